Source: an optimization exercise on an open RTL-to-GDS flow (aim: small area, a short achievable clock period and few clock cycles). Production flows keep margins and buffers that such runs may drop.
RTL that was checked went through simulation tests only; none was proved equivalent to the original.
The runs stand in the order in which they began. Some may have run side by side, so a run need not build on the results above it, and the first need not be the original design.
The series may have gaps, and a smaller design here may also do less where the tests do not look.
No functional check of the RTL was part of runs 2, 4 to 6, 9, 14, 20 and 23.

$ cat flow/config.mk
export PLATFORM = sky130hd
export DESIGN_NAME = crack_partial
export DESIGN_NICKNAME = crack_partial
export VERILOG_FILES = /design/flow/design.v
export SDC_FILE = /design/flow/constraint.sdc
export NUM_CORES = 4
export LEC_CHECK = 0
export CAP_MARGIN = 20
export CORE_MARGIN = 2
export CORE_UTILIZATION = 40
export SLEW_MARGIN = 20
$ cat flow/constraint.sdc
create_clock -name core_clock -period 12.0 [get_ports {clk}]
set_input_delay 2.4000 -clock core_clock [delete_from_list [all_inputs] [get_ports {clk}]]
set_output_delay 2.4000 -clock core_clock [all_outputs]
set_load 0.01 [all_outputs]
$ cat flow/design.v
module BCDUnitAdder (input  [3:0] A,
                     input  [3:0] B,
                     input        Cin,
                     output [3:0] Sum,
                     output       Carry);
    wire [4:0] bin = A + B + Cin;
    assign Carry = (bin > 5'd9);
    assign Sum   = Carry ? (bin[3:0] + 4'd6) : bin[3:0];
endmodule
module BCDAdder #(parameter SIZE = 8)
                 (input [SIZE*4-1:0] A,
                  input [SIZE*4-1:0] B,
                  output [SIZE*4-1:0] Answer);
    wire [SIZE-1:0] carry;
    genvar i;
    BCDUnitAdder A0(
        .A(A[3:0]),
        .B(B[3:0]),
        .Cin(0),
        .Sum(Answer[3:0]),
        .Carry(carry[0])
    );
    for (i=1;i<SIZE;i=i+1)begin
        BCDUnitAdder unit(
        .A(A[4*i+:4]),
        .B(B[4*i+:4]),
        .Cin(carry[i-1]),
        .Sum(Answer[4*i+:4]),
        .Carry(carry[i])
    );
    end
endmodule
`timescale 1ns / 1ps
module md5 (input clk,
            input reset_n,
            input [63:0] pwd,
            output [127:0] hash,
            output done);
    function [31:0] LeftRotate;
        input [31:0]x;
        input [4:0]c;
        LeftRotate = (((x) << (c)) | ((x) >> (32'd32 - (c))));
    endfunction
    function [31:0] R;
        input [5:0] i;
        case (i)
            6'd0: R = 32'd7;
            6'd1: R = 32'd12;
            6'd2: R = 32'd17;
            6'd3: R = 32'd22;
            6'd4: R = 32'd7;
            6'd5: R = 32'd12;
            6'd6: R = 32'd17;
            6'd7: R = 32'd22;
            6'd8: R = 32'd7;
            6'd9: R = 32'd12;
            6'd10: R = 32'd17;
            6'd11: R = 32'd22;
            6'd12: R = 32'd7;
            6'd13: R = 32'd12;
            6'd14: R = 32'd17;
            6'd15: R = 32'd22;
            6'd16: R = 32'd5;
            6'd17: R = 32'd9;
            6'd18: R = 32'd14;
            6'd19: R = 32'd20;
            6'd20: R = 32'd5;
            6'd21: R = 32'd9;
            6'd22: R = 32'd14;
            6'd23: R = 32'd20;
            6'd24: R = 32'd5;
            6'd25: R = 32'd9;
            6'd26: R = 32'd14;
            6'd27: R = 32'd20;
            6'd28: R = 32'd5;
            6'd29: R = 32'd9;
            6'd30: R = 32'd14;
            6'd31: R = 32'd20;
            6'd32: R = 32'd4;
            6'd33: R = 32'd11;
            6'd34: R = 32'd16;
            6'd35: R = 32'd23;
            6'd36: R = 32'd4;
            6'd37: R = 32'd11;
            6'd38: R = 32'd16;
            6'd39: R = 32'd23;
            6'd40: R = 32'd4;
            6'd41: R = 32'd11;
            6'd42: R = 32'd16;
            6'd43: R = 32'd23;
            6'd44: R = 32'd4;
            6'd45: R = 32'd11;
            6'd46: R = 32'd16;
            6'd47: R = 32'd23;
            6'd48: R = 32'd6;
            6'd49: R = 32'd10;
            6'd50: R = 32'd15;
            6'd51: R = 32'd21;
            6'd52: R = 32'd6;
            6'd53: R = 32'd10;
            6'd54: R = 32'd15;
            6'd55: R = 32'd21;
            6'd56: R = 32'd6;
            6'd57: R = 32'd10;
            6'd58: R = 32'd15;
            6'd59: R = 32'd21;
            6'd60: R = 32'd6;
            6'd61: R = 32'd10;
            6'd62: R = 32'd15;
            6'd63: R = 32'd21;
            default: R = 32'd0;
        endcase
    endfunction
    function [31:0] K;
        input [5:0] i;
        case (i)
            6'd0: K = 32'hd76aa478;
            6'd1: K = 32'he8c7b756;
            6'd2: K = 32'h242070db;
            6'd3: K = 32'hc1bdceee;
            6'd4: K = 32'hf57c0faf;
            6'd5: K = 32'h4787c62a;
            6'd6: K = 32'ha8304613;
            6'd7: K = 32'hfd469501;
            6'd8: K = 32'h698098d8;
            6'd9: K = 32'h8b44f7af;
            6'd10: K = 32'hffff5bb1;
            6'd11: K = 32'h895cd7be;
            6'd12: K = 32'h6b901122;
            6'd13: K = 32'hfd987193;
            6'd14: K = 32'ha679438e;
            6'd15: K = 32'h49b40821;
            6'd16: K = 32'hf61e2562;
            6'd17: K = 32'hc040b340;
            6'd18: K = 32'h265e5a51;
            6'd19: K = 32'he9b6c7aa;
            6'd20: K = 32'hd62f105d;
            6'd21: K = 32'h02441453;
            6'd22: K = 32'hd8a1e681;
            6'd23: K = 32'he7d3fbc8;
            6'd24: K = 32'h21e1cde6;
            6'd25: K = 32'hc33707d6;
            6'd26: K = 32'hf4d50d87;
            6'd27: K = 32'h455a14ed;
            6'd28: K = 32'ha9e3e905;
            6'd29: K = 32'hfcefa3f8;
            6'd30: K = 32'h676f02d9;
            6'd31: K = 32'h8d2a4c8a;
            6'd32: K = 32'hfffa3942;
            6'd33: K = 32'h8771f681;
            6'd34: K = 32'h6d9d6122;
            6'd35: K = 32'hfde5380c;
            6'd36: K = 32'ha4beea44;
            6'd37: K = 32'h4bdecfa9;
            6'd38: K = 32'hf6bb4b60;
            6'd39: K = 32'hbebfbc70;
            6'd40: K = 32'h289b7ec6;
            6'd41: K = 32'heaa127fa;
            6'd42: K = 32'hd4ef3085;
            6'd43: K = 32'h04881d05;
            6'd44: K = 32'hd9d4d039;
            6'd45: K = 32'he6db99e5;
            6'd46: K = 32'h1fa27cf8;
            6'd47: K = 32'hc4ac5665;
            6'd48: K = 32'hf4292244;
            6'd49: K = 32'h432aff97;
            6'd50: K = 32'hab9423a7;
            6'd51: K = 32'hfc93a039;
            6'd52: K = 32'h655b59c3;
            6'd53: K = 32'h8f0ccc92;
            6'd54: K = 32'hffeff47d;
            6'd55: K = 32'h85845dd1;
            6'd56: K = 32'h6fa87e4f;
            6'd57: K = 32'hfe2ce6e0;
            6'd58: K = 32'ha3014314;
            6'd59: K = 32'h4e0811a1;
            6'd60: K = 32'hf7537e82;
            6'd61: K = 32'hbd3af235;
            6'd62: K = 32'h2ad7d2bb;
            6'd63: K = 32'heb86d391;
            default: K = 32'd0;
        endcase
    endfunction
    wire [31:0] w [15:0];
    localparam [31:0] h0 = 32'h67452301;
    localparam [31:0] h1 = 32'hefcdab89;
    localparam [31:0] h2 = 32'h98badcfe;
    localparam [31:0] h3 = 32'h10325476;
    reg [31:0] a;
    reg [31:0] b;
    reg [31:0] c;
    reg [31:0] d;
    wire [31:0] h0_a;
    wire [31:0] h1_b;
    wire [31:0] h2_c;
    wire [31:0] h3_d;
    reg [31:0] f;
    reg [8:0] g;
    wire[31:0] k_show;
    wire [31:0] w_show;
    wire [31:0] r_show;
    reg [7:0] msg [7:0];
    parameter PAD_LEN = 56;
    localparam S_IDLE = 0;
    localparam S_LOOP = 1;
    localparam S_DONE = 2;
    reg [1:0]current_state, next_state;
    reg[6:0]loop_idx;
    assign w[0]  = {msg[3],msg[2],msg[1],msg[0]};
    assign w[1]  = {msg[7],msg[6],msg[5],msg[4]};
    assign w[2]  = 32'h00000080;
    assign w[3]  = 32'd0;
    assign w[4]  = 32'd0;
    assign w[5]  = 32'd0;
    assign w[6]  = 32'd0;
    assign w[7]  = 32'd0;
    assign w[8]  = 32'd0;
    assign w[9]  = 32'd0;
    assign w[10] = 32'd0;
    assign w[11] = 32'd0;
    assign w[12] = 32'd0;
    assign w[13] = 32'd0;
    assign w[14] = {24'd0, 8'd64};
    assign w[15] = 32'd0;
    always @(posedge clk) begin
        if (current_state == S_IDLE)begin
            msg[7]       <= pwd[ 0+:8]+"0";
            msg[6]       <= pwd[ 8+:8]+"0";
            msg[5]       <= pwd[16+:8]+"0";
            msg[4]       <= pwd[24+:8]+"0";
            msg[3]       <= pwd[32+:8]+"0";
            msg[2]       <= pwd[40+:8]+"0";
            msg[1]       <= pwd[48+:8]+"0";
            msg[0]       <= pwd[56+:8]+"0";
        end
    end
    always @(posedge clk) begin
        if (!reset_n)current_state <= S_IDLE;
        else current_state         <= next_state;
    end
    always @(*) begin
        case(current_state)
            S_IDLE:next_state = S_LOOP;
            S_LOOP:next_state = (loop_idx == 63)?S_DONE:S_LOOP;
            S_DONE:next_state = S_DONE;
            default next_state =S_IDLE;
        endcase
    end
    always @(posedge clk) begin
        if (current_state == S_IDLE) loop_idx      <= 0;
        else if (current_state == S_LOOP) loop_idx <= loop_idx+1;
    end
    always @(*) begin
        if (current_state == S_IDLE)f = 0;
        else if (current_state == S_LOOP)begin
        if (loop_idx< 16)f         = (b & c) | ((~b) & d);
        else if (loop_idx<32)f     = (d & b) | ((~d) & c);
        else if (loop_idx<48)f = b ^ c ^ d;
        else f                 = c ^ (b | (~d));
            end
        else f = 0;
    end
    always @(*) begin
        if (current_state == S_IDLE) g = 0;
        else if (current_state == S_LOOP)begin
            if (loop_idx< 16)g = loop_idx;
            else if (loop_idx<32)g = (5*loop_idx + 1) % 16;
            else if (loop_idx<48)g = (3*loop_idx + 5) % 16;
            else g                 = (7*loop_idx) % 16;
        end
        else g = 0;
    end
    always @(posedge clk) begin
        if (current_state == S_IDLE)begin
            a <= h0;
            b <= h1;
            c <= h2;
            d <= h3;
        end
        else if (current_state == S_LOOP)begin
            a <= d;
            d <= c;
            c <= b;
            b <= b+LeftRotate(a+f+k_show+w_show, r_show[4:0]);
        end        
    end
    assign k_show = K(loop_idx[5:0]);
    assign w_show = w[g%64];
    assign r_show = R(loop_idx[5:0]);
    assign h0_a = h0+a;
    assign h1_b = h1+b;
    assign h2_c = h2+c;
    assign h3_d = h3+d;
    assign hash = {
    h0_a[7:0],h0_a[15:8],h0_a[23:16],h0_a[31:24],
    h1_b[0+:8],h1_b[8+:8],h1_b[16+:8],h1_b[24+:8],
    h2_c[0+:8],h2_c[8+:8],h2_c[16+:8],h2_c[24+:8],
    h3_d[0+:8],h3_d[8+:8],h3_d[16+:8],h3_d[24+:8]
    };
    assign done = (current_state == S_DONE);
endmodule
`timescale 1ns / 1ps
module crack_partial(
    input clk,
    input rst_n,
    input [31:0]lower_bound,
    input [31:0]upper_bound,
    input [127:0]hash_answer,
    output [31:0]answer,
    output reg answer_found,
    output done);
    reg [31:0] i;
    localparam S_IDLE = 0;
    localparam S_CHECK = 1;
    localparam S_CRACK = 2;
    localparam S_DONE = 3;
    reg [1:0] current_state, next_state;
    reg md5_rst_n;
    wire [63:0] md5_pwd;
    wire [127:0] md5_hash;
    wire md5_done;
    assign md5_pwd = {
        4'd0,i[28+:4],4'd0,i[24+:4],4'd0,i[20+:4],4'd0,i[16+:4],4'd0,i[12+:4],4'd0,i[8+:4],4'd0,i[4+:4],4'd0,i[0+:4]
        };
    md5 md5(
    .clk(clk),
    .reset_n(md5_rst_n),
    .pwd(md5_pwd),
    .hash(md5_hash),
    .done(md5_done)
    );
    wire [31:0] BCD_Answer;
    BCDAdder BCDAdder(
     .A(i),
     .B(1),
     .Answer(BCD_Answer)
    );
    always @(posedge clk ) begin
        if(!rst_n)current_state<=S_IDLE;
        else current_state<=next_state;
    end
    always @(*) begin
        case(current_state)
        S_IDLE:next_state=S_CHECK;
        S_CHECK:next_state=(i>upper_bound)?S_DONE:S_CRACK;
        S_CRACK:begin
            if(md5_done && md5_hash != hash_answer) next_state = S_CHECK;
            else if(md5_done && md5_hash == hash_answer) next_state = S_DONE;
            else next_state = S_CRACK;
        end
        S_DONE:next_state= S_DONE;
        endcase
    end
    always @(posedge clk ) begin
        if(current_state == S_IDLE) i<=lower_bound;
        else if(current_state == S_CRACK && next_state ==S_CHECK) i<=BCD_Answer;
    end
    always @(posedge clk ) begin
        if(current_state == S_CRACK && next_state == S_CHECK)  md5_rst_n <=0;
        else if(current_state == S_IDLE && next_state == S_CHECK) md5_rst_n <= 0;
        else md5_rst_n<=1;
    end
    assign done =(current_state == S_DONE);
    assign answer = i;
    always @(posedge clk ) begin
        if(current_state == S_IDLE) answer_found <= 0;
        else if(current_state == S_CRACK && next_state == S_DONE) answer_found <= 1;
    end
endmodule
$ cat flow/run.sh
#!/bin/bash
# synth_recipe.tcl (not shown) runs the flow's synth.tcl, then flattens the netlist and writes it again
# the make line also repeats each setting of config.mk as NAME=value (left out here)
make -C /OpenROAD-flow-scripts/flow DESIGN_CONFIG=/design/flow/config.mk WORK_HOME=/design/flow/orfs CLKGATE_MAP_FILE= SYNTH_SCRIPT=/design/flow/synth_recipe.tcl finish
==> qor.csv, run 1 <==
stage,metric,value,unit
status,status,no timing/DRC/antenna violations,
grt,antenna_found_initial,9,
synthesis,synth_top_area_share,0.120,
placed_design,place_area,0.0324,mm2
critical_path,cp_max_fo,4,
critical_path,worstReg2RegStart,i[0]$_DFFE_PP_,
min_path,whs_path_depth,2,
synthesis,synth-seq-area-share,0.185,
synthesis,ys_dominant_reg_cell,dfxtp_1,
drt,drcViolationCount,0,
die,core,0.0731,mm2
critical_path,worstPathArrival,11.84,ns
synthesis,synth_area_leaders,"dfxtp_1 12%, ha_1 6.7%, edfxtp_1 6.5%",
sta,fin_tns_setup,0,ns
sta,tightest_slew,1.12,ns
clock_tree,ctsHoldBuffers,0,
synthesis,synth_edf_count,64,
grt,grt_max_degree,86,
sta,period_minus_slack,11.54,ns
critical_path,crit_type,flop to flop,
min_path,holdPathEnd,md5.current_state[0]$_SDFF_PN0_,
placed_design,port_buffers,227,
sta,relSlewSlack,0.253,
sta,fmax,0.0866,GHz
die,die-area,0.0761,mm2
sta,post-route-period-util,0.962,
critical_path,cp_common_cell,ha_2,
clock_tree,clk_pin_slew,0.07,ns
critical_path,required,12.30,ns
flow_run,maxCapViolations,0,
synthesis,synth_cell_type_count,98,
drt,via_per_inst,6.31,
grt,grt.overflow.total,0,
drt,dr.pass1.iters,19,
synthesis,syn_area_per_cell,7.30,um2
sta,final-setup-viol-count,0,
die,die_w,276,um
clock_tree,clock-sinks,242,
drt,antenna_left,0,
die,initial_core_util,0.405,
clock_tree,clock_path_buffers,3,
clock_tree,cts_tree,built,
drt,routed_wirelength,124,mm
critical_path,critPathLaunchType,flop,
die,num_rows,99,
final_layout,area_growth,14.9,%
final_layout,fillers,7387,
synthesis,synth_cells,4051,
synthesis,ys.warnings.count,4,
synthesis,yosysTopAreaCell,dfxtp_1,
synthesis,syn_area,0.0296,mm2
sta,finalMaxSlewViolations,0,
final_layout,final_area,0.0340,mm2
grt,track_usage,0.315,
synthesis,async_reset_ff_frac,0,
sta,clock_skew,0.0468,ns
critical_path,r2r_end,i[31]$_DFFE_PP_,
min_path,min_path_type,flop to flop,
grt,grt_pass1_vias,28600,
placed_design,gp_congestion,1.01,
critical_path,cp_slowest_cell,edfxtp_1,
synthesis,synth_nets,4464,
placed_design,dp_hpwl,93.8,mm
synthesis,synth_seq_cells,242,
drt,num_vias,31900,
sta,hold_viol_final,0,
critical_path,worst_setup_path_end_kind,flop,
final_layout,nets,4484,
die,ios,228,
critical_path,max_stage_delay,0.46,ns
grt,grt_pass1_wl,183,mm
critical_path,rrSetupSlack,0.46,ns
clock_tree,ctsHtreeMaxLevel,2,
drt,drt_iter0_markers,4360,
critical_path,r2r_cells,68,
clock_tree,worstSkewPairLatency,0.60,ns
drt,drt-wirelength-per-cell,24.5,um
die,fp.dieH,276,um
clock_tree,ctsRootBufferMaster,clkbuf_16,
final_layout,drive_gt1_frac,0.0720,
clock_tree,numCtsBuffers,34,
min_path,holdCritStartpoint,md5_rst_n$_SDFF_PP0_,
[registers in the layout (all words and copies together) (netlist names)]
| name | cells |
|---|---|
| i | 32 |
| md5.a | 32 |
| md5.b | 32 |
| md5.c | 32 |
| md5.d | 32 |
| md5.k_show | 32 |
| md5.msg | 32 |
| md5.loop_idx | 7 |
| md5.r_show | 5 |
| current_state | 2 |
| md5.current_state | 2 |
| answer_found | 1 |
| md5_rst_n | 1 |
[cell families (layout without fill, tap and decap cells)]
kind of cell / after synthesis / count (layout) / synth area share
and+or+nand+nor: 1242 / 1242 / 0.189
muxes: 132 / 132 / 0.0501
xor gates and xnor gates: 342 / 342 / 0.101
buffers and inverters: 517 / 563 / 0.0663
DFF: 242 / 242 / 0.185
AOI/OAI and AO/OA: 1357 / 1357 / 0.300
adders and majority gates: 219 / 219 / 0.108
other: 0 / 2 / 0
[layout by cell type, fill, tap and decap left out, types with 108 or more instances in the layout]
cell type / count
a21oi_1: 335
ha_1: 141
xnor2_1: 195
nand3_1: 108
clkdlybuf4s50_1: 227
nand2_1: 456
xor2_1: 137
dfxtp_1: 173
inv_1: 168
nor2_1: 339
o21ai_0: 319
[layout make-up]
type | instances | area, um2 | share of cell area
multi-input cells | 3292 | 22400 | 0.660
flip-flops and latches | 242 | 5500 | 0.162
repair buffers | 317 | 2950 | 0.0867
well taps | 959 | 1200 | 0.0353
clock buffers | 44 | 973 | 0.0286
inverters | 184 | 691 | 0.0203
clock inverters | 18 | 230 | 0.00677
diodes | 2 | 5.00 | 0.000147
[repair_timing]
item | CTS | global route
gates resized for setup | 15 | 40
pin swaps | 5 | 15
buffers inserted | 6 | 7
endpoints found under the setup margin | 3 | 3
cloned | 0 | 0
[metrics by stage]
stage	utilization	setup slack, ns	std cells	hold WS (ns)
2_1_floorplan	-	0.0539	4051	0.417
3_3_place_gp	0.444	0.108	4981	0.423
3_5_place_dp	0.444	-0.366	4981	0.422
4_1_cts	0.462	0.0293	5049	0.433
5_1_grt	0.465	-0.142	5056	0.450
6_report	0.465	0.457	5058	0.429
[cell usage after synthesis (all sizes together), types with 15 or more instances]
| master | count |
|---|---|
| a2111oi | 17 |
| a211oi | 48 |
| a21boi | 20 |
| a21o | 61 |
| a21oi | 338 |
| a221o | 24 |
| a221oi | 28 |
| a22oi | 38 |
| a2bb2oi | 52 |
| a311oi | 15 |
| a31oi | 54 |
| and3 | 23 |
| buf | 45 |
| clkbuf | 288 |
| dfxtp | 178 |
| edfxtp | 64 |
| fa | 60 |
| ha | 159 |
| inv | 177 |
| mux2 | 28 |
| mux2i | 94 |
| nand2 | 456 |
| nand2b | 46 |
| nand3 | 109 |
| nand4 | 33 |
| nor2 | 341 |
| nor2b | 22 |
| nor3 | 95 |
| nor3b | 18 |
| nor4 | 22 |
| o2111ai | 18 |
| o211ai | 48 |
| o21a | 50 |
| o21ai | 333 |
| o221ai | 51 |
| o22ai | 62 |
| or2 | 28 |
| or3 | 21 |
| xnor2 | 204 |
| xor2 | 138 |
[worst max path at each step]
stage	end	start	cells after the start	slack, ns
6_report	i[31]$_DFFE_PP_	i[0]$_DFFE_PP_	68	0.46
5_1_grt	i[31]$_DFFE_PP_	i[0]$_DFFE_PP_	69	-0.14
4_1_cts	i[31]$_DFFE_PP_	i[0]$_DFFE_PP_	67	0.03
3_5_place_dp	i[31]$_DFFE_PP_	i[1]$_DFFE_PP_	65	-0.37
3_3_place_gp	i[31]$_DFFE_PP_	i[0]$_DFFE_PP_	65	0.11
2_1_floorplan	i[31]$_DFFE_PP_	i[0]$_DFFE_PP_	65	0.05
[layer usage]
metal | GRT usage | part of all wire | vias to the layer above
met5 | 0 | 0.00078 | -
met4 | 0.129 | 0.046 | 14
met3 | 0.0655 | 0.11 | 336
met2 | 0.476 | 0.43 | 1808
met1 | 0.436 | 0.41 | 15000
li1 | - | - | 14700
[worst max-delay path: cells and delay by family (launching register included)]
kind                     cells  cell delay (ns)
AND/OR/NAND/NOR              5             0.40
flip-flops                   1             0.46
XOR/XNOR                     6             0.91
multiplexers                 3             0.84
buffers and inverters       11             0.90
adder cells (fa/ha/maj)     23             4.80
AO/OA/AOI/OAI               20             2.94
Testbench counts, summed over its fixed seeds: cycles 85,709.
Power of run 1 is not shown: default switching activity piles up to over one toggle a cycle in this logic, so the estimate is an artifact.
==> run 2: changes to the inputs <==
==> flow/design.v (replaced) <==
module BCDUnitAdder (input  [3:0] A,
                     input  [3:0] B,
                     input        Cin,
                     output [3:0] Sum,
                     output       Carry);
    wire [4:0] bin = A + B + Cin;
    assign Carry = (bin > 5'd9);
    assign Sum   = Carry ? (bin[3:0] + 4'd6) : bin[3:0];
endmodule
module BCDAdder #(parameter SIZE = 8)
                 (input [SIZE*4-1:0] A,
                  input [SIZE*4-1:0] B,
                  output [SIZE*4-1:0] Answer);
    wire [SIZE-1:0] carry;
    genvar i;
    BCDUnitAdder A0(
        .A(A[3:0]),
        .B(B[3:0]),
        .Cin(0),
        .Sum(Answer[3:0]),
        .Carry(carry[0])
    );
    for (i=1;i<SIZE;i=i+1)begin
        BCDUnitAdder unit(
        .A(A[4*i+:4]),
        .B(B[4*i+:4]),
        .Cin(carry[i-1]),
        .Sum(Answer[4*i+:4]),
        .Carry(carry[i])
    );
    end
endmodule
module md5_round (
    input  [5:0]  r,
    input  [31:0] P,
    input  [31:0] B,
    input  [31:0] C,
    input  [31:0] D,
    output [31:0] Q
);
function [1:0] FR; input [5:0] r; case (r)
    6'd0: FR = 2'd3;
    6'd1: FR = 2'd3;
    6'd2: FR = 2'd3;
    6'd3: FR = 2'd2;
    6'd4: FR = 2'd3;
    6'd5: FR = 2'd3;
    6'd6: FR = 2'd3;
    6'd7: FR = 2'd2;
    6'd8: FR = 2'd3;
    6'd9: FR = 2'd3;
    6'd10: FR = 2'd3;
    6'd11: FR = 2'd2;
    6'd12: FR = 2'd3;
    6'd13: FR = 2'd3;
    6'd14: FR = 2'd3;
    6'd15: FR = 2'd2;
    6'd16: FR = 2'd1;
    6'd17: FR = 2'd0;
    6'd18: FR = 2'd0;
    6'd19: FR = 2'd0;
    6'd20: FR = 2'd1;
    6'd21: FR = 2'd0;
    6'd22: FR = 2'd0;
    6'd23: FR = 2'd0;
    6'd24: FR = 2'd1;
    6'd25: FR = 2'd0;
    6'd26: FR = 2'd0;
    6'd27: FR = 2'd0;
    6'd28: FR = 2'd1;
    6'd29: FR = 2'd0;
    6'd30: FR = 2'd0;
    6'd31: FR = 2'd0;
    6'd32: FR = 2'd0;
    6'd33: FR = 2'd2;
    6'd34: FR = 2'd2;
    6'd35: FR = 2'd3;
    6'd36: FR = 2'd0;
    6'd37: FR = 2'd2;
    6'd38: FR = 2'd2;
    6'd39: FR = 2'd3;
    6'd40: FR = 2'd0;
    6'd41: FR = 2'd2;
    6'd42: FR = 2'd2;
    6'd43: FR = 2'd3;
    6'd44: FR = 2'd0;
    6'd45: FR = 2'd2;
    6'd46: FR = 2'd2;
    6'd47: FR = 2'd3;
    6'd48: FR = 2'd2;
    6'd49: FR = 2'd1;
    6'd50: FR = 2'd1;
    6'd51: FR = 2'd1;
    6'd52: FR = 2'd2;
    6'd53: FR = 2'd1;
    6'd54: FR = 2'd1;
    6'd55: FR = 2'd1;
    6'd56: FR = 2'd2;
    6'd57: FR = 2'd1;
    6'd58: FR = 2'd1;
    6'd59: FR = 2'd1;
    6'd60: FR = 2'd2;
    6'd61: FR = 2'd1;
    6'd62: FR = 2'd1;
    6'd63: FR = 2'd1;
endcase endfunction
    reg [31:0] F;
    always @(*) begin
        case (r[5:4])
            2'd0: F = (B & C) | (~B & D);
            2'd1: F = (D & B) | (~D & C);
            2'd2: F = B ^ C ^ D;
            default: F = C ^ (B | ~D);
        endcase
    end
    wire [31:0] S = P + F;
    wire [1:0] fr = FR(r);
    reg [31:0] t1, t2;
    always @(*) begin
        case (fr)
            2'd0: t1 = {S[27:0], S[31:28]};
            2'd1: t1 = {S[26:0], S[31:27]};
            2'd2: t1 = {S[25:0], S[31:26]};
            default: t1 = {S[24:0], S[31:25]};
        endcase
        case (r[1:0])
            2'd0: t2 = t1;
            2'd1: t2 = {t1[26:0], t1[31:27]};
            2'd2: t2 = {t1[21:0], t1[31:22]};
            default: t2 = {t1[15:0], t1[31:16]};
        endcase
    end
    assign Q = B + t2;
endmodule
module md5_kwn (
    input  [5:0]  r,
    output [31:0] kw
);
function [31:0] KWN; input [5:0] r; case (r)
    6'd0: KWN = 32'h18f7e786;
    6'd1: KWN = 32'h2420715b;
    6'd2: KWN = 32'hc1bdceee;
    6'd3: KWN = 32'hf57c0faf;
    6'd4: KWN = 32'h4787c62a;
    6'd5: KWN = 32'ha8304613;
    6'd6: KWN = 32'hfd469501;
    6'd7: KWN = 32'h698098d8;
    6'd8: KWN = 32'h8b44f7af;
    6'd9: KWN = 32'hffff5bb1;
    6'd10: KWN = 32'h895cd7be;
    6'd11: KWN = 32'h6b901122;
    6'd12: KWN = 32'hfd987193;
    6'd13: KWN = 32'ha67943ce;
    6'd14: KWN = 32'h49b40821;
    6'd15: KWN = 32'h264e5592;
    6'd16: KWN = 32'hc040b340;
    6'd17: KWN = 32'h265e5a51;
    6'd18: KWN = 32'h19e6f7da;
    6'd19: KWN = 32'hd62f105d;
    6'd20: KWN = 32'h02441453;
    6'd21: KWN = 32'hd8a1e681;
    6'd22: KWN = 32'he7d3fbc8;
    6'd23: KWN = 32'h21e1cde6;
    6'd24: KWN = 32'hc3370816;
    6'd25: KWN = 32'hf4d50d87;
    6'd26: KWN = 32'h455a14ed;
    6'd27: KWN = 32'ha9e3e905;
    6'd28: KWN = 32'hfcefa478;
    6'd29: KWN = 32'h676f02d9;
    6'd30: KWN = 32'h8d2a4c8a;
    6'd31: KWN = 32'hfffa3942;
    6'd32: KWN = 32'h8771f681;
    6'd33: KWN = 32'h6d9d6122;
    6'd34: KWN = 32'hfde5384c;
    6'd35: KWN = 32'hd4ef1a74;
    6'd36: KWN = 32'h4bdecfa9;
    6'd37: KWN = 32'hf6bb4b60;
    6'd38: KWN = 32'hbebfbc70;
    6'd39: KWN = 32'h289b7ec6;
    6'd40: KWN = 32'h1ad1582a;
    6'd41: KWN = 32'hd4ef3085;
    6'd42: KWN = 32'h04881d05;
    6'd43: KWN = 32'hd9d4d039;
    6'd44: KWN = 32'he6db99e5;
    6'd45: KWN = 32'h1fa27cf8;
    6'd46: KWN = 32'hc4ac56e5;
    6'd47: KWN = 32'h24595274;
    6'd48: KWN = 32'h432aff97;
    6'd49: KWN = 32'hab9423e7;
    6'd50: KWN = 32'hfc93a039;
    6'd51: KWN = 32'h655b59c3;
    6'd52: KWN = 32'h8f0ccc92;
    6'd53: KWN = 32'hffeff47d;
    6'd54: KWN = 32'hb5b48e01;
    6'd55: KWN = 32'h6fa87e4f;
    6'd56: KWN = 32'hfe2ce6e0;
    6'd57: KWN = 32'ha3014314;
    6'd58: KWN = 32'h4e0811a1;
    6'd59: KWN = 32'hf7537e82;
    6'd60: KWN = 32'hbd3af235;
    6'd61: KWN = 32'h2ad7d33b;
    6'd62: KWN = 32'heb86d391;
    6'd63: KWN = 32'h079ad4a8;
endcase endfunction
    assign kw = KWN(r);
endmodule
module crack_partial(
    input clk,
    input rst_n,
    input [31:0]lower_bound,
    input [31:0]upper_bound,
    input [127:0]hash_answer,
    output [31:0]answer,
    output reg answer_found,
    output reg done);
    localparam [31:0] H0 = 32'h67452301;
    localparam [31:0] H1 = 32'hefcdab89;
    localparam [31:0] H2 = 32'h98badcfe;
    localparam [31:0] H3 = 32'h10325476;
    localparam [31:0] KW0 = 32'h6edff7a9;
    function sum_eq;
        input [31:0] x, y, z;
        reg [32:0] c;
        integer k;
        begin
            c[0] = 1'b0;
            for (k = 0; k < 32; k = k + 1)
                c[k+1] = (x[k] & y[k]) | ((x[k] ^ y[k]) & ~z[k]);
            sum_eq = &(~(x ^ y ^ z ^ c[31:0]));
        end
    endfunction
    function [31:0] bswap;
        input [31:0] x;
        bswap = {x[7:0], x[15:8], x[23:16], x[31:24]};
    endfunction
    function [31:0] bcd_inc;
        input [31:0] x;
        reg cy;
        integer k;
        begin
            cy = 1'b1;
            for (k = 0; k < 8; k = k + 1) begin
                if (cy) bcd_inc[4*k +: 4] = (x[4*k +: 4] == 4'd9) ? 4'd0 : x[4*k +: 4] + 4'd1;
                else    bcd_inc[4*k +: 4] = x[4*k +: 4];
                cy = cy & (x[4*k +: 4] == 4'd9);
            end
        end
    endfunction
    function [31:0] w0d;
        input [31:0] x;
        w0d = {4'd0, x[19:16], 4'd0, x[23:20], 4'd0, x[27:24], 4'd0, x[31:28]};
    endfunction
    function [31:0] w1d;
        input [31:0] x;
        w1d = {4'd0, x[3:0], 4'd0, x[7:4], 4'd0, x[11:8], 4'd0, x[15:12]};
    endfunction
    reg [31:0] i;             
    reg [31:0] P, B, C, D;    
    reg [5:0]  r;             
    reg        prep;          
    reg        run;           
    reg        vfy;           
    reg        vm;            
    reg        last;          
    wire [31:0] Q;
    md5_round round (.r(r), .P(P), .B(B), .C(C), .D(D), .Q(Q));
    wire [31:0] kwn;
    md5_kwn kwtab (.r(r), .kw(kwn));
    wire [31:0] inc = bcd_inc(i);
    wire gt = i > upper_bound;
    wire ge = i >= upper_bound;
    wire [1:0] vsel = !vfy ? 2'd0 : (r == 6'd62) ? 2'd1 : (r == 6'd63) ? 2'd2 : 2'd3;
    reg [31:0] hsel, zsel;
    always @(*) begin
        case (vsel)
            2'd0: begin hsel = H0; zsel = bswap(hash_answer[127:96]); end
            2'd1: begin hsel = H3; zsel = bswap(hash_answer[31:0]);   end
            2'd2: begin hsel = H2; zsel = bswap(hash_answer[63:32]);  end
            default: begin hsel = H1; zsel = bswap(hash_answer[95:64]); end
        endcase
    end
    wire m = sum_eq(B, hsel, zsel);
    wire at61  = run & ~vfy & (r == 6'd61);
    wire atfin = run & vfy & (r == 6'd0);
    wire fail  = (at61 & ~m) | (atfin & ~(vm & m));
    wire hit   = atfin & vm & m;
    wire restart = (prep & ~gt) | (fail & ~last);
    wire stop    = (prep & gt) | (fail & last);
    wire [31:0] wd = (r == 6'd18 || r == 6'd40 || r == 6'd47) ? w0d(i) :
                     (r == 6'd0 || r == 6'd15 || r == 6'd35 || r == 6'd54) ? w1d(i) : 32'd0;
    wire [31:0] pinit = KW0 + w0d(prep ? i : inc);
    always @(posedge clk) begin
        if (!rst_n) begin
            i <= lower_bound;
            prep <= 1'b1;
            run <= 1'b0;
            vfy <= 1'b0;
            done <= 1'b0;
            answer_found <= 1'b0;
        end else begin
            prep <= 1'b0;
            if (restart) begin
                run <= 1'b1;
                vfy <= 1'b0;
                if (!prep) i <= inc;
            end else if (stop) begin
                run <= 1'b0;
                done <= 1'b1;
            end else if (hit) begin
                run <= 1'b0;
                done <= 1'b1;
                answer_found <= 1'b1;
            end else if (at61) begin
                vfy <= 1'b1;
            end
        end
    end
    always @(posedge clk) begin
        last <= ge;
        vm <= (r == 6'd62) ? m : (vm & m);
        if (restart) begin
            r <= 6'd0;
            P <= pinit;
            B <= H1;
            C <= H2;
            D <= H3;
        end else begin
            r <= r + 6'd1;
            P <= D + kwn + wd;
            B <= Q;
            C <= B;
            D <= C;
        end
    end
    assign answer = i;
endmodule
==> qor.csv, run 2 <==
stage,metric,value,unit,change
critical_path,crit_type,flop to flop,,
die,initial_core_util,0.405,,about the same
synthesis,ys_dominant_reg_cell,dfxtp_1,,
sta,relSlewSlack,0.246,,-0.00689
critical_path,worst_setup_path_end_kind,flop,,
critical_path,cp_max_fo,38,,+34
critical_path,rrSetupSlack,3.07,ns,+2.61 ns
final_layout,area_growth,17.4,%,
sta,post-route-period-util,0.744,,-0.217
die,fp.dieH,237,um,-14%
clock_tree,clock_path_buffers,3,,unchanged
die,die_w,237,um,-14%
clock_tree,cts_resized,0,,-15
sta,fin_tns_setup,0,ns,unchanged
sta,hold_viol_final,0,,unchanged
sta,tightest_slew,1.13,ns,+0.0103 ns
drt,via_per_inst,6.24,,-1.2%
synthesis,ys.warnings.count,3,,-1
min_path,whs_path_depth,2,,unchanged
critical_path,r2r_end,kwn[22]$_DFF_P_,,
die,num_rows,85,,-14%
critical_path,required,12.41,ns,+0.11 ns
synthesis,async_reset_ff_frac,0,,unchanged
synthesis,ys_top_cells_by_count,"321 x nand2_1, 303 x a21oi_1, 276 x nor2_1",,
sta,hold_slack,0.460,ns,+0.0306 ns
final_layout,nets,3415,,-24%
grt,grt_pass1_vias,21900,,-23%
die,die-area,0.0563,mm2,-26%
critical_path,worstPathArrival,9.34,ns,-2.50 ns
sta,finalMaxSlewViolations,0,,unchanged
synthesis,synth_cells,2873,,-29%
clock_tree,ctsHoldBuffers,0,,unchanged
sta,fmax,0.112,GHz,+29%
sta,rsz0062_at_grt,no,,
synthesis,syn_area_per_cell,7.58,um2,+3.8%
status,status,no timing/DRC/antenna violations,,
grt,grt_pass1_wl,135,mm,-27%
synthesis,synth_cell_type_count,97,,-1.0%
placed_design,gp_congestion,1.01,,-0.51%
placed_design,port_buffers,227,,unchanged
min_path,holdPathEnd,D[19]$_SDFF_PP0_,,
synthesis,yosysTopAreaCell,dfxtp_1,,
drt,drcViolationCount,0,,unchanged
clock_tree,ctsHtreeMaxLevel,1,,-1
grt,grt_max_degree,75,,-13%
critical_path,worstReg2RegStart,r[0]$_SDFF_PP0_,,
synthesis,synth.most_common_cell,nand2_1,,
drt,dr.pass1.iters,6,,-13
drt,routed_wirelength,89.6,mm,-28%
synthesis,synth_seq_cells,207,,-14%
synthesis,synth_area_leaders,"dfxtp_1 16%, ha_1 11%, a21oi_1 7.0%",,
drt,num_vias,23100,,-28%
grt,grt.overflow.total,0,,unchanged
clock_tree,ctsRootBufferMaster,clkbuf_16,,
clock_tree,worstSkewPairLatency,0.58,ns,-0.02 ns
final_layout,fillers,5349,,-28%
final_layout,mostFrequentLayoutCells,"321 x nand2_1, 303 x a21oi_1, 276 x nor2_1",,
clock_tree,cts_tree,built,,
clock_tree,clk_pin_slew,0.07,ns,about the same
critical_path,crit_start,r[0]$_SDFF_PP0_,,
placed_design,dp_hpwl,67.9,mm,-28%
min_path,holdCritStartpoint,C[19]$_SDFF_PP1_,,
final_layout,drive_gt1_frac,0.0492,,-0.0228
flow_run,maxCapViolations,0,,unchanged
grt,antenna_found_initial,2,,-7
synthesis,syn_area,0.0218,mm2,-26%
sta,clock_skew,0.0225,ns,-0.0243 ns
synthesis,synth_nets,3300,,-26%
synthesis,synth_edf_count,32,,-50%
drt,antenna_left,0,,unchanged
die,ios,228,,unchanged
clock_tree,cts_setup_buffers,0,,-6
drt,drt_iter0_markers,2315,,-47%
die,core,0.0538,mm2,-26%
grt,track_usage,0.306,,-0.00913
sta,period_minus_slack,8.93,ns,-2.61 ns
drt,drt-wirelength-per-cell,24.2,um,-1.4%
clock_tree,clock-sinks,207,,-14%
synthesis,synth-seq-area-share,0.205,,+0.0196
final_layout,layout_commonest_cell,nand2_1,,
clock_tree,numCtsBuffers,27,,-21%
sta,final-setup-viol-count,0,,unchanged
critical_path,r2r_cells,27,,-60%
min_path,min_path_type,flop to flop,,
synthesis,synth_top_area_share,0.161,,+0.0404
critical_path,critPathLaunchType,flop,,
-- run 2: cell count changes after synthesis, moves of 52 or more --
cell | previous run | this run
mux2i_1 | 94 | 38
o21ai_0 | 320 | 173
nor2_1 | 340 | 276
nand2_1 | 456 | 321
nand3_1 | 108 | 56
xnor2_1 | 204 | 125
nor3_1 | 94 | 32
xor2_1 | 138 | 78
clkbuf_1 | 288 | 139
-- run 2: worst max path at each step --
stage	end	slack, ns	cells after the start
6_report	kwn[22]$_DFF_P_	3.07	27
3_5_place_dp	kwn[22]$_DFF_P_	3.24	20
5_1_grt	B[29]$_SDFF_PP1_	2.83	30
4_1_cts	kwn[22]$_DFF_P_	3.44	27
3_3_place_gp	kwn[22]$_DFF_P_	3.35	20
2_1_floorplan	B[30]$_SDFF_PP1_	4.91	31
-- run 2: worst max-delay path: stages (launching register included) --
cell and delay, ns:
dfxtp_1 0.31, inv_1 0.44, ha_1 0.25, buf_4 0.38, inv_1 0.13, a31o_2 0.27, inv_1 0.06, ha_1 0.13
buf_4 0.31, clkinv_1 0.33, buf_4 0.32, o21ai_0 0.35, fa_1 0.49, xor2_1 0.27, nand4_1 0.14, nor4_1 0.34
nand4_1 0.36, o211ai_1 0.32, a21oi_2 0.13, a31o_4 0.39, nor2_1 0.48, inv_1 0.25, ha_1 0.87, nor2_1 0.22
a2111oi_0 0.79, a31oi_1 0.15, nand2_1 0.13, o31ai_1 0.09
-- run 2: cell type report --
cell class,count,area [um2],area share
inverters,133,499,0.0195
well taps,696,871,0.0341
clock buffers,33,771,0.0302
repair buffers,274,2630,0.103
flip-flops and latches,207,4470,0.175
clock inverters,16,171,0.00671
diodes,1,2.50,0.0000979
multi-input cells,2345,16100,0.632
-- run 2: through the flow --
| step | utilization | setup WS, ns | area [um2] | std cells |
|---|---|---|---|---|
| floorplan | - | 4.91 | 21800 | 2873 |
| global placement | 0.457 | 3.35 | 24600 | 3654 |
| detailed placement | 0.457 | 3.24 | 24600 | 3655 |
| CTS | 0.475 | 3.44 | 25600 | 3704 |
| global route | 0.475 | 2.83 | 25600 | 3704 |
| finish | 0.475 | 3.07 | 25600 | 3705 |
-- run 2: cell families (layout without fill, tap and decap cells) --
family / after synthesis / after routing / share of synthesized area
simple gates: 856 / 856 / 0.177
other cells: 0 / 1 / 0
xor+xnor: 204 / 204 / 0.0824
fa+ha+maj: 234 / 234 / 0.152
buf+inv: 321 / 456 / 0.0576
flops: 207 / 207 / 0.205
mux: 47 / 47 / 0.0237
compound gates: 1004 / 1004 / 0.303
-- run 2: layer usage --
layer | track usage | part of all wire | routed length, um
met4 | 0.140 | 0.050 | 4490
met5 | 0 | 0.00015 | 13
met1 | 0.416 | 0.43 | 38500
met2 | 0.484 | 0.45 | 40300
met3 | 0.0403 | 0.070 | 6310
Power of run 2 is not shown: the default activity estimate is doubtful for this run.
==> run 3: changes to the inputs <==
--- a/flow/design.v
+++ b/flow/design.v
@@ -32,6 +32,7 @@
 endmodule
 module md5_round (
     input  [5:0]  r,
+    input  [3:0]  fs,
     input  [31:0] P,
     input  [31:0] B,
     input  [31:0] C,
@@ -104,15 +105,10 @@
     6'd62: FR = 2'd1;
     6'd63: FR = 2'd1;
 endcase endfunction
-    reg [31:0] F;
-    always @(*) begin
-        case (r[5:4])
-            2'd0: F = (B & C) | (~B & D);
-            2'd1: F = (D & B) | (~D & C);
-            2'd2: F = B ^ C ^ D;
-            default: F = C ^ (B | ~D);
-        endcase
-    end
+    wire [31:0] F = ({32{fs[0]}} & ((B & C) | (~B & D)))
+                  | ({32{fs[1]}} & ((D & B) | (~D & C)))
+                  | ({32{fs[2]}} & (B ^ C ^ D))
+                  | ({32{fs[3]}} & (C ^ (B | ~D)));
     wire [31:0] S = P + F;
     wire [1:0] fr = FR(r);
     reg [31:0] t1, t2;
@@ -136,73 +132,8 @@
     input  [5:0]  r,
     output [31:0] kw
 );
-function [31:0] KWN; input [5:0] r; case (r)
-    6'd0: KWN = 32'h18f7e786;
-    6'd1: KWN = 32'h2420715b;
-    6'd2: KWN = 32'hc1bdceee;
-    6'd3: KWN = 32'hf57c0faf;
-    6'd4: KWN = 32'h4787c62a;
-    6'd5: KWN = 32'ha8304613;
-    6'd6: KWN = 32'hfd469501;
-    6'd7: KWN = 32'h698098d8;
-    6'd8: KWN = 32'h8b44f7af;
-    6'd9: KWN = 32'hffff5bb1;
-    6'd10: KWN = 32'h895cd7be;
-    6'd11: KWN = 32'h6b901122;
-    6'd12: KWN = 32'hfd987193;
-    6'd13: KWN = 32'ha67943ce;
-    6'd14: KWN = 32'h49b40821;
-    6'd15: KWN = 32'h264e5592;
-    6'd16: KWN = 32'hc040b340;
-    6'd17: KWN = 32'h265e5a51;
-    6'd18: KWN = 32'h19e6f7da;
-    6'd19: KWN = 32'hd62f105d;
-    6'd20: KWN = 32'h02441453;
-    6'd21: KWN = 32'hd8a1e681;
-    6'd22: KWN = 32'he7d3fbc8;
-    6'd23: KWN = 32'h21e1cde6;
-    6'd24: KWN = 32'hc3370816;
-    6'd25: KWN = 32'hf4d50d87;
-    6'd26: KWN = 32'h455a14ed;
-    6'd27: KWN = 32'ha9e3e905;
-    6'd28: KWN = 32'hfcefa478;
-    6'd29: KWN = 32'h676f02d9;
-    6'd30: KWN = 32'h8d2a4c8a;
-    6'd31: KWN = 32'hfffa3942;
-    6'd32: KWN = 32'h8771f681;
-    6'd33: KWN = 32'h6d9d6122;
-    6'd34: KWN = 32'hfde5384c;
-    6'd35: KWN = 32'hd4ef1a74;
-    6'd36: KWN = 32'h4bdecfa9;
-    6'd37: KWN = 32'hf6bb4b60;
-    6'd38: KWN = 32'hbebfbc70;
-    6'd39: KWN = 32'h289b7ec6;
-    6'd40: KWN = 32'h1ad1582a;
-    6'd41: KWN = 32'hd4ef3085;
-    6'd42: KWN = 32'h04881d05;
-    6'd43: KWN = 32'hd9d4d039;
-    6'd44: KWN = 32'he6db99e5;
-    6'd45: KWN = 32'h1fa27cf8;
-    6'd46: KWN = 32'hc4ac56e5;
-    6'd47: KWN = 32'h24595274;
-    6'd48: KWN = 32'h432aff97;
-    6'd49: KWN = 32'hab9423e7;
-    6'd50: KWN = 32'hfc93a039;
-    6'd51: KWN = 32'h655b59c3;
-    6'd52: KWN = 32'h8f0ccc92;
-    6'd53: KWN = 32'hffeff47d;
-    6'd54: KWN = 32'hb5b48e01;
-    6'd55: KWN = 32'h6fa87e4f;
-    6'd56: KWN = 32'hfe2ce6e0;
-    6'd57: KWN = 32'ha3014314;
-    6'd58: KWN = 32'h4e0811a1;
-    6'd59: KWN = 32'hf7537e82;
-    6'd60: KWN = 32'hbd3af235;
-    6'd61: KWN = 32'h2ad7d33b;
-    6'd62: KWN = 32'heb86d391;
-    6'd63: KWN = 32'h079ad4a8;
-endcase endfunction
-    assign kw = KWN(r);
+    localparam [2047:0] KWN = 2048'h079ad4a8eb86d3912ad7d33bbd3af235f7537e824e0811a1a3014314fe2ce6e06fa87e4fb5b48e01ffeff47d8f0ccc92655b59c3fc93a039ab9423e7432aff9724595274c4ac56e51fa27cf8e6db99e5d9d4d03904881d05d4ef30851ad1582a289b7ec6bebfbc70f6bb4b604bdecfa9d4ef1a74fde5384c6d9d61228771f681fffa39428d2a4c8a676f02d9fcefa478a9e3e905455a14edf4d50d87c337081621e1cde6e7d3fbc8d8a1e68102441453d62f105d19e6f7da265e5a51c040b340264e559249b40821a67943cefd9871936b901122895cd7beffff5bb18b44f7af698098d8fd469501a83046134787c62af57c0fafc1bdceee2420715b18f7e786;
+    assign kw = KWN[32*r +: 32];
 endmodule
 module crack_partial(
     input clk,
@@ -257,13 +188,14 @@
     reg [31:0] i;             
     reg [31:0] P, B, C, D;    
     reg [5:0]  r;             
+    reg [3:0]  fs;            
     reg        prep;          
     reg        run;           
     reg        vfy;           
     reg        vm;            
     reg        last;          
     wire [31:0] Q;
-    md5_round round (.r(r), .P(P), .B(B), .C(C), .D(D), .Q(Q));
+    md5_round round (.r(r), .fs(fs), .P(P), .B(B), .C(C), .D(D), .Q(Q));
     wire [31:0] kwn;
     md5_kwn kwtab (.r(r), .kw(kwn));
     wire [31:0] inc = bcd_inc(i);
@@ -320,12 +252,14 @@
         vm <= (r == 6'd62) ? m : (vm & m);
         if (restart) begin
             r <= 6'd0;
+            fs <= 4'b0001;
             P <= pinit;
             B <= H1;
             C <= H2;
             D <= H3;
         end else begin
             r <= r + 6'd1;
+            if (r[3:0] == 4'd15) fs <= {fs[2:0], fs[3]};
             P <= D + kwn + wd;
             B <= Q;
             C <= B;
--- a/flow/config.mk
+++ b/flow/config.mk
@@ -5,6 +5,7 @@
 export SDC_FILE = /design/flow/constraint.sdc
 export NUM_CORES = 4
 export LEC_CHECK = 0
+export ABC_AREA = 1
 export CAP_MARGIN = 20
 export CORE_MARGIN = 2
 export CORE_UTILIZATION = 40
==> qor.csv, run 3 <==
stage,metric,value,unit,change
status,status,no timing/DRC/antenna violations,,
die,die_w,239,um,+0.90%
clock_tree,ctsHoldBuffers,0,,unchanged
critical_path,critPathLaunchType,flop,,
drt,antenna_left,0,,unchanged
die,initial_core_util,0.403,,-0.00134
final_layout,fillers,5962,,+11%
drt,num_vias,25800,,+11%
synthesis,synth_area_leaders,"nand2_1 16%, dfxtp_1 13%, ha_1 10%",,
drt,drt_iter0_markers,2842,,+23%
synthesis,ys_dominant_reg_cell,dfxtp_1,,
sta,rsz0062_at_grt,no,,
critical_path,worst_setup_path_end_kind,flop,,
sta,clock_skew,0.0211,ns,-0.00139 ns
clock_tree,cts_setup_buffers,0,,unchanged
grt,grt.overflow.total,0,,unchanged
final_layout,layout.cells.non_filler,4602,,+24%
die,ios,228,,unchanged
sta,fmax,0.119,GHz,+6.6%
critical_path,timing.critical_path.buf_inv,6,,-2
final_layout,area_growth,16.2,%,
placed_design,port_buffers,227,,unchanged
die,num_rows,86,,+1.2%
die,die-area,0.0573,mm2,+1.8%
synthesis,synth.most_common_cell,nand2_1,,
placed_design,dpl.cell_count,4569,,+25%
critical_path,max_stage_delay,0.77,ns,-0.10 ns
synthesis,synth_seq_cells,179,,-14%
sta,tightest_slew,1.21,ns,+0.0828 ns
synthesis,syn_area,0.0222,mm2,+1.8%
clock_tree,cts_resized,0,,unchanged
placed_design,dp_hpwl,78.0,mm,+15%
synthesis,synth_nets,4091,,+24%
placed_design,place_ws,3.83,ns,+0.587 ns
grt,grt_max_degree,66,,-12%
critical_path,cp_max_fo,65,,+71%
final_layout,mostFrequentLayoutCells,"937 x nand2_1, 524 x inv_1, 402 x nor2_1",,
critical_path,cp_common_cell,nand2_1,,
sta,post-route-period-util,0.698,,-0.0460
drt,drt-wirelength-per-cell,21.0,um,-13%
synthesis,synth_top_area_share,0.159,,-0.00228
critical_path,crit_type,flop to flop,,
final_layout,layout_commonest_cell,nand2_1,,
clock_tree,ctsHtreeMaxLevel,4,,+3
grt,grt_pass1_vias,23600,,+7.7%
clock_tree,ctsRootBufferMaster,clkbuf_16,,
sta,period_minus_slack,8.38,ns,-0.552 ns
synthesis,synth_edf_count,32,,unchanged
clock_tree,clock-sinks,179,,-14%
critical_path,critPathTopFamily,simple AND/OR/NAND/NOR gates,,
critical_path,required,12.03,ns,-0.38 ns
clock_tree,numCtsBuffers,17,,-37%
final_layout,fin_util,0.469,,-0.00618
sta,worst_slack,3.62,ns,+0.552 ns
critical_path,path_cells,"ha_1, buf_4, inv_1, a31oi_1, ha_1, buf_4, inv_1, o21ai_0, fa_1, nand2_1, nand2_1, nor3_1, nand2_1, nor2_1, nand2_1, nor2_1, nand3_2, nand2_1, nand2_1, nand3_2, nand2_4, inv_2, buf_4, nand2_1",,
grt,grt_pass1_wl,144,mm,+7.2%
flow_run,maxCapViolations,0,,unchanged
clock_tree,worstSkewPairLatency,0.49,ns,-0.09 ns
sta,hold_viol_final,0,,unchanged
synthesis,ys_top_cells_by_count,"937 x nand2_1, 524 x inv_1, 403 x nor2_1",,
sta,final-setup-viol-count,0,,unchanged
synthesis,synth_cell_type_count,57,,-41%
synthesis,synth-seq-area-share,0.176,,-0.0290
die,fp.dieH,239,um,+0.90%
drt,dr.pass1.iters,6,,unchanged
drt,routed_wirelength,96.5,mm,+7.6%
clock_tree,cts_tree,built,,
critical_path,cp_slowest_cell,dfxtp_1,,
min_path,min_path_type,flop to flop,,
synthesis,yosysTopAreaCell,nand2_1,,
critical_path,worstPathArrival,8.41,ns,-0.93 ns
final_layout,drive_gt1_frac,0.0293,,-0.0199
placed_design,gp_congestion,1.02,,+1.2%
sta,relSlewSlack,0.170,,-0.0761
die,core,0.0550,mm2,+2.2%
clock_tree,clock_path_buffers,2,,-1
grt,antenna_found_initial,3,,+1
synthesis,syn_area_per_cell,6.05,um2,-20%
synthesis,ys.warnings.count,2,,-1
clock_tree,clk_pin_slew,0.07,ns,about the same
drt,drcViolationCount,0,,unchanged
sta,finalMaxSlewViolations,0,,unchanged
final_layout,nets,4266,,+25%
synthesis,async_reset_ff_frac,0,,unchanged
synthesis,synth_cells,3665,,+28%
drt,via_per_inst,5.60,,-10%
sta,fin_tns_setup,0,ns,unchanged
grt,track_usage,0.334,,+0.0277
==> run 3: logic make-up after synthesis <==
family | share of synthesized area
AO/OA/AOI/OAI | 0.202
flip-flops | 0.176
XOR/XNOR | 0.0316
AND/OR/NAND/NOR | 0.330
adder cells (fa/ha/maj) | 0.148
buffers and inverters | 0.112
==> run 3: layout make-up <==
class / instances / area, um2 / area share
Antenna cell: 1 / 2.50 / 0.0000971
Sequential cell: 179 / 3910 / 0.152
Clock buffer: 18 / 429 / 0.0167
Inverter: 539 / 2020 / 0.0785
Clock inverter: 14 / 128 / 0.00495
Timing Repair Buffer: 264 / 2550 / 0.0989
Multi-Input combinational cell: 2839 / 15800 / 0.613
Tap cell: 748 / 936 / 0.0363
==> run 3: metrics by stage <==
| stage | hold slack, ns | instance area, um2 |
|---|---|---|
| 2_1_floorplan | 0.443 | 22200 |
| 3_3_place_gp | 0.455 | 25200 |
| 3_5_place_dp | 0.459 | 25200 |
| 4_1_cts | 0.468 | 25800 |
| 5_1_grt | 0.482 | 25800 |
| 6_report | 0.458 | 25800 |
==> run 3: worst reg2reg max path: stages (launching register included) <==
cell and delay (ns):
dfxtp_1 0.77, ha_1 0.52, buf_4 0.40, inv_1 0.33
a31oi_1 0.57, ha_1 0.26, buf_4 0.34, inv_1 0.55
o21ai_0 0.46, fa_1 0.49, nand2_1 0.09, nand2_1 0.07
nor3_1 0.14, nand2_1 0.07, nor2_1 0.10, nand2_1 0.05
nor2_1 0.37, nand3_2 0.15, nand2_1 0.11, nand2_1 0.07
nand3_2 0.16, nand2_4 0.30, inv_2 0.12, buf_4 0.66
nand2_1 0.79
==> run 3: path summary, 6_finish.rpt <==
path	startpoint	endpoint	slack (ns)	depth (start not counted)
worst max register to register	r[1]$_SDFF_PP0_	i[31]$_DFFE_PN_	3.62	24
worst min register to register	answer_found$_SDFFE_PN0P_	answer_found$_SDFFE_PN0P_	0.46	2
worst max-delay path	r[1]$_SDFF_PP0_	i[31]$_DFFE_PN_	3.62	24
worst min-delay path	answer_found$_SDFFE_PN0P_	answer_found$_SDFFE_PN0P_	0.46	2
==> run 3: layer usage <==
| metal | track usage | vias up | part of all wire |
|---|---|---|---|
| met2 | 0.492 | 1306 | 0.42 |
| met1 | 0.466 | 11800 | 0.44 |
| met5 | 0 | - | 0 |
| met4 | 0.139 | 0 | 0.044 |
| li1 | - | 12500 | - |
| met3 | 0.0766 | 191 | 0.10 |
Testbench counts for the RTL of run 3, summed over its fixed seeds: cycles 79,517.
Power of run 3 is not shown: default switching activity piles up to over one toggle a cycle in this logic, so the estimate is an artifact.
==> run 4: changes to the inputs <==
--- a/flow/design.v
+++ b/flow/design.v
@@ -189,7 +189,9 @@
     reg [31:0] P, B, C, D;    
     reg [5:0]  r;             
     reg [3:0]  fs;            
+    reg        prep1;         
     reg        prep;          
+    reg        gtr;           
     reg        run;           
     reg        vfy;           
     reg        vm;            
@@ -199,38 +201,39 @@
     wire [31:0] kwn;
     md5_kwn kwtab (.r(r), .kw(kwn));
     wire [31:0] inc = bcd_inc(i);
-    wire gt = i > upper_bound;
     wire ge = i >= upper_bound;
-    wire [1:0] vsel = !vfy ? 2'd0 : (r == 6'd62) ? 2'd1 : (r == 6'd63) ? 2'd2 : 2'd3;
-    reg [31:0] hsel, zsel;
+    reg [31:0] hsel;
+    reg [31:0] hc;
     always @(*) begin
-        case (vsel)
-            2'd0: begin hsel = H0; zsel = bswap(hash_answer[127:96]); end
-            2'd1: begin hsel = H3; zsel = bswap(hash_answer[31:0]);   end
-            2'd2: begin hsel = H2; zsel = bswap(hash_answer[63:32]);  end
-            default: begin hsel = H1; zsel = bswap(hash_answer[95:64]); end
-        endcase
-    end
-    wire m = sum_eq(B, hsel, zsel);
+        case (r[1:0])
+            2'd1: hc = H0;
+            2'd2: hc = H3;
+            2'd3: hc = H2;
+            default: hc = H1;
+        endcase
+    end
+    wire m = sum_eq(B, hc, hsel);
     wire at61  = run & ~vfy & (r == 6'd61);
     wire atfin = run & vfy & (r == 6'd0);
     wire fail  = (at61 & ~m) | (atfin & ~(vm & m));
     wire hit   = atfin & vm & m;
-    wire restart = (prep & ~gt) | (fail & ~last);
-    wire stop    = (prep & gt) | (fail & last);
+    wire restart = (prep & ~gtr) | (fail & ~last);
+    wire stop    = (prep & gtr) | (fail & last);
     wire [31:0] wd = (r == 6'd18 || r == 6'd40 || r == 6'd47) ? w0d(i) :
                      (r == 6'd0 || r == 6'd15 || r == 6'd35 || r == 6'd54) ? w1d(i) : 32'd0;
     wire [31:0] pinit = KW0 + w0d(prep ? i : inc);
     always @(posedge clk) begin
         if (!rst_n) begin
             i <= lower_bound;
-            prep <= 1'b1;
+            prep1 <= 1'b1;
+            prep <= 1'b0;
             run <= 1'b0;
             vfy <= 1'b0;
             done <= 1'b0;
             answer_found <= 1'b0;
         end else begin
-            prep <= 1'b0;
+            prep1 <= 1'b0;
+            prep <= prep1;
             if (restart) begin
                 run <= 1'b1;
                 vfy <= 1'b0;
@@ -249,6 +252,13 @@
     end
     always @(posedge clk) begin
         last <= ge;
+        gtr <= i > upper_bound;
+        case (r[1:0])
+            2'd0: hsel <= bswap(hash_answer[127:96]);
+            2'd1: hsel <= bswap(hash_answer[31:0]);
+            2'd2: hsel <= bswap(hash_answer[63:32]);
+            default: hsel <= bswap(hash_answer[95:64]);
+        endcase
         vm <= (r == 6'd62) ? m : (vm & m);
         if (restart) begin
             r <= 6'd0;
==> flow/flow/run.sh (new file) <==
#!/bin/bash
set -euo pipefail
MARGIN=$(cat flow/margin.txt)
bash standard.sh synth > synth.log 2>&1
sed "s/\"\\\${@:-finish}\"/SETUP_SLACK_MARGIN=${MARGIN} \"\${@:-finish}\"/" standard.sh > standard_margin.sh
grep -q "SETUP_SLACK_MARGIN=${MARGIN}" standard_margin.sh
bash standard_margin.sh finish > layout.log 2>&1
==> flow/flow/margin.txt (new file) <==
7.5
==> flow/standard.sh (new file) <==
#!/bin/bash
# synth_recipe.tcl (not shown) runs the flow's synth.tcl, then flattens the netlist and writes it again
# the make line also repeats each setting of config.mk as NAME=value (left out here)
make -C /OpenROAD-flow-scripts/flow DESIGN_CONFIG=/design/flow/config.mk WORK_HOME=/design/flow/orfs CLKGATE_MAP_FILE= SYNTH_SCRIPT=/design/flow/synth_recipe.tcl "${@:-finish}"
removed: flow/run.sh
==> qor.csv, run 4 <==
stage,metric,value,unit,change
die,num_rows,87,,+1.2%
clock_tree,worstSkewPairLatency,0.56,ns,+0.07 ns
die,initial_core_util,0.406,,+0.00285
sta,relSlewSlack,0.301,,+0.131
sta,fin_tns_setup,0,ns,unchanged
grt,use_met2,0.535,,+0.0430
critical_path,crit_type,flop to flop,,
final_layout,layout_commonest_cell,nand2_1,,
final_layout,mostFrequentLayoutCells,"804 x nand2_1, 471 x inv_1, 285 x nor2_1",,
synthesis,synth_area_leaders,"dfxtp_1 16%, nand2_1 15%, ha_1 9.9%",,
synthesis,synth_seq_cells,213,,+19%
final_layout,fillers,5302,,-11%
grt,grt_pass1_vias,25900,,+9.5%
grt,grtUsageMet3,0.0507,,-0.0259
drt,routed_wirelength,109,mm,+13%
grt,antenna_found_initial,2,,-1
clock_tree,clock-sinks,213,,+19%
flow_run,maxCapViolations,0,,unchanged
synthesis,synth_cells,3692,,+0.74%
sta,rsz0062_at_grt,yes,,
synthesis,syn_area,0.0230,mm2,+3.9%
final_layout,area_growth,41.7,%,
sta,hold_viol_final,0,,unchanged
sta,fmax,0.198,GHz,+66%
synthesis,synth_edf_count,32,,unchanged
synthesis,yosysTopAreaCell,dfxtp_1,,
drt,num_vias,28000,,+8.7%
drt,drt_iter0_markers,3170,,+12%
placed_design,dp_hpwl,79.1,mm,+1.4%
min_path,min_path_type,flop to flop,,
grt,busiest_layer,met2,,
final_layout,nets,4500,,+5.5%
critical_path,required,12.49,ns,+0.46 ns
synthesis,synth_cell_type_count,75,,+32%
drt,antenna_left,0,,unchanged
sta,final-setup-viol-count,0,,unchanged
critical_path,critPathLaunchType,flop,,
drt,drt-wirelength-per-cell,22.5,um,+7.6%
sta,tightest_slew,1.05,ns,-0.167 ns
synthesis,ys_dominant_reg_cell,dfxtp_1,,
die,fp.dieH,244,um,+1.9%
final_layout,final_area,0.0326,mm2,+27%
grt,grt_pass1_wl,157,mm,+8.9%
clock_tree,ctsHtreeMaxLevel,1,,-3
sta,period_minus_slack,5.06,ns,-3.32 ns
grt,met1_usage,0.470,,+0.00387
grt,track_usage,0.343,,+0.00872
synthesis,synth-seq-area-share,0.199,,+0.0230
clock_tree,clock_path_buffers,3,,+1
drt,via_per_inst,5.77,,+3.2%
die,ios,228,,unchanged
grt,grt_max_degree,84,,+27%
drt,dr.pass1.iters,7,,+1
clock_tree,ctsRootBufferMaster,clkbuf_16,,
synthesis,syn_area_per_cell,6.24,um2,+3.1%
placed_design,gp_congestion,0.999,,-1.9%
critical_path,cp_max_fo,4,,-94%
synthesis,synth.most_common_cell,nand2_1,,
sta,clock_skew,0.0102,ns,-0.0110 ns
clock_tree,ctsHoldBuffers,0,,unchanged
critical_path,worst_setup_path_end_kind,flop,,
placed_design,port_buffers,227,,unchanged
synthesis,ys_top_cells_by_count,"919 x nand2_1, 541 x inv_1, 364 x nor2_1",,
status,status,no timing/DRC/antenna violations,,
synthesis,synth_nets,4119,,+0.68%
drt,drcViolationCount,0,,unchanged
die,core,0.0567,mm2,+3.1%
clock_tree,numCtsBuffers,27,,+10
clock_tree,clk_pin_slew,0.06,ns,about the same
synthesis,async_reset_ff_frac,0,,unchanged
final_layout,drive_gt1_frac,0.250,,+0.221
critical_path,worstPathArrival,5.55,ns,-2.86 ns
sta,finalMaxSlewViolations,0,,unchanged
placed_design,place_area,0.0260,mm2,+3.2%
synthesis,synth_top_area_share,0.157,,-0.00129
sta,post-route-period-util,0.422,,-0.277
die,die_w,244,um,+1.9%
grt,grt.overflow.total,0,,unchanged
synthesis,ys.warnings.count,2,,unchanged
clock_tree,cts_tree,built,,
die,die-area,0.0595,mm2,+3.8%
## run 4: cell types whose count changed after synthesis, moves of 17 or more
| cell | change |
|---|---|
| nand3_1 | -25 |
| nand2_1 | -18 |
| a31oi_1 | +30 |
| or2_2 | +24 |
| inv_1 | +17 |
| a21oi_1 | +19 |
| nor2_1 | -39 |
| dfxtp_1 | +34 |
## run 4: path summary, 6_finish.rpt
check	start	to	slack [ns]	depth (start not counted)
worst max register to register	B[0]$_SDFF_PP1_	B[29]$_SDFF_PP1_	6.94	26
worst max-delay path	B[0]$_SDFF_PP1_	B[29]$_SDFF_PP1_	6.94	26
worst min register to register	prep1$_DFF_P_	prep$_SDFF_PN0_	0.42	2
worst min-delay path	prep1$_DFF_P_	prep$_SDFF_PN0_	0.42	2
## run 4: stage by stage
| stage | setup WS (ns) | hold slack, ns | cells | utilization |
|---|---|---|---|---|
| finish | 6.94 | 0.416 | 4849 | 0.575 |
| global route | 6.74 | 0.450 | 4848 | 0.575 |
| CTS | 7.10 | 0.416 | 4759 | 0.536 |
| detailed placement | 5.83 | 0.400 | 4586 | 0.459 |
| global placement | 5.88 | 0.399 | 4586 | 0.459 |
| floorplan | 7.49 | 0.390 | 3692 | - |
## run 4: what timing repair did
| item | 4_1_cts | 5_1_grt |
|---|---|---|
| endpoints found under the setup margin | 176 | 111 |
| hold endpoints to repair | 0 | 0 |
| resized for setup | 565 | 405 |
| pin swaps | 123 | 205 |
| setup buffers | 121 | 84 |
| cloned | 4 | 5 |
## run 4: layer usage
layer / part of all wire / wire length [um]
met1: 0.42 / 45800
met4: 0.052 / 5650
met2: 0.44 / 47800
met5: 0.00013 / 14
met3: 0.091 / 10000
## run 4: layout make-up
| cell class | instances | area [um2] | area share |
|---|---|---|---|
| clock buffer | 35 | 771 | 0.0236 |
| timing repair inverter | 1 | 5.00 | 0.000153 |
| tap | 756 | 946 | 0.0290 |
| inverter | 550 | 2160 | 0.0663 |
| clock inverter | 13 | 130 | 0.00399 |
| multi-input combinational | 2814 | 19300 | 0.592 |
| sequential | 213 | 4760 | 0.146 |
| antenna | 1 | 2.50 | 0.0000767 |
| timing repair buffer | 466 | 4540 | 0.139 |
## run 4: kinds of logic (layout without fill, tap and decap cells)
family,count (synthesis),after routing,synth area share
AOI/OAI and AO/OA,806,807,0.209
xor gates and xnor gates,59,59,0.0228
adders and majority gates,233,233,0.143
buffers and inverters,666,1065,0.111
DFF,213,213,0.199
other,0,1,0
and+or+nand+nor,1715,1715,0.316
## run 4: critical path, cell delays in order (launching register included)
cell	delay [ns]
dfxtp_4	0.38
nor2_1	0.06
nor3_1	0.28
o2111ai_2	0.18
ha_2	0.23
fa_2	0.41
nand2_1	0.11
nand3_2	0.09
and2_4	0.18
xor2_4	0.25
inv_1	0.10
o221ai_1	0.15
o21ai_1	0.20
o21ai_0	0.21
a21oi_1	0.07
a21oi_1	0.35
ha_1	0.30
nand2_1	0.19
nor4_4	0.32
nand2_1	0.07
o211ai_1	0.23
nand2_1	0.08
o211ai_1	0.15
nand2_1	0.11
nand2_2	0.10
a21oi_2	0.05
o21ai_1	0.11
Power of run 4 is left out for the same reason.
==> run 5: changes to the inputs <==
==> flow/design.v (replaced) <==
module BCDUnitAdder (input  [3:0] A,
                     input  [3:0] B,
                     input        Cin,
                     output [3:0] Sum,
                     output       Carry);
    wire [4:0] bin = A + B + Cin;
    assign Carry = (bin > 5'd9);
    assign Sum   = Carry ? (bin[3:0] + 4'd6) : bin[3:0];
endmodule
module BCDAdder #(parameter SIZE = 8)
                 (input [SIZE*4-1:0] A,
                  input [SIZE*4-1:0] B,
                  output [SIZE*4-1:0] Answer);
    wire [SIZE-1:0] carry;
    genvar i;
    BCDUnitAdder A0(
        .A(A[3:0]),
        .B(B[3:0]),
        .Cin(0),
        .Sum(Answer[3:0]),
        .Carry(carry[0])
    );
    for (i=1;i<SIZE;i=i+1)begin
        BCDUnitAdder unit(
        .A(A[4*i+:4]),
        .B(B[4*i+:4]),
        .Cin(carry[i-1]),
        .Sum(Answer[4*i+:4]),
        .Carry(carry[i])
    );
    end
endmodule
module md5_s1 (
    input  [3:0]  fs,
    input  [31:0] P,
    input  [31:0] B,
    input  [31:0] C,
    input  [31:0] D,
    output [31:0] S
);
    wire [31:0] F = ({32{fs[0]}} & ((B & C) | (~B & D)))
                  | ({32{fs[1]}} & ((D & B) | (~D & C)))
                  | ({32{fs[2]}} & (B ^ C ^ D))
                  | ({32{fs[3]}} & (C ^ (B | ~D)));
    assign S = P + F;
endmodule
module md5_s2 (
    input  [1:0]  fine,
    input  [1:0]  coarse,
    input  [31:0] S,
    input  [31:0] B,
    output [31:0] Q
);
    reg [31:0] t1, t2;
    always @(*) begin
        case (fine)
            2'd0: t1 = {S[27:0], S[31:28]};
            2'd1: t1 = {S[26:0], S[31:27]};
            2'd2: t1 = {S[25:0], S[31:26]};
            default: t1 = {S[24:0], S[31:25]};
        endcase
        case (coarse)
            2'd0: t2 = t1;
            2'd1: t2 = {t1[26:0], t1[31:27]};
            2'd2: t2 = {t1[21:0], t1[31:22]};
            default: t2 = {t1[15:0], t1[31:16]};
        endcase
    end
    assign Q = B + t2;
endmodule
module md5_tab (
    input  [5:0]  r,
    output [31:0] kw2,
    output [1:0]  fine
);
    localparam [2047:0] KW2 = 2048'h18f7e786079ad4a8eb86d3912ad7d33bbd3af235f7537e824e0811a1a3014314fe2ce6e06fa87e4fb5b48e01ffeff47d8f0ccc92655b59c3fc93a039ab9423e7432aff9724595274c4ac56e51fa27cf8e6db99e5d9d4d03904881d05d4ef30851ad1582a289b7ec6bebfbc70f6bb4b604bdecfa9d4ef1a74fde5384c6d9d61228771f681fffa39428d2a4c8a676f02d9fcefa478a9e3e905455a14edf4d50d87c337081621e1cde6e7d3fbc8d8a1e68102441453d62f105d19e6f7da265e5a51c040b340264e559249b40821a67943cefd9871936b901122895cd7beffff5bb18b44f7af698098d8fd469501a83046134787c62af57c0fafc1bdceee2420715b;
    localparam [127:0] FR = 128'b01010110010101100101011001010110111010001110100011101000111010000000000100000001000000010000000110111111101111111011111110111111;
    assign kw2 = KW2[32*r +: 32];
    assign fine = FR[2*r +: 2];
endmodule
module crack_partial(
    input clk,
    input rst_n,
    input [31:0]lower_bound,
    input [31:0]upper_bound,
    input [127:0]hash_answer,
    output [31:0]answer,
    output reg answer_found,
    output reg done);
    localparam [31:0] H0 = 32'h67452301;
    localparam [31:0] H1 = 32'hefcdab89;
    localparam [31:0] H2 = 32'h98badcfe;
    localparam [31:0] H3 = 32'h10325476;
    localparam [31:0] KW0 = 32'h6edff7a9;
    localparam [31:0] KW1 = 32'h18f7e786;
    function sum_eq;
        input [31:0] x, y, z;
        reg [32:0] c;
        integer k;
        begin
            c[0] = 1'b0;
            for (k = 0; k < 32; k = k + 1)
                c[k+1] = (x[k] & y[k]) | ((x[k] ^ y[k]) & ~z[k]);
            sum_eq = &(~(x ^ y ^ z ^ c[31:0]));
        end
    endfunction
    function [31:0] bswap;
        input [31:0] x;
        bswap = {x[7:0], x[15:8], x[23:16], x[31:24]};
    endfunction
    function [31:0] bcd_inc;
        input [31:0] x;
        reg cy;
        integer k;
        begin
            cy = 1'b1;
            for (k = 0; k < 8; k = k + 1) begin
                if (cy) bcd_inc[4*k +: 4] = (x[4*k +: 4] == 4'd9) ? 4'd0 : x[4*k +: 4] + 4'd1;
                else    bcd_inc[4*k +: 4] = x[4*k +: 4];
                cy = cy & (x[4*k +: 4] == 4'd9);
            end
        end
    endfunction
    function [31:0] w0d;
        input [31:0] x;
        w0d = {4'd0, x[19:16], 4'd0, x[23:20], 4'd0, x[27:24], 4'd0, x[31:28]};
    endfunction
    function [31:0] w1d;
        input [31:0] x;
        w1d = {4'd0, x[3:0], 4'd0, x[7:4], 4'd0, x[11:8], 4'd0, x[15:12]};
    endfunction
    reg [31:0] aP, aB, aC, aD;   
    reg [31:0] akw;              
    reg [1:0]  awsel;            
    reg [5:0]  ar;               
    reg [3:0]  afs;              
    reg [31:0] acand;            
    reg        arun, apend, avfy, avm;
    reg [31:0] kP, kB, kC;       
    reg [31:0] S;                
    reg [5:0]  kr;
    reg [1:0]  kfine;            
    reg [31:0] kcand;
    reg        krun, kpend, kvfy, kvm;
    reg        km;               
    reg [31:0] nx;               
    reg [31:0] ub;               
    reg [31:0] hsel;             
    wire [31:0] S_n;
    md5_s1 s1 (.fs(afs), .P(aP), .B(aB), .C(aC), .D(aD), .S(S_n));
    wire [31:0] wd = awsel[0] ? w0d(acand) : awsel[1] ? w1d(acand) : 32'd0;
    wire [31:0] P_n = aD + akw + wd;
    wire [31:0] kw2_unused;
    wire [1:0]  fine_n;
    md5_tab tab1 (.r(ar), .kw2(kw2_unused), .fine(fine_n));
    reg [31:0] hc;
    always @(*) begin
        case (ar[1:0])
            2'd1: hc = H0;
            2'd2: hc = H3;
            2'd3: hc = H2;
            default: hc = H1;
        endcase
    end
    wire m_n = sum_eq(aB, hc, hsel);
    wire [31:0] Q;
    md5_s2 s2 (.fine(kfine), .coarse(kr[1:0]), .S(S), .B(kB), .Q(Q));
    wire [31:0] kw2_n;
    wire [1:0]  fine_unused;
    md5_tab tab2 (.r(kr), .kw2(kw2_n), .fine(fine_unused));
    wire chk61   = krun & ~kvfy & (kr == 6'd61);
    wire fin     = krun & kvfy & (kr == 6'd0);
    wire fail    = (chk61 & ~km) | (fin & ~(kvm & km));
    wire hit     = fin & kvm & km;
    wire need    = fail | kpend;
    wire exh     = nx > ub;
    wire restart = need & ~exh & ~done;
    wire a_alive = restart | (krun & ~need);
    wire k_alive = arun | apend;
    wire [5:0] r1 = kr + 6'd1;
    reg  [3:0] fs_n;
    always @(*) begin
        case (r1[5:4])
            2'd0: fs_n = 4'b0001;
            2'd1: fs_n = 4'b0010;
            2'd2: fs_n = 4'b0100;
            default: fs_n = 4'b1000;
        endcase
    end
    wire [1:0] wsel_n = {kr == 6'd14 || kr == 6'd34 || kr == 6'd53,
                         kr == 6'd17 || kr == 6'd39 || kr == 6'd46};
    always @(posedge clk) begin
        S <= S_n;
        kP <= P_n;
        kB <= aB;
        kC <= aC;
        kr <= ar;
        kfine <= fine_n;
        kvfy <= avfy;
        kvm <= avm;
        km <= m_n;
        case (kr[1:0])
            2'd0: hsel <= bswap(hash_answer[127:96]);
            2'd1: hsel <= bswap(hash_answer[31:0]);
            2'd2: hsel <= bswap(hash_answer[63:32]);
            default: hsel <= bswap(hash_answer[95:64]);
        endcase
        if (restart) begin
            aP <= KW0 + w0d(nx);
            aB <= H1;
            aC <= H2;
            aD <= H3;
            ar <= 6'd0;
            afs <= 4'b0001;
            akw <= KW1;
            awsel <= 2'b10;
            avfy <= 1'b0;
        end else begin
            aP <= kP;
            aB <= Q;
            aC <= kB;
            aD <= kC;
            ar <= r1;
            afs <= fs_n;
            akw <= kw2_n;
            awsel <= wsel_n;
            avfy <= kvfy | chk61;
        end
        avm <= (kr == 6'd62) ? km : (kvm & km);
        if (!done) begin
            acand <= restart ? nx : kcand;
            kcand <= acand;
        end
    end
    always @(posedge clk) begin
        if (!rst_n) begin
            nx <= lower_bound;
            ub <= upper_bound;
            arun <= 1'b0;
            krun <= 1'b0;
            apend <= 1'b1;
            kpend <= 1'b1;
            done <= 1'b0;
            answer_found <= 1'b0;
        end else begin
            if (restart) nx <= bcd_inc(nx);
            arun <= a_alive;
            apend <= 1'b0;
            krun <= arun;
            kpend <= apend;
            if (!done) begin
                done <= hit | (~a_alive & ~k_alive);
                answer_found <= hit;
            end
        end
    end
    assign answer = acand;
endmodule
==> flow/flow/margin.txt (replaced) <==
8.3
==> qor.csv, run 5 <==
stage,metric,value,unit,change
status,status,no timing/DRC/antenna violations,,
grt,track_usage,0.269,,-0.0733
clock_tree,ctsHtreeMaxLevel,2,,+1
synthesis,syn_area,0.0293,mm2,+27%
critical_path,max_stage_delay,0.47,ns,+0.06 ns
sta,post-route-period-util,0.307,,-0.115
critical_path,critPathTopFamily,flip-flops,,
sta,final-setup-viol-count,0,,unchanged
drt,dr.pass1.iters,6,,-1
critical_path,worstReg2RegStart,kfine[1]$_DFF_P_,,
flow_run,maxCapViolations,0,,unchanged
final_layout,layout_commonest_cell,nand2_1,,
synthesis,syn_area_per_cell,7.51,um2,+20%
critical_path,path_cells,buf_2,,
critical_path,timing.critical_path.buf_inv,1,,unchanged
die,num_rows,99,,+14%
synthesis,synth_area_leaders,"dfxtp_1 24%, edfxtp_1 13%, nand2_1 10%",,
final_layout,area_growth,18.5,%,
min_path,holdCritStartpoint,ar[3]$_SDFF_PP0_,,
grt,grt_pass1_vias,26000,,+0.43%
grt,grt_pass1_wl,156,mm,-1.0%
final_layout,nets,4557,,+1.3%
placed_design,port_buffers,227,,unchanged
placed_design,dpl.cell_count,4987,,+8.7%
die,ios,228,,unchanged
drt,routed_wirelength,105,mm,-4.1%
synthesis,yosysTopAreaCell,dfxtp_1,,
grt,grt_max_degree,83,,-1.2%
clock_tree,cts_tree,built,,
clock_tree,worstSkewPairLatency,0.63,ns,+0.07 ns
drt,via_per_inst,5.49,,-4.9%
die,core,0.0727,mm2,+28%
synthesis,async_reset_ff_frac,0,,unchanged
final_layout,mostFrequentLayoutCells,"801 x nand2_1, 482 x inv_1, 414 x nor2_1",,
synthesis,synth_seq_cells,479,,+120%
sta,period_minus_slack,3.69,ns,-1.37 ns
final_layout,final_area,0.0347,mm2,+6.3%
grt,grt.overflow.total,0,,unchanged
drt,drt-wirelength-per-cell,20.4,um,-9.5%
die,die_w,274,um,+13%
critical_path,required,9.60,ns,-2.89 ns
drt,drcViolationCount,0,,unchanged
synthesis,synth.most_common_cell,nand2_1,,
sta,relSlewSlack,0.378,,+0.0764
sta,rsz0062_at_grt,yes,,
critical_path,critPathLaunchType,flop,,
synthesis,ys_dominant_reg_cell,dfxtp_1,,
critical_path,crit_start,acand[21]$_DFFE_PN_,,
placed_design,dp_hpwl,80.6,mm,+1.9%
clock_tree,clk_pin_slew,0.06,ns,about the same
synthesis,synth_nets,4318,,+4.8%
synthesis,ys_top_cells_by_count,"804 x nand2_1, 490 x inv_1, 415 x nor2_1",,
critical_path,crit_type,flop to output port,,
die,fp.dieH,274,um,+13%
synthesis,synth-seq-area-share,0.371,,+0.172
placed_design,gp_congestion,1.03,,+3.2%
sta,tightest_slew,0.930,ns,-0.117 ns
critical_path,worst_setup_path_end_kind,output port,,
synthesis,synth_cell_type_count,62,,-17%
clock_tree,numCtsBuffers,55,,+100%
synthesis,synth_top_area_share,0.240,,+0.0828
synthesis,synth_edf_count,128,,+300%
sta,clock_skew,0.0180,ns,+0.00780 ns
placed_design,place_area,0.0324,mm2,+24%
synthesis,synth_cells,3896,,+5.5%
critical_path,cp_max_fo,2,,-2
sta,fmax,0.271,GHz,+37%
die,die-area,0.0753,mm2,+27%
sta,fin_tns_setup,0,ns,unchanged
grt,antenna_found_initial,2,,unchanged
clock_tree,clock-sinks,479,,+120%
synthesis,ys.warnings.count,2,,unchanged
final_layout,layout.cells.non_filler,5138,,+6.0%
min_path,min_path_type,flop to flop,,
sta,hold_viol_final,0,,unchanged
drt,antenna_left,0,,unchanged
clock_tree,ctsRootBufferMaster,clkbuf_16,,
final_layout,drive_gt1_frac,0.0730,,-0.177
die,initial_core_util,0.403,,-0.00365
sta,finalMaxSlewViolations,0,,unchanged
drt,num_vias,28200,,+0.76%
clock_tree,clock_path_buffers,3,,unchanged
critical_path,cp_slowest_cell,edfxtp_1,,
drt,drt_iter0_markers,2857,,-9.9%
clock_tree,ctsHoldBuffers,0,,unchanged
critical_path,worstPathArrival,1.29,ns,-4.26 ns
-- run 5: cell count changes after synthesis, moves of 13 or more --
cell / previous run / this run
edfxtp_1: 32 / 128
o21ai_0: 256 / 338
xor2_1: 42 / 73
nor2_1: 364 / 415
nand3_1: 218 / 138
nand4_1: 51 / 35
dfxtp_1: 181 / 351
a22o_1: 1 / 17
o22ai_1: 12 / 28
nand2_1: 919 / 804
a21o_1: 7 / 45
a22oi_1: 19 / 6
inv_1: 541 / 490
-- run 5: repair_timing --
| action | CTS | global route |
|---|---|---|
| setup endpoints to repair | 154 | 137 |
| gates cloned | 0 | 1 |
| pin swaps | 0 | 3 |
| gates resized for setup | 157 | 33 |
| setup buffers | 31 | 18 |
-- run 5: path summary, 6_finish.rpt --
path / endpoint / slack (ns) / cells after the start
max: answer[21] / 8.31 / 1
min reg2reg: kr[3]$_DFF_P_ / 0.32 / 0
min: kr[3]$_DFF_P_ / 0.32 / 0
max reg2reg: aB[23]$_SDFF_PP1_ / 8.41 / 17
-- run 5: cell families after synthesis --
group           share of synthesized area
xor+xnor                           0.0257
flops                               0.371
simple gates                        0.218
fa+ha+maj                           0.110
compound gates                      0.191
buf+inv                            0.0836
-- run 5: final cells by class --
cell class	instances	area, um2
Clock inverter	14	193
Timing Repair Buffer	304	2780
Timing Repair inverter	1	5.00
Inverter	500	1900
Tap cell	959	1200
Clock buffer	84	1670
Multi-Input combinational cell	2794	16000
Fill cell	7256	38000
Sequential cell	479	10900
Antenna cell	3	7.51
-- run 5: stage by stage --
stage               worst slack (ns)  utilization  hold WS (ns)
CTS                             8.23        0.474         0.326
global route                    8.25        0.477         0.334
finish                          8.31        0.477         0.324
global placement                7.53        0.446         0.310
detailed placement              7.50        0.446         0.312
floorplan                       8.44            -         0.310
-- run 5: routing by layer --
metal	global-route usage	up-vias	part of all wire
li1	-	13600	-
met1	0.368	13300	0.44
met2	0.435	1144	0.46
met3	0.0365	224	0.069
met4	0.0955	2	0.036
met5	0	-	0.00012
Power of run 5 is not shown: the default activity estimate is doubtful for this run.
==> run 6: changes to the inputs <==
==> flow/design.v: back to that of run 4 <==
==> flow/flow/margin.txt (replaced) <==
6.5
==> qor.csv, run 6 <==
stage,metric,value,unit,change
critical_path,cp_slowest_cell,fa_1,,
synthesis,synth_top_area_share,0.157,,-0.0828
critical_path,worstPathArrival,5.74,ns,+4.45 ns
clock_tree,worstSkewPairLatency,0.57,ns,-0.06 ns
clock_tree,clock-sinks,213,,-56%
synthesis,syn_area_per_cell,6.24,um2,-17%
synthesis,yosysTopAreaCell,dfxtp_1,,
critical_path,r2r_cells,20,,+3
flow_run,maxCapViolations,0,,unchanged
critical_path,path_cells,"inv_1, ha_2, clkinvlp_4, nor2_2, inv_1, nand2_1, o21ai_0, a32oi_1, nand3_1, fa_1, inv_1, ha_1, a21oi_1, inv_1, a31oi_1, o21ai_0, a21oi_1, nor2_1, nor3_1, a31oi_1",,
critical_path,cp_common_cell,inv_1,,
placed_design,dp_hpwl,78.0,mm,-3.3%
synthesis,synth_cell_type_count,75,,+21%
clock_tree,cts_tree,built,,
drt,drt_iter0_markers,3247,,+14%
sta,fmax,0.187,GHz,-31%
placed_design,gp_congestion,1.04,,+1.1%
grt,antenna_found_initial,2,,unchanged
grt,grt_max_degree,71,,-14%
sta,finalMaxSlewViolations,0,,unchanged
synthesis,synth.most_common_cell,nand2_1,,
status,status,no timing/DRC/antenna violations,,
critical_path,worst_setup_path_end_kind,flop,,
die,die-area,0.0595,mm2,-21%
clock_tree,ctsHoldBuffers,0,,unchanged
sta,final-setup-viol-count,0,,unchanged
drt,drcViolationCount,0,,unchanged
sta,rsz0062_at_grt,yes,,
drt,drt-wirelength-per-cell,21.3,um,+4.6%
final_layout,nets,4331,,-5.0%
synthesis,synth-seq-area-share,0.199,,-0.172
sta,period_minus_slack,5.34,ns,+1.65 ns
sta,post-route-period-util,0.445,,+0.137
critical_path,worstReg2RegStart,r[1]$_SDFF_PP0_,,
drt,num_vias,26700,,-5.4%
critical_path,crit_start,r[1]$_SDFF_PP0_,,
sta,hold_viol_final,0,,unchanged
synthesis,synth_cells,3692,,-5.2%
final_layout,mostFrequentLayoutCells,"899 x nand2_1, 528 x inv_1, 329 x nor2_1",,
grt,track_usage,0.320,,+0.0505
sta,relSlewSlack,0.285,,-0.0931
sta,fin_tns_setup,0,ns,unchanged
synthesis,ys.warnings.count,2,,unchanged
sta,tightest_slew,1.07,ns,+0.142 ns
synthesis,ys_top_cells_by_count,"919 x nand2_1, 541 x inv_1, 364 x nor2_1",,
drt,routed_wirelength,99.9,mm,-4.8%
drt,antenna_left,0,,unchanged
grt,grt_pass1_vias,24300,,-6.5%
placed_design,port_buffers,227,,unchanged
synthesis,synth_edf_count,32,,-75%
critical_path,cp_max_fo,14,,+12
clock_tree,numCtsBuffers,27,,-51%
drt,dr.pass1.iters,10,,+4
critical_path,r2r_end,P[16]$_DFF_P_,,
synthesis,ys_dominant_reg_cell,dfxtp_1,,
die,core,0.0567,mm2,-22%
clock_tree,clk_pin_slew,0.06,ns,about the same
synthesis,synth_seq_cells,213,,-56%
final_layout,drive_gt1_frac,0.110,,+0.0368
critical_path,required,12.41,ns,+2.81 ns
synthesis,syn_area,0.0230,mm2,-21%
final_layout,diodes,0,,-3
final_layout,area_growth,24.1,%,
clock_tree,ctsHtreeMaxLevel,1,,-1
critical_path,critPathLaunchType,flop,,
die,fp.dieH,244,um,-11%
min_path,holdPathEnd,prep$_SDFF_PN0_,,
critical_path,max_stage_delay,0.57,ns,+0.10 ns
sta,clock_skew,0.0307,ns,+0.0128 ns
drt,via_per_inst,5.70,,+3.8%
min_path,holdCritStartpoint,prep1$_DFF_P_,,
die,ios,228,,unchanged
min_path,whs_path_depth,2,,+2
die,num_rows,87,,-12%
grt,grt.overflow.total,0,,unchanged
grt,grt_pass1_wl,147,mm,-5.5%
final_layout,layout_commonest_cell,nand2_1,,
synthesis,synth_area_leaders,"dfxtp_1 16%, nand2_1 15%, ha_1 9.9%",,
critical_path,crit_type,flop to flop,,
min_path,min_path_type,flop to flop,,
clock_tree,clock_path_buffers,3,,unchanged
die,die_w,244,um,-11%
synthesis,async_reset_ff_frac,0,,unchanged
synthesis,synth_nets,4119,,-4.6%
critical_path,rrSetupSlack,6.66,ns,-1.75 ns
clock_tree,ctsRootBufferMaster,clkbuf_16,,
die,initial_core_util,0.406,,+0.00365
-- run 6: changes by cell type after synthesis, moves of 31 or more --
cell / change
dfxtp_1: -170
nand2_1: +115
edfxtp_1: -96
o21ai_0: -82
nand3_1: +80
inv_1: +51
nor2_1: -51
a21o_1: -38
xor2_1: -31
-- run 6: how the worst max path moves through the flow --
stage                                  end  slack [ns]  cells after the start
after detailed placement     P[17]$_DFF_P_        5.70                     21
after floorplan            i[16]$_DFFE_PN_        7.16                     20
after CTS                    P[17]$_DFF_P_        6.50                     24
after global placement       P[17]$_DFF_P_        5.78                     21
after global routing      B[30]$_SDFF_PP1_        6.34                     39
final                        P[16]$_DFF_P_        6.66                     20
-- run 6: cell type report --
cell class              count  area [um2]
fillers                  5853       28100
multi-input cells        2813       17100
flip-flops and latches    213        4690
repair buffers            299        2880
inverters                 550        2080
well taps                 756         946
clock buffers              34         746
clock inverters            14         148
-- run 6: cells by family (layout without fill, tap and decap cells) --
kind of cell    count (synthesis)  in the layout  synth area share
fa+ha+maj                     233            233             0.143
simple gates                 1715           1715             0.316
buf+inv                       666            897             0.111
compound gates                806            806             0.209
xor+xnor                       59             59            0.0228
flops                         213            213             0.199
-- run 6: routing by layer --
layer,up-vias,part of all wire,track usage
met5,-,0.00013,0
met4,2,0.040,0.124
met3,235,0.088,0.0407
met2,1345,0.44,0.494
met1,12400,0.43,0.452
li1,12700,-,-
-- run 6: critical path, delay by kind of cell, from the launching register on --
kind	cells	cell delay (ns)
compound gates	7	1.34
fa+ha+maj	3	1.24
flops	1	0.40
buf+inv	5	0.92
simple gates	5	1.25
-- run 6: metrics by stage --
step                hold slack [ns]  setup slack, ns  std cells   util  area (um2)
finish                        0.419             6.66       4679  0.504       28600
floorplan                     0.390             7.16       3692      -       23000
global placement              0.398             5.78       4588  0.459       26000
CTS                           0.417             6.50       4642  0.482       27300
global route                  0.451             6.34       4679  0.504       28600
detailed placement            0.403             5.70       4588  0.459       26000
-- run 6: repair_timing --
action	CTS	global route
buffers inserted	6	37
setup endpoints to repair	146	73
resized for setup	88	235
pin swaps	5	55
cloned	0	0
Power of run 6 is not shown: default switching activity piles up to over one toggle a cycle in this logic, so the estimate is an artifact.
==> run 7: changes to the inputs <==
==> flow/design.v (replaced) <==
module BCDUnitAdder (input  [3:0] A,
                     input  [3:0] B,
                     input        Cin,
                     output [3:0] Sum,
                     output       Carry);
    wire [4:0] bin = A + B + Cin;
    assign Carry = (bin > 5'd9);
    assign Sum   = Carry ? (bin[3:0] + 4'd6) : bin[3:0];
endmodule
module BCDAdder #(parameter SIZE = 8)
                 (input [SIZE*4-1:0] A,
                  input [SIZE*4-1:0] B,
                  output [SIZE*4-1:0] Answer);
    wire [SIZE-1:0] carry;
    genvar i;
    BCDUnitAdder A0(
        .A(A[3:0]),
        .B(B[3:0]),
        .Cin(0),
        .Sum(Answer[3:0]),
        .Carry(carry[0])
    );
    for (i=1;i<SIZE;i=i+1)begin
        BCDUnitAdder unit(
        .A(A[4*i+:4]),
        .B(B[4*i+:4]),
        .Cin(carry[i-1]),
        .Sum(Answer[4*i+:4]),
        .Carry(carry[i])
    );
    end
endmodule
module md5_s1 (
    input  [3:0]  fs,
    input  [1:0]  fine,
    input  [31:0] P,
    input  [31:0] B,
    input  [31:0] C,
    input  [31:0] D,
    output [31:0] S
);
    wire [31:0] F = ({32{fs[0]}} & ((B & C) | (~B & D)))
                  | ({32{fs[1]}} & ((D & B) | (~D & C)))
                  | ({32{fs[2]}} & (B ^ C ^ D))
                  | ({32{fs[3]}} & (C ^ (B | ~D)));
    wire [31:0] T;
    add32 add (.x(P), .y(F), .s(T));
    reg [31:0] t1;
    always @(*) begin
        case (fine)
            2'd0: t1 = {T[27:0], T[31:28]};
            2'd1: t1 = {T[26:0], T[31:27]};
            2'd2: t1 = {T[25:0], T[31:26]};
            default: t1 = {T[24:0], T[31:25]};
        endcase
    end
    assign S = t1;
endmodule
module md5_s2 (
    input  [3:0]  coarse,    
    input  [31:0] S,
    input  [31:0] B,
    output [31:0] Q
);
    wire [31:0] t2 = ({32{coarse[0]}} & S)
                   | ({32{coarse[1]}} & {S[26:0], S[31:27]})
                   | ({32{coarse[2]}} & {S[21:0], S[31:22]})
                   | ({32{coarse[3]}} & {S[15:0], S[31:16]});
    add32 add (.x(B), .y(t2), .s(Q));
endmodule
module md5_tab (
    input  [5:0]  r,
    output [31:0] kw2,
    output [1:0]  fine
);
    localparam [2047:0] KW2 = 2048'h18f7e786079ad4a8eb86d3912ad7d33bbd3af235f7537e824e0811a1a3014314fe2ce6e06fa87e4fb5b48e01ffeff47d8f0ccc92655b59c3fc93a039ab9423e7432aff9724595274c4ac56e51fa27cf8e6db99e5d9d4d03904881d05d4ef30851ad1582a289b7ec6bebfbc70f6bb4b604bdecfa9d4ef1a74fde5384c6d9d61228771f681fffa39428d2a4c8a676f02d9fcefa478a9e3e905455a14edf4d50d87c337081621e1cde6e7d3fbc8d8a1e68102441453d62f105d19e6f7da265e5a51c040b340264e559249b40821a67943cefd9871936b901122895cd7beffff5bb18b44f7af698098d8fd469501a83046134787c62af57c0fafc1bdceee2420715b;
    localparam [127:0] FR = 128'b01010110010101100101011001010110111010001110100011101000111010000000000100000001000000010000000110111111101111111011111110111111;
    assign kw2 = KW2[32*r +: 32];
    assign fine = FR[2*r +: 2];
endmodule
module add32 (
    input  [31:0] x,
    input  [31:0] y,
    output [31:0] s
);
    reg [31:0] G, P;
    integer i, l, d;
    always @(*) begin
        G = x & y;
        P = x ^ y;
        for (l = 0; l < 5; l = l + 1) begin
            d = 1 << l;
            for (i = 0; i < 32; i = i + 1)
                if (((i + 1) % (2 * d)) == 0) begin
                    G[i] = G[i] | (P[i] & G[i - d]);
                    P[i] = P[i] & P[i - d];
                end
        end
        for (l = 3; l >= 0; l = l - 1) begin
            d = 1 << l;
            for (i = 0; i < 32; i = i + 1)
                if (((i + 1) % (2 * d)) == d && i >= 2 * d) begin
                    G[i] = G[i] | (P[i] & G[i - d]);
                    P[i] = P[i] & P[i - d];
                end
        end
    end
    assign s = (x ^ y) ^ {G[30:0], 1'b0};
endmodule
module crack_partial(
    input clk,
    input rst_n,
    input [31:0]lower_bound,
    input [31:0]upper_bound,
    input [127:0]hash_answer,
    output [31:0]answer,
    output reg answer_found,
    output reg done);
    localparam [31:0] H0 = 32'h67452301;
    localparam [31:0] H1 = 32'hefcdab89;
    localparam [31:0] H2 = 32'h98badcfe;
    localparam [31:0] H3 = 32'h10325476;
    localparam [31:0] KW0 = 32'h6edff7a9;
    localparam [31:0] KW1 = 32'h18f7e786;
    function sum_eq;
        input [31:0] x, y, z;
        reg [32:0] c;
        integer k;
        begin
            c[0] = 1'b0;
            for (k = 0; k < 32; k = k + 1)
                c[k+1] = (x[k] & y[k]) | ((x[k] ^ y[k]) & ~z[k]);
            sum_eq = &(~(x ^ y ^ z ^ c[31:0]));
        end
    endfunction
    function [31:0] bswap;
        input [31:0] x;
        bswap = {x[7:0], x[15:8], x[23:16], x[31:24]};
    endfunction
    function [31:0] bcd_inc;
        input [31:0] x;
        reg cy;
        integer k;
        begin
            cy = 1'b1;
            for (k = 0; k < 8; k = k + 1) begin
                if (cy) bcd_inc[4*k +: 4] = (x[4*k +: 4] == 4'd9) ? 4'd0 : x[4*k +: 4] + 4'd1;
                else    bcd_inc[4*k +: 4] = x[4*k +: 4];
                cy = cy & (x[4*k +: 4] == 4'd9);
            end
        end
    endfunction
    function [31:0] w0d;
        input [31:0] x;
        w0d = {4'd0, x[19:16], 4'd0, x[23:20], 4'd0, x[27:24], 4'd0, x[31:28]};
    endfunction
    function [31:0] w1d;
        input [31:0] x;
        w1d = {4'd0, x[3:0], 4'd0, x[7:4], 4'd0, x[11:8], 4'd0, x[15:12]};
    endfunction
    reg [31:0] aP, aB, aC, aD;   
    reg [31:0] akw;              
    reg [1:0]  awsel;            
    reg [5:0]  ar;               
    reg [3:0]  afs;              
    reg [31:0] acand;            
    reg        arun, apend, avfy, avm;
    reg [31:0] kP, kB, kC;       
    reg [31:0] S;                
    reg [5:0]  kr;
    reg [3:0]  kco;              
    reg [31:0] kcand;
    reg        krun, kpend, kvfy, kvm;
    reg        km;               
    reg [31:0] nx;               
    reg [31:0] ub;               
    reg [31:0] hsel;             
    wire [31:0] kw2_unused;
    wire [1:0]  fine_n;
    md5_tab tab1 (.r(ar), .kw2(kw2_unused), .fine(fine_n));
    wire [31:0] S_n;
    md5_s1 s1 (.fs(afs), .fine(fine_n), .P(aP), .B(aB), .C(aC), .D(aD), .S(S_n));
    wire [31:0] wd = awsel[0] ? w0d(acand) : awsel[1] ? w1d(acand) : 32'd0;
    wire [31:0] ps = aD ^ akw ^ wd;
    wire [31:0] pc = (aD & akw) | (aD & wd) | (akw & wd);
    wire [31:0] P_n;
    add32 padd (.x(ps), .y({pc[30:0], 1'b0}), .s(P_n));
    reg [31:0] hc;
    always @(*) begin
        case (ar[1:0])
            2'd1: hc = H0;
            2'd2: hc = H3;
            2'd3: hc = H2;
            default: hc = H1;
        endcase
    end
    wire m_n = sum_eq(aB, hc, hsel);
    wire [31:0] Q;
    md5_s2 s2 (.coarse(kco), .S(S), .B(kB), .Q(Q));
    wire [31:0] kw2_n;
    wire [1:0]  fine_unused;
    md5_tab tab2 (.r(kr), .kw2(kw2_n), .fine(fine_unused));
    wire chk61   = krun & ~kvfy & (kr == 6'd61);
    wire fin     = krun & kvfy & (kr == 6'd0);
    wire fail    = (chk61 & ~km) | (fin & ~(kvm & km));
    wire hit     = fin & kvm & km;
    wire need    = fail | kpend;
    wire exh     = nx > ub;
    wire restart = need & ~exh & ~done;
    wire a_alive = restart | (krun & ~need);
    wire k_alive = arun | apend;
    wire [5:0] r1 = kr + 6'd1;
    reg  [3:0] fs_n;
    always @(*) begin
        case (r1[5:4])
            2'd0: fs_n = 4'b0001;
            2'd1: fs_n = 4'b0010;
            2'd2: fs_n = 4'b0100;
            default: fs_n = 4'b1000;
        endcase
    end
    wire [1:0] wsel_n = {kr == 6'd14 || kr == 6'd34 || kr == 6'd53,
                         kr == 6'd17 || kr == 6'd39 || kr == 6'd46};
    always @(posedge clk) begin
        S <= S_n;
        kP <= P_n;
        kB <= aB;
        kC <= aC;
        kr <= ar;
        kco <= 4'b0001 << ar[1:0];
        kvfy <= avfy;
        kvm <= avm;
        km <= m_n;
        ub <= upper_bound;
        case (kr[1:0])
            2'd0: hsel <= bswap(hash_answer[127:96]);
            2'd1: hsel <= bswap(hash_answer[31:0]);
            2'd2: hsel <= bswap(hash_answer[63:32]);
            default: hsel <= bswap(hash_answer[95:64]);
        endcase
        if (restart) begin
            aP <= KW0 + w0d(nx);
            aB <= H1;
            aC <= H2;
            aD <= H3;
            ar <= 6'd0;
            afs <= 4'b0001;
            akw <= KW1;
            awsel <= 2'b10;
            avfy <= 1'b0;
        end else begin
            aP <= kP;
            aB <= Q;
            aC <= kB;
            aD <= kC;
            ar <= r1;
            afs <= fs_n;
            akw <= kw2_n;
            awsel <= wsel_n;
            avfy <= kvfy | chk61;
        end
        avm <= (kr == 6'd62) ? km : (kvm & km);
        acand <= restart ? nx : kcand;
        kcand <= acand;
    end
    always @(posedge clk) begin
        if (!rst_n) begin
            nx <= lower_bound;
            arun <= 1'b0;
            krun <= 1'b0;
            apend <= 1'b1;
            kpend <= 1'b1;
            done <= 1'b0;
            answer_found <= 1'b0;
        end else begin
            if (restart) nx <= bcd_inc(nx);
            else if (hit & ~done) nx <= kcand;
            arun <= a_alive;
            apend <= 1'b0;
            krun <= arun;
            kpend <= apend;
            if (!done) begin
                done <= hit | (~a_alive & ~k_alive);
                answer_found <= hit;
            end
        end
    end
    assign answer = nx;
endmodule
==> flow/flow/margin.txt (replaced) <==
8.5
==> qor.csv, run 7 <==
stage,metric,value,unit,change
grt,antenna_found_initial,3,,+1
synthesis,async_reset_ff_frac,0,,unchanged
synthesis,synthSimpleGateAreaFrac,0.187,,-0.129
synthesis,ys_top_cells_by_count,"618 x nand2_1, 464 x inv_1, 449 x dfxtp_1",,
critical_path,required,9.60,ns,-2.81 ns
die,fp.dieH,262,um,+7.4%
final_layout,fillers,6318,,+7.9%
placed_design,dp_hpwl,67.8,mm,-13%
clock_tree,cts_tree,built,,
grt,grt.overflow.total,0,,unchanged
critical_path,setup.worst_path.end,answer[0],,
sta,fmax,0.273,GHz,+46%
sta,finalMaxSlewViolations,0,,unchanged
clock_tree,worstSkewPairLatency,0.64,ns,+0.07 ns
status,status,no timing/DRC/antenna violations,,
synthesis,synth_compound_gate_area_share,0.176,,-0.0326
grt,grt_max_degree,64,,-9.9%
synthesis,syn_area,0.0266,mm2,+16%
clock_tree,ctsRootBufferMaster,clkbuf_16,,
synthesis,synth_cells,3393,,-8.1%
synthesis,synth_seq_cells,481,,+130%
clock_tree,numCtsBuffers,54,,+100%
placed_design,port_buffers,227,,unchanged
drt,dr.pass1.iters,6,,-4
final_layout,seqCellArea,0.0101,mm2,+110%
sta,rsz0062_at_grt,yes,,
drt,drt-wirelength-per-cell,20.7,um,-3.0%
synthesis,synthMuxAreaShare,0,,unchanged
synthesis,yosysTopAreaCell,dfxtp_1,,
final_layout,area_growth,25.6,%,
clock_tree,ctsHtreeMaxLevel,2,,+1
synthesis,synth_edf_count,32,,unchanged
critical_path,worstPathArrival,1.26,ns,-4.48 ns
final_layout,nets,4151,,-4.2%
critical_path,crit_cells,1,,-95%
synthesis,synth-xor-area-share,0.0247,,+0.00191
synthesis,ys_dominant_reg_cell,dfxtp_1,,
die,initial_core_util,0.404,,-0.00183
final_layout,final_area,0.0334,mm2,+17%
die,die_w,262,um,+7.4%
die,core,0.0659,mm2,+16%
final_layout,drive_gt1_frac,0.141,,+0.0310
drt,routed_wirelength,95.2,mm,-4.6%
clock_tree,clock-sinks,481,,+130%
synthesis,synth_top_area_share,0.338,,+0.180
sta,final-setup-viol-count,0,,unchanged
sta,clock_skew,0.0301,ns,-0.000667 ns
die,num_rows,94,,+8.0%
sta,period_minus_slack,3.66,ns,-1.67 ns
grt,track_usage,0.269,,-0.0510
critical_path,path_cells,buf_2,,
drt,via_per_inst,5.45,,-4.3%
synthesis,synth_area_leaders,"dfxtp_1 34%, nand2_1 8.7%, ha_1 7.9%",,
min_path,holdCritStartpoint,avm$_DFF_P_,,
synthesis,synth-seq-area-share,0.374,,+0.175
synthesis,synth.most_common_cell,nand2_1,,
critical_path,worst_setup_path_end_kind,output port,,
drt,num_vias,25100,,-6.0%
sta,post-route-period-util,0.305,,-0.139
critical_path,max_stage_delay,0.45,ns,-0.12 ns
critical_path,worstReg2RegStart,kr[2]$_DFF_P_,,
drt,drt_iter0_markers,2373,,-27%
die,ios,228,,unchanged
critical_path,cp_slowest_cell,edfxtp_1,,
synthesis,ys.warnings.count,3,,+1
critical_path,crit_type,flop to output port,,
die,die-area,0.0687,mm2,+15%
flow_run,maxCapViolations,0,,unchanged
drt,antenna_left,0,,unchanged
sta,tightest_slew,1.12,ns,+0.0494 ns
placed_design,gp_congestion,1.06,,+1.5%
critical_path,crit_start,nx[0]$_DFFE_PP_,,
clock_tree,clk_pin_slew,0.06,ns,about the same
critical_path,critPathLaunchType,flop,,
min_path,min_path_type,flop to flop,,
synthesis,synth_top_family_by_area,simple AND/OR/NAND/NOR gates,,
sta,relSlewSlack,0.252,,-0.0330
grt,grt_pass1_wl,141,mm,-4.2%
critical_path,r2r_end,akw[11]$_SDFF_PP0_,,
sta,fin_tns_setup,0,ns,unchanged
sta,hold_slack,0.334,ns,-0.0846 ns
critical_path,r2r_cells,8,,-60%
critical_path,timing.critical_path.buf_inv,1,,-4
clock_tree,clock_path_buffers,3,,unchanged
sta,hold_viol_final,0,,unchanged
placed_design,place_area,0.0296,mm2,+14%
final_layout,layout_commonest_cell,nand2_1,,
synthesis,synth-adder-area-share,0.150,,+0.00721
critical_path,cp_max_fo,2,,-12
final_layout,mostFrequentLayoutCells,"589 x nand2_1, 446 x inv_1, 403 x dfxtp_1",,
final_layout,multi_input_area,0.0152,mm2,-11%
drt,drcViolationCount,0,,unchanged
critical_path,critPathTopFamily,flip-flops,,
synthesis,syn_area_per_cell,7.85,um2,+26%
critical_path,rrSetupSlack,8.44,ns,+1.78 ns
grt,grt_pass1_vias,23600,,-2.9%
synthesis,synth_cell_type_count,53,,-29%
synthesis,synth_nets,3850,,-6.5%
## run 7: worst min-delay path by stage
stage               cells past startpoint  slack, ns             to
global placement                        0       0.31   kvfy$_DFF_P_
finish                                  0       0.33    kvm$_DFF_P_
global route                            0       0.35  kr[3]$_DFF_P_
CTS                                     0       0.34   kvfy$_DFF_P_
detailed placement                      0       0.31   kvfy$_DFF_P_
floorplan                               0       0.31  kr[2]$_DFF_P_
## run 7: cell type report
type	count	area share
timing repair inverter	4	0.000748
multi-input combinational	2312	0.453
timing repair buffer	369	0.0996
sequential	481	0.301
antenna	1	0.0000748
inverter	472	0.0548
tap	864	0.0323
clock buffer	72	0.0470
clock inverter	24	0.0113
## run 7: layer usage
metal  GRT usage  wire length, um  vias up
met5           0               13        -
met4       0.116             4920        2
met3      0.0406             6970      271
met2       0.422            42400     1185
met1       0.368            41000    11700
li1            -                -    11900
## run 7: metrics by stage
| stage | std cells | util | setup WS (ns) |
|---|---|---|---|
| global route | 4598 | 0.508 | 8.28 |
| floorplan | 3393 | - | 8.48 |
| global placement | 4374 | 0.449 | 7.32 |
| CTS | 4548 | 0.492 | 8.31 |
| detailed placement | 4374 | 0.449 | 7.23 |
| finish | 4599 | 0.508 | 8.34 |
## run 7: kinds of logic after synthesis
group	after synthesis
adders and majority gates	263
xor gates and xnor gates	75
DFF	481
and+or+nand+nor	1192
buffers and inverters	603
AOI/OAI and AO/OA	779
## run 7: timing repair
item,CTS,global route
endpoints found under the setup margin,321,181
buffers inserted,72,49
pin swaps,26,74
hold buffers,0,0
gates cloned,6,1
resized for setup,270,174
Testbench counts for the RTL of run 7, summed over its fixed seeds: cycles 82,876.
Power of run 7 is not shown: the default activity estimate is doubtful for this run.
==> run 8: changes to the inputs <==
==> flow/flow/margin.txt (replaced) <==
8.0
==> qor.csv, run 8 <==
stage,metric,value,unit,change
sta,relSlewSlack,0.349,,+0.0975
die,initial_core_util,0.404,,unchanged
final_layout,layout_commonest_cell,nand2_1,,
clock_tree,worstSkewPairLatency,0.64,ns,about the same
synthesis,synth_seq_cells,481,,unchanged
critical_path,worst_setup_path_end_kind,output port,,
drt,routed_wirelength,91.3,mm,-4.1%
clock_tree,clock-sinks,481,,unchanged
drt,dr.pass1.iters,8,,+2
clock_tree,ctsRootBufferMaster,clkbuf_16,,
synthesis,synth_cell_type_count,53,,unchanged
critical_path,required,9.60,ns,about the same
synthesis,ys_dominant_reg_cell,dfxtp_1,,
final_layout,fillers,6480,,+2.6%
clock_tree,clk_pin_slew,0.06,ns,about the same
critical_path,max_stage_delay,0.57,ns,+0.12 ns
drt,antenna_left,0,,unchanged
critical_path,worstPathArrival,1.56,ns,+0.30 ns
sta,rsz0062_at_grt,yes,,
critical_path,path_cells,clkdlybuf4s50_1,,
drt,drt-wirelength-per-cell,20.1,um,-2.8%
synthesis,synth_area_leaders,"dfxtp_1 34%, nand2_1 8.7%, ha_1 7.9%",,
synthesis,async_reset_ff_frac,0,,unchanged
die,num_rows,94,,unchanged
sta,final-setup-viol-count,0,,unchanged
die,core,0.0659,mm2,unchanged
critical_path,timing.critical_path.buf_inv,1,,unchanged
synthesis,synth_cells,3393,,unchanged
placed_design,gp_congestion,1.04,,-1.4%
grt,grt.overflow.total,0,,unchanged
final_layout,mostFrequentLayoutCells,"614 x nand2_1, 458 x inv_1, 427 x dfxtp_1",,
final_layout,nets,4084,,-1.6%
drt,via_per_inst,5.39,,-1.2%
final_layout,diodes,0,,-1
clock_tree,cts_tree,built,,
sta,finalMaxSlewViolations,0,,unchanged
grt,antenna_found_initial,3,,unchanged
flow_run,maxCapViolations,0,,unchanged
placed_design,dp_hpwl,67.0,mm,-1.2%
drt,drcViolationCount,0,,unchanged
synthesis,ys_top_cells_by_count,"618 x nand2_1, 464 x inv_1, 449 x dfxtp_1",,
clock_tree,ctsHtreeMaxLevel,2,,unchanged
synthesis,synth-seq-area-share,0.374,,unchanged
sta,fin_tns_setup,0,ns,unchanged
synthesis,syn_area,0.0266,mm2,unchanged
critical_path,crit_type,flop to output port,,
die,ios,228,,unchanged
die,die-area,0.0687,mm2,unchanged
grt,track_usage,0.261,,-0.00767
synthesis,synth_top_area_share,0.338,,unchanged
grt,grt_max_degree,75,,+17%
final_layout,drive_gt1_frac,0.0763,,-0.0646
synthesis,synth_nets,3850,,unchanged
die,fp.dieH,262,um,unchanged
critical_path,critPathTopFamily,buffers and inverters,,
clock_tree,clock_path_buffers,3,,unchanged
sta,clock_skew,0.0275,ns,-0.00259 ns
synthesis,yosysTopAreaCell,dfxtp_1,,
min_path,min_path_type,flop to flop,,
die,die_w,262,um,unchanged
sta,hold_viol_final,0,,unchanged
critical_path,critPathLaunchType,flop,,
synthesis,synth.most_common_cell,nand2_1,,
critical_path,cp_slowest_cell,clkdlybuf4s50_1,,
drt,num_vias,24400,,-2.6%
synthesis,syn_area_per_cell,7.85,um2,unchanged
grt,grt_pass1_wl,137,mm,-3.0%
status,status,no timing/DRC/antenna violations,,
placed_design,port_buffers,227,,unchanged
sta,post-route-period-util,0.330,,+0.0245
clock_tree,numCtsBuffers,53,,-1.9%
grt,grt_pass1_vias,22600,,-4.2%
clock_tree,ctsHoldBuffers,0,,unchanged
sta,tightest_slew,0.966,ns,-0.155 ns
critical_path,cp_max_fo,2,,unchanged
drt,drt_iter0_markers,2634,,+11%
synthesis,synth_edf_count,32,,unchanged
final_layout,area_growth,20.6,%,
synthesis,ys.warnings.count,3,,unchanged
sta,fmax,0.253,GHz,-7.4%
sta,period_minus_slack,3.96,ns,+0.294 ns
## run 8: cell count changes in the layout (fill, tap and decap cells not counted), moves of 12 or more
cell,delta
buf_2,-27
o21ai_1,-21
dfxtp_4,-17
nand2_2,-17
o21ai_0,+27
dlygate4sd2_1,+16
fa_2,-12
buf_6,-12
nand2_1,+25
inv_1,+12
buf_4,-56
fa_1,+12
dfxtp_1,+24
## run 8: final cells by class
cell class,instances,area [um2],share of cell area
Multi-Input combinational cell,2311,14400,0.450
Sequential cell,481,9980,0.311
Timing Repair Buffer,302,2850,0.0889
Inverter,472,1810,0.0563
Clock buffer,71,1530,0.0476
Tap cell,864,1080,0.0337
Clock inverter,28,380,0.0118
Timing Repair inverter,6,30.0,0.000935
## run 8: logic make-up after synthesis
kind of cell    count (synthesis)  synth area share
fa+ha+maj                     263             0.150
flops                         481             0.374
xor+xnor                       75            0.0247
buf+inv                       603            0.0886
simple gates                 1192             0.187
compound gates                779             0.176
## run 8: metrics by stage
stage	setup WS, ns	area, um2	hold slack, ns	std cells	util
after floorplan	8.45	26600	0.310	3393	-
after global placement	7.22	29600	0.310	4378	0.450
after detailed placement	7.10	29600	0.317	4378	0.450
after CTS	8.00	31800	0.345	4515	0.483
after global routing	8.00	32100	0.347	4535	0.488
final	8.04	32100	0.339	4535	0.488
## run 8: path summary, 6_finish.rpt
check / from / to / slack [ns] / depth (start not counted)
setup reg to reg: kco[2]$_DFF_P_ / aB[31]$_SDFF_PP1_ / 8.23 / 19
setup / recovery: nx[23]$_DFFE_PP_ / answer[23] / 8.04 / 1
hold / removal: avfy$_SDFF_PP0_ / kvfy$_DFF_P_ / 0.34 / 0
hold reg to reg: avfy$_SDFF_PP0_ / kvfy$_DFF_P_ / 0.34 / 0
## run 8: layer usage
metal / wire, um / share of wire / global-route usage
met1: 39700 / 0.43 / 0.364
met2: 39800 / 0.44 / 0.397
met3: 7000 / 0.077 / 0.0426
met4: 4810 / 0.053 / 0.121
met5: 0 / 0 / 0
## run 8: repair_timing
| action | in CTS | in global routing |
|---|---|---|
| setup endpoints to repair | 210 | 177 |
| hold endpoints to repair | 0 | 0 |
| gates cloned | 6 | 2 |
| gates resized for setup | 41 | 45 |
| pin swaps | 1 | 1 |
| setup buffers | 32 | 18 |
Power of run 8 is not shown: the default activity estimate is doubtful for this run.
==> run 9: changes to the inputs <==
--- a/flow/design.v
+++ b/flow/design.v
@@ -60,12 +60,14 @@
     input  [3:0]  coarse,    
     input  [31:0] S,
     input  [31:0] B,
+    output [31:0] R,         
     output [31:0] Q
 );
     wire [31:0] t2 = ({32{coarse[0]}} & S)
                    | ({32{coarse[1]}} & {S[26:0], S[31:27]})
                    | ({32{coarse[2]}} & {S[21:0], S[31:22]})
                    | ({32{coarse[3]}} & {S[15:0], S[31:16]});
+    assign R = t2;
     add32 add (.x(B), .y(t2), .s(Q));
 endmodule
 module md5_tab (
@@ -122,15 +124,18 @@
     localparam [31:0] H3 = 32'h10325476;
     localparam [31:0] KW0 = 32'h6edff7a9;
     localparam [31:0] KW1 = 32'h18f7e786;
-    function sum_eq;
-        input [31:0] x, y, z;
+    function sum3_eq;
+        input [31:0] x, y, h, z;
+        reg [31:0] s, t;
         reg [32:0] c;
         integer k;
         begin
+            s = x ^ y ^ h;
+            t = {(x[30:0] & y[30:0]) | (x[30:0] & h[30:0]) | (y[30:0] & h[30:0]), 1'b0};
             c[0] = 1'b0;
             for (k = 0; k < 32; k = k + 1)
-                c[k+1] = (x[k] & y[k]) | ((x[k] ^ y[k]) & ~z[k]);
-            sum_eq = &(~(x ^ y ^ z ^ c[31:0]));
+                c[k+1] = (s[k] & t[k]) | ((s[k] ^ t[k]) & ~z[k]);
+            sum3_eq = &(~(s ^ t ^ z ^ c[31:0]));
         end
     endfunction
     function [31:0] bswap;
@@ -171,7 +176,6 @@
     reg [3:0]  kco;              
     reg [31:0] kcand;
     reg        krun, kpend, kvfy, kvm;
-    reg        km;               
     reg [31:0] nx;               
     reg [31:0] ub;               
     reg [31:0] hsel;             
@@ -185,24 +189,17 @@
     wire [31:0] pc = (aD & akw) | (aD & wd) | (akw & wd);
     wire [31:0] P_n;
     add32 padd (.x(ps), .y({pc[30:0], 1'b0}), .s(P_n));
-    reg [31:0] hc;
-    always @(*) begin
-        case (ar[1:0])
-            2'd1: hc = H0;
-            2'd2: hc = H3;
-            2'd3: hc = H2;
-            default: hc = H1;
-        endcase
-    end
-    wire m_n = sum_eq(aB, hc, hsel);
-    wire [31:0] Q;
-    md5_s2 s2 (.coarse(kco), .S(S), .B(kB), .Q(Q));
+    wire [31:0] Q, R;
+    md5_s2 s2 (.coarse(kco), .S(S), .B(kB), .R(R), .Q(Q));
+    wire [31:0] hc = ({32{kco[0]}} & H0) | ({32{kco[1]}} & H3)
+                   | ({32{kco[2]}} & H2) | ({32{kco[3]}} & H1);
+    wire km = sum3_eq(kB, R, hc, hsel);
     wire [31:0] kw2_n;
     wire [1:0]  fine_unused;
     md5_tab tab2 (.r(kr), .kw2(kw2_n), .fine(fine_unused));
-    wire chk61   = krun & ~kvfy & (kr == 6'd61);
-    wire fin     = krun & kvfy & (kr == 6'd0);
-    wire fail    = (chk61 & ~km) | (fin & ~(kvm & km));
+    wire chk60   = krun & ~kvfy & (kr == 6'd60);
+    wire fin     = krun & kvfy & (kr == 6'd63);
+    wire fail    = (chk60 & ~km) | (fin & ~(kvm & km));
     wire hit     = fin & kvm & km;
     wire need    = fail | kpend;
     wire exh     = nx > ub;
@@ -230,9 +227,8 @@
         kco <= 4'b0001 << ar[1:0];
         kvfy <= avfy;
         kvm <= avm;
-        km <= m_n;
         ub <= upper_bound;
-        case (kr[1:0])
+        case (ar[1:0])
             2'd0: hsel <= bswap(hash_answer[127:96]);
             2'd1: hsel <= bswap(hash_answer[31:0]);
             2'd2: hsel <= bswap(hash_answer[63:32]);
@@ -257,9 +253,9 @@
             afs <= fs_n;
             akw <= kw2_n;
             awsel <= wsel_n;
-            avfy <= kvfy | chk61;
-        end
-        avm <= (kr == 6'd62) ? km : (kvm & km);
+            avfy <= kvfy | chk60;
+        end
+        avm <= (kr == 6'd61) ? km : (kvm & km);
         acand <= restart ? nx : kcand;
         kcand <= acand;
     end
==> flow/flow/margin.txt (replaced) <==
8.5
==> qor.csv, run 9 <==
stage,metric,value,unit,change
drt,num_vias,27000,,+11%
synthesis,synth-seq-area-share,0.362,,-0.0114
placed_design,port_buffers,227,,unchanged
critical_path,timing.critical_path.buf_inv,5,,+4
final_layout,fillers,5871,,-9.4%
die,fp.dieH,266,um,+1.4%
synthesis,ys.warnings.count,3,,unchanged
flow_run,maxCapViolations,0,,unchanged
final_layout,final_area,0.0388,mm2,+21%
synthesis,synth_edf_count,32,,unchanged
sta,period_minus_slack,4.14,ns,+0.180 ns
min_path,holdCritStartpoint,ar[2]$_SDFF_PN0_,,
sta,finalMaxSlewViolations,0,,unchanged
critical_path,cp_common_cell,nor2_4,,
synthesis,synth.most_common_cell,nand2_1,,
grt,grt_pass1_wl,159,mm,+16%
synthesis,ys_dominant_reg_cell,dfxtp_1,,
die,die-area,0.0706,mm2,+2.9%
min_path,holdPathEnd,kr[2]$_DFF_P_,,
sta,tightest_slew,0.885,ns,-0.0812 ns
critical_path,rrSetupSlack,7.86,ns,-0.37 ns
critical_path,max_stage_delay,0.56,ns,about the same
synthesis,ys_top_cells_by_count,"806 x nand2_1, 524 x inv_1, 448 x dfxtp_1",,
critical_path,critPathLaunchType,flop,,
drt,drcViolationCount,0,,unchanged
critical_path,crit_type,flop to flop,,
drt,antenna_left,0,,unchanged
synthesis,synth-adder-area-share,0.164,,+0.0140
die,num_rows,95,,+1.1%
synthesis,synth_nets,3994,,+3.7%
synthesis,synth_compound_gate_area_share,0.151,,-0.0247
clock_tree,clock_path_buffers,3,,unchanged
critical_path,r2r_end,nx[31]$_DFFE_PP_,,
sta,relSlewSlack,0.404,,+0.0547
synthesis,synth-xor-area-share,0.0211,,-0.00358
synthesis,yosysTopAreaCell,dfxtp_1,,
min_path,whs_path_depth,0,,unchanged
grt,grt.overflow.total,0,,unchanged
grt,grt_pass1_vias,25700,,+14%
synthesis,synth_cell_type_count,57,,+7.5%
clock_tree,worstSkewPairLatency,0.63,ns,about the same
synthesis,async_reset_ff_frac,0,,unchanged
sta,clock_skew,0.0327,ns,+0.00519 ns
critical_path,required,12.32,ns,+2.72 ns
grt,antenna_found_initial,3,,unchanged
synthesis,synth_cells,3515,,+3.6%
status,status,no timing/DRC/antenna violations,,
final_layout,area_growth,41.4,%,
sta,final-setup-viol-count,0,,unchanged
synthesis,synth_area_leaders,"dfxtp_1 33%, nand2_1 11%, fa_1 9.1%",,
critical_path,worst_setup_path_end_kind,flop,,
sta,fmax,0.242,GHz,-4.3%
placed_design,gp_congestion,0.997,,-4.4%
clock_tree,ctsHtreeMaxLevel,2,,unchanged
die,ios,228,,unchanged
grt,grt_max_degree,66,,-12%
sta,rsz0062_at_grt,yes,,
critical_path,cp_max_fo,6,,+4
sta,fin_tns_setup,0,ns,unchanged
drt,dr.pass1.iters,6,,-2
synthesis,synthSimpleGateAreaFrac,0.207,,+0.0200
synthesis,syn_area,0.0274,mm2,+2.9%
critical_path,path_cells,"clkinvlp_4, buf_8, o21ai_4, nor2_4, fa_1, fa_2, nor2_1, nor2_1, nand2_1, nor2_1, nand2_1, nor2_4, nand4_1, buf_6, buf_6, or2_4, nor2_4, nor2_4, buf_8, nor2_4",,
sta,worst_slack,7.86,ns,-0.180 ns
clock_tree,ctsHoldBuffers,0,,unchanged
clock_tree,cts_tree,built,,
final_layout,mostFrequentLayoutCells,"597 x nand2_1, 448 x inv_1, 393 x dfxtp_1",,
critical_path,critPathTopFamily,simple AND/OR/NAND/NOR gates,,
synthesis,synth_top_family_by_area,simple AND/OR/NAND/NOR gates,,
clock_tree,clk_pin_slew,0.06,ns,about the same
die,die_w,266,um,+1.4%
placed_design,dp_hpwl,70.2,mm,+4.8%
drt,drt_iter0_markers,2721,,+3.3%
placed_design,place_ws,5.87,ns,-1.22 ns
die,core,0.0675,mm2,+2.5%
sta,post-route-period-util,0.345,,+0.0150
synthesis,synth_top_area_share,0.327,,-0.0104
synthesis,synthMuxAreaShare,0,,unchanged
placed_design,place_area,0.0304,mm2,+2.8%
synthesis,syn_area_per_cell,7.80,um2,-0.63%
critical_path,r2r_cells,20,,+1
drt,via_per_inst,5.51,,+2.3%
grt,track_usage,0.297,,+0.0361
synthesis,synth_seq_cells,480,,-0.21%
final_layout,multi_input_area,0.0180,mm2,+25%
critical_path,worstReg2RegStart,kco[2]$_DFF_P_,,
sta,hold_viol_final,0,,unchanged
final_layout,seqCellArea,0.0101,mm2,+0.74%
final_layout,layout_commonest_cell,nand2_1,,
clock_tree,clock-sinks,480,,-0.21%
critical_path,worstPathArrival,4.46,ns,+2.90 ns
critical_path,cp_slowest_cell,fa_2,,
drt,routed_wirelength,110,mm,+20%
final_layout,drive_gt1_frac,0.275,,+0.199
drt,drt-wirelength-per-cell,22.4,um,+11%
final_layout,nets,4462,,+9.3%
die,initial_core_util,0.406,,+0.00173
min_path,min_path_type,flop to flop,,
clock_tree,ctsRootBufferMaster,clkbuf_16,,
clock_tree,numCtsBuffers,52,,-1.9%
==> run 9: cell count changes after synthesis, sizes merged, moves of 9 or more <==
cell,delta
o2111ai,+9
inv,+60
o21ai,-10
fa,+30
nand4,+22
a21oi,-57
a31oi,-36
xor2,-10
o22ai,-16
nor2,-20
nand3,-23
nand2,+188
==> run 9: logic make-up after synthesis <==
| family | count (synthesis) |
|---|---|
| flops | 480 |
| fa+ha+maj | 285 |
| xor+xnor | 66 |
| compound gates | 673 |
| buf+inv | 650 |
| simple gates | 1361 |
==> run 9: worst max-delay path by stage <==
stage	end	slack [ns]	cells past startpoint	start
6_report	nx[31]$_DFFE_PP_	7.86	20	kco[2]$_DFF_P_
5_1_grt	nx[31]$_DFFE_PP_	7.75	21	kco[2]$_DFF_P_
3_5_place_dp	nx[16]$_DFFE_PP_	5.87	19	kco[1]$_DFF_P_
3_3_place_gp	nx[16]$_DFFE_PP_	5.90	19	kco[1]$_DFF_P_
4_1_cts	nx[16]$_DFFE_PP_	7.98	21	kco[2]$_DFF_P_
2_1_floorplan	nx[10]$_DFFE_PP_	8.39	21	kco[3]$_DFF_P_
==> run 9: layout make-up <==
class | instances | share of cell area
multi-input combinational | 2399 | 0.465
sequential | 480 | 0.259
timing repair buffer | 509 | 0.146
inverter | 530 | 0.0526
clock buffer | 79 | 0.0401
tap | 873 | 0.0282
clock inverter | 16 | 0.00520
timing repair inverter | 11 | 0.00323
antenna | 3 | 0.000194
==> run 9: repair_timing <==
item | CTS | global route
endpoints found under the setup margin | 361 | 350
cloned | 54 | 0
buffers inserted | 175 | 57
gates resized for setup | 780 | 479
pin swaps | 108 | 151
==> run 9: layer usage <==
layer | vias to the layer above | global-route usage | part of all wire
met2 | 1295 | 0.499 | 0.47
met1 | 12900 | 0.389 | 0.41
li1 | 12500 | - | -
met4 | 2 | 0.119 | 0.049
met3 | 327 | 0.0362 | 0.072
met5 | - | 0 | 0.00012
==> run 9: worst register-to-register path: stages (launching register included) <==
cell        delay, ns
dfxtp_4          0.43
clkinvlp_4       0.15
buf_8            0.16
o21ai_4          0.17
nor2_4           0.07
fa_1             0.47
fa_2             0.56
nor2_1           0.04
nor2_1           0.10
nand2_1          0.07
nor2_1           0.10
nand2_1          0.11
nor2_4           0.20
nand4_1          0.14
buf_6            0.17
buf_6            0.12
or2_4            0.25
nor2_4           0.14
nor2_4           0.06
buf_8            0.14
nor2_4           0.19
==> run 9: per-stage QoR <==
stage | hold WS [ns] | utilization | std cells
floorplan | 0.310 | - | 3515
global placement | 0.311 | 0.451 | 4515
detailed placement | 0.312 | 0.451 | 4515
CTS | 0.325 | 0.543 | 4839
global route | 0.331 | 0.574 | 4899
finish | 0.326 | 0.574 | 4900
Power of run 9 is not shown: the default activity estimate is doubtful for this run.
==> run 10: changes to the inputs <==
==> flow/design.v: back to that of run 7 <==
--- a/flow/config.mk
+++ b/flow/config.mk
@@ -9,4 +9,6 @@
 export CAP_MARGIN = 20
 export CORE_MARGIN = 2
 export CORE_UTILIZATION = 40
+export CTS_CLUSTER_DIAMETER = 150
+export CTS_CLUSTER_SIZE = 25
 export SLEW_MARGIN = 20
==> qor.csv, run 10 <==
stage,metric,value,unit,change
die,num_rows,94,,-1.1%
critical_path,r2r_end,akw[11]$_SDFF_PP0_,,
critical_path,cp_max_fo,2,,-4
sta,clock_skew,0.0268,ns,-0.00590 ns
synthesis,ys.warnings.count,3,,unchanged
clock_tree,numCtsBuffers,23,,-56%
clock_tree,worstSkewPairLatency,0.60,ns,-0.03 ns
clock_tree,cts_tree,built,,
sta,rsz0062_at_grt,yes,,
sta,hold_viol_final,0,,unchanged
min_path,holdCritStartpoint,avfy$_SDFF_PP0_,,
critical_path,path_cells,buf_2,,
sta,relSlewSlack,0.250,,-0.154
grt,grt_pass1_vias,23200,,-9.7%
clock_tree,ctsRootBufferMaster,clkbuf_16,,
synthesis,synth-seq-area-share,0.374,,+0.0114
drt,antenna_left,0,,unchanged
placed_design,place_area,0.0296,mm2,-2.8%
final_layout,mostFrequentLayoutCells,"587 x nand2_1, 447 x inv_1, 400 x dfxtp_1",,
synthesis,synth_seq_cells,481,,+0.21%
critical_path,max_stage_delay,0.46,ns,-0.10 ns
placed_design,port_buffers,227,,unchanged
die,fp.dieH,262,um,-1.4%
die,die_w,262,um,-1.4%
grt,antenna_found_initial,2,,-1
status,status,no timing/DRC/antenna violations,,
critical_path,rrSetupSlack,8.46,ns,+0.60 ns
clock_tree,clock_path_buffers,3,,unchanged
clock_tree,ctsHoldBuffers,0,,unchanged
placed_design,dp_hpwl,67.8,mm,-3.5%
die,initial_core_util,0.404,,-0.00173
final_layout,final_area,0.0322,mm2,-17%
drt,via_per_inst,5.43,,-1.4%
drt,routed_wirelength,94.1,mm,-14%
synthesis,synth_nets,3850,,-3.6%
drt,drt-wirelength-per-cell,20.7,um,-7.5%
sta,tightest_slew,1.12,ns,+0.239 ns
die,die-area,0.0687,mm2,-2.8%
final_layout,drive_gt1_frac,0.127,,-0.147
drt,num_vias,24700,,-8.6%
clock_tree,clk_pin_slew,0.11,ns,+0.05 ns
critical_path,required,9.60,ns,-2.72 ns
placed_design,dpl.cell_count,4374,,-3.1%
min_path,min_path_type,flop to flop,,
critical_path,timing.critical_path.buf_inv,1,,-4
die,core,0.0659,mm2,-2.4%
sta,fmax,0.276,GHz,+14%
synthesis,syn_area,0.0266,mm2,-2.9%
synthesis,async_reset_ff_frac,0,,unchanged
synthesis,synth_cell_type_count,53,,-7.0%
grt,track_usage,0.264,,-0.0332
grt,grt.overflow.total,0,,unchanged
drt,dr.pass1.iters,7,,+1
grt,grt_pass1_wl,139,mm,-13%
critical_path,cp_slowest_cell,edfxtp_1,,
final_layout,fin_util,0.489,,-0.0856
synthesis,ys_dominant_reg_cell,dfxtp_1,,
sta,fin_tns_setup,0,ns,unchanged
synthesis,ys_top_cells_by_count,"618 x nand2_1, 464 x inv_1, 449 x dfxtp_1",,
critical_path,critPathTopFamily,flip-flops,,
critical_path,crit_type,flop to output port,,
final_layout,nets,4129,,-7.5%
flow_run,maxCapViolations,0,,unchanged
sta,period_minus_slack,3.62,ns,-0.519 ns
synthesis,syn_area_per_cell,7.85,um2,+0.63%
critical_path,worst_setup_path_end_kind,output port,,
drt,drcViolationCount,0,,unchanged
critical_path,worstReg2RegStart,kr[2]$_DFF_P_,,
sta,finalMaxSlewViolations,0,,unchanged
clock_tree,clock-sinks,481,,+0.21%
final_layout,diodes,0,,-3
drt,drt_iter0_markers,2385,,-12%
final_layout,layout.cells.non_filler,4543,,-7.3%
synthesis,synth_cells,3393,,-3.5%
min_path,holdPathEnd,kvfy$_DFF_P_,,
clock_tree,ctsHtreeMaxLevel,1,,-1
synthesis,synth_area_leaders,"dfxtp_1 34%, nand2_1 8.7%, ha_1 7.9%",,
final_layout,area_growth,20.9,%,
final_layout,layout_commonest_cell,nand2_1,,
min_path,whs_path_depth,0,,unchanged
critical_path,critPathLaunchType,flop,,
critical_path,worstPathArrival,1.22,ns,-3.24 ns
sta,final-setup-viol-count,0,,unchanged
synthesis,synth.most_common_cell,nand2_1,,
synthesis,synth_edf_count,32,,unchanged
synthesis,yosysTopAreaCell,dfxtp_1,,
critical_path,r2r_cells,8,,-60%
sta,post-route-period-util,0.302,,-0.0432
placed_design,gp_congestion,1.06,,+6.1%
die,ios,228,,unchanged
grt,grt_max_degree,64,,-3.0%
synthesis,synth_top_area_share,0.338,,+0.0104
==> run 10: cell count changes in the layout (fill, tap and decap cells not counted), sizes merged, moves of 16 or more <==
cell | previous run | this run
nand2 | 808 | 623
buf | 316 | 185
inv | 531 | 462
a21oi | 106 | 163
clkbuf | 79 | 29
a31oi | 14 | 50
fa | 124 | 94
nand4 | 63 | 41
nor2 | 276 | 295
o22ai | 52 | 68
==> run 10: final cells by class <==
type	count	area, um2
Clock buffer	29	608
Clock inverter	3	30.0
Fill cell	6429	33700
Inverter	472	1840
Multi-Input combinational cell	2312	15100
Sequential cell	481	10100
Tap cell	864	1080
Timing Repair Buffer	377	3390
Timing Repair inverter	5	32.5
==> run 10: worst max path at each step <==
stage / from / endpoint / slack, ns / cells after the start
2_1_floorplan: rst_n / done$_SDFF_PN0_ / 8.48 / 5
3_3_place_gp: kr[1]$_DFF_P_ / afs[0]$_SDFF_PP1_ / 7.32 / 14
3_5_place_dp: kr[1]$_DFF_P_ / afs[0]$_SDFF_PP1_ / 7.23 / 14
4_1_cts: nx[0]$_DFFE_PP_ / answer[0] / 8.35 / 1
5_1_grt: aB[0]$_SDFF_PP1_ / S[4]$_DFF_P_ / 8.28 / 24
6_report: nx[31]$_DFFE_PP_ / answer[31] / 8.38 / 1
==> run 10: logic make-up after synthesis <==
logic type | after synthesis | synth area share
AOI/OAI and AO/OA | 779 | 0.176
DFF | 481 | 0.374
xor gates and xnor gates | 75 | 0.0247
and+or+nand+nor | 1192 | 0.187
adders and majority gates | 263 | 0.150
buffers and inverters | 603 | 0.0886
==> run 10: stage by stage <==
stage	hold WS, ns	setup slack, ns
finish	0.320	8.38
global route	0.346	8.28
CTS	0.327	8.35
detailed placement	0.314	7.23
global placement	0.311	7.32
floorplan	0.310	8.48
==> run 10: per-layer routing <==
metal  up-vias  share of wire  GRT usage
li1      11800              -          -
met1     11500           0.43      0.364
met2      1088           0.44      0.419
met3       257          0.073     0.0394
met4         0          0.049     0.0989
met5         -              0          0
==> run 10: repair_timing <==
| action | 4_1_cts | 5_1_grt |
|---|---|---|
| pin swaps | 29 | 65 |
| resized for setup | 279 | 168 |
| setup endpoints to repair | 325 | 182 |
| cloned | 7 | 1 |
| setup buffers | 77 | 52 |
Testbench counts for the RTL of run 10, summed over its fixed seeds: cycles 82,876.
Power of run 10 is not shown: the default activity estimate is doubtful for this run.
==> run 11: changes to the inputs <==
--- a/flow/config.mk
+++ b/flow/config.mk
@@ -8,7 +8,7 @@
 export ABC_AREA = 1
 export CAP_MARGIN = 20
 export CORE_MARGIN = 2
-export CORE_UTILIZATION = 40
+export CORE_UTILIZATION = 60
 export CTS_CLUSTER_DIAMETER = 150
 export CTS_CLUSTER_SIZE = 25
 export SLEW_MARGIN = 20
==> qor.csv, run 11 <==
stage,metric,value,unit,change
die,ios,228,,unchanged
min_path,whs_path_depth,0,,unchanged
critical_path,r2r_cells,23,,+15
synthesis,ys_top_cells_by_count,"618 x nand2_1, 464 x inv_1, 449 x dfxtp_1",,
die,num_rows,77,,-18%
placed_design,gp_congestion,1.08,,+2.4%
synthesis,synthSimpleGateAreaFrac,0.187,,unchanged
die,fp.dieH,215,um,-18%
synthesis,synth_nets,3850,,unchanged
sta,hold_viol_final,0,,unchanged
drt,num_vias,26300,,+6.6%
critical_path,critPathTopFamily,flip-flops,,
synthesis,synth_cells,3393,,unchanged
critical_path,path_cells,buf_2,,
critical_path,critPathLaunchType,flop,,
sta,rsz0062_at_grt,yes,,
critical_path,timing.critical_path.buf_inv,1,,unchanged
synthesis,synth_compound_gate_area_share,0.176,,unchanged
grt,grt_max_degree,88,,+38%
synthesis,async_reset_ff_frac,0,,unchanged
placed_design,port_buffers,227,,unchanged
critical_path,max_stage_delay,0.51,ns,+0.05 ns
synthesis,ys.warnings.count,3,,unchanged
grt,antenna_found_initial,2,,unchanged
clock_tree,clock-sinks,481,,unchanged
synthesis,synth-adder-area-share,0.150,,unchanged
final_layout,mostFrequentLayoutCells,"593 x nand2_1, 454 x inv_1, 401 x dfxtp_1",,
sta,period_minus_slack,3.66,ns,+0.0412 ns
final_layout,area_growth,18.1,%,
drt,dr.pass1.iters,9,,+2
drt,via_per_inst,6.20,,+14%
synthesis,synth.most_common_cell,nand2_1,,
critical_path,required,9.60,ns,about the same
die,die_w,215,um,-18%
die,die-area,0.0461,mm2,-33%
final_layout,fillers,3362,,-48%
sta,fin_tns_setup,0,ns,unchanged
synthesis,synth_top_family_by_area,simple AND/OR/NAND/NOR gates,,
synthesis,synth_cell_type_count,53,,unchanged
sta,post-route-period-util,0.305,,+0.00343
drt,drcViolationCount,0,,unchanged
sta,fmax,0.273,GHz,-1.1%
sta,clock_skew,0.0522,ns,+0.0255 ns
synthesis,synth_area_leaders,"dfxtp_1 34%, nand2_1 8.7%, ha_1 7.9%",,
critical_path,crit_type,flop to output port,,
status,status,no timing/DRC/antenna violations,,
clock_tree,ctsHtreeMaxLevel,1,,unchanged
clock_tree,clk_pin_slew,0.10,ns,about the same
min_path,min_path_type,flop to flop,,
synthesis,ys_dominant_reg_cell,dfxtp_1,,
sta,final-setup-viol-count,0,,unchanged
placed_design,dp_hpwl,68.3,mm,+0.71%
final_layout,layout_commonest_cell,nand2_1,,
critical_path,cp_slowest_cell,edfxtp_1,,
synthesis,syn_area,0.0266,mm2,unchanged
synthesis,synth-xor-area-share,0.0247,,unchanged
synthesis,synth_edf_count,32,,unchanged
clock_tree,cts_tree,built,,
clock_tree,clock_path_buffers,3,,unchanged
die,core,0.0440,mm2,-33%
synthesis,synth_seq_cells,481,,unchanged
final_layout,drive_gt1_frac,0.117,,-0.0104
sta,relSlewSlack,0.333,,+0.0830
drt,drt_iter0_markers,3836,,+61%
grt,grt_pass1_vias,25000,,+7.6%
flow_run,maxCapViolations,0,,unchanged
drt,drt-wirelength-per-cell,22.5,um,+8.6%
clock_tree,ctsRootBufferMaster,clkbuf_16,,
critical_path,cp_max_fo,2,,unchanged
clock_tree,ctsHoldBuffers,0,,unchanged
synthesis,syn_area_per_cell,7.85,um2,unchanged
synthesis,synthMuxAreaShare,0,,unchanged
critical_path,crit_cells,1,,unchanged
grt,grt.overflow.total,0,,unchanged
critical_path,worstPathArrival,1.26,ns,+0.04 ns
final_layout,nets,4105,,-0.58%
drt,routed_wirelength,95.5,mm,+1.5%
synthesis,synth-seq-area-share,0.374,,unchanged
sta,tightest_slew,1.00,ns,-0.123 ns
grt,track_usage,0.390,,+0.125
clock_tree,worstSkewPairLatency,0.60,ns,about the same
critical_path,worst_setup_path_end_kind,output port,,
sta,finalMaxSlewViolations,0,,unchanged
die,initial_core_util,0.605,,+0.201
clock_tree,numCtsBuffers,23,,unchanged
synthesis,synth_top_area_share,0.338,,unchanged
drt,antenna_left,0,,unchanged
grt,grt_pass1_wl,140,mm,+1.1%
synthesis,yosysTopAreaCell,dfxtp_1,,
## run 11: cell counts after synthesis
No cell type changed its count.
## run 11: metrics by stage
stage                     instances  hold slack, ns  utilization  area [um2]  setup WS (ns)
after global placement         4106           0.312        0.665       29300           7.25
after CTS                      4201           0.335        0.696       30600           8.35
after floorplan                3393           0.310            -       26600           8.48
final                          4248           0.330        0.715       31500           8.34
after global routing           4247           0.333        0.714       31500           8.22
after detailed placement       4106           0.313        0.665       29300           7.21
## run 11: cell families (layout without fill, tap and decap cells)
| group | Yosys count | in the layout |
|---|---|---|
| flip-flops | 481 | 481 |
| XOR/XNOR | 75 | 75 |
| buffers and inverters | 603 | 865 |
| AND/OR/NAND/NOR | 1192 | 1192 |
| other | 0 | 1 |
| adder cells (fa/ha/maj) | 263 | 263 |
| AO/OA/AOI/OAI | 779 | 779 |
## run 11: worst paths after layout
kind / end / slack, ns / from
worst max-delay path: answer[17] / 8.34 / nx[17]$_DFFE_PP_
worst min-delay path: kr[2]$_DFF_P_ / 0.33 / ar[2]$_SDFF_PP0_
worst max register to register: S[6]$_DFF_P_ / 8.38 / aB[0]$_SDFF_PP1_
worst min register to register: kr[2]$_DFF_P_ / 0.33 / ar[2]$_SDFF_PP0_
## run 11: metal layers
layer | track usage | vias to the layer above | part of all wire
met4 | 0.219 | 0 | 0.071
met5 | 0 | - | 0
met3 | 0.0601 | 402 | 0.10
met1 | 0.500 | 12300 | 0.37
met2 | 0.630 | 1838 | 0.45
li1 | - | 11800 | -
## run 11: area by class of cell
class,count,area (um2),area share
inverter,472,1810,0.0575
timing repair inverter,5,37.5,0.00119
antenna,1,2.50,0.0000795
timing repair buffer,356,3200,0.102
multi-input combinational,2309,15000,0.476
sequential,481,10000,0.319
tap,592,741,0.0235
clock inverter,2,28.8,0.000915
clock buffer,30,612,0.0194
## run 11: repair_timing
| item | 4_1_cts | 5_1_grt |
|---|---|---|
| setup endpoints to repair | 308 | 229 |
| resized for setup | 263 | 136 |
| gates cloned | 4 | 3 |
| pin swaps | 19 | 55 |
| setup buffers | 59 | 43 |
Power of run 11 is not shown: the default activity estimate is doubtful for this run.
==> run 12: changes to the inputs <==
--- a/flow/design.v
+++ b/flow/design.v
@@ -122,7 +122,7 @@
     localparam [31:0] H3 = 32'h10325476;
     localparam [31:0] KW0 = 32'h6edff7a9;
     localparam [31:0] KW1 = 32'h18f7e786;
-    function sum_eq;
+    function [31:0] sum_eq_bits;
         input [31:0] x, y, z;
         reg [32:0] c;
         integer k;
@@ -130,7 +130,7 @@
             c[0] = 1'b0;
             for (k = 0; k < 32; k = k + 1)
                 c[k+1] = (x[k] & y[k]) | ((x[k] ^ y[k]) & ~z[k]);
-            sum_eq = &(~(x ^ y ^ z ^ c[31:0]));
+            sum_eq_bits = ~(x ^ y ^ z ^ c[31:0]);
         end
     endfunction
     function [31:0] bswap;
@@ -171,10 +171,9 @@
     reg [3:0]  kco;              
     reg [31:0] kcand;
     reg        krun, kpend, kvfy, kvm;
-    reg        km;               
+    reg [7:0]  kmn;              
     reg [31:0] nx;               
     reg [31:0] ub;               
-    reg [31:0] hsel;             
     wire [31:0] kw2_unused;
     wire [1:0]  fine_n;
     md5_tab tab1 (.r(ar), .kw2(kw2_unused), .fine(fine_n));
@@ -194,12 +193,24 @@
             default: hc = H1;
         endcase
     end
-    wire m_n = sum_eq(aB, hc, hsel);
+    reg [31:0] hw;
+    always @(*) begin
+        case (ar[1:0])
+            2'd1: hw = bswap(hash_answer[127:96]);
+            2'd2: hw = bswap(hash_answer[31:0]);
+            2'd3: hw = bswap(hash_answer[63:32]);
+            default: hw = bswap(hash_answer[95:64]);
+        endcase
+    end
+    wire [31:0] mb = sum_eq_bits(aB, hc, hw);
+    wire [7:0] mn_n = {&mb[31:28], &mb[27:24], &mb[23:20], &mb[19:16],
+                       &mb[15:12], &mb[11:8], &mb[7:4], &mb[3:0]};
     wire [31:0] Q;
     md5_s2 s2 (.coarse(kco), .S(S), .B(kB), .Q(Q));
     wire [31:0] kw2_n;
     wire [1:0]  fine_unused;
     md5_tab tab2 (.r(kr), .kw2(kw2_n), .fine(fine_unused));
+    wire km      = &kmn;
     wire chk61   = krun & ~kvfy & (kr == 6'd61);
     wire fin     = krun & kvfy & (kr == 6'd0);
     wire fail    = (chk61 & ~km) | (fin & ~(kvm & km));
@@ -230,14 +241,8 @@
         kco <= 4'b0001 << ar[1:0];
         kvfy <= avfy;
         kvm <= avm;
-        km <= m_n;
+        kmn <= mn_n;
         ub <= upper_bound;
-        case (kr[1:0])
-            2'd0: hsel <= bswap(hash_answer[127:96]);
-            2'd1: hsel <= bswap(hash_answer[31:0]);
-            2'd2: hsel <= bswap(hash_answer[63:32]);
-            default: hsel <= bswap(hash_answer[95:64]);
-        endcase
         if (restart) begin
             aP <= KW0 + w0d(nx);
             aB <= H1;
--- a/flow/config.mk
+++ b/flow/config.mk
@@ -8,7 +8,7 @@
 export ABC_AREA = 1
 export CAP_MARGIN = 20
 export CORE_MARGIN = 2
-export CORE_UTILIZATION = 60
+export CORE_UTILIZATION = 40
 export CTS_CLUSTER_DIAMETER = 150
 export CTS_CLUSTER_SIZE = 25
 export SLEW_MARGIN = 20
==> qor.csv, run 12 <==
stage,metric,value,unit,change
critical_path,max_stage_delay,0.53,ns,+0.02 ns
grt,grt_max_degree,93,,+5.7%
placed_design,port_buffers,227,,unchanged
synthesis,synth_edf_count,32,,unchanged
final_layout,area_growth,23.9,%,
synthesis,yosysTopAreaCell,dfxtp_1,,
final_layout,nets,4058,,-1.1%
status,status,no timing/DRC/antenna violations,,
die,initial_core_util,0.404,,-0.201
placed_design,gp_congestion,0.990,,-8.7%
sta,fin_tns_setup,0,ns,unchanged
grt,grt.overflow.total,0,,unchanged
clock_tree,ctsRootBufferMaster,clkbuf_16,,
clock_tree,clock_path_buffers,3,,unchanged
min_path,holdCritStartpoint,ar[3]$_SDFF_PP0_,,
clock_tree,clock-sinks,456,,-5.2%
die,num_rows,93,,+21%
clock_tree,cts_tree,built,,
critical_path,r2r_cells,20,,-13%
synthesis,ys_dominant_reg_cell,dfxtp_1,,
critical_path,crit_cells,1,,unchanged
synthesis,synth_nets,3783,,-1.7%
placed_design,dpl.cell_count,4307,,+4.9%
drt,routed_wirelength,90.7,mm,-5.0%
critical_path,path_cells,buf_2,,
sta,hold_viol_final,0,,unchanged
placed_design,dp_hpwl,64.1,mm,-6.1%
grt,grt_pass1_vias,22700,,-9.3%
synthesis,ys_top_cells_by_count,"646 x nand2_1, 448 x inv_1, 424 x dfxtp_1",,
die,core,0.0643,mm2,+46%
critical_path,cp_slowest_cell,edfxtp_1,,
drt,drt_iter0_markers,2477,,-35%
sta,post-route-period-util,0.311,,+0.00567
final_layout,mostFrequentLayoutCells,"594 x nand2_1, 429 x inv_1, 363 x dfxtp_1",,
synthesis,synth_area_leaders,"dfxtp_1 33%, nand2_1 9.3%, ha_1 8.0%",,
grt,antenna_found_initial,1,,-1
sta,fmax,0.268,GHz,-1.8%
placed_design,place_area,0.0291,mm2,-0.66%
drt,drcViolationCount,0,,unchanged
grt,grt_pass1_wl,135,mm,-4.1%
critical_path,worstPathArrival,1.33,ns,+0.07 ns
critical_path,required,9.60,ns,about the same
sta,relSlewSlack,0.329,,-0.00404
die,ios,228,,unchanged
final_layout,drive_gt1_frac,0.166,,+0.0486
synthesis,syn_area_per_cell,7.81,um2,-0.47%
clock_tree,worstSkewPairLatency,0.61,ns,about the same
synthesis,synth_cell_type_count,58,,+9.4%
drt,drt-wirelength-per-cell,20.3,um,-9.6%
critical_path,worstReg2RegStart,aB[15]$_SDFF_PP1_,,
final_layout,fillers,6161,,+83%
clock_tree,clk_pin_slew,0.10,ns,about the same
synthesis,async_reset_ff_frac,0,,unchanged
drt,num_vias,23900,,-9.1%
clock_tree,ctsHtreeMaxLevel,1,,unchanged
clock_tree,numCtsBuffers,22,,-4.3%
final_layout,layout.cells.non_filler,4465,,+5.1%
synthesis,syn_area,0.0260,mm2,-2.3%
synthesis,synth-seq-area-share,0.363,,-0.0103
sta,rsz0062_at_grt,yes,,
critical_path,crit_type,flop to output port,,
critical_path,critPathTopFamily,flip-flops,,
die,die-area,0.0671,mm2,+46%
drt,antenna_left,0,,unchanged
min_path,min_path_type,flop to flop,,
drt,dr.pass1.iters,6,,-3
die,die_w,259,um,+21%
drt,via_per_inst,5.36,,-14%
critical_path,critPathLaunchType,flop,,
min_path,whs_path_depth,0,,unchanged
final_layout,layout_commonest_cell,nand2_1,,
sta,period_minus_slack,3.73,ns,+0.0680 ns
synthesis,synth_seq_cells,456,,-5.2%
synthesis,synth_top_area_share,0.326,,-0.0111
grt,track_usage,0.261,,-0.129
critical_path,crit_start,nx[29]$_DFFE_PP_,,
synthesis,ys.warnings.count,3,,unchanged
critical_path,timing.critical_path.buf_inv,1,,unchanged
die,fp.dieH,259,um,+21%
sta,clock_skew,0.0554,ns,+0.00317 ns
synthesis,synth.most_common_cell,nand2_1,,
critical_path,worst_setup_path_end_kind,output port,,
sta,final-setup-viol-count,0,,unchanged
flow_run,maxCapViolations,0,,unchanged
synthesis,synth_cells,3329,,-1.9%
critical_path,cp_max_fo,3,,+1
sta,finalMaxSlewViolations,0,,unchanged
final_layout,diodes,0,,-1
sta,tightest_slew,1.00,ns,+0.0000293 ns
final_layout,final_area,0.0322,mm2,+2.5%
==> run 12: cell types whose count changed in the layout (fill, tap and decap cells not counted), sizes merged, moves of 21 or more <==
cell | before | now
dfxtp | 449 | 424
nand2 | 620 | 650
buf | 162 | 183
dlymetal6s2s | 0 | 22
dlygate4sd2 | 0 | 73
nand4 | 41 | 17
clkdlybuf4s50 | 192 | 79
a21oi | 163 | 128
==> run 12: logic make-up after synthesis <==
logic type      count (synthesis)  synth area share
xor+xnor                       79            0.0266
flops                         456             0.363
buf+inv                       585            0.0877
simple gates                 1190             0.189
fa+ha+maj                     260             0.152
compound gates                759             0.181
==> run 12: area by class of cell <==
type                    instances  area [um2]  share of cell area
inverters                     461        1810              0.0561
clock inverters                 2        36.3             0.00113
repair buffers                373        3380               0.105
clock buffers                  28         573              0.0178
repair inverters                1        5.00            0.000155
flip-flops and latches        456        9600               0.298
well taps                     855        1070              0.0332
multi-input cells            2289       15800               0.489
==> run 12: what timing repair did <==
action                                  CTS  global route
hold buffers                              0             0
resized for setup                       482           243
setup buffers                            81            43
gates cloned                              3             1
endpoints found under the setup margin  272           151
pin swaps                               143           118
==> run 12: per-layer routing <==
layer / track usage / wire length, um
met5: 0 / 13
met1: 0.342 / 38000
met2: 0.438 / 42200
met3: 0.0300 / 6180
met4: 0.107 / 4360
==> run 12: worst paths after layout <==
path	endpoint	slack (ns)
worst max register to register	S[6]$_DFF_P_	8.52
worst min-delay path	kr[3]$_DFF_P_	0.31
worst max-delay path	answer[29]	8.27
worst min register to register	kr[3]$_DFF_P_	0.31
==> run 12: per-stage QoR <==
step	setup slack, ns	utilization	hold slack, ns
4_1_cts	8.25	0.483	0.318
3_3_place_gp	6.93	0.452	0.311
6_report	8.27	0.501	0.313
2_1_floorplan	8.24	-	0.310
5_1_grt	8.25	0.501	0.329
3_5_place_dp	6.86	0.452	0.313
Testbench counts for the RTL of run 12, summed over its fixed seeds: cycles 82,876.
Power of run 12 is not shown: the default activity estimate is doubtful for this run.
==> run 13: changes to the inputs <==
==> flow/design.v: back to that of run 7 <==
--- a/flow/config.mk
+++ b/flow/config.mk
@@ -12,3 +12,4 @@
 export CTS_CLUSTER_DIAMETER = 150
 export CTS_CLUSTER_SIZE = 25
 export SLEW_MARGIN = 20
+export TNS_END_PERCENT = 0
==> qor.csv, run 13 <==
stage,metric,value,unit,change
drt,dr.pass1.iters,7,,+1
sta,post-route-period-util,0.303,,-0.00754
synthesis,synth-seq-area-share,0.374,,+0.0103
final_layout,mostFrequentLayoutCells,"603 x nand2_1, 455 x inv_1, 408 x dfxtp_1",,
grt,grt_max_degree,64,,-31%
drt,drt_iter0_markers,2509,,+1.3%
die,initial_core_util,0.404,,about the same
grt,antenna_found_initial,2,,+1
status,status,no timing/DRC/antenna violations,,
critical_path,crit_start,aB[0]$_SDFF_PP1_,,
placed_design,port_buffers,227,,unchanged
synthesis,synth_area_leaders,"dfxtp_1 34%, nand2_1 8.7%, ha_1 7.9%",,
sta,fin_tns_setup,0,ns,unchanged
final_layout,area_growth,17.3,%,
flow_run,maxCapViolations,0,,unchanged
critical_path,r2r_end,S[19]$_DFF_P_,,
synthesis,synth_nets,3850,,+1.8%
critical_path,max_stage_delay,0.40,ns,-0.13 ns
critical_path,cp_slowest_cell,dfxtp_4,,
grt,grt_pass1_wl,138,mm,+2.5%
sta,finalMaxSlewViolations,0,,unchanged
sta,period_minus_slack,3.64,ns,-0.0904 ns
critical_path,worst_setup_path_end_kind,flop,,
drt,num_vias,24400,,+2.0%
placed_design,dp_hpwl,67.8,mm,+5.7%
sta,tightest_slew,1.04,ns,+0.0443 ns
synthesis,synth.most_common_cell,nand2_1,,
critical_path,crit_type,flop to flop,,
sta,relSlewSlack,0.303,,-0.0262
drt,via_per_inst,5.43,,+1.4%
critical_path,setup.worst_path.end,S[19]$_DFF_P_,,
synthesis,syn_area,0.0266,mm2,+2.4%
final_layout,diodes,0,,unchanged
synthesis,yosysTopAreaCell,dfxtp_1,,
synthesis,ys.warnings.count,3,,unchanged
min_path,holdCritStartpoint,avfy$_SDFF_PP0_,,
clock_tree,clk_pin_slew,0.11,ns,about the same
synthesis,synth_edf_count,32,,unchanged
placed_design,gp_congestion,1.06,,+6.9%
clock_tree,worstSkewPairLatency,0.59,ns,-0.02 ns
final_layout,fillers,6533,,+6.0%
sta,fmax,0.275,GHz,+2.5%
synthesis,synth_cells,3393,,+1.9%
clock_tree,numCtsBuffers,23,,+4.5%
synthesis,synth_top_area_share,0.338,,+0.0111
critical_path,cp_max_fo,4,,+1
die,ios,228,,unchanged
final_layout,drive_gt1_frac,0.0924,,-0.0733
sta,rsz0062_at_grt,yes,,
die,die-area,0.0687,mm2,+2.4%
clock_tree,clock_path_buffers,3,,unchanged
critical_path,worstReg2RegStart,aB[0]$_SDFF_PP1_,,
grt,grt_pass1_vias,23100,,+1.7%
sta,final-setup-viol-count,0,,unchanged
sta,hold_viol_final,0,,unchanged
clock_tree,ctsHtreeMaxLevel,1,,unchanged
critical_path,required,12.48,ns,+2.88 ns
final_layout,nets,4077,,+0.47%
critical_path,r2r_cells,21,,+5.0%
synthesis,ys_top_cells_by_count,"618 x nand2_1, 464 x inv_1, 449 x dfxtp_1",,
clock_tree,cts_tree,built,,
grt,track_usage,0.262,,+0.00121
synthesis,ys_dominant_reg_cell,dfxtp_1,,
final_layout,layout_commonest_cell,nand2_1,,
min_path,min_path_type,flop to flop,,
drt,drcViolationCount,0,,unchanged
clock_tree,clock-sinks,481,,+5.5%
critical_path,cp_common_cell,buf_4,,
placed_design,place_area,0.0296,mm2,+1.8%
die,die_w,262,um,+1.2%
synthesis,async_reset_ff_frac,0,,unchanged
die,core,0.0659,mm2,+2.4%
synthesis,syn_area_per_cell,7.85,um2,+0.47%
critical_path,rrSetupSlack,8.36,ns,-0.16 ns
die,num_rows,94,,+1.1%
drt,routed_wirelength,92.5,mm,+1.9%
synthesis,synth_cell_type_count,53,,-8.6%
critical_path,critPathLaunchType,flop,,
drt,antenna_left,0,,unchanged
final_layout,final_area,0.0312,mm2,-3.1%
clock_tree,ctsRootBufferMaster,clkbuf_16,,
drt,drt-wirelength-per-cell,20.6,um,+1.3%
die,fp.dieH,262,um,+1.2%
synthesis,synth_seq_cells,481,,+5.5%
grt,grt.overflow.total,0,,unchanged
critical_path,worstPathArrival,4.11,ns,+2.78 ns
sta,clock_skew,0.0257,ns,-0.0297 ns
critical_path,path_cells,"buf_6, nand2_4, inv_4, o21ai_2, nand2_1, o2111ai_2, ha_2, fa_2, nand3_2, nand2_2, nand4_1, nand3_4, buf_4, nand2_1, nand3_1, a31o_2, fa_2, xnor2_4, buf_4, buf_4, o2111ai_1",,
## run 13: changes by cell type after synthesis, moves of 17 or more
cell | before | now
nand4_1 | 17 | 41
nand2_1 | 646 | 618
a22o_1 | 36 | 17
o22ai_1 | 85 | 68
a21oi_1 | 128 | 163
dfxtp_1 | 424 | 449
o21ai_1 | 11 | 37
## run 13: worst max-delay path, delay by kind of cell, from the launching register on
| kind | cells | cell delay (ns) |
|---|---|---|
| buf+inv | 5 | 0.63 |
| xor+xnor | 1 | 0.17 |
| compound gates | 4 | 0.67 |
| flops | 1 | 0.40 |
| fa+ha+maj | 3 | 0.97 |
| simple gates | 8 | 0.67 |
## run 13: how the worst min path moves through the flow
stage	slack (ns)	endpoint	cells past startpoint
floorplan	0.31	kr[2]$_DFF_P_	0
global placement	0.31	kvfy$_DFF_P_	0
detailed placement	0.31	kvfy$_DFF_P_	0
CTS	0.33	kvfy$_DFF_P_	0
global route	0.35	kr[3]$_DFF_P_	0
finish	0.32	kvfy$_DFF_P_	0
## run 13: layout make-up
type,count,area [um2],area share
Multi-Input combinational cell,2311,14700,0.471
Clock inverter,3,30.0,0.000961
Timing Repair Buffer,327,2930,0.0939
Timing Repair inverter,4,27.5,0.000881
Sequential cell,481,10000,0.321
Clock buffer,29,608,0.0195
Inverter,472,1820,0.0582
Tap cell,864,1080,0.0346
## run 13: metrics by stage
step | hold slack, ns | cells | worst slack, ns | utilization
6_report | 0.324 | 4491 | 8.36 | 0.474
5_1_grt | 0.346 | 4491 | 8.19 | 0.474
3_5_place_dp | 0.314 | 4374 | 7.23 | 0.449
2_1_floorplan | 0.310 | 3393 | 8.48 | -
3_3_place_gp | 0.311 | 4374 | 7.32 | 0.449
4_1_cts | 0.327 | 4477 | 8.35 | 0.468
## run 13: repair_timing
| action | in CTS | in global routing |
|---|---|---|
| hold endpoints to repair | 0 | 0 |
| pin swaps | 15 | 27 |
| buffers inserted | 65 | 14 |
| gates resized for setup | 208 | 93 |
| setup endpoints to repair | 325 | 225 |
| cloned | 6 | 0 |
| hold buffers | 0 | 0 |
## run 13: logic make-up after synthesis
kind of cell | count (synthesis) | synth area share
AOI/OAI and AO/OA | 779 | 0.176
xor gates and xnor gates | 75 | 0.0247
adders and majority gates | 263 | 0.150
buffers and inverters | 603 | 0.0886
DFF | 481 | 0.374
and+or+nand+nor | 1192 | 0.187
## run 13: routing by layer
metal / track usage / share of wire
met4: 0.0992 / 0.044
met2: 0.415 / 0.45
met5: 0 / 0.00014
met3: 0.0397 / 0.070
met1: 0.361 / 0.44
Testbench counts for the RTL of run 13, summed over its fixed seeds: cycles 82,876.
Power of run 13 is not shown: the default activity estimate is doubtful for this run.
==> run 14: changes to the inputs <==
--- a/flow/design.v
+++ b/flow/design.v
@@ -174,6 +174,8 @@
     reg        km;               
     reg [31:0] nx;               
     reg [31:0] ub;               
+    reg [31:0] ans;              
+    reg        pre;              
     reg [31:0] hsel;             
     wire [31:0] kw2_unused;
     wire [1:0]  fine_n;
@@ -206,8 +208,8 @@
     wire hit     = fin & kvm & km;
     wire need    = fail | kpend;
     wire exh     = nx > ub;
-    wire restart = need & ~exh & ~done;
-    wire a_alive = restart | (krun & ~need);
+    wire restart = need & ~exh & ~done & ~pre;
+    wire a_alive = restart | (krun & ~need) | (kpend & pre);
     wire k_alive = arun | apend;
     wire [5:0] r1 = kr + 6'd1;
     reg  [3:0] fs_n;
@@ -264,8 +266,9 @@
         kcand <= acand;
     end
     always @(posedge clk) begin
+        pre <= ~rst_n;
+        ans <= (hit & ~done) ? kcand : nx;
         if (!rst_n) begin
-            nx <= lower_bound;
             arun <= 1'b0;
             krun <= 1'b0;
             apend <= 1'b1;
@@ -273,10 +276,11 @@
             done <= 1'b0;
             answer_found <= 1'b0;
         end else begin
-            if (restart) nx <= bcd_inc(nx);
+            if (pre) nx <= lower_bound;
+            else if (restart) nx <= bcd_inc(nx);
             else if (hit & ~done) nx <= kcand;
             arun <= a_alive;
-            apend <= 1'b0;
+            apend <= kpend & pre;    
             krun <= arun;
             kpend <= apend;
             if (!done) begin
@@ -285,5 +289,5 @@
             end
         end
     end
-    assign answer = nx;
-endmodule
+    assign answer = ans;
+endmodule
==> flow/flow/margin.txt (replaced) <==
8.6
--- a/flow/config.mk
+++ b/flow/config.mk
@@ -12,4 +12,3 @@
 export CTS_CLUSTER_DIAMETER = 150
 export CTS_CLUSTER_SIZE = 25
 export SLEW_MARGIN = 20
-export TNS_END_PERCENT = 0
==> qor.csv, run 14 <==
stage,metric,value,unit,change
synthesis,syn_area_per_cell,7.85,um2,about the same
final_layout,area_growth,21.0,%,
min_path,min_path_type,flop to flop,,
drt,drcViolationCount,0,,unchanged
placed_design,place_ws,7.03,ns,-0.206 ns
sta,finalMaxSlewViolations,0,,unchanged
sta,hold_slack,0.332,ns,+0.00769 ns
synthesis,ys_top_cells_by_count,"691 x nand2_1, 500 x inv_1, 482 x dfxtp_1",,
synthesis,synth_nets,3994,,+3.7%
placed_design,dp_hpwl,71.4,mm,+5.4%
sta,rsz0062_at_grt,yes,,
min_path,holdPathEnd,kr[3]$_DFF_P_,,
synthesis,synth-seq-area-share,0.382,,+0.00866
sta,final-setup-viol-count,0,,unchanged
critical_path,required,12.46,ns,-0.02 ns
grt,grt.overflow.total,0,,unchanged
final_layout,mostFrequentLayoutCells,"662 x nand2_1, 483 x inv_1, 414 x dfxtp_1",,
die,initial_core_util,0.405,,about the same
synthesis,ys.warnings.count,3,,unchanged
die,core,0.0686,mm2,+4.1%
sta,fin_tns_setup,0,ns,unchanged
final_layout,fin_util,0.490,,+0.0151
critical_path,worst_setup_path_end_kind,flop,,
die,die-area,0.0715,mm2,+4.2%
drt,via_per_inst,5.36,,-1.4%
synthesis,synth_edf_count,32,,unchanged
sta,tightest_slew,1.07,ns,+0.0261 ns
drt,dr.pass1.iters,6,,-1
drt,drt_iter0_markers,2404,,-4.2%
flow_run,maxCapViolations,0,,unchanged
grt,grtUsageMet3,0.0342,,-0.00553
min_path,whs_path_depth,0,,unchanged
grt,busiest_layer,met2,,
final_layout,nets,4241,,+4.0%
grt,antenna_found_initial,1,,-1
final_layout,drive_gt1_frac,0.128,,+0.0356
synthesis,syn_area,0.0278,mm2,+4.2%
synthesis,synth_area_leaders,"dfxtp_1 35%, nand2_1 9.3%, ha_1 7.7%",,
synthesis,synth.most_common_cell,nand2_1,,
critical_path,worstReg2RegStart,aB[0]$_SDFF_PP1_,,
grt,met1_usage,0.362,,+0.00149
final_layout,layout_commonest_cell,nand2_1,,
critical_path,r2r_end,S[3]$_DFF_P_,,
sta,hold_viol_final,0,,unchanged
final_layout,fillers,6690,,+2.4%
grt,use_met2,0.423,,+0.00754
drt,routed_wirelength,97.3,mm,+5.3%
clock_tree,clk_pin_slew,0.11,ns,about the same
critical_path,rrSetupSlack,8.43,ns,+0.06 ns
die,fp.dieH,267,um,+2.1%
die,num_rows,96,,+2.1%
grt,grt_pass1_vias,23800,,+3.3%
grt,grt_pass1_wl,144,mm,+4.4%
final_layout,seqCellArea,0.0108,mm2,+7.1%
clock_tree,ctsHoldBuffers,0,,unchanged
critical_path,worstPathArrival,4.03,ns,-0.08 ns
grt,track_usage,0.263,,+0.000472
clock_tree,clock-sinks,514,,+6.9%
grt,grt_max_degree,82,,+28%
final_layout,multi_input_area,0.0156,mm2,+6.0%
critical_path,cp_max_fo,5,,+1
clock_tree,ctsHtreeMaxLevel,1,,unchanged
clock_tree,worstSkewPairLatency,0.60,ns,about the same
critical_path,critPathLaunchType,flop,,
die,ios,228,,unchanged
clock_tree,clock_path_buffers,3,,unchanged
sta,post-route-period-util,0.298,,-0.00531
sta,period_minus_slack,3.57,ns,-0.0638 ns
sta,fmax,0.280,GHz,+1.8%
min_path,holdCritStartpoint,ar[3]$_SDFF_PP0_,,
synthesis,synth_top_area_share,0.348,,+0.0101
synthesis,yosysTopAreaCell,dfxtp_1,,
sta,clock_skew,0.0286,ns,+0.00293 ns
placed_design,port_buffers,227,,unchanged
synthesis,synth_seq_cells,514,,+6.9%
clock_tree,numCtsBuffers,24,,+4.3%
status,status,no timing/DRC/antenna violations,,
clock_tree,ctsRootBufferMaster,clkbuf_16,,
synthesis,synth_cell_type_count,55,,+3.8%
drt,num_vias,25300,,+3.6%
drt,drt-wirelength-per-cell,20.6,um,+0.14%
synthesis,async_reset_ff_frac,0,,unchanged
sta,worst_slack,8.43,ns,+0.0638 ns
final_layout,diodes,0,,unchanged
drt,antenna_left,0,,unchanged
synthesis,ys_dominant_reg_cell,dfxtp_1,,
synthesis,synth_cells,3536,,+4.2%
sta,relSlewSlack,0.285,,-0.0174
die,die_w,267,um,+2.1%
critical_path,crit_type,flop to flop,,
clock_tree,cts_tree,built,,
placed_design,gp_congestion,1.00,,-5.2%
critical_path,r2r_cells,23,,+9.5%
==> run 14: how the worst max path moves through the flow <==
| stage | from | endpoint | slack, ns |
|---|---|---|---|
| CTS | aB[0]$_SDFF_PP1_ | S[4]$_DFF_P_ | 8.43 |
| finish | aB[0]$_SDFF_PP1_ | S[3]$_DFF_P_ | 8.43 |
| global route | aD[0]$_SDFF_PP0_ | S[4]$_DFF_P_ | 8.25 |
| global placement | nx[31]$_DFFE_PP_ | afs[0]$_SDFF_PP1_ | 7.17 |
| floorplan | aD[0]$_SDFF_PP0_ | S[3]$_DFF_P_ | 8.61 |
| detailed placement | nx[31]$_DFFE_PP_ | afs[0]$_SDFF_PP1_ | 7.03 |
==> run 14: repair_timing <==
action	in CTS	in global routing
pin swaps	48	61
gates resized for setup	358	163
buffers inserted	50	45
cloned	9	3
endpoints found under the setup margin	353	187
hold endpoints to repair	0	0
==> run 14: layer usage <==
layer / part of all wire / up-vias
met5: 0 / -
met4: 0.042 / 0
met3: 0.068 / 206
met2: 0.45 / 968
met1: 0.43 / 11900
li1: - / 12200
==> run 14: metrics by stage <==
step	instance area [um2]	instances
2_1_floorplan	27800	3536
3_3_place_gp	30800	4581
3_5_place_dp	30800	4581
4_1_cts	32600	4673
5_1_grt	33600	4721
6_report	33600	4721
==> run 14: cell families (layout without fill, tap and decap cells) <==
kind of cell             after synthesis  count (layout)  share of synthesized area
buffers and inverters                647             897                     0.0904
AO/OA/AOI/OAI                        833             833                      0.183
adder cells (fa/ha/maj)              264             264                      0.144
flip-flops                           514             514                      0.382
XOR/XNOR                              70              70                     0.0221
AND/OR/NAND/NOR                     1208            1212                      0.178
==> run 14: final cells by class <==
class                      count  area share
clock buffer                  31      0.0193
clock inverter                 2    0.000447
inverter                     509      0.0590
multi-input combinational   2379       0.465
sequential                   514       0.320
tap                          931      0.0347
timing repair buffer         350       0.101
timing repair inverter         5    0.000969
==> run 14: critical path, cell delays in order, from the launching register on <==
cell and delay (ns):
dfxtp_4 0.38, nand2_1 0.07, inv_1 0.05, o21ai_0 0.21
o2111ai_2 0.15, ha_2 0.20, fa_2 0.38, nand3_2 0.09
nand2_2 0.07, nand4_1 0.09, nand3_2 0.13, nand3_2 0.12
nand2_4 0.09, nand2_4 0.09, nand2_4 0.06, nand2_4 0.07
nand2_4 0.05, nand2_2 0.06, nand2_2 0.05, fa_2 0.38
xor2_4 0.19, or2_4 0.29, nand3_2 0.07, o2111ai_2 0.10
Power of run 14 is not shown: the default activity estimate is doubtful for this run.
==> run 15: changes to the inputs <==
--- a/flow/design.v
+++ b/flow/design.v
@@ -174,8 +174,6 @@
     reg        km;               
     reg [31:0] nx;               
     reg [31:0] ub;               
-    reg [31:0] ans;              
-    reg        pre;              
     reg [31:0] hsel;             
     wire [31:0] kw2_unused;
     wire [1:0]  fine_n;
@@ -208,8 +206,8 @@
     wire hit     = fin & kvm & km;
     wire need    = fail | kpend;
     wire exh     = nx > ub;
-    wire restart = need & ~exh & ~done & ~pre;
-    wire a_alive = restart | (krun & ~need) | (kpend & pre);
+    wire restart = need & ~exh & ~done;
+    wire a_alive = restart | (krun & ~need);
     wire k_alive = arun | apend;
     wire [5:0] r1 = kr + 6'd1;
     reg  [3:0] fs_n;
@@ -266,9 +264,8 @@
         kcand <= acand;
     end
     always @(posedge clk) begin
-        pre <= ~rst_n;
-        ans <= (hit & ~done) ? kcand : nx;
         if (!rst_n) begin
+            nx <= lower_bound;
             arun <= 1'b0;
             krun <= 1'b0;
             apend <= 1'b1;
@@ -276,11 +273,10 @@
             done <= 1'b0;
             answer_found <= 1'b0;
         end else begin
-            if (pre) nx <= lower_bound;
-            else if (restart) nx <= bcd_inc(nx);
+            if (restart) nx <= bcd_inc(nx);
             else if (hit & ~done) nx <= kcand;
             arun <= a_alive;
-            apend <= kpend & pre;    
+            apend <= 1'b0;
             krun <= arun;
             kpend <= apend;
             if (!done) begin
@@ -289,5 +285,5 @@
             end
         end
     end
-    assign answer = ans;
-endmodule
+    assign answer = nx;
+endmodule
==> flow/flow/margin.txt (replaced) <==
8.3
--- a/flow/config.mk
+++ b/flow/config.mk
@@ -12,3 +12,4 @@
 export CTS_CLUSTER_DIAMETER = 150
 export CTS_CLUSTER_SIZE = 25
 export SLEW_MARGIN = 20
+export TNS_END_PERCENT = 0
==> qor.csv, run 15 <==
stage,metric,value,unit,change
clock_tree,clock_path_buffers,3,,unchanged
sta,hold_viol_final,0,,unchanged
final_layout,drive_gt1_frac,0.0630,,-0.0650
critical_path,r2r_cells,20,,-13%
sta,fmax,0.265,GHz,-5.2%
drt,via_per_inst,5.41,,+1.0%
synthesis,synth_cells,3393,,-4.0%
min_path,whs_path_depth,0,,unchanged
synthesis,async_reset_ff_frac,0,,unchanged
grt,antenna_found_initial,4,,+3
final_layout,area_growth,15.9,%,
die,die_w,262,um,-2.0%
final_layout,layout_commonest_cell,nand2_1,,
final_layout,fillers,6602,,-1.3%
clock_tree,worstSkewPairLatency,0.59,ns,about the same
sta,final-setup-viol-count,0,,unchanged
min_path,holdPathEnd,kr[3]$_DFF_P_,,
critical_path,crit_cells,1,,-96%
sta,tightest_slew,1.08,ns,+0.00883 ns
critical_path,worst_setup_path_end_kind,output port,,
synthesis,synth_edf_count,32,,unchanged
synthesis,synth_seq_cells,481,,-6.4%
sta,period_minus_slack,3.77,ns,+0.196 ns
clock_tree,numCtsBuffers,23,,-4.2%
critical_path,cp_slowest_cell,edfxtp_1,,
synthesis,synth_nets,3850,,-3.6%
sta,rsz0062_at_grt,yes,,
critical_path,rrSetupSlack,8.33,ns,-0.10 ns
min_path,min_path_type,flop to flop,,
sta,fin_tns_setup,0,ns,unchanged
grt,grt_pass1_vias,22200,,-6.6%
synthesis,yosysTopAreaCell,dfxtp_1,,
synthesis,synth_cell_type_count,53,,-3.6%
sta,finalMaxSlewViolations,0,,unchanged
critical_path,required,9.60,ns,-2.86 ns
placed_design,port_buffers,227,,unchanged
die,initial_core_util,0.404,,about the same
clock_tree,clock-sinks,481,,-6.4%
drt,routed_wirelength,90.0,mm,-7.5%
critical_path,critPathTopFamily,flip-flops,,
critical_path,path_cells,dlygate4sd2_1,,
sta,clock_skew,0.0275,ns,-0.00110 ns
clock_tree,ctsHtreeMaxLevel,1,,unchanged
die,core,0.0659,mm2,-4.0%
critical_path,cp_max_fo,2,,-3
drt,antenna_left,0,,unchanged
die,num_rows,94,,-2.1%
status,status,no timing/DRC/antenna violations,,
synthesis,syn_area_per_cell,7.85,um2,about the same
drt,drt_iter0_markers,2547,,+5.9%
placed_design,dp_hpwl,67.0,mm,-6.2%
critical_path,max_stage_delay,0.47,ns,+0.09 ns
critical_path,critPathLaunchType,flop,,
final_layout,seqCellArea,0.0100,mm2,-7.1%
critical_path,worstReg2RegStart,kco[3]$_DFF_P_,,
synthesis,synth_top_area_share,0.338,,-0.0101
final_layout,nets,4053,,-4.4%
final_layout,mostFrequentLayoutCells,"613 x nand2_1, 458 x inv_1, 424 x dfxtp_1",,
critical_path,r2r_end,aB[31]$_SDFF_PP1_,,
min_path,holdCritStartpoint,ar[3]$_SDFF_PP0_,,
synthesis,ys.warnings.count,3,,unchanged
clock_tree,cts_tree,built,,
placed_design,gp_congestion,1.04,,+4.0%
sta,post-route-period-util,0.314,,+0.0164
synthesis,synth-seq-area-share,0.374,,-0.00866
die,die-area,0.0687,mm2,-4.0%
flow_run,maxCapViolations,0,,unchanged
grt,track_usage,0.256,,-0.00638
grt,grt.overflow.total,0,,unchanged
synthesis,syn_area,0.0266,mm2,-4.1%
critical_path,worstPathArrival,1.37,ns,-2.66 ns
grt,grt_pass1_wl,135,mm,-6.4%
die,fp.dieH,262,um,-2.0%
grt,grt_max_degree,75,,-8.5%
sta,relSlewSlack,0.273,,-0.0127
synthesis,ys_dominant_reg_cell,dfxtp_1,,
critical_path,timing.critical_path.buf_inv,1,,unchanged
drt,dr.pass1.iters,8,,+2
drt,drt-wirelength-per-cell,20.1,um,-2.3%
die,ios,228,,unchanged
drt,drcViolationCount,0,,unchanged
clock_tree,ctsRootBufferMaster,clkbuf_16,,
critical_path,crit_type,flop to output port,,
synthesis,synth.most_common_cell,nand2_1,,
synthesis,synth_area_leaders,"dfxtp_1 34%, nand2_1 8.7%, ha_1 7.9%",,
final_layout,multi_input_area,0.0145,mm2,-7.1%
synthesis,ys_top_cells_by_count,"618 x nand2_1, 464 x inv_1, 449 x dfxtp_1",,
drt,num_vias,24200,,-4.4%
clock_tree,clk_pin_slew,0.10,ns,about the same
[run 15: cell types whose count changed after synthesis, moves of 22 or more]
| cell | delta |
|---|---|
| nand4_1 | +23 |
| inv_1 | -36 |
| o21ai_0 | -32 |
| nand2_1 | -73 |
| o21a_1 | -22 |
| o21ai_1 | +28 |
| dfxtp_1 | -33 |
[run 15: routing by layer]
layer	track usage	up-vias	part of all wire
met5	0	-	0.00014
met4	0.106	2	0.050
met3	0.0352	249	0.074
met2	0.392	1097	0.44
met1	0.363	11200	0.44
li1	-	11700	-
[run 15: cell type report]
class,instances,area share
multi-input cells,2311,0.470
flip-flops and latches,481,0.324
clock buffers,29,0.0194
inverters,472,0.0587
repair buffers,302,0.0915
diodes,1,0.0000811
clock inverters,3,0.000973
repair inverters,5,0.000811
well taps,864,0.0350
[run 15: worst max path at each step]
stage	from	to	slack, ns
6_report	nx[30]$_DFFE_PP_	answer[30]	8.23
5_1_grt	aD[0]$_SDFF_PP0_	S[20]$_DFF_P_	8.09
4_1_cts	answer_found$_SDFFE_PN0N_	answer_found	8.10
3_5_place_dp	kr[0]$_DFF_P_	aP[0]$_DFF_P_	7.10
3_3_place_gp	kr[0]$_DFF_P_	aP[0]$_DFF_P_	7.22
2_1_floorplan	aD[0]$_SDFF_PP0_	S[6]$_DFF_P_	8.45
[run 15: stage by stage]
step	hold WS, ns	worst slack (ns)	area, um2	util	instances
global route	0.338	8.09	30900	0.468	4467
global placement	0.310	7.22	29600	0.450	4378
CTS	0.337	8.10	30600	0.465	4457
floorplan	0.310	8.45	26600	-	3393
finish	0.335	8.23	30900	0.469	4468
detailed placement	0.317	7.10	29600	0.450	4378
[run 15: cells by family after synthesis]
group | Yosys count | synth area share
simple gates | 1192 | 0.187
compound gates | 779 | 0.176
buf+inv | 603 | 0.0886
flops | 481 | 0.374
fa+ha+maj | 263 | 0.150
xor+xnor | 75 | 0.0247
[run 15: what timing repair did]
| action | in CTS | in global routing |
|---|---|---|
| buffers inserted | 41 | 9 |
| setup endpoints to repair | 287 | 198 |
| hold buffers | 0 | 0 |
| gates resized for setup | 60 | 56 |
| gates cloned | 6 | 1 |
| pin swaps | 2 | 3 |
Testbench counts for the RTL of run 15, summed over its fixed seeds: cycles 82,876.
Power of run 15 is not shown: the default activity estimate is doubtful for this run.
==> run 16: changes to the inputs <==
==> flow/flow/margin.txt (replaced) <==
8.7
==> qor.csv, run 16 <==
stage,metric,value,unit,change
drt,via_per_inst,5.41,,about the same
sta,tightest_slew,0.953,ns,-0.126 ns
final_layout,fin_util,0.473,,+0.00464
final_layout,diodes,0,,-1
sta,post-route-period-util,0.306,,-0.00773
synthesis,synth_edf_count,32,,unchanged
final_layout,layout_commonest_cell,nand2_1,,
final_layout,fillers,6496,,-1.6%
drt,drt_iter0_markers,2454,,-3.7%
placed_design,gp_congestion,1.01,,-3.5%
sta,relSlewSlack,0.364,,+0.0918
critical_path,required,9.60,ns,about the same
synthesis,ys_dominant_reg_cell,dfxtp_1,,
die,fp.dieH,262,um,unchanged
critical_path,worstPathArrival,1.28,ns,-0.09 ns
grt,grt_max_degree,79,,+5.3%
synthesis,ys.warnings.count,3,,unchanged
critical_path,path_cells,clkdlybuf4s15_1,,
synthesis,synth.most_common_cell,nand2_1,,
die,die_w,262,um,unchanged
die,die-area,0.0687,mm2,unchanged
clock_tree,clock-sinks,481,,unchanged
sta,period_minus_slack,3.68,ns,-0.0927 ns
status,status,no timing/DRC/antenna violations,,
critical_path,timing.critical_path.buf_inv,1,,unchanged
clock_tree,ctsHtreeMaxLevel,1,,unchanged
synthesis,synth_top_area_share,0.338,,unchanged
drt,num_vias,24100,,-0.12%
clock_tree,clock_path_buffers,3,,unchanged
die,initial_core_util,0.404,,unchanged
final_layout,multi_input_area,0.0147,mm2,+1.6%
critical_path,cp_slowest_cell,edfxtp_1,,
die,ios,228,,unchanged
synthesis,ys_top_cells_by_count,"618 x nand2_1, 464 x inv_1, 449 x dfxtp_1",,
critical_path,rrSetupSlack,8.39,ns,+0.06 ns
synthesis,synth_cell_type_count,53,,unchanged
placed_design,port_buffers,227,,unchanged
synthesis,synth_nets,3850,,unchanged
sta,fin_tns_setup,0,ns,unchanged
clock_tree,ctsRootBufferMaster,clkbuf_16,,
synthesis,syn_area,0.0266,mm2,unchanged
grt,antenna_found_initial,1,,-3
die,num_rows,94,,unchanged
synthesis,synth_area_leaders,"dfxtp_1 34%, nand2_1 8.7%, ha_1 7.9%",,
clock_tree,worstSkewPairLatency,0.59,ns,about the same
sta,final-setup-viol-count,0,,unchanged
clock_tree,clk_pin_slew,0.10,ns,about the same
critical_path,critPathTopFamily,flip-flops,,
synthesis,async_reset_ff_frac,0,,unchanged
synthesis,synth_cells,3393,,unchanged
clock_tree,cts_tree,built,,
grt,grt_pass1_wl,135,mm,+0.28%
grt,grt.overflow.total,0,,unchanged
sta,finalMaxSlewViolations,0,,unchanged
grt,track_usage,0.258,,+0.00179
final_layout,drive_gt1_frac,0.0769,,+0.0139
grt,grt_pass1_vias,22200,,-0.067%
drt,dr.pass1.iters,7,,-1
synthesis,syn_area_per_cell,7.85,um2,unchanged
synthesis,synth-seq-area-share,0.374,,unchanged
sta,rsz0062_at_grt,yes,,
drt,routed_wirelength,91.1,mm,+1.2%
critical_path,critPathLaunchType,flop,,
sta,fmax,0.272,GHz,+2.5%
placed_design,dp_hpwl,68.0,mm,+1.4%
clock_tree,ctsHoldBuffers,0,,unchanged
final_layout,area_growth,17.0,%,
drt,drt-wirelength-per-cell,20.4,um,+1.2%
synthesis,synth_seq_cells,481,,unchanged
sta,hold_slack,0.331,ns,-0.00359 ns
synthesis,yosysTopAreaCell,dfxtp_1,,
clock_tree,numCtsBuffers,23,,unchanged
sta,clock_skew,0.0441,ns,+0.0166 ns
final_layout,mostFrequentLayoutCells,"606 x nand2_1, 458 x inv_1, 413 x dfxtp_1",,
drt,drcViolationCount,0,,unchanged
min_path,min_path_type,flop to flop,,
drt,antenna_left,0,,unchanged
final_layout,seqCellArea,0.0100,mm2,+0.31%
flow_run,maxCapViolations,0,,unchanged
critical_path,worst_setup_path_end_kind,output port,,
die,core,0.0659,mm2,unchanged
critical_path,max_stage_delay,0.45,ns,-0.02 ns
sta,hold_viol_final,0,,unchanged
critical_path,crit_type,flop to output port,,
critical_path,cp_max_fo,2,,unchanged
final_layout,nets,4054,,+0.025%
run 16: changes by cell type in the layout (fill, tap and decap cells not counted), sizes merged:
cell           delta
dlymetal6s2s      -1
inv               +3
clkinv            -2
diode             -1
clkinvlp          -6
clkdlybuf4s15    +27
buf               +9
dlygate4sd2      -31
run 16: per-layer routing:
| metal | share of wire | vias to the layer above | GRT usage |
|---|---|---|---|
| met1 | 0.45 | 11400 | 0.372 |
| met3 | 0.065 | 190 | 0.0335 |
| met4 | 0.041 | 2 | 0.0921 |
| met5 | 0.000088 | - | 0 |
| li1 | - | 11700 | - |
| met2 | 0.44 | 943 | 0.395 |
run 16: final cells by class:
class                   count  area share
multi-input cells        2311       0.473
flip-flops and latches    481       0.322
repair buffers            306      0.0932
inverters                 472      0.0577
well taps                 864      0.0347
clock buffers              29      0.0192
clock inverters             1    0.000642
repair inverters            2    0.000321
run 16: cell families (layout without fill, tap and decap cells):
group | after synthesis | count (layout) | share of synthesized area
and+or+nand+nor | 1192 | 1194 | 0.187
AOI/OAI and AO/OA | 779 | 779 | 0.176
buffers and inverters | 603 | 810 | 0.0886
DFF | 481 | 481 | 0.374
adders and majority gates | 263 | 263 | 0.150
xor gates and xnor gates | 75 | 75 | 0.0247
run 16: timing repair:
action                                  4_1_cts  5_1_grt
resized for setup                           158       62
endpoints found under the setup margin      359      298
pin swaps                                    17       23
buffers inserted                             43       11
gates cloned                                  4        0
run 16: worst paths after layout:
check,startpoint,endpoint,cells past startpoint
setup / recovery,nx[13]$_DFFE_PP_,answer[13],1
hold / removal,ar[3]$_SDFF_PP0_,kr[3]$_DFF_P_,0
setup reg to reg,aB[0]$_SDFF_PP1_,S[17]$_DFF_P_,18
hold reg to reg,ar[3]$_SDFF_PP0_,kr[3]$_DFF_P_,0
run 16: stage by stage:
step / cells / worst slack, ns / instance area [um2]
floorplan: 3393 / 8.65 / 26700
global placement: 4378 / 7.51 / 29600
detailed placement: 4378 / 7.47 / 29600
CTS: 4455 / 8.31 / 30800
global route: 4466 / 8.22 / 31200
finish: 4466 / 8.32 / 31200
Power of run 16 is not shown: the default activity estimate is doubtful for this run.
==> run 17: changes to the inputs <==
==> flow/flow/run.sh (replaced) <==
#!/bin/bash
set -euo pipefail
MARGIN=$(cat flow/margin.txt)
bash standard.sh synth > synth.log 2>&1
sed "s/\"\\\${@:-finish}\"/SETUP_SLACK_MARGIN=${MARGIN} \"\${@:-finish}\"/" standard.sh > standard_margin.sh
grep -q "SETUP_SLACK_MARGIN=${MARGIN}" standard_margin.sh
export BUFFER_PORTS_ARGS="-buffer_cell sky130_fd_sc_hd__buf_1"
bash standard_margin.sh finish > layout.log 2>&1
==> flow/flow/margin.txt (replaced) <==
8.5
==> qor.csv, run 17 <==
stage,metric,value,unit,change
sta,rsz0062_at_grt,yes,,
die,num_rows,94,,unchanged
critical_path,timing.critical_path.buf_inv,1,,unchanged
sta,clock_skew,0.0302,ns,-0.0139 ns
critical_path,required,9.60,ns,about the same
grt,grt_pass1_wl,134,mm,-1.0%
clock_tree,worstSkewPairLatency,0.59,ns,about the same
grt,grt.overflow.total,0,,unchanged
synthesis,syn_area_per_cell,7.85,um2,unchanged
flow_run,maxCapViolations,0,,unchanged
sta,fin_tns_setup,0,ns,unchanged
final_layout,layout_commonest_cell,nand2_1,,
clock_tree,clock_path_buffers,3,,unchanged
clock_tree,numCtsBuffers,23,,unchanged
placed_design,gp_congestion,1.03,,+2.7%
synthesis,synth_area_leaders,"dfxtp_1 34%, nand2_1 8.7%, ha_1 7.9%",,
final_layout,drive_gt1_frac,0.0910,,+0.0141
drt,antenna_left,0,,unchanged
critical_path,max_stage_delay,0.48,ns,+0.03 ns
placed_design,dp_hpwl,66.4,mm,-2.4%
critical_path,crit_type,flop to output port,,
min_path,min_path_type,flop to flop,,
grt,antenna_found_initial,0,,-1
placed_design,place_ws,6.70,ns,-0.765 ns
drt,dr.pass1.iters,8,,+1
synthesis,synth_cells,3393,,unchanged
status,status,no timing/DRC/antenna violations,,
sta,relSlewSlack,0.395,,+0.0301
clock_tree,ctsRootBufferMaster,clkbuf_16,,
synthesis,synth_nets,3850,,unchanged
synthesis,synth_seq_cells,481,,unchanged
synthesis,yosysTopAreaCell,dfxtp_1,,
drt,drt-wirelength-per-cell,20.2,um,-0.77%
synthesis,synth_edf_count,32,,unchanged
sta,final-setup-viol-count,0,,unchanged
synthesis,synth.most_common_cell,nand2_1,,
synthesis,syn_area,0.0266,mm2,unchanged
sta,period_minus_slack,3.62,ns,-0.0619 ns
synthesis,synth_cell_type_count,53,,unchanged
synthesis,synth_top_area_share,0.338,,unchanged
placed_design,port_buffers,227,,unchanged
sta,finalMaxSlewViolations,0,,unchanged
drt,via_per_inst,5.44,,+0.59%
synthesis,ys_top_cells_by_count,"618 x nand2_1, 464 x inv_1, 449 x dfxtp_1",,
clock_tree,ctsHtreeMaxLevel,1,,unchanged
drt,drcViolationCount,0,,unchanged
critical_path,worstPathArrival,1.22,ns,-0.06 ns
die,die-area,0.0687,mm2,unchanged
die,ios,228,,unchanged
clock_tree,cts_tree,built,,
die,die_w,262,um,unchanged
min_path,whs_path_depth,0,,unchanged
sta,hold_viol_final,0,,unchanged
die,fp.dieH,262,um,unchanged
final_layout,nets,4066,,+0.30%
final_layout,mostFrequentLayoutCells,"596 x nand2_1, 453 x inv_1, 402 x dfxtp_1",,
die,core,0.0659,mm2,unchanged
critical_path,r2r_cells,8,,-10
critical_path,cp_slowest_cell,edfxtp_1,,
sta,fmax,0.277,GHz,+1.7%
die,initial_core_util,0.404,,unchanged
synthesis,synth-seq-area-share,0.374,,unchanged
sta,worst_slack,8.38,ns,+0.0619 ns
synthesis,ys_dominant_reg_cell,dfxtp_1,,
drt,num_vias,24400,,+0.93%
sta,post-route-period-util,0.301,,-0.00516
critical_path,cp_max_fo,2,,unchanged
critical_path,critPathLaunchType,flop,,
clock_tree,clock-sinks,481,,unchanged
grt,grt_max_degree,77,,-2.5%
critical_path,critPathTopFamily,flip-flops,,
final_layout,fillers,6641,,+2.2%
final_layout,area_growth,13.2,%,
sta,tightest_slew,0.885,ns,-0.0680 ns
grt,grt_pass1_vias,21900,,-1.4%
critical_path,crit_cells,1,,unchanged
final_layout,fin_util,0.458,,-0.0155
synthesis,async_reset_ff_frac,0,,unchanged
drt,drt_iter0_markers,2567,,+4.6%
drt,routed_wirelength,90.7,mm,-0.44%
clock_tree,clk_pin_slew,0.10,ns,about the same
critical_path,path_cells,buf_1,,
grt,track_usage,0.255,,-0.00347
synthesis,ys.warnings.count,3,,unchanged
critical_path,worst_setup_path_end_kind,output port,,
[run 17: cell counts after synthesis]
Identical to the previous run, type by type.
[run 17: worst paths after layout]
check | startpoint | end | slack (ns)
max reg2reg | kr[2]$_DFF_P_ | akw[9]$_SDFF_PP1_ | 8.50
min reg2reg | ar[3]$_SDFF_PP0_ | kr[3]$_DFF_P_ | 0.33
min | ar[3]$_SDFF_PP0_ | kr[3]$_DFF_P_ | 0.33
max | nx[28]$_DFFE_PP_ | answer[28] | 8.38
[run 17: cells by family (layout without fill, tap and decap cells)]
group | count (synthesis) | count (layout) | share of synthesized area
compound gates | 779 | 779 | 0.176
buf+inv | 603 | 822 | 0.0886
fa+ha+maj | 263 | 263 | 0.150
simple gates | 1192 | 1195 | 0.187
flops | 481 | 481 | 0.374
other cells | 0 | 2 | 0
xor+xnor | 75 | 75 | 0.0247
[run 17: per-stage QoR]
stage / cell area (um2) / hold slack (ns) / instances
CTS: 29500 / 0.336 / 4461
floorplan: 26600 / 0.310 / 3393
global placement: 28200 / 0.310 / 4375
detailed placement: 28200 / 0.314 / 4375
finish: 30100 / 0.334 / 4481
global route: 30100 / 0.346 / 4479
[run 17: timing repair]
| action | 4_1_cts | 5_1_grt |
|---|---|---|
| pin swaps | 20 | 43 |
| endpoints found under the setup margin | 358 | 245 |
| setup buffers | 49 | 16 |
| gates cloned | 6 | 1 |
| hold buffers | 0 | 0 |
| gates resized for setup | 97 | 131 |
[run 17: final cells by class]
type	instances	area, um2	share of cell area
Multi-Input combinational cell	2312	14900	0.493
Timing Repair Buffer	315	1650	0.0546
Clock buffer	29	598	0.0198
Clock inverter	2	28.8	0.000955
Timing Repair inverter	4	25.0	0.000830
Inverter	472	1840	0.0611
Antenna cell	2	5.00	0.000166
Tap cell	864	1080	0.0359
Sequential cell	481	10100	0.334
[run 17: layer usage]
metal	vias up	track usage	wire, um
met5	-	0	0
met4	0	0.0833	3310
met3	178	0.0330	6090
met2	1026	0.406	41500
met1	11500	0.357	39800
li1	11700	-	-
Power of run 17 is not shown: the default activity estimate is doubtful for this run.
==> run 18: changes to the inputs <==
--- a/flow/config.mk
+++ b/flow/config.mk
@@ -6,10 +6,10 @@
 export NUM_CORES = 4
 export LEC_CHECK = 0
 export ABC_AREA = 1
-export CAP_MARGIN = 20
+export CAP_MARGIN = 5
 export CORE_MARGIN = 2
 export CORE_UTILIZATION = 40
 export CTS_CLUSTER_DIAMETER = 150
 export CTS_CLUSTER_SIZE = 25
-export SLEW_MARGIN = 20
+export SLEW_MARGIN = 5
 export TNS_END_PERCENT = 0
==> qor.csv, run 18 <==
stage,metric,value,unit,change
synthesis,ys_dominant_reg_cell,dfxtp_1,,
final_layout,nets,4065,,-0.025%
critical_path,max_stage_delay,0.48,ns,about the same
min_path,min_path_type,flop to flop,,
final_layout,fillers,6645,,+0.060%
final_layout,seqCellArea,0.0101,mm2,unchanged
clock_tree,ctsRootBufferMaster,clkbuf_16,,
critical_path,path_cells,buf_1,,
critical_path,r2r_cells,20,,+12
sta,period_minus_slack,3.62,ns,+0.00195 ns
critical_path,crit_start,nx[28]$_DFFE_PP_,,
critical_path,cp_slowest_cell,edfxtp_1,,
sta,rsz0062_at_grt,yes,,
clock_tree,cts_tree,built,,
critical_path,timing.critical_path.buf_inv,1,,unchanged
status,status,no timing/DRC/antenna violations,,
clock_tree,ctsHoldBuffers,0,,unchanged
clock_tree,worstSkewPairLatency,0.59,ns,about the same
final_layout,drive_gt1_frac,0.0908,,-0.000252
drt,via_per_inst,5.46,,+0.33%
synthesis,synth_area_leaders,"dfxtp_1 34%, nand2_1 8.7%, ha_1 7.9%",,
final_layout,multi_input_area,0.0149,mm2,unchanged
sta,post-route-period-util,0.301,,about the same
final_layout,final_area,0.0301,mm2,about the same
critical_path,rrSetupSlack,8.50,ns,about the same
clock_tree,clock_path_buffers,3,,unchanged
critical_path,worstPathArrival,1.22,ns,about the same
synthesis,synth_nets,3850,,unchanged
die,ios,228,,unchanged
sta,final-setup-viol-count,0,,unchanged
flow_run,maxCapViolations,0,,unchanged
synthesis,ys_top_cells_by_count,"618 x nand2_1, 464 x inv_1, 449 x dfxtp_1",,
drt,drt-wirelength-per-cell,20.3,um,+0.11%
critical_path,crit_cells,1,,unchanged
sta,finalMaxSlewViolations,0,,unchanged
synthesis,synth-seq-area-share,0.374,,unchanged
placed_design,place_area,0.0282,mm2,unchanged
critical_path,critPathLaunchType,flop,,
synthesis,async_reset_ff_frac,0,,unchanged
grt,antenna_found_initial,0,,unchanged
clock_tree,clk_pin_slew,0.11,ns,about the same
placed_design,dp_hpwl,66.4,mm,unchanged
clock_tree,numCtsBuffers,23,,unchanged
die,num_rows,94,,unchanged
drt,num_vias,24400,,+0.27%
drt,routed_wirelength,90.7,mm,about the same
critical_path,setup.worst_path.end,answer[28],,
drt,antenna_left,0,,unchanged
synthesis,synth.most_common_cell,nand2_1,,
drt,drcViolationCount,0,,unchanged
grt,grt_pass1_wl,134,mm,unchanged
die,core,0.0659,mm2,unchanged
drt,drt_iter0_markers,2486,,-3.2%
final_layout,layout_commonest_cell,nand2_1,,
synthesis,syn_area_per_cell,7.85,um2,unchanged
synthesis,synth_edf_count,32,,unchanged
final_layout,fin_util,0.457,,about the same
critical_path,worstReg2RegStart,aB[0]$_SDFF_PP1_,,
critical_path,cp_max_fo,2,,unchanged
synthesis,synth_cell_type_count,53,,unchanged
final_layout,area_growth,13.1,%,about the same
synthesis,syn_area,0.0266,mm2,unchanged
die,die_w,262,um,unchanged
grt,grt_pass1_vias,21900,,unchanged
placed_design,port_buffers,227,,unchanged
synthesis,synth_cells,3393,,unchanged
critical_path,crit_type,flop to output port,,
clock_tree,clock-sinks,481,,unchanged
final_layout,mostFrequentLayoutCells,"596 x nand2_1, 453 x inv_1, 402 x dfxtp_1",,
sta,fmax,0.276,GHz,about the same
die,die-area,0.0687,mm2,unchanged
sta,clock_skew,0.0285,ns,-0.00171 ns
drt,dr.pass1.iters,6,,-2
clock_tree,ctsHtreeMaxLevel,1,,unchanged
die,initial_core_util,0.404,,unchanged
critical_path,r2r_end,S[20]$_DFF_P_,,
final_layout,diodes,0,,-2
synthesis,yosysTopAreaCell,dfxtp_1,,
synthesis,synth_top_area_share,0.338,,unchanged
synthesis,synth_seq_cells,481,,unchanged
critical_path,critPathTopFamily,flip-flops,,
sta,hold_viol_final,0,,unchanged
grt,grt.overflow.total,0,,unchanged
placed_design,gp_congestion,1.03,,unchanged
sta,relSlewSlack,0.282,,-0.112
synthesis,ys.warnings.count,3,,unchanged
grt,grt_max_degree,77,,unchanged
critical_path,required,9.60,ns,about the same
critical_path,worst_setup_path_end_kind,output port,,
die,fp.dieH,262,um,unchanged
grt,track_usage,0.255,,unchanged
sta,tightest_slew,1.07,ns,+0.185 ns
sta,fin_tns_setup,0,ns,unchanged
[run 18: cell counts after synthesis]
Identical to the previous run, type by type.
[run 18: how the worst min path moves through the flow]
| stage | start | end | cells after the start |
|---|---|---|---|
| after floorplan | ar[2]$_SDFF_PP0_ | kr[2]$_DFF_P_ | 0 |
| after global placement | ar[2]$_SDFF_PP0_ | kr[2]$_DFF_P_ | 0 |
| after detailed placement | ar[2]$_SDFF_PP0_ | kr[2]$_DFF_P_ | 0 |
| after CTS | ar[3]$_SDFF_PP0_ | kr[3]$_DFF_P_ | 0 |
| after global routing | avm$_DFF_P_ | kvm$_DFF_P_ | 0 |
| final | ar[3]$_SDFF_PP0_ | kr[3]$_DFF_P_ | 0 |
[run 18: cell type report]
type / instances / share of cell area
Multi-Input combinational cell: 2312 / 0.494
Sequential cell: 481 / 0.334
Inverter: 472 / 0.0612
Timing Repair Buffer: 314 / 0.0538
Tap cell: 864 / 0.0359
Clock buffer: 29 / 0.0199
Clock inverter: 2 / 0.000956
Timing Repair inverter: 4 / 0.000831
[run 18: cells by family after synthesis]
kind of cell	count (synthesis)	share of synthesized area
XOR/XNOR	75	0.0247
flip-flops	481	0.374
adder cells (fa/ha/maj)	263	0.150
AND/OR/NAND/NOR	1192	0.187
buffers and inverters	603	0.0886
AO/OA/AOI/OAI	779	0.176
[run 18: per-stage QoR]
stage	hold WS, ns	setup slack, ns	cells
after floorplan	0.310	8.48	3393
after CTS	0.336	8.37	4461
final	0.334	8.38	4478
after detailed placement	0.314	6.70	4375
after global routing	0.346	8.30	4478
after global placement	0.310	6.77	4375
[run 18: routing by layer]
metal	share of wire	track usage	wire length (um)
met5	0	0	0
met4	0.037	0.0833	3320
met3	0.075	0.0330	6850
met2	0.46	0.406	41300
met1	0.43	0.357	39200
[run 18: repair_timing]
action / in CTS / in global routing
buffers inserted: 49 / 16
pin swaps: 20 / 43
gates cloned: 6 / 1
setup endpoints to repair: 358 / 245
gates resized for setup: 97 / 131
Power of run 18 is not shown: the default activity estimate is doubtful for this run.
==> run 19: changes to the inputs <==
==> flow/flow/margin.txt (replaced) <==
8.7
==> qor.csv, run 19 <==
stage,metric,value,unit,change
sta,finalMaxSlewViolations,0,,unchanged
die,fp.dieH,262,um,unchanged
clock_tree,clk_pin_slew,0.10,ns,about the same
sta,tightest_slew,1.05,ns,-0.0247 ns
clock_tree,ctsHoldBuffers,0,,unchanged
die,core,0.0659,mm2,unchanged
critical_path,path_cells,buf_1,,
drt,num_vias,24400,,-0.32%
placed_design,gp_congestion,1.01,,-2.6%
drt,drt-wirelength-per-cell,20.4,um,+0.46%
clock_tree,clock_path_buffers,3,,unchanged
min_path,holdCritStartpoint,ar[2]$_SDFF_PP0_,,
synthesis,synth-seq-area-share,0.374,,unchanged
drt,drcViolationCount,0,,unchanged
grt,track_usage,0.256,,+0.00126
sta,fmax,0.276,GHz,about the same
critical_path,worstPathArrival,1.22,ns,about the same
clock_tree,cts_tree,built,,
sta,final-setup-viol-count,0,,unchanged
critical_path,max_stage_delay,0.47,ns,about the same
synthesis,synth_area_leaders,"dfxtp_1 34%, nand2_1 8.7%, ha_1 7.9%",,
status,status,no timing/DRC/antenna violations,,
critical_path,critPathTopFamily,flip-flops,,
min_path,whs_path_depth,0,,unchanged
sta,post-route-period-util,0.301,,about the same
grt,grt_pass1_wl,135,mm,+0.74%
die,die_w,262,um,unchanged
final_layout,drive_gt1_frac,0.0915,,+0.000729
clock_tree,worstSkewPairLatency,0.59,ns,about the same
final_layout,area_growth,13.2,%,
critical_path,worstReg2RegStart,aC[0]$_SDFF_PP0_,,
min_path,holdPathEnd,kr[2]$_DFF_P_,,
die,die-area,0.0687,mm2,unchanged
final_layout,multi_input_area,0.0148,mm2,-0.29%
synthesis,syn_area,0.0266,mm2,unchanged
final_layout,seqCellArea,0.0101,mm2,+0.19%
final_layout,fin_util,0.458,,+0.000589
sta,fin_tns_setup,0,ns,unchanged
sta,clock_skew,0.0276,ns,-0.000904 ns
synthesis,syn_area_per_cell,7.85,um2,unchanged
critical_path,cp_max_fo,2,,unchanged
critical_path,r2r_cells,22,,+10%
flow_run,maxCapViolations,0,,unchanged
synthesis,synth_edf_count,32,,unchanged
critical_path,cp_slowest_cell,edfxtp_1,,
drt,via_per_inst,5.43,,-0.47%
grt,grt.overflow.total,0,,unchanged
clock_tree,numCtsBuffers,23,,unchanged
clock_tree,ctsHtreeMaxLevel,1,,unchanged
placed_design,dp_hpwl,67.2,mm,+1.3%
sta,hold_viol_final,0,,unchanged
synthesis,ys_dominant_reg_cell,dfxtp_1,,
drt,routed_wirelength,91.3,mm,+0.62%
placed_design,port_buffers,227,,unchanged
synthesis,synth_top_area_share,0.338,,unchanged
critical_path,r2r_end,S[4]$_DFF_P_,,
grt,antenna_found_initial,0,,unchanged
synthesis,ys.warnings.count,3,,unchanged
grt,grt_max_degree,69,,-10%
critical_path,required,9.60,ns,about the same
critical_path,rrSetupSlack,8.51,ns,about the same
sta,period_minus_slack,3.62,ns,-0.000420 ns
sta,rsz0062_at_grt,yes,,
critical_path,timing.critical_path.buf_inv,1,,unchanged
final_layout,layout_commonest_cell,nand2_1,,
sta,relSlewSlack,0.303,,+0.0209
synthesis,synth_cells,3393,,unchanged
final_layout,fillers,6562,,-1.2%
critical_path,worst_setup_path_end_kind,output port,,
critical_path,critPathLaunchType,flop,,
final_layout,mostFrequentLayoutCells,"602 x nand2_1, 453 x inv_1, 397 x dfxtp_1",,
synthesis,async_reset_ff_frac,0,,unchanged
synthesis,ys_top_cells_by_count,"618 x nand2_1, 464 x inv_1, 449 x dfxtp_1",,
drt,antenna_left,0,,unchanged
drt,drt_iter0_markers,2570,,+3.4%
drt,dr.pass1.iters,5,,-1
final_layout,nets,4068,,+0.074%
clock_tree,clock-sinks,481,,unchanged
synthesis,synth_seq_cells,481,,unchanged
die,ios,228,,unchanged
clock_tree,ctsRootBufferMaster,clkbuf_16,,
die,initial_core_util,0.404,,unchanged
synthesis,synth_nets,3850,,unchanged
critical_path,crit_type,flop to output port,,
synthesis,yosysTopAreaCell,dfxtp_1,,
die,num_rows,94,,unchanged
grt,grt_pass1_vias,22400,,+2.4%
synthesis,synth_cell_type_count,53,,unchanged
synthesis,synth.most_common_cell,nand2_1,,
min_path,min_path_type,flop to flop,,
==> run 19: layout make-up <==
class / count / share of cell area
Multi-Input combinational cell: 2311 / 0.492
Sequential cell: 481 / 0.334
Inverter: 472 / 0.0610
Timing Repair Buffer: 318 / 0.0556
Tap cell: 864 / 0.0359
Clock buffer: 29 / 0.0198
Clock inverter: 3 / 0.000996
Timing Repair inverter: 4 / 0.000913
Antenna cell: 3 / 0.000249
==> run 19: kinds of logic after synthesis <==
logic type                 after synthesis  synth area share
AOI/OAI and AO/OA                      779             0.176
DFF                                    481             0.374
xor gates and xnor gates                75            0.0247
adders and majority gates              263             0.150
buffers and inverters                  603            0.0886
and+or+nand+nor                       1192             0.187
==> run 19: stage by stage <==
step | setup slack [ns] | area [um2] | hold slack (ns) | std cells
6_report | 8.38 | 30200 | 0.336 | 4485
5_1_grt | 8.31 | 30100 | 0.343 | 4482
4_1_cts | 8.35 | 29500 | 0.336 | 4453
3_5_place_dp | 7.13 | 28200 | 0.312 | 4375
3_3_place_gp | 7.22 | 28200 | 0.311 | 4375
2_1_floorplan | 8.65 | 26700 | 0.310 | 3393
==> run 19: routing by layer <==
layer | global-route usage | vias up | share of wire | wire length, um
li1 | - | 11700 | - | -
met1 | 0.359 | 11400 | 0.44 | 40500
met2 | 0.408 | 1008 | 0.45 | 41400
met3 | 0.0259 | 220 | 0.061 | 5600
met4 | 0.0949 | 0 | 0.042 | 3860
met5 | 0 | - | 0 | 0
==> run 19: how the worst max path moves through the flow <==
stage | end | slack [ns] | startpoint | cells past startpoint
floorplan | done$_SDFF_PN0_ | 8.65 | rst_n | 5
global placement | aP[0]$_DFF_P_ | 7.22 | kr[1]$_DFF_P_ | 16
detailed placement | aP[0]$_DFF_P_ | 7.13 | kr[1]$_DFF_P_ | 16
CTS | answer[31] | 8.35 | nx[31]$_DFFE_PP_ | 1
global route | S[0]$_DFF_P_ | 8.31 | aD[22]$_SDFF_PP0_ | 18
finish | answer[31] | 8.38 | nx[31]$_DFFE_PP_ | 1
==> run 19: repair_timing <==
action / CTS / global route
gates resized for setup: 90 / 126
setup endpoints to repair: 360 / 353
buffers inserted: 41 / 26
pin swaps: 18 / 34
cloned: 5 / 3
Power of run 19 is not shown: the default activity estimate is doubtful for this run.
==> run 20: changes to the inputs <==
--- a/flow/design.v
+++ b/flow/design.v
@@ -31,7 +31,7 @@
     end
 endmodule
 module md5_s1 (
-    input  [3:0]  fs,
+    input  [1:0]  g,
     input  [1:0]  fine,
     input  [31:0] P,
     input  [31:0] B,
@@ -39,10 +39,15 @@
     input  [31:0] D,
     output [31:0] S
 );
-    wire [31:0] F = ({32{fs[0]}} & ((B & C) | (~B & D)))
-                  | ({32{fs[1]}} & ((D & B) | (~D & C)))
-                  | ({32{fs[2]}} & (B ^ C ^ D))
-                  | ({32{fs[3]}} & (C ^ (B | ~D)));
+    reg [31:0] F;
+    always @(*) begin
+        case (g)
+            2'd0: F = (B & C) | (~B & D);
+            2'd1: F = (D & B) | (~D & C);
+            2'd2: F = B ^ C ^ D;
+            default: F = C ^ (B | ~D);
+        endcase
+    end
     wire [31:0] T;
     add32 add (.x(P), .y(F), .s(T));
     reg [31:0] t1;
@@ -162,7 +167,6 @@
     reg [31:0] akw;              
     reg [1:0]  awsel;            
     reg [5:0]  ar;               
-    reg [3:0]  afs;              
     reg [31:0] acand;            
     reg        arun, apend, avfy, avm;
     reg [31:0] kP, kB, kC;       
@@ -179,7 +183,7 @@
     wire [1:0]  fine_n;
     md5_tab tab1 (.r(ar), .kw2(kw2_unused), .fine(fine_n));
     wire [31:0] S_n;
-    md5_s1 s1 (.fs(afs), .fine(fine_n), .P(aP), .B(aB), .C(aC), .D(aD), .S(S_n));
+    md5_s1 s1 (.g(ar[5:4]), .fine(fine_n), .P(aP), .B(aB), .C(aC), .D(aD), .S(S_n));
     wire [31:0] wd = awsel[0] ? w0d(acand) : awsel[1] ? w1d(acand) : 32'd0;
     wire [31:0] ps = aD ^ akw ^ wd;
     wire [31:0] pc = (aD & akw) | (aD & wd) | (akw & wd);
@@ -210,15 +214,6 @@
     wire a_alive = restart | (krun & ~need);
     wire k_alive = arun | apend;
     wire [5:0] r1 = kr + 6'd1;
-    reg  [3:0] fs_n;
-    always @(*) begin
-        case (r1[5:4])
-            2'd0: fs_n = 4'b0001;
-            2'd1: fs_n = 4'b0010;
-            2'd2: fs_n = 4'b0100;
-            default: fs_n = 4'b1000;
-        endcase
-    end
     wire [1:0] wsel_n = {kr == 6'd14 || kr == 6'd34 || kr == 6'd53,
                          kr == 6'd17 || kr == 6'd39 || kr == 6'd46};
     always @(posedge clk) begin
@@ -244,7 +239,6 @@
             aC <= H2;
             aD <= H3;
             ar <= 6'd0;
-            afs <= 4'b0001;
             akw <= KW1;
             awsel <= 2'b10;
             avfy <= 1'b0;
@@ -254,7 +248,6 @@
             aC <= kB;
             aD <= kC;
             ar <= r1;
-            afs <= fs_n;
             akw <= kw2_n;
             awsel <= wsel_n;
             avfy <= kvfy | chk61;
==> flow/flow/margin.txt (replaced) <==
8.5
==> qor.csv, run 20 <==
stage,metric,value,unit,change
status,status,no timing/DRC/antenna violations,,
clock_tree,numCtsBuffers,23,,unchanged
min_path,min_path_type,flop to flop,,
drt,drcViolationCount,0,,unchanged
critical_path,max_stage_delay,0.43,ns,-0.04 ns
die,initial_core_util,0.406,,+0.00158
synthesis,synth-adder-area-share,0.150,,+0.000203
critical_path,required,12.50,ns,+2.90 ns
drt,routed_wirelength,90.4,mm,-1.0%
clock_tree,ctsHtreeMaxLevel,1,,unchanged
drt,drt_iter0_markers,2807,,+9.2%
flow_run,maxCapViolations,0,,unchanged
synthesis,yosysTopAreaCell,dfxtp_1,,
critical_path,worst_setup_path_end_kind,flop,,
critical_path,critPathTopFamily,simple AND/OR/NAND/NOR gates,,
critical_path,timing.critical_path.buf_inv,3,,+2
critical_path,worstPathArrival,4.45,ns,+3.23 ns
clock_tree,clock_path_buffers,3,,unchanged
sta,hold_viol_final,0,,unchanged
synthesis,ys.warnings.count,3,,unchanged
synthesis,synth_edf_count,32,,unchanged
final_layout,drive_gt1_frac,0.0742,,-0.0173
critical_path,cp_max_fo,8,,+6
drt,antenna_left,0,,unchanged
grt,antenna_found_initial,0,,unchanged
placed_design,place_ws,6.84,ns,-0.287 ns
critical_path,cp_common_cell,nand2_4,,
synthesis,synth.most_common_cell,nand2_1,,
synthesis,synth-xor-area-share,0.0253,,+0.000680
final_layout,nets,4004,,-1.6%
grt,grt_max_degree,84,,+22%
grt,grt_pass1_vias,22500,,+0.31%
clock_tree,clk_pin_slew,0.09,ns,about the same
synthesis,synth_compound_gate_area_share,0.156,,-0.0199
final_layout,diodes,0,,-3
sta,hold_slack,0.333,ns,-0.00355 ns
sta,final-setup-viol-count,0,,unchanged
sta,fin_tns_setup,0,ns,unchanged
sta,finalMaxSlewViolations,0,,unchanged
final_layout,mostFrequentLayoutCells,"684 x nand2_1, 435 x dfxtp_1, 380 x inv_1",,
sta,period_minus_slack,3.95,ns,+0.334 ns
sta,worst_slack,8.05,ns,-0.334 ns
synthesis,synthMuxAreaShare,0,,unchanged
final_layout,area_growth,11.8,%,
synthesis,synth_nets,3817,,-0.86%
clock_tree,cts_tree,built,,
die,die-area,0.0677,mm2,-1.4%
grt,grt_pass1_wl,134,mm,-0.59%
drt,drt-wirelength-per-cell,20.5,um,+0.59%
synthesis,synth_area_leaders,"dfxtp_1 34%, nand2_1 10%, ha_1 7.9%",,
sta,clock_skew,0.0459,ns,+0.0183 ns
critical_path,critPathLaunchType,flop,,
synthesis,synth_seq_cells,477,,-0.83%
sta,rsz0062_at_grt,yes,,
grt,track_usage,0.258,,+0.00199
placed_design,port_buffers,227,,unchanged
critical_path,crit_type,flop to flop,,
clock_tree,clock-sinks,477,,-0.83%
die,die_w,260,um,-0.69%
synthesis,synth_cell_type_count,55,,+3.8%
die,num_rows,93,,-1.1%
final_layout,fillers,6591,,+0.44%
synthesis,syn_area,0.0263,mm2,-1.4%
die,fp.dieH,260,um,-0.69%
critical_path,cp_slowest_cell,dfxtp_4,,
synthesis,synth_cells,3364,,-0.85%
synthesis,synthSimpleGateAreaFrac,0.212,,+0.0253
drt,dr.pass1.iters,8,,+3
drt,num_vias,24200,,-0.55%
placed_design,gp_congestion,1.01,,+0.20%
grt,grt.overflow.total,0,,unchanged
sta,relSlewSlack,0.343,,+0.0394
synthesis,async_reset_ff_frac,0,,unchanged
synthesis,synth-seq-area-share,0.376,,+0.00220
synthesis,ys_dominant_reg_cell,dfxtp_1,,
sta,fmax,0.253,GHz,-8.4%
clock_tree,ctsRootBufferMaster,clkbuf_16,,
synthesis,synth_top_family_by_area,simple AND/OR/NAND/NOR gates,,
clock_tree,worstSkewPairLatency,0.61,ns,+0.02 ns
sta,post-route-period-util,0.329,,+0.0278
clock_tree,ctsHoldBuffers,0,,unchanged
synthesis,synth_top_area_share,0.339,,+0.00169
placed_design,dp_hpwl,66.9,mm,-0.49%
die,ios,228,,unchanged
synthesis,ys_top_cells_by_count,"698 x nand2_1, 445 x dfxtp_1, 390 x inv_1",,
sta,tightest_slew,0.976,ns,-0.0694 ns
final_layout,layout_commonest_cell,nand2_1,,
drt,via_per_inst,5.49,,+1.1%
die,core,0.0647,mm2,-1.8%
synthesis,syn_area_per_cell,7.81,um2,-0.54%
==> run 20: cell families (layout without fill, tap and decap cells) <==
group / Yosys count / count (layout)
compound gates: 698 / 698
fa+ha+maj: 259 / 259
buf+inv: 536 / 729
simple gates: 1318 / 1319
flops: 477 / 477
xor+xnor: 76 / 76
==> run 20: path summary, 6_finish.rpt <==
path	from	to	slack (ns)	cells past startpoint
worst max register to register	ar[4]$_SDFF_PP0_	S[3]$_DFF_P_	8.05	25
worst min register to register	ar[3]$_SDFF_PP0_	kr[3]$_DFF_P_	0.33	0
worst max-delay path	ar[4]$_SDFF_PP0_	S[3]$_DFF_P_	8.05	25
worst min-delay path	ar[3]$_SDFF_PP0_	kr[3]$_DFF_P_	0.33	0
==> run 20: layout make-up <==
| class | count | area (um2) | area share |
|---|---|---|---|
| clock inverters | 3 | 45.0 | 0.00153 |
| well taps | 855 | 1070 | 0.0364 |
| repair inverters | 4 | 20.0 | 0.000682 |
| clock buffers | 29 | 598 | 0.0204 |
| multi-input cells | 2352 | 14600 | 0.498 |
| flip-flops and latches | 477 | 9890 | 0.337 |
| inverters | 401 | 1550 | 0.0528 |
| repair buffers | 292 | 1560 | 0.0531 |
==> run 20: through the flow <==
| step | instance area (um2) | util | cells |
|---|---|---|---|
| final | 29400 | 0.454 | 4413 |
| after global routing | 29400 | 0.454 | 4413 |
| after CTS | 29000 | 0.448 | 4398 |
| after detailed placement | 27800 | 0.430 | 4338 |
| after global placement | 27800 | 0.430 | 4338 |
| after floorplan | 26300 | - | 3364 |
==> run 20: routing by layer <==
layer,routed length (um),GRT usage
met5,0,0
met4,4110,0.0990
met3,6250,0.0263
met2,40800,0.417
met1,39200,0.354
==> run 20: worst register-to-register path: cells and delay by family, from the launching register on <==
| kind | cells | cell delay (ns) |
|---|---|---|
| AO/OA/AOI/OAI | 5 | 0.87 |
| flip-flops | 1 | 0.43 |
| XOR/XNOR | 2 | 0.49 |
| AND/OR/NAND/NOR | 13 | 1.07 |
| buffers and inverters | 3 | 0.32 |
| adder cells (fa/ha/maj) | 2 | 0.69 |
==> run 20: repair_timing <==
item,in CTS,in global routing
endpoints found under the setup margin,349,311
cloned,8,2
buffers inserted,20,13
resized for setup,69,64
pin swaps,4,17
Power of run 20 is not shown: the default activity estimate is doubtful for this run.
==> run 21: changes to the inputs <==
==> flow/design.v: back to that of run 7 <==
--- a/flow/config.mk
+++ b/flow/config.mk
@@ -8,7 +8,7 @@
 export ABC_AREA = 1
 export CAP_MARGIN = 5
 export CORE_MARGIN = 2
-export CORE_UTILIZATION = 40
+export CORE_UTILIZATION = 50
 export CTS_CLUSTER_DIAMETER = 150
 export CTS_CLUSTER_SIZE = 25
 export SLEW_MARGIN = 5
==> qor.csv, run 21 <==
stage,metric,value,unit,change
critical_path,path_cells,buf_1,,
die,ios,228,,unchanged
synthesis,synth.most_common_cell,nand2_1,,
synthesis,synth_nets,3850,,+0.86%
die,die-area,0.0551,mm2,-19%
sta,fmax,0.274,GHz,+8.3%
flow_run,maxCapViolations,0,,unchanged
grt,grt_pass1_wl,143,mm,+6.6%
final_layout,seqCellArea,0.0101,mm2,+1.8%
die,num_rows,84,,-9.7%
grt,grt_pass1_vias,24100,,+7.2%
clock_tree,cts_tree,built,,
synthesis,yosysTopAreaCell,dfxtp_1,,
final_layout,nets,4065,,+1.5%
clock_tree,ctsRootBufferMaster,clkbuf_16,,
critical_path,cp_slowest_cell,edfxtp_1,,
synthesis,synth_top_area_share,0.338,,-0.00169
final_layout,multi_input_area,0.0148,mm2,+1.1%
die,core,0.0527,mm2,-19%
critical_path,critPathLaunchType,flop,,
sta,final-setup-viol-count,0,,unchanged
critical_path,rrSetupSlack,8.39,ns,+0.34 ns
synthesis,syn_area_per_cell,7.85,um2,+0.54%
critical_path,worstPathArrival,1.25,ns,-3.20 ns
synthesis,synth-seq-area-share,0.374,,-0.00220
synthesis,async_reset_ff_frac,0,,unchanged
die,die_w,235,um,-9.8%
drt,routed_wirelength,95.5,mm,+5.7%
grt,track_usage,0.332,,+0.0747
drt,drcViolationCount,0,,unchanged
sta,finalMaxSlewViolations,0,,unchanged
die,initial_core_util,0.506,,+0.0998
sta,fin_tns_setup,0,ns,unchanged
die,fp.dieH,235,um,-9.8%
clock_tree,numCtsBuffers,23,,unchanged
sta,period_minus_slack,3.65,ns,-0.304 ns
synthesis,ys.warnings.count,3,,unchanged
clock_tree,worstSkewPairLatency,0.58,ns,-0.03 ns
clock_tree,ctsHtreeMaxLevel,1,,unchanged
synthesis,ys_top_cells_by_count,"618 x nand2_1, 464 x inv_1, 449 x dfxtp_1",,
critical_path,crit_type,flop to output port,,
grt,grt_max_degree,82,,-2.4%
synthesis,ys_dominant_reg_cell,dfxtp_1,,
sta,tightest_slew,1.08,ns,+0.106 ns
final_layout,fillers,4851,,-26%
grt,grt.overflow.total,0,,unchanged
drt,dr.pass1.iters,6,,-2
critical_path,timing.critical_path.buf_inv,1,,-2
synthesis,synth_cell_type_count,53,,-3.6%
clock_tree,clock-sinks,481,,+0.84%
critical_path,required,9.60,ns,-2.90 ns
synthesis,synth_cells,3393,,+0.86%
min_path,min_path_type,flop to flop,,
drt,drt_iter0_markers,2627,,-6.4%
placed_design,dp_hpwl,72.0,mm,+7.6%
sta,relSlewSlack,0.271,,-0.0716
clock_tree,clk_pin_slew,0.11,ns,+0.02 ns
synthesis,synth_area_leaders,"dfxtp_1 34%, nand2_1 8.7%, ha_1 7.9%",,
final_layout,area_growth,11.9,%,
critical_path,max_stage_delay,0.52,ns,+0.09 ns
synthesis,syn_area,0.0266,mm2,+1.4%
sta,post-route-period-util,0.304,,-0.0253
sta,clock_skew,0.0391,ns,-0.00678 ns
final_layout,mostFrequentLayoutCells,"603 x nand2_1, 454 x inv_1, 404 x dfxtp_1",,
synthesis,synth_edf_count,32,,unchanged
sta,hold_viol_final,0,,unchanged
final_layout,drive_gt1_frac,0.0878,,+0.0136
drt,antenna_left,0,,unchanged
sta,rsz0062_at_grt,yes,,
clock_tree,clock_path_buffers,3,,unchanged
placed_design,port_buffers,227,,unchanged
drt,via_per_inst,5.82,,+6.1%
drt,num_vias,25000,,+3.4%
status,status,no timing/DRC/antenna violations,,
grt,antenna_found_initial,0,,unchanged
critical_path,worst_setup_path_end_kind,output port,,
synthesis,synth_seq_cells,481,,+0.84%
critical_path,cp_max_fo,6,,-2
critical_path,critPathTopFamily,flip-flops,,
drt,drt-wirelength-per-cell,22.2,um,+8.5%
final_layout,layout_commonest_cell,nand2_1,,
placed_design,gp_congestion,1.00,,-0.68%
-- run 21: cell types whose count changed in the layout (fill, tap and decap cells not counted), sizes merged, moves of 8 or more --
cell / change
o211ai: +33
nand2: -83
buf: +24
o21ai: +130
o2111ai: +17
nand3: -26
a21o: +31
o22ai: -29
inv: +69
a31oi: -8
a21oi: -93
or2: -27
-- run 21: stage by stage --
step	worst slack [ns]	hold WS (ns)	utilization	cells	area, um2
after floorplan	8.48	0.310	-	3393	26600
after global placement	7.35	0.316	0.532	4208	28000
after detailed placement	7.28	0.320	0.532	4209	28000
after CTS	8.31	0.333	0.554	4275	29200
after global routing	8.25	0.333	0.566	4300	29800
final	8.35	0.325	0.566	4301	29800
-- run 21: area by class of cell --
type | instances | share of cell area
sequential | 481 | 0.338
timing repair buffer | 316 | 0.0542
clock inverter | 2 | 0.000840
clock buffer | 27 | 0.0198
antenna | 1 | 0.0000840
tap | 688 | 0.0289
multi-input combinational | 2309 | 0.497
timing repair inverter | 5 | 0.00109
inverter | 472 | 0.0609
-- run 21: path summary, 6_finish.rpt --
kind | depth (start not counted) | startpoint | to
setup / recovery | 1 | nx[0]$_DFFE_PP_ | answer[0]
hold / removal | 0 | ar[3]$_SDFF_PP0_ | kr[3]$_DFF_P_
setup reg to reg | 17 | aD[23]$_SDFF_PP0_ | S[31]$_DFF_P_
hold reg to reg | 0 | ar[3]$_SDFF_PP0_ | kr[3]$_DFF_P_
-- run 21: logic make-up (layout without fill, tap and decap cells) --
| kind of cell | after synthesis | after routing | synth area share |
|---|---|---|---|
| XOR/XNOR | 75 | 75 | 0.0247 |
| flip-flops | 481 | 481 | 0.374 |
| AO/OA/AOI/OAI | 779 | 779 | 0.176 |
| buffers and inverters | 603 | 822 | 0.0886 |
| adder cells (fa/ha/maj) | 263 | 263 | 0.150 |
| other | 0 | 1 | 0 |
| AND/OR/NAND/NOR | 1192 | 1192 | 0.187 |
-- run 21: repair_timing --
item	CTS	global route
setup endpoints to repair	332	250
hold buffers	0	0
resized for setup	84	133
gates cloned	4	2
pin swaps	16	30
buffers inserted	33	23
-- run 21: layer usage --
metal | up-vias | part of all wire | GRT usage
met5 | - | 0 | 0
met4 | 0 | 0.053 | 0.148
met3 | 216 | 0.070 | 0.0343
met2 | 1186 | 0.46 | 0.538
met1 | 11900 | 0.42 | 0.451
li1 | 11700 | - | -
Testbench counts for the RTL of run 21, summed over its fixed seeds: cycles 82,876.
Power of run 21 is not shown: the default activity estimate is doubtful for this run.
==> run 22: changes to the inputs <==
==> flow/design.v: back to that of run 12 <==
--- a/flow/config.mk
+++ b/flow/config.mk
@@ -8,7 +8,7 @@
 export ABC_AREA = 1
 export CAP_MARGIN = 5
 export CORE_MARGIN = 2
-export CORE_UTILIZATION = 50
+export CORE_UTILIZATION = 40
 export CTS_CLUSTER_DIAMETER = 150
 export CTS_CLUSTER_SIZE = 25
 export SLEW_MARGIN = 5
==> qor.csv, run 22 <==
stage,metric,value,unit,change
grt,track_usage,0.246,,-0.0869
final_layout,layout.cells.non_filler,4398,,+2.3%
grt,grt_pass1_vias,21900,,-9.3%
drt,dr.pass1.iters,6,,unchanged
synthesis,synth_area_leaders,"dfxtp_1 33%, nand2_1 9.3%, ha_1 8.0%",,
sta,relSlewSlack,0.365,,+0.0944
placed_design,dp_hpwl,63.6,mm,-12%
final_layout,mostFrequentLayoutCells,"632 x nand2_1, 443 x inv_1, 385 x dfxtp_1",,
critical_path,critPathLaunchType,flop,,
clock_tree,ctsRootBufferMaster,clkbuf_16,,
sta,clock_skew,0.0205,ns,-0.0186 ns
sta,period_minus_slack,3.68,ns,+0.0294 ns
critical_path,timing.critical_path.buf_inv,1,,unchanged
synthesis,ys_top_cells_by_count,"646 x nand2_1, 448 x inv_1, 424 x dfxtp_1",,
synthesis,synth-seq-area-share,0.363,,-0.0103
sta,hold_slack,0.332,ns,+0.00703 ns
die,initial_core_util,0.404,,-0.102
final_layout,layout_commonest_cell,nand2_1,,
drt,routed_wirelength,85.1,mm,-11%
clock_tree,numCtsBuffers,22,,-4.3%
sta,rsz0062_at_grt,yes,,
flow_run,maxCapViolations,0,,unchanged
final_layout,diodes,0,,-1
die,fp.dieH,259,um,+10%
critical_path,worstPathArrival,1.28,ns,+0.03 ns
sta,fin_tns_setup,0,ns,unchanged
placed_design,dpl.cell_count,4313,,+2.5%
critical_path,path_cells,clkbuf_2,,
final_layout,nets,3991,,-1.8%
drt,drcViolationCount,0,,unchanged
drt,drt-wirelength-per-cell,19.3,um,-13%
critical_path,required,9.60,ns,about the same
sta,post-route-period-util,0.306,,+0.00245
synthesis,synth_edf_count,32,,unchanged
critical_path,cp_max_fo,4,,-2
synthesis,async_reset_ff_frac,0,,unchanged
critical_path,crit_type,flop to output port,,
synthesis,synth_top_area_share,0.326,,-0.0111
die,core,0.0643,mm2,+22%
drt,drt_iter0_markers,2284,,-13%
sta,fmax,0.272,GHz,-0.80%
grt,grt_pass1_wl,128,mm,-10%
synthesis,syn_area_per_cell,7.81,um2,-0.47%
sta,tightest_slew,0.946,ns,-0.136 ns
die,ios,228,,unchanged
drt,num_vias,23400,,-6.7%
die,die-area,0.0671,mm2,+22%
critical_path,cp_slowest_cell,edfxtp_1,,
final_layout,fin_util,0.454,,-0.112
synthesis,synth_seq_cells,456,,-5.2%
synthesis,synth.most_common_cell,nand2_1,,
drt,antenna_left,0,,unchanged
synthesis,syn_area,0.0260,mm2,-2.3%
sta,finalMaxSlewViolations,0,,unchanged
clock_tree,clock-sinks,456,,-5.2%
sta,hold_viol_final,0,,unchanged
min_path,min_path_type,flop to flop,,
drt,via_per_inst,5.31,,-8.8%
status,status,no timing/DRC/antenna violations,,
final_layout,drive_gt1_frac,0.0816,,-0.00619
final_layout,area_growth,12.4,%,
synthesis,synth_nets,3783,,-1.7%
clock_tree,clk_pin_slew,0.10,ns,about the same
sta,final-setup-viol-count,0,,unchanged
clock_tree,clock_path_buffers,3,,unchanged
die,num_rows,93,,+11%
critical_path,worst_setup_path_end_kind,output port,,
critical_path,max_stage_delay,0.52,ns,about the same
grt,grt.overflow.total,0,,unchanged
synthesis,ys.warnings.count,3,,unchanged
synthesis,ys_dominant_reg_cell,dfxtp_1,,
synthesis,synth_cell_type_count,58,,+9.4%
grt,antenna_found_initial,0,,unchanged
placed_design,gp_congestion,1.04,,+3.6%
critical_path,critPathTopFamily,flip-flops,,
clock_tree,ctsHtreeMaxLevel,1,,unchanged
clock_tree,worstSkewPairLatency,0.58,ns,about the same
die,die_w,259,um,+10%
placed_design,port_buffers,227,,unchanged
synthesis,yosysTopAreaCell,dfxtp_1,,
clock_tree,cts_tree,built,,
synthesis,synth_cells,3329,,-1.9%
grt,grt_max_degree,99,,+21%
## run 22: changes by cell type in the layout (fill, tap and decap cells not counted), sizes merged, moves of 17 or more
cell	change
a21oi	-35
nand2	+30
dfxtp	-25
nand4	-24
o21ai	-20
a22o	+19
o22ai	+17
## run 22: path summary, 6_finish.rpt
path / start / end / slack, ns / depth (start not counted)
worst min register to register: ar[2]$_SDFF_PP0_ / kr[2]$_DFF_P_ / 0.33 / 0
worst max register to register: afs[1]$_SDFF_PP0_ / S[6]$_DFF_P_ / 8.38 / 19
worst min-delay path: ar[2]$_SDFF_PP0_ / kr[2]$_DFF_P_ / 0.33 / 0
worst max-delay path: nx[29]$_DFFE_PP_ / answer[29] / 8.32 / 1
## run 22: logic make-up after synthesis
group,count (synthesis),share of synthesized area
flip-flops,456,0.363
XOR/XNOR,79,0.0266
AND/OR/NAND/NOR,1190,0.189
AO/OA/AOI/OAI,759,0.181
buffers and inverters,585,0.0877
adder cells (fa/ha/maj),260,0.152
## run 22: worst reg2reg max path: stages, from the launching register on
cell and delay [ns]:
dfxtp_1 0.32, buf_4 0.39, o211ai_1 0.22, o2111ai_1 0.15, ha_1 0.30, a21oi_2 0.15, nor2_1 0.08, a211oi_2 0.28
nor2_1 0.08, nor2_2 0.16, nand2_4 0.09, nand2_4 0.08, nand2_4 0.07, nand2_2 0.08, nand2_2 0.06, fa_2 0.41
xor2_2 0.16, or2_4 0.26, nand3_2 0.06, o2111ai_1 0.11
## run 22: layout make-up
type,instances,area [um2]
fillers,6415,35100
multi-input cells,2289,14700
flip-flops and latches,456,9530
inverters,461,1750
repair buffers,306,1550
well taps,855,1070
clock buffers,28,594
clock inverters,2,46.3
repair inverters,1,5.00
## run 22: per-layer routing
| layer | global-route usage | vias up | part of all wire |
|---|---|---|---|
| met1 | 0.324 | 10600 | 0.42 |
| met2 | 0.402 | 1046 | 0.45 |
| met3 | 0.0325 | 236 | 0.074 |
| met4 | 0.110 | 0 | 0.053 |
| met5 | 0 | - | 0 |
| li1 | - | 11500 | - |
## run 22: repair_timing
| item | 4_1_cts | 5_1_grt |
|---|---|---|
| buffers inserted | 28 | 25 |
| cloned | 2 | 0 |
| gates resized for setup | 45 | 111 |
| endpoints found under the setup margin | 281 | 271 |
| pin swaps | 1 | 22 |
| hold buffers | 0 | 0 |
## run 22: per-stage QoR
step | cell area (um2) | setup WS (ns)
6_report | 29200 | 8.32
5_1_grt | 29200 | 8.19
4_1_cts | 28600 | 8.29
3_5_place_dp | 27600 | 7.47
3_3_place_gp | 27600 | 7.49
2_1_floorplan | 26000 | 8.23
Testbench counts for the RTL of run 22, summed over its fixed seeds: cycles 82,876.
Power of run 22 is not shown: the default activity estimate is doubtful for this run.
==> run 23: changes to the inputs <==
--- a/flow/design.v
+++ b/flow/design.v
@@ -173,7 +173,7 @@
     reg        krun, kpend, kvfy, kvm;
     reg [7:0]  kmn;              
     reg [31:0] nx;               
-    reg [31:0] ub;               
+    reg        exh;              
     wire [31:0] kw2_unused;
     wire [1:0]  fine_n;
     md5_tab tab1 (.r(ar), .kw2(kw2_unused), .fine(fine_n));
@@ -216,7 +216,6 @@
     wire fail    = (chk61 & ~km) | (fin & ~(kvm & km));
     wire hit     = fin & kvm & km;
     wire need    = fail | kpend;
-    wire exh     = nx > ub;
     wire restart = need & ~exh & ~done;
     wire a_alive = restart | (krun & ~need);
     wire k_alive = arun | apend;
@@ -242,7 +241,6 @@
         kvfy <= avfy;
         kvm <= avm;
         kmn <= mn_n;
-        ub <= upper_bound;
         if (restart) begin
             aP <= KW0 + w0d(nx);
             aB <= H1;
@@ -271,6 +269,7 @@
     always @(posedge clk) begin
         if (!rst_n) begin
             nx <= lower_bound;
+            exh <= lower_bound > upper_bound;
             arun <= 1'b0;
             krun <= 1'b0;
             apend <= 1'b1;
@@ -279,6 +278,7 @@
             answer_found <= 1'b0;
         end else begin
             if (restart) nx <= bcd_inc(nx);
+            if (restart && nx == upper_bound) exh <= 1'b1;
             else if (hit & ~done) nx <= kcand;
             arun <= a_alive;
             apend <= 1'b0;
==> qor.csv, run 23 <==
stage,metric,value,unit,change
status,status,no timing/DRC/antenna violations,,
grt,track_usage,0.256,,+0.0105
die,fp.dieH,261,um,+0.64%
sta,relSlewSlack,0.163,,-0.202
synthesis,synth_cells,3578,,+7.5%
critical_path,worstPathArrival,1.25,ns,-0.03 ns
die,initial_core_util,0.402,,-0.00198
final_layout,mostFrequentLayoutCells,"792 x nand2_1, 449 x inv_1, 355 x dfxtp_1",,
synthesis,synth.most_common_cell,nand2_1,,
final_layout,diodes,0,,unchanged
synthesis,synth_top_area_share,0.322,,-0.00422
sta,fin_tns_setup,0,ns,unchanged
critical_path,required,9.60,ns,about the same
drt,antenna_left,0,,unchanged
die,num_rows,94,,+1.1%
synthesis,synth_seq_cells,425,,-6.8%
drt,dr.pass1.iters,6,,unchanged
sta,fmax,0.274,GHz,+0.62%
flow_run,maxCapViolations,0,,unchanged
final_layout,area_growth,13.5,%,
sta,period_minus_slack,3.65,ns,-0.0226 ns
synthesis,synth_cell_type_count,54,,-6.9%
clock_tree,cts_tree,built,,
min_path,min_path_type,flop to flop,,
drt,drt_iter0_markers,2004,,-12%
synthesis,yosysTopAreaCell,dfxtp_1,,
clock_tree,clock_path_buffers,3,,unchanged
placed_design,dp_hpwl,65.5,mm,+3.0%
die,die-area,0.0679,mm2,+1.3%
clock_tree,worstSkewPairLatency,0.58,ns,about the same
clock_tree,numCtsBuffers,20,,-9.1%
synthesis,syn_area,0.0263,mm2,+1.3%
critical_path,timing.critical_path.buf_inv,1,,unchanged
grt,grt_pass1_vias,23200,,+5.9%
critical_path,cp_slowest_cell,dfxtp_1,,
final_layout,seqCellArea,0.00867,mm2,-9.0%
die,die_w,261,um,+0.64%
critical_path,crit_type,flop to output port,,
sta,worst_slack,8.35,ns,+0.0226 ns
sta,final-setup-viol-count,0,,unchanged
die,ios,228,,unchanged
critical_path,path_cells,buf_1,,
placed_design,place_ws,7.17,ns,-0.305 ns
final_layout,multi_input_area,0.0162,mm2,+10%
synthesis,synth-seq-area-share,0.323,,-0.0400
critical_path,worst_setup_path_end_kind,output port,,
drt,routed_wirelength,90.7,mm,+6.7%
drt,via_per_inst,5.40,,+1.6%
synthesis,synth_area_leaders,"dfxtp_1 32%, nand2_1 12%, ha_1 8.0%",,
die,core,0.0655,mm2,+1.8%
final_layout,fillers,6720,,+4.8%
drt,num_vias,25000,,+7.2%
grt,grt_max_degree,88,,-11%
drt,drt-wirelength-per-cell,19.6,um,+1.2%
final_layout,nets,4230,,+6.0%
synthesis,ys_dominant_reg_cell,dfxtp_1,,
final_layout,drive_gt1_frac,0.101,,+0.0199
synthesis,syn_area_per_cell,7.36,um2,-5.7%
placed_design,gp_congestion,1.03,,-0.36%
synthesis,async_reset_ff_frac,0,,unchanged
clock_tree,clock-sinks,425,,-6.8%
sta,hold_viol_final,0,,unchanged
sta,tightest_slew,1.25,ns,+0.308 ns
critical_path,max_stage_delay,0.50,ns,-0.02 ns
synthesis,ys_top_cells_by_count,"808 x nand2_1, 460 x inv_1, 424 x dfxtp_1",,
final_layout,layout_commonest_cell,nand2_1,,
drt,drcViolationCount,0,,unchanged
grt,antenna_found_initial,0,,unchanged
synthesis,synth_edf_count,1,,-97%
placed_design,port_buffers,227,,unchanged
grt,grt.overflow.total,0,,unchanged
clock_tree,ctsRootBufferMaster,clkbuf_16,,
sta,finalMaxSlewViolations,0,,unchanged
critical_path,critPathLaunchType,flop,,
sta,rsz0062_at_grt,yes,,
sta,clock_skew,0.0229,ns,+0.00239 ns
critical_path,cp_max_fo,6,,+2
sta,post-route-period-util,0.305,,-0.00188
grt,grt_pass1_wl,135,mm,+5.7%
synthesis,synth_nets,4034,,+6.6%
clock_tree,ctsHtreeMaxLevel,1,,unchanged
critical_path,critPathTopFamily,flip-flops,,
synthesis,ys.warnings.count,3,,unchanged
clock_tree,clk_pin_slew,0.10,ns,about the same
## run 23: layer usage
metal | vias to the layer above | track usage | wire [um]
li1 | 12200 | - | -
met1 | 11500 | 0.342 | 39300
met2 | 1078 | 0.417 | 40500
met3 | 221 | 0.0298 | 6080
met4 | 0 | 0.114 | 4860
met5 | - | 0 | 0
## run 23: area by class of cell
cell class              count  share of cell area
inverters                 482              0.0624
clock buffers              21              0.0169
repair inverters            6             0.00125
repair buffers            301              0.0518
well taps                 864              0.0361
multi-input cells        2538               0.541
flip-flops and latches    425               0.290
clock inverters             1            0.000544
## run 23: stage by stage
step                 util  instances  instance area [um2]  hold slack, ns
floorplan               -       3578                26400           0.310
global placement    0.426       4548                27900           0.310
detailed placement  0.426       4548                27900           0.314
CTS                 0.444       4596                29100           0.334
global route        0.457       4638                29900           0.334
finish              0.457       4638                29900           0.332
## run 23: what timing repair did
action                                  4_1_cts  5_1_grt
buffers inserted                             18       36
pin swaps                                    23       50
gates cloned                                  8        6
resized for setup                           128      147
hold buffers                                  0        0
endpoints found under the setup margin      216      203
## run 23: final timing paths
| check | from | to | cells past startpoint | slack, ns |
|---|---|---|---|---|
| min | ar[3]$_SDFF_PP0_ | kr[3]$_DFF_P_ | 0 | 0.33 |
| max reg2reg | kr[0]$_DFF_P_ | nx[24]$_DFF_P_ | 15 | 8.41 |
| max | nx[31]$_DFF_P_ | answer[31] | 1 | 8.35 |
| min reg2reg | ar[3]$_SDFF_PP0_ | kr[3]$_DFF_P_ | 0 | 0.33 |
## run 23: cell families (layout without fill, tap and decap cells)
kind of cell / count (synthesis) / count (layout) / share of synthesized area
AO/OA/AOI/OAI: 785 / 785 / 0.185
XOR/XNOR: 86 / 86 / 0.0286
flip-flops: 425 / 425 / 0.323
buffers and inverters: 622 / 811 / 0.0908
adder cells (fa/ha/maj): 262 / 262 / 0.151
AND/OR/NAND/NOR: 1398 / 1405 / 0.221
Power of run 23 is not shown: the default activity estimate is doubtful for this run.
==> run 24: changes to the inputs <==
--- a/flow/design.v
+++ b/flow/design.v
@@ -173,7 +173,7 @@
     reg        krun, kpend, kvfy, kvm;
     reg [7:0]  kmn;              
     reg [31:0] nx;               
-    reg        exh;              
+    reg [31:0] ub;               
     wire [31:0] kw2_unused;
     wire [1:0]  fine_n;
     md5_tab tab1 (.r(ar), .kw2(kw2_unused), .fine(fine_n));
@@ -216,6 +216,7 @@
     wire fail    = (chk61 & ~km) | (fin & ~(kvm & km));
     wire hit     = fin & kvm & km;
     wire need    = fail | kpend;
+    wire exh     = nx > ub;
     wire restart = need & ~exh & ~done;
     wire a_alive = restart | (krun & ~need);
     wire k_alive = arun | apend;
@@ -241,6 +242,7 @@
         kvfy <= avfy;
         kvm <= avm;
         kmn <= mn_n;
+        ub <= upper_bound;
         if (restart) begin
             aP <= KW0 + w0d(nx);
             aB <= H1;
@@ -269,7 +271,6 @@
     always @(posedge clk) begin
         if (!rst_n) begin
             nx <= lower_bound;
-            exh <= lower_bound > upper_bound;
             arun <= 1'b0;
             krun <= 1'b0;
             apend <= 1'b1;
@@ -278,7 +279,6 @@
             answer_found <= 1'b0;
         end else begin
             if (restart) nx <= bcd_inc(nx);
-            if (restart && nx == upper_bound) exh <= 1'b1;
             else if (hit & ~done) nx <= kcand;
             arun <= a_alive;
             apend <= 1'b0;
--- a/flow/config.mk
+++ b/flow/config.mk
@@ -11,5 +11,6 @@
 export CORE_UTILIZATION = 40
 export CTS_CLUSTER_DIAMETER = 150
 export CTS_CLUSTER_SIZE = 25
+export PLACE_DENSITY = 0.75
 export SLEW_MARGIN = 5
 export TNS_END_PERCENT = 0
==> qor.csv, run 24 <==
stage,metric,value,unit,change
clock_tree,clock_path_buffers,3,,unchanged
synthesis,async_reset_ff_frac,0,,unchanged
clock_tree,ctsHoldBuffers,0,,unchanged
synthesis,synth_top_area_share,0.326,,+0.00422
drt,num_vias,24100,,-3.6%
critical_path,cp_max_fo,2,,-4
sta,finalMaxSlewViolations,0,,unchanged
status,status,no timing/DRC/antenna violations,,
critical_path,timing.critical_path.buf_inv,1,,unchanged
synthesis,synth-seq-area-share,0.363,,+0.0400
synthesis,synth_cell_type_count,58,,+7.4%
flow_run,maxCapViolations,0,,unchanged
die,core,0.0643,mm2,-1.8%
sta,clock_skew,0.0216,ns,-0.00125 ns
critical_path,crit_type,flop to output port,,
clock_tree,cts_tree,built,,
synthesis,synth_edf_count,32,,+31
critical_path,worstPathArrival,1.24,ns,about the same
final_layout,fillers,6161,,-8.3%
critical_path,cp_slowest_cell,edfxtp_1,,
sta,fmax,0.275,GHz,+0.31%
die,die_w,259,um,-0.64%
final_layout,nets,4018,,-5.0%
placed_design,place_area,0.0276,mm2,-1.0%
final_layout,mostFrequentLayoutCells,"627 x nand2_1, 435 x inv_1, 377 x dfxtp_1",,
final_layout,multi_input_area,0.0148,mm2,-8.6%
synthesis,synth_seq_cells,456,,+7.3%
synthesis,yosysTopAreaCell,dfxtp_1,,
critical_path,required,9.60,ns,about the same
drt,antenna_left,0,,unchanged
clock_tree,ctsHtreeMaxLevel,1,,unchanged
synthesis,synth_cells,3329,,-7.0%
placed_design,port_buffers,227,,unchanged
sta,fin_tns_setup,0,ns,unchanged
sta,relSlewSlack,0.247,,+0.0838
synthesis,ys_top_cells_by_count,"646 x nand2_1, 448 x inv_1, 424 x dfxtp_1",,
drt,dr.pass1.iters,7,,+1
drt,drt_iter0_markers,2824,,+41%
critical_path,critPathTopFamily,flip-flops,,
min_path,min_path_type,flop to flop,,
placed_design,place_ws,7.41,ns,+0.247 ns
placed_design,dp_hpwl,61.3,mm,-6.3%
critical_path,worst_setup_path_end_kind,output port,,
grt,grt_max_degree,66,,-25%
clock_tree,clock-sinks,456,,+7.3%
drt,via_per_inst,5.45,,+0.98%
clock_tree,clk_pin_slew,0.10,ns,about the same
sta,final-setup-viol-count,0,,unchanged
die,ios,228,,unchanged
die,num_rows,93,,-1.1%
final_layout,area_growth,13.6,%,about the same
final_layout,final_area,0.0296,mm2,-1.2%
clock_tree,ctsRootBufferMaster,clkbuf_16,,
die,initial_core_util,0.404,,+0.00198
synthesis,synth_nets,3783,,-6.2%
drt,routed_wirelength,84.3,mm,-7.1%
grt,grt_pass1_wl,126,mm,-6.5%
sta,hold_viol_final,0,,unchanged
die,fp.dieH,259,um,-0.64%
drt,drcViolationCount,0,,unchanged
final_layout,seqCellArea,0.00955,mm2,+10%
sta,worst_slack,8.36,ns,+0.0114 ns
grt,track_usage,0.239,,-0.0168
clock_tree,numCtsBuffers,22,,+10%
sta,rsz0062_at_grt,yes,,
grt,grt_pass1_vias,22600,,-2.5%
synthesis,ys.warnings.count,3,,unchanged
placed_design,gp_congestion,1.06,,+2.0%
sta,tightest_slew,1.12,ns,-0.131 ns
drt,drt-wirelength-per-cell,19.0,um,-2.7%
die,die-area,0.0671,mm2,-1.3%
grt,antenna_found_initial,0,,unchanged
synthesis,ys_dominant_reg_cell,dfxtp_1,,
synthesis,syn_area,0.0260,mm2,-1.3%
synthesis,synth_area_leaders,"dfxtp_1 33%, nand2_1 9.3%, ha_1 8.0%",,
clock_tree,worstSkewPairLatency,0.58,ns,about the same
critical_path,path_cells,buf_6,,
synthesis,syn_area_per_cell,7.81,um2,+6.1%
synthesis,synth.most_common_cell,nand2_1,,
sta,period_minus_slack,3.64,ns,-0.0114 ns
final_layout,layout_commonest_cell,nand2_1,,
final_layout,drive_gt1_frac,0.0992,,-0.00232
critical_path,critPathLaunchType,flop,,
grt,grt.overflow.total,0,,unchanged
critical_path,max_stage_delay,0.49,ns,about the same
sta,post-route-period-util,0.304,,-0.000951
-- run 24: changes by cell type in the layout (fill, tap and decap cells not counted), moves of 12 or more --
cell / before / now
nand3b_1: 23 / 0
buf_4: 63 / 95
inv_1: 449 / 435
edfxtp_1: 1 / 32
dfxtp_2: 43 / 30
nand2_1: 792 / 627
dfxtp_1: 355 / 377
o2111ai_1: 45 / 33
-- run 24: repair_timing --
item,CTS,global route
cloned,1,3
gates resized for setup,61,158
buffers inserted,42,37
pin swaps,3,40
hold endpoints to repair,0,0
setup endpoints to repair,258,292
-- run 24: cell families (layout without fill, tap and decap cells) --
family                   count (synthesis)  in the layout  share of synthesized area
AND/OR/NAND/NOR                       1190           1192                      0.189
AO/OA/AOI/OAI                          759            759                      0.181
buffers and inverters                  585            824                     0.0877
flip-flops                             456            456                      0.363
adder cells (fa/ha/maj)                260            260                      0.152
XOR/XNOR                                79             79                     0.0266
other                                    0              1                          0
-- run 24: final cells by class --
type                       count  share of cell area
clock buffer                  29              0.0202
clock inverter                 1            0.000677
sequential                   456               0.323
tap                          855              0.0362
timing repair buffer         332              0.0593
multi-input combinational   2290               0.501
inverter                     461              0.0594
antenna                        1           0.0000847
timing repair inverter         1            0.000254
-- run 24: per-stage QoR --
stage | hold WS, ns | util | std cells
after floorplan | 0.310 | - | 3329
after global routing | 0.333 | 0.459 | 4425
after global placement | 0.311 | 0.429 | 4312
final | 0.331 | 0.459 | 4426
after detailed placement | 0.315 | 0.429 | 4312
after CTS | 0.333 | 0.446 | 4385
-- run 24: path summary, 6_finish.rpt --
kind | depth (start not counted) | to | slack, ns | from
max | 1 | answer[31] | 8.36 | nx[31]$_DFFE_PP_
min reg2reg | 0 | kr[2]$_DFF_P_ | 0.33 | ar[2]$_SDFF_PP0_
min | 0 | kr[2]$_DFF_P_ | 0.33 | ar[2]$_SDFF_PP0_
max reg2reg | 21 | S[6]$_DFF_P_ | 8.39 | aB[5]$_SDFF_PP0_
-- run 24: routing by layer --
metal	global-route usage	wire, um
met1	0.319	35100
met2	0.377	36700
met3	0.0415	7800
met4	0.114	4750
met5	0	0
Testbench counts for the RTL of run 24, summed over its fixed seeds: cycles 82,876.
Power of run 24 is not shown: the default activity estimate is doubtful for this run.
==> run 25: changes to the inputs <==
--- a/flow/config.mk
+++ b/flow/config.mk
@@ -10,7 +10,6 @@
 export CORE_MARGIN = 2
 export CORE_UTILIZATION = 40
 export CTS_CLUSTER_DIAMETER = 150
-export CTS_CLUSTER_SIZE = 25
-export PLACE_DENSITY = 0.75
+export CTS_CLUSTER_SIZE = 28
 export SLEW_MARGIN = 5
 export TNS_END_PERCENT = 0
==> qor.csv, run 25 <==
stage,metric,value,unit,change
status,status,no timing/DRC/antenna violations,,
critical_path,timing.critical_path.buf_inv,1,,unchanged
synthesis,async_reset_ff_frac,0,,unchanged
sta,finalMaxSlewViolations,0,,unchanged
clock_tree,cts_tree,built,,
critical_path,worstPathArrival,1.24,ns,about the same
sta,relSlewSlack,0.348,,+0.101
sta,tightest_slew,0.975,ns,-0.148 ns
drt,drcViolationCount,0,,unchanged
final_layout,mostFrequentLayoutCells,"632 x nand2_1, 443 x inv_1, 387 x dfxtp_1",,
synthesis,ys_top_cells_by_count,"646 x nand2_1, 448 x inv_1, 424 x dfxtp_1",,
critical_path,max_stage_delay,0.51,ns,+0.02 ns
final_layout,layout_commonest_cell,nand2_1,,
synthesis,ys_dominant_reg_cell,dfxtp_1,,
clock_tree,worstSkewPairLatency,0.57,ns,about the same
critical_path,worstReg2RegStart,aD[5]$_SDFF_PP1_,,
sta,fmax,0.274,GHz,about the same
critical_path,cp_max_fo,3,,+1
critical_path,crit_type,flop to output port,,
grt,grt_pass1_wl,128,mm,+1.2%
final_layout,area_growth,12.5,%,
flow_run,maxCapViolations,0,,unchanged
sta,final-setup-viol-count,0,,unchanged
synthesis,synth_edf_count,32,,unchanged
clock_tree,clock-sinks,456,,unchanged
drt,num_vias,23400,,-3.0%
synthesis,yosysTopAreaCell,dfxtp_1,,
critical_path,critPathTopFamily,flip-flops,,
final_layout,fillers,6416,,+4.1%
die,initial_core_util,0.404,,unchanged
sta,period_minus_slack,3.64,ns,+0.00153 ns
drt,via_per_inst,5.32,,-2.4%
die,die_w,259,um,unchanged
grt,grt_max_degree,99,,+50%
critical_path,required,9.60,ns,about the same
drt,drt-wirelength-per-cell,19.3,um,+1.3%
critical_path,cp_slowest_cell,edfxtp_1,,
clock_tree,numCtsBuffers,20,,-9.1%
drt,routed_wirelength,84.9,mm,+0.76%
die,die-area,0.0671,mm2,unchanged
placed_design,dp_hpwl,63.6,mm,+3.7%
synthesis,syn_area_per_cell,7.81,um2,unchanged
placed_design,gp_congestion,1.04,,-1.7%
sta,clock_skew,0.0382,ns,+0.0165 ns
synthesis,synth_nets,3783,,unchanged
synthesis,synth_cells,3329,,unchanged
clock_tree,ctsHtreeMaxLevel,1,,unchanged
clock_tree,clock_path_buffers,3,,unchanged
grt,track_usage,0.245,,+0.00573
synthesis,synth_cell_type_count,58,,unchanged
drt,drt_iter0_markers,2393,,-15%
sta,hold_viol_final,0,,unchanged
critical_path,crit_start,nx[28]$_DFFE_PP_,,
synthesis,ys.warnings.count,3,,unchanged
min_path,holdCritStartpoint,ar[2]$_SDFF_PP0_,,
synthesis,synth.most_common_cell,nand2_1,,
clock_tree,ctsRootBufferMaster,clkbuf_16,,
synthesis,synth_area_leaders,"dfxtp_1 33%, nand2_1 9.3%, ha_1 8.0%",,
grt,antenna_found_initial,1,,+1
sta,post-route-period-util,0.304,,about the same
final_layout,nets,3995,,-0.57%
die,num_rows,93,,unchanged
critical_path,critPathLaunchType,flop,,
die,ios,228,,unchanged
final_layout,drive_gt1_frac,0.0827,,-0.0165
grt,grt.overflow.total,0,,unchanged
min_path,min_path_type,flop to flop,,
final_layout,multi_input_area,0.0147,mm2,-0.49%
final_layout,seqCellArea,0.00953,mm2,-0.18%
sta,fin_tns_setup,0,ns,unchanged
critical_path,path_cells,buf_1,,
sta,hold_slack,0.334,ns,+0.00324 ns
grt,grt_pass1_vias,21900,,-3.3%
synthesis,synth-seq-area-share,0.363,,unchanged
synthesis,synth_top_area_share,0.326,,unchanged
die,core,0.0643,mm2,unchanged
placed_design,place_ws,7.47,ns,+0.0580 ns
clock_tree,ctsHoldBuffers,0,,unchanged
die,fp.dieH,259,um,unchanged
drt,dr.pass1.iters,8,,+1
synthesis,syn_area,0.0260,mm2,unchanged
drt,antenna_left,0,,unchanged
synthesis,synth_seq_cells,456,,unchanged
sta,worst_slack,8.36,ns,-0.00153 ns
placed_design,port_buffers,227,,unchanged
sta,rsz0062_at_grt,yes,,
clock_tree,clk_pin_slew,0.11,ns,about the same
critical_path,worst_setup_path_end_kind,output port,,
## run 25: cell counts after synthesis
No cell type changed its count.
## run 25: path summary, 6_finish.rpt
path                                 endpoint  slack (ns)  cells past startpoint
worst max register to register   S[4]$_DFF_P_        8.46                     23
worst min-delay path            kr[2]$_DFF_P_        0.33                      0
worst max-delay path               answer[28]        8.36                      1
worst min register to register  kr[2]$_DFF_P_        0.33                      0
## run 25: per-layer routing
layer / routed length (um) / share of wire / track usage
met1: 36000 / 0.42 / 0.325
met2: 38700 / 0.46 / 0.406
met3: 6080 / 0.072 / 0.0292
met4: 4110 / 0.048 / 0.0992
met5: 8 / 0.000094 / 0
## run 25: cell type report
| type | count | area share |
|---|---|---|
| Antenna cell | 1 | 0.0000856 |
| Clock buffer | 24 | 0.0184 |
| Clock inverter | 2 | 0.000856 |
| Inverter | 461 | 0.0598 |
| Multi-Input combinational cell | 2289 | 0.503 |
| Sequential cell | 456 | 0.326 |
| Tap cell | 855 | 0.0366 |
| Timing Repair Buffer | 312 | 0.0549 |
| Timing Repair inverter | 1 | 0.000171 |
## run 25: repair_timing
item                                    CTS  global route
resized for setup                        53           112
pin swaps                                 3            25
cloned                                    2             0
setup buffers                            33            26
endpoints found under the setup margin  282           268
## run 25: cells by family (layout without fill, tap and decap cells)
family / Yosys count / after routing / synth area share
AND/OR/NAND/NOR: 1190 / 1191 / 0.189
AO/OA/AOI/OAI: 759 / 759 / 0.181
buffers and inverters: 585 / 800 / 0.0877
flip-flops: 456 / 456 / 0.363
adder cells (fa/ha/maj): 260 / 260 / 0.152
XOR/XNOR: 79 / 79 / 0.0266
other: 0 / 1 / 0
## run 25: through the flow
step	cell area [um2]	std cells	util
floorplan	26000	3329	-
global placement	27600	4312	0.429
detailed placement	27600	4313	0.429
CTS	28600	4374	0.445
global route	29200	4400	0.454
finish	29200	4401	0.455
Power of run 25 is not shown: the default activity estimate is doubtful for this run.
==> run 26: changes to the inputs <==
==> flow/flow/margin.txt (replaced) <==
8.4
==> qor.csv, run 26 <==
stage,metric,value,unit,change
die,initial_core_util,0.404,,unchanged
critical_path,worstReg2RegStart,aB[5]$_SDFF_PP0_,,
clock_tree,numCtsBuffers,20,,unchanged
sta,period_minus_slack,3.71,ns,+0.0612 ns
critical_path,worst_setup_path_end_kind,output port,,
sta,post-route-period-util,0.309,,+0.00510
grt,grt.overflow.total,0,,unchanged
drt,dr.pass1.iters,9,,+1
synthesis,synth_nets,3783,,unchanged
final_layout,diodes,0,,-1
critical_path,cp_max_fo,7,,+4
synthesis,synth-seq-area-share,0.363,,unchanged
critical_path,r2r_cells,22,,-4.3%
drt,drt_iter0_markers,2319,,-3.1%
synthesis,synth_cells,3329,,unchanged
sta,rsz0062_at_grt,yes,,
drt,drcViolationCount,0,,unchanged
clock_tree,ctsHoldBuffers,0,,unchanged
clock_tree,ctsRootBufferMaster,clkbuf_16,,
grt,antenna_found_initial,1,,unchanged
synthesis,synth_cell_type_count,58,,unchanged
synthesis,async_reset_ff_frac,0,,unchanged
critical_path,timing.critical_path.buf_inv,1,,unchanged
min_path,holdPathEnd,kr[2]$_DFF_P_,,
critical_path,worstPathArrival,1.31,ns,+0.07 ns
final_layout,layout_commonest_cell,nand2_1,,
final_layout,drive_gt1_frac,0.0637,,-0.0189
synthesis,synth.most_common_cell,nand2_1,,
sta,clock_skew,0.0345,ns,-0.00372 ns
min_path,whs_path_depth,0,,unchanged
final_layout,fillers,6457,,+0.64%
grt,grt_pass1_vias,21800,,-0.46%
sta,fmax,0.270,GHz,-1.7%
clock_tree,ctsHtreeMaxLevel,1,,unchanged
drt,num_vias,23300,,-0.51%
grt,grt_max_degree,99,,unchanged
min_path,min_path_type,flop to flop,,
clock_tree,cts_tree,built,,
sta,final-setup-viol-count,0,,unchanged
critical_path,critPathLaunchType,flop,,
grt,grt_pass1_wl,127,mm,-0.44%
critical_path,r2r_end,S[3]$_DFF_P_,,
synthesis,synth_seq_cells,456,,unchanged
drt,route.met3.wl,6.03,mm,-0.82%
drt,routed_wirelength,84.3,mm,-0.77%
clock_tree,clk_pin_slew,0.12,ns,about the same
synthesis,syn_area,0.0260,mm2,unchanged
drt,wl_met2,38.0,mm,-1.7%
sta,finalMaxSlewViolations,0,,unchanged
status,status,no timing/DRC/antenna violations,,
synthesis,ys_dominant_reg_cell,dfxtp_1,,
synthesis,ys.warnings.count,3,,unchanged
die,fp.dieH,259,um,unchanged
critical_path,max_stage_delay,0.51,ns,about the same
grt,track_usage,0.244,,-0.00111
die,ios,228,,unchanged
placed_design,dp_hpwl,63.6,mm,unchanged
die,die_w,259,um,unchanged
clock_tree,worstSkewPairLatency,0.57,ns,about the same
critical_path,cp_slowest_cell,edfxtp_1,,
synthesis,syn_area_per_cell,7.81,um2,unchanged
critical_path,required,9.60,ns,about the same
drt,met1_length,36.0,mm,unchanged
final_layout,mostFrequentLayoutCells,"639 x nand2_1, 444 x inv_1, 392 x dfxtp_1",,
drt,drt-wirelength-per-cell,19.3,um,about the same
flow_run,maxCapViolations,0,,unchanged
drt,antenna_left,0,,unchanged
placed_design,gp_congestion,1.04,,unchanged
drt,via_per_inst,5.33,,+0.20%
min_path,holdCritStartpoint,ar[2]$_SDFF_PP0_,,
critical_path,crit_type,flop to output port,,
sta,tightest_slew,0.993,ns,+0.0180 ns
placed_design,port_buffers,227,,unchanged
critical_path,rrSetupSlack,8.44,ns,-0.02 ns
synthesis,yosysTopAreaCell,dfxtp_1,,
die,die-area,0.0671,mm2,unchanged
final_layout,area_growth,10.7,%,
clock_tree,clock_path_buffers,3,,unchanged
clock_tree,clock-sinks,456,,unchanged
sta,fin_tns_setup,0,ns,unchanged
sta,hold_viol_final,0,,unchanged
synthesis,synth_area_leaders,"dfxtp_1 33%, nand2_1 9.3%, ha_1 8.0%",,
critical_path,path_cells,buf_1,,
synthesis,synth_top_area_share,0.326,,unchanged
die,core,0.0643,mm2,unchanged
final_layout,nets,3965,,-0.75%
die,num_rows,93,,unchanged
synthesis,synth_edf_count,32,,unchanged
sta,relSlewSlack,0.336,,-0.0120
critical_path,critPathTopFamily,flip-flops,,
drt,maxUsedRoutingLayer,met5,,
synthesis,ys_top_cells_by_count,"646 x nand2_1, 448 x inv_1, 424 x dfxtp_1",,
[run 26: cell counts after synthesis]
Identical to the previous run, type by type.
[run 26: metrics by stage]
stage | area [um2] | hold WS (ns) | worst slack, ns | util | cells
2_1_floorplan | 26000 | 0.310 | 8.23 | - | 3329
3_3_place_gp | 27600 | 0.311 | 7.49 | 0.429 | 4312
3_5_place_dp | 27600 | 0.318 | 7.47 | 0.429 | 4313
4_1_cts | 28500 | 0.340 | 8.26 | 0.443 | 4361
5_1_grt | 28800 | 0.346 | 8.22 | 0.447 | 4370
6_report | 28800 | 0.335 | 8.29 | 0.447 | 4370
[run 26: repair_timing]
| item | 4_1_cts | 5_1_grt |
|---|---|---|
| gates resized for setup | 40 | 67 |
| cloned | 2 | 0 |
| endpoints found under the hold margin | 0 | 0 |
| pin swaps | 1 | 10 |
| endpoints found under the setup margin | 261 | 246 |
| setup buffers | 20 | 9 |
[run 26: kinds of logic after synthesis]
group | count (synthesis) | share of synthesized area
compound gates | 759 | 0.181
xor+xnor | 79 | 0.0266
fa+ha+maj | 260 | 0.152
buf+inv | 585 | 0.0877
flops | 456 | 0.363
simple gates | 1190 | 0.189
[run 26: worst max path at each step]
stage                           startpoint                end  depth (start not counted)
after global placement               rst_n   nx[22]$_DFFE_PP_                          8
after detailed placement             rst_n   nx[16]$_DFFE_PP_                          8
after CTS                 nx[31]$_DFFE_PP_         answer[31]                          1
final                     nx[22]$_DFFE_PP_         answer[22]                          1
after global routing        kco[3]$_DFF_P_  aB[31]$_SDFF_PP1_                         22
after floorplan           hash_answer[117]     kmn[3]$_DFF_P_                          6
[run 26: cell type report]
cell class | instances | area (um2) | area share
clock buffer | 24 | 537 | 0.0186
sequential | 456 | 9520 | 0.331
clock inverter | 2 | 25.0 | 0.000869
timing repair inverter | 1 | 5.00 | 0.000174
multi-input combinational | 2289 | 14500 | 0.505
inverter | 461 | 1750 | 0.0607
tap | 855 | 1070 | 0.0372
timing repair buffer | 282 | 1350 | 0.0468
[run 26: worst reg2reg max path, delay by kind of cell, from the launching register on]
family,cells,cell delay [ns]
DFF,1,0.38
buffers and inverters,1,0.07
AOI/OAI and AO/OA,7,0.96
adders and majority gates,2,0.72
and+or+nand+nor,11,1.14
xor gates and xnor gates,1,0.16
[run 26: per-layer routing]
metal / GRT usage / vias to the layer above
li1: - / 11400
met1: 0.324 / 10600
met2: 0.402 / 1035
met3: 0.0288 / 228
met4: 0.101 / 2
met5: 0 / -
Power of run 26 is not shown: the default activity estimate is doubtful for this run.

-- afterwards: timing with drivers on the ports --
How much do the figures lean on ideal ports? The routed layouts below were timed once more, with nothing changed but the port constraints.
Step 1 (the two cells are an assumption about what drives the block):
set clk [get_ports {clk}]
set_driving_cell -lib_cell sky130_fd_sc_hd__clkbuf_16 $clk
set_driving_cell -lib_cell sky130_fd_sc_hd__buf_2 [delete_from_list [all_inputs] $clk]
Step 2 also shifts input and output timing later by t, the mid clock arrival at the registers, as if the neighbouring blocks saw the same clock.
a / b / c = no drivers / after step 1 / after step 2; a / b = the first two.
run | t, ns | slack for setup (ns) | worst setup path after step 2 | clock arrival spread, ns | worst register clock-pin slew, ns
run 1 | 0.636 | 0.457 / 0.457 / 0.457 | register to register | 0.047 / 0.046 | 0.07 / 0.07
run 2 | 0.623 | 3.066 / 3.066 / 2.955 | input to register | 0.022 / 0.022 | 0.07 / 0.07
run 3 | 0.540 | 3.618 / 3.618 / 3.618 | register to register | 0.021 / 0.021 | 0.08 / 0.08
run 4 | 0.617 | 6.939 / 6.939 / 6.939 | register to register | 0.010 / 0.011 | 0.07 / 0.07
run 5 | 0.683 | 8.314 / 8.252 / 7.754 | input to register | 0.019 / 0.019 | 0.07 / 0.07
run 6 | 0.615 | 6.664 / 6.664 / 6.664 | register to register | 0.031 / 0.031 | 0.07 / 0.07
run 7 | 0.686 | 8.336 / 8.272 / 7.984 | input to register | 0.031 / 0.030 | 0.07 / 0.07
run 8 | 0.684 | 8.042 / 7.979 / 7.676 | input to register | 0.027 / 0.027 | 0.07 / 0.07
run 9 | 0.675 | 7.862 / 7.862 / 7.388 | input to register | 0.033 / 0.033 | 0.07 / 0.07
run 10 | 0.649 | 8.381 / 8.316 / 7.977 | input to register | 0.027 / 0.027 | 0.12 / 0.12
run 11 | 0.635 | 8.339 / 8.279 / 8.042 | input to register | 0.052 / 0.053 | 0.11 / 0.11
run 12 | 0.639 | 8.271 / 8.212 / 7.886 | input to register | 0.056 / 0.055 | 0.11 / 0.11
run 13 | 0.646 | 8.362 / 8.307 / 7.857 | input to register | 0.026 / 0.026 | 0.11 / 0.11
run 14 | 0.647 | 8.426 / 8.426 / 8.309 | input to register | 0.030 / 0.030 | 0.11 / 0.11
run 15 | 0.639 | 8.229 / 8.163 / 7.686 | input to register | 0.029 / 0.029 | 0.11 / 0.11
run 16 | 0.625 | 8.322 / 8.261 / 7.820 | input to register | 0.047 / 0.047 | 0.11 / 0.11
run 17 | 0.641 | 8.384 / 8.318 / 8.039 | input to register | 0.034 / 0.033 | 0.11 / 0.11
run 18 | 0.641 | 8.382 / 8.317 / 8.036 | input to register | 0.033 / 0.033 | 0.11 / 0.11
run 19 | 0.637 | 8.382 / 8.319 / 7.876 | input to register | 0.028 / 0.027 | 0.11 / 0.11
run 20 | 0.653 | 8.049 / 8.049 / 7.579 | input to register | 0.047 / 0.047 | 0.11 / 0.11
run 21 | 0.625 | 8.353 / 8.289 / 7.939 | input to register | 0.039 / 0.039 | 0.11 / 0.11
run 22 | 0.627 | 8.323 / 8.263 / 7.743 | input to register | 0.021 / 0.021 | 0.11 / 0.11
run 23 | 0.631 | 8.346 / 8.284 / 7.826 | input to register | 0.023 / 0.023 | 0.12 / 0.12
run 24 | 0.625 | 8.357 / 8.300 / 7.897 | input to register | 0.021 / 0.021 | 0.10 / 0.10
run 25 | 0.615 | 8.356 / 8.297 / 7.776 | input to register | 0.038 / 0.038 | 0.12 / 0.12
run 26 | 0.614 | 8.295 / 8.235 / 7.760 | input to register | 0.035 / 0.034 | 0.12 / 0.12
After both steps setup and hold are still met in every run listed.
